From an optimization exercise on the open Yosys and OpenROAD flow, aimed at a short achievable clock period and few clock cycles; shortcuts taken in it are not production practice. Where RTL was checked, it was by simulation tests only, not by an equivalence proof against the original. Runs are listed by start time; runs that overlapped did not see each other's results, and the first one shown may already differ from the original design. Some runs may be left out. An edit can pass the tests and still lose a function that they never use. Function not checked in runs 1, 2, 4 to 6 and 9 to 11: the RTL went through the layout flow alone. No driver is modelled on the clock port, so clocking that relies on it looks cheaper here than on a real chip. Power figures rest on the tool's default switching activity, not on a simulated workload.

==> flow/run.sh <==
#!/bin/bash
# synth_recipe.tcl (not shown) runs the flow's synth.tcl, then flattens the netlist and writes it again
# the make line also repeats each setting of config.mk as NAME=value (left out here)
make -C /OpenROAD-flow-scripts/flow DESIGN_CONFIG=/design/flow/config.mk WORK_HOME=/design/flow/orfs CLKGATE_MAP_FILE= SYNTH_SCRIPT=/design/flow/synth_recipe.tcl finish
==> flow/config.mk <==
export PLATFORM = sky130hd
export DESIGN_NAME = RISCV_TOP
export DESIGN_NICKNAME = RISCV_TOP
export VERILOG_FILES = /design/flow/design.v
export SDC_FILE = /design/flow/constraint.sdc
export NUM_CORES = 4
export LEC_CHECK = 0
export CAP_MARGIN = 20
export CORE_MARGIN = 2
export CORE_UTILIZATION = 40
export SETUP_SLACK_MARGIN = 5
export SLEW_MARGIN = 20
export TNS_END_PERCENT = 100
==> flow/constraint.sdc <==
create_clock -name core_clock -period 10.0 [get_ports {CLK}]
set_input_delay 2.0000 -clock core_clock [delete_from_list [all_inputs] [get_ports {CLK}]]
set_output_delay 2.0000 -clock core_clock [all_outputs]
set_load 0.01 [all_outputs]
==> flow/design.v <==
module RISCV_TOP (
	input wire CLK,
	input wire RSTn,
	output wire I_MEM_CSN,
	input wire [31:0] I_MEM_DI, 
	output reg [11:0] I_MEM_ADDR, 
	output wire D_MEM_CSN,
	input wire [31:0] D_MEM_DI,
	output wire [31:0] D_MEM_DOUT,
	output wire [11:0] D_MEM_ADDR, 
	output wire D_MEM_WEN,
	output wire [3:0] D_MEM_BE,
	output wire RF_WE,
	output wire [4:0] RF_RA1,
	output wire [4:0] RF_RA2,
	output wire [4:0] RF_WA1,
	input wire [31:0] RF_RD1,
	input wire [31:0] RF_RD2,
	output wire [31:0] RF_WD,
	output wire HALT,                    
	output reg [31:0] NUM_INST,          
	output wire [31:0] OUTPUT_PORT       
	);
	reg rstq;
	reg csn;
	always @(posedge CLK) begin
		rstq <= RSTn;
		csn <= ~RSTn;
	end
	assign I_MEM_CSN = csn;
	assign D_MEM_CSN = csn;
	reg [11:2] pcF;
	reg vD;
	reg [31:0] irD;
	reg [11:2] pcD;
	reg predTD, hitD;
	reg [1:0] ctrD;
	reg [31:0] opA, opB, immE;
	reg selA_M, selA_W, selA_R;
	reg selB_I, selB_M, selB_W, selB_R;
	reg selS_M, selS_W, selS_R;
	reg subE, arithE;
	reg rAdd, rSll, rSlt, rSltu, rXor, rSr, rOr, rAnd, rLink;
	reg [2:0] f3E;
	reg [4:0] rdE;
	reg weE, ldE, stE, brE, jalE, jrE, haltE, vE;
	reg [12:2] linkE;
	reg [11:2] pcE, brTgtE, fallE, predNextE;
	reg predTE, hitE;
	reg [1:0] ctrE;
	reg [31:0] resM, stdM;
	reg [4:0] rdM;
	reg weM, ldM, nwenM, haltM, vM;
	reg [31:0] resW;
	reg [4:0] rdW;
	reg weW, haltW, vW;
	reg [31:0] btb_v;
	reg [11:7] btb_tag [0:31];
	reg [11:2] btb_tgt [0:31];
	reg btb_unc [0:31];
	reg [1:0] btb_ctr [0:31];
	reg updV, updUnc;
	reg [6:2] updIdx;
	reg [11:7] updTag;
	reg [11:2] updTgt;
	reg [1:0] updCtr;
	wire [6:2] fidx = pcF[6:2];
	wire hitF = rstq & btb_v[fidx] & (btb_tag[fidx] == pcF[11:7]);
	wire [1:0] ctrF = btb_ctr[fidx];
	wire predTF = hitF & (btb_unc[fidx] | ctrF[1]);
	wire [11:2] btbTgtF = btb_tgt[fidx];
	integer k;
	always @(posedge CLK) begin
		if (!rstq) begin
			btb_v <= 32'b0;
		end
		else if (updV) begin
			btb_v[updIdx] <= 1'b1;
			btb_tag[updIdx] <= updTag;
			btb_tgt[updIdx] <= updTgt;
			btb_unc[updIdx] <= updUnc;
			btb_ctr[updIdx] <= updCtr;
		end
	end
	wire [6:0] opD = irD[6:0];
	wire [4:0] rdD = irD[11:7];
	wire [4:0] rs1D = irD[19:15];
	wire [4:0] rs2D = irD[24:20];
	wire [2:0] f3D = irD[14:12];
	wire isRD = opD == 7'b0110011;
	wire isID = opD == 7'b0010011;
	wire isLdD = opD == 7'b0000011;
	wire isStD = opD == 7'b0100011;
	wire isBrD = opD == 7'b1100011;
	wire isJalD = opD == 7'b1101111;
	wire isJalrD = opD == 7'b1100111;
	wire wrD = isRD | isID | isLdD | isJalD | isJalrD;
	wire useRs1D = isRD | isID | isLdD | isStD | isBrD | isJalrD;
	wire useRs2D = isRD | isStD | isBrD;
	wire useImmD = isID | isLdD | isStD | isJalrD;
	wire [31:0] immD = isStD ? {{20{irD[31]}}, irD[31:25], irD[11:7]} : {{20{irD[31]}}, irD[31:20]};
	wire [11:2] tgtBD = pcD + {irD[7], irD[30:25], irD[11:9]};
	wire [11:2] tgtJD = pcD + {irD[20], irD[30:22]};
	wire [11:2] tgtJrD = linkE[11:2] + irD[31:22];
	wire [11:2] fallD = pcD + 10'd1;
	wire stall = vD & ldE & weE & ((useRs1D & (rs1D == rdE)) | (useRs2D & (rs2D == rdE)));
	wire redirE;
	wire [11:2] tgtE;
	wire jrFwdD = jalE & (rdE == rs1D) | jrE & (rdE == rs1D);
	wire dJal = isJalD & (pcF != tgtJD);
	wire dBr = isBrD & ~hitD & irD[31];
	wire dJr = isJalrD & weE & jrFwdD & (pcF != tgtJrD);
	wire redirD = vD & ~stall & (dJal | dBr | dJr);
	wire [11:2] tgtD = isJalD ? tgtJD : (isBrD ? tgtBD : tgtJrD);
	wire mA_E = weE & (rdE == rs1D);
	wire mA_M = weM & (rdM == rs1D);
	wire mB_E = weE & (rdE == rs2D);
	wire mB_M = weM & (rdM == rs2D);
	wire goE = vD & ~redirE & ~stall;
	always @(*) I_MEM_ADDR = {pcF, 2'b00};
	always @(posedge CLK) begin
		if (!RSTn) begin
			pcF <= 10'b0;
			vD <= 1'b0;
		end
		else if (redirE) begin
			pcF <= tgtE;
			vD <= 1'b0;
		end
		else if (!stall) begin
			if (redirD) pcF <= tgtD;
			else if (predTF) pcF <= btbTgtF;
			else pcF <= pcF + 10'd1;
			vD <= ~redirD;
		end
	end
	always @(posedge CLK) begin
		if (!stall) begin
			irD <= I_MEM_DI;
			pcD <= pcF;
			predTD <= predTF;
			hitD <= hitF;
			ctrD <= ctrF;
		end
	end
	always @(posedge CLK) begin
		opA <= RF_RD1;
		opB <= RF_RD2;
		immE <= immD;
		selA_M <= mA_E;
		selA_W <= ~mA_E & mA_M;
		selA_R <= ~mA_E & ~mA_M;
		selB_I <= useImmD;
		selB_M <= ~useImmD & mB_E;
		selB_W <= ~useImmD & ~mB_E & mB_M;
		selB_R <= ~useImmD & ~mB_E & ~mB_M;
		selS_M <= mB_E;
		selS_W <= ~mB_E & mB_M;
		selS_R <= ~mB_E & ~mB_M;
		subE <= (isRD & (f3D == 3'b000) & irD[30]) | ((isRD | isID) & (f3D == 3'b010 || f3D == 3'b011)) | isBrD;
		arithE <= irD[30];
		rAdd <= ((isRD | isID) & (f3D == 3'b000)) | isLdD | isStD;
		rSll <= (isRD | isID) & (f3D == 3'b001);
		rSlt <= (isRD | isID) & (f3D == 3'b010);
		rSltu <= (isRD | isID) & (f3D == 3'b011);
		rXor <= (isRD | isID) & (f3D == 3'b100);
		rSr <= (isRD | isID) & (f3D == 3'b101);
		rOr <= (isRD | isID) & (f3D == 3'b110);
		rAnd <= (isRD | isID) & (f3D == 3'b111);
		rLink <= isJalD | isJalrD;
		f3E <= f3D;
		rdE <= rdD;
		linkE <= {1'b0, pcD} + 11'd1;
		pcE <= pcD;
		brTgtE <= isJalD ? tgtJD : tgtBD;
		fallE <= fallD;
		predNextE <= redirD ? tgtD : pcF;
		predTE <= predTD | (isBrD & dBr);
		hitE <= hitD;
		ctrE <= ctrD;
	end
	always @(posedge CLK) begin
		if (!RSTn) begin
			vE <= 1'b0;
			weE <= 1'b0;
			ldE <= 1'b0;
			stE <= 1'b0;
			brE <= 1'b0;
			jalE <= 1'b0;
			jrE <= 1'b0;
			haltE <= 1'b0;
		end
		else begin
			vE <= goE;
			weE <= goE & wrD & (rdD != 5'd0);
			ldE <= goE & isLdD;
			stE <= goE & isStD;
			brE <= goE & isBrD;
			jalE <= goE & isJalD;
			jrE <= goE & isJalrD;
			haltE <= goE & (irD == 32'h00008067);
		end
	end
	wire [31:0] A = ({32{selA_M}} & resM) | ({32{selA_W}} & resW) | ({32{selA_R}} & opA);
	wire [31:0] B = ({32{selB_I}} & immE) | ({32{selB_M}} & resM) | ({32{selB_W}} & resW) | ({32{selB_R}} & opB);
	wire [31:0] S = ({32{selS_M}} & resM) | ({32{selS_W}} & resW) | ({32{selS_R}} & opB);
	wire [32:0] sum = {1'b0, A} + {1'b0, B ^ {32{subE}}} + {32'b0, subE};
	wire ltu = ~sum[32];
	wire lt = (A[31] ^ B[31]) ? A[31] : sum[31];
	wire eq = (A == S);
	wire signed [31:0] sraV = $signed(A) >>> B[4:0];
	wire [31:0] srlV = A >> B[4:0];
	wire [31:0] srv = arithE ? sraV : srlV;
	wire [31:0] res =
		({32{rAdd}} & sum[31:0]) |
		({32{rSll}} & (A << B[4:0])) |
		({32{rSlt}} & {31'b0, lt}) |
		({32{rSltu}} & {31'b0, ltu}) |
		({32{rXor}} & (A ^ B)) |
		({32{rSr}} & srv) |
		({32{rOr}} & (A | B)) |
		({32{rAnd}} & (A & B)) |
		({32{rLink}} & {19'b0, linkE, 2'b00});
	reg taken;
	always @(*) begin
		case (f3E)
			3'b000: taken = eq;
			3'b001: taken = ~eq;
			3'b100: taken = lt;
			3'b101: taken = ~lt;
			3'b110: taken = ltu;
			3'b111: taken = ~ltu;
			default: taken = 1'b0;
		endcase
	end
	wire jrMiss = (sum[11:2] != predNextE);
	assign redirE = (brE & (taken ^ predTE)) | (jrE & jrMiss);
	assign tgtE = jrE ? sum[11:2] : (predTE ? fallE : brTgtE);
	always @(posedge CLK) begin
		updV <= (brE & (taken | hitE)) | (jalE & (brTgtE != fallE)) | jrE;
		updIdx <= pcE[6:2];
		updTag <= pcE[11:7];
		updTgt <= jrE ? sum[11:2] : brTgtE;
		updUnc <= ~brE;
		if (hitE)
			updCtr <= taken ? ((ctrE == 2'b11) ? 2'b11 : ctrE + 2'd1) : ((ctrE == 2'b00) ? 2'b00 : ctrE - 2'd1);
		else
			updCtr <= 2'b11;
	end
	always @(posedge CLK) begin
		resM <= res;
		stdM <= S;
		rdM <= rdE;
		ldM <= ldE;
	end
	always @(posedge CLK) begin
		if (!RSTn) begin
			weM <= 1'b0;
			nwenM <= 1'b1;
			haltM <= 1'b0;
			vM <= 1'b0;
		end
		else begin
			weM <= weE;
			nwenM <= ~stE;
			haltM <= haltE & (A == 32'd12);
			vM <= vE;
		end
	end
	assign D_MEM_ADDR = resM[11:0];
	assign D_MEM_DOUT = stdM;
	assign D_MEM_WEN = nwenM;
	assign D_MEM_BE = 4'b1111;
	always @(posedge CLK) begin
		resW <= ldM ? D_MEM_DI : resM;
		rdW <= rdM;
	end
	always @(posedge CLK) begin
		if (!RSTn) begin
			weW <= 1'b0;
			haltW <= 1'b0;
			vW <= 1'b0;
		end
		else begin
			weW <= weM;
			haltW <= haltM;
			vW <= vM;
		end
	end
	assign RF_RA1 = rs1D;
	assign RF_RA2 = rs2D;
	assign RF_WE = weW;
	assign RF_WA1 = rdW;
	assign RF_WD = resW;
	assign OUTPUT_PORT = resW;
	assign HALT = haltW;
	always @(posedge CLK) begin
		if (!rstq) NUM_INST <= 32'b0;
		else NUM_INST <= NUM_INST + {31'b0, vW};
	end
endmodule
==> results of run 1 <==
## cell usage after synthesis, drive strengths merged (109+ instances only)
cell type and number:
o21ai 140, dfxtp 377, nand2 327, mux2i 156, buf 139, edfxtp 622
xor2 110, xnor2 109, mux4 162, inv 147, ha 125, clkbuf 134
a21oi 194, nor2 172
## routing by layer
layer	wire [µm]	vias up
li1	-	14740
met1	65900	16510
met2	67390	1554
met3	12630	217
met4	3738	0
met5	0	-
## how the worst min path moves through the flow
stage               startpoint         to
floorplan               pcE[2]  updIdx[2]
global placement        pcE[3]  updIdx[3]
detailed placement      pcE[4]  updIdx[4]
CTS                     pcE[3]  updIdx[3]
global route            pcE[3]  updIdx[3]
finish                  pcE[3]  updIdx[3]
## power by group
group          leakage [nW]  switching (mW)  internal (mW)
logic                  9.26           0.625          0.451
registers              8.54           0.142           4.46
clock network          1.72            1.67           2.25
## cells by family after synthesis
| kind of cell | share of synthesized area |
|---|---|
| other | 0.0001598 |
| flip-flops | 0.5579 |
| AND/OR/NAND/NOR | 0.09236 |
| multiplexers | 0.1262 |
| buffers and inverters | 0.03990 |
| adder cells (fa/ha/maj) | 0.03498 |
| XOR/XNOR | 0.04176 |
| AO/OA/AOI/OAI | 0.1068 |
## final cells by class
| cell class | count | area, µm² |
|---|---|---|
| Timing Repair Buffer | 388 | 3751 |
| Clock buffer | 137 | 2924 |
| Fill cell | 10400 | 61300 |
| Tap cell | 1524 | 1907 |
| Clock inverter | 58 | 579.3 |
| Multi-Input combinational cell | 2389 | 19090 |
| Sequential cell | 999 | 26250 |
| Antenna cell | 2 | 5.005 |
| Inverter | 147 | 551.8 |
## repair_timing
item / 4_1_cts / 5_1_grt
buffers inserted: 9 / 3
pin swaps: 2 / 3
endpoints found under the setup margin: 34 / 26
cloned: 0 / 1
resized for setup: 10 / 13
==> impl_metrics.xml, run 1 <==
<?xml version="1.0" encoding="UTF-8"?>
<metrics>
  <group name="timing">
    <metric name="worst_pin_slew" unit="ps">1123</metric>
    <metric name="hold_slack" unit="ps">333.6</metric>
    <metric name="setup_viol" unit="">0</metric>
    <metric name="achievable-frequency" unit="GHz">0.2096</metric>
    <metric name="worst_clock_skew" unit="ps">35.16</metric>
    <metric name="final.setup.tns" unit="ps">0</metric>
    <metric name="layout_worst_path_cycle_share" unit="">0.4771</metric>
    <metric name="max_slew_margin" unit="">0.2501</metric>
    <metric name="timing.final.max_slew_violations" unit="">0</metric>
    <metric name="final_ws_setup" unit="ps">5229</metric>
    <metric name="timing.final.crit_period" unit="ps">4771</metric>
    <metric name="number_of_hold_violations_in_the_final_report" unit="">0</metric>
    <metric name="unrepaired_setup_endpoints_after_global_routing" unit="">false</metric>
  </group>
  <group name="detailed_routing">
    <metric name="detail_route.vias_per_cell" unit="">5.851</metric>
    <metric name="num_vias" unit="">33030</metric>
    <metric name="drt_first_iter_violations" unit="">3962</metric>
    <metric name="final_antenna_net_count" unit="">0</metric>
    <metric name="drcViolationCount" unit="">0</metric>
    <metric name="routed_wire_length_per_instance" unit="µm">26.51</metric>
    <metric name="first_pass_iters" unit="">9</metric>
    <metric name="finalWirelength" unit="µm">149600</metric>
  </group>
  <group name="clocking">
    <metric name="cts-htree-levels" unit="">3</metric>
    <metric name="ctsHoldBuffers" unit="">0</metric>
    <metric name="cts-buffers-inserted" unit="">103</metric>
    <metric name="cts.path.max_buffers" unit="">3</metric>
    <metric name="clock-sinks" unit="">999</metric>
    <metric name="clk_latency" unit="ps">720</metric>
    <metric name="clk_root_buffer_cell" unit="">sky130_fd_sc_hd__clkbuf_16</metric>
    <metric name="tritoncts" unit="">done</metric>
    <metric name="clkTransAtPathRegs" unit="ps">60</metric>
  </group>
  <group name="place">
    <metric name="dpl.hpwl" unit="µm">102100</metric>
    <metric name="placement.cell_area" unit="µm²">51340</metric>
    <metric name="place.port_buffers" unit="">299</metric>
    <metric name="place.gp.congestion" unit="">0.9888</metric>
    <metric name="preCtsSetupSlack" unit="ps">4045</metric>
    <metric name="placed_cells_incl_taps" unit="">5434</metric>
  </group>
  <group name="global_route">
    <metric name="grt_pass1_wl" unit="µm">218600</metric>
    <metric name="grt-ovfl-total" unit="">0</metric>
    <metric name="globalRoute.busiestLayer" unit="">met2</metric>
    <metric name="grt_pass1_vias" unit="">31800</metric>
    <metric name="largest_net_degree_at_the_start_of_global_routing" unit="">114</metric>
    <metric name="number_of_antenna_violations_at_the_first_check_in_global_routing" unit="">3</metric>
    <metric name="grt_util_met3" unit="">0.04420</metric>
    <metric name="grt.met1_usage" unit="">0.3503</metric>
    <metric name="global_route.usage.met2" unit="">0.3758</metric>
    <metric name="grt_util_all_layers" unit="">0.2426</metric>
  </group>
  <group name="critical_path">
    <metric name="regToRegStartpoint" unit="">selB_M</metric>
    <metric name="critical_path_peak_fanout" unit="">50</metric>
    <metric name="slowest_stage" unit="">sky130_fd_sc_hd__o41ai_4</metric>
    <metric name="worst-r2r-cell-count" unit="">19</metric>
    <metric name="crit_path_end_kind" unit="">flip-flop</metric>
    <metric name="crit_buf_inv" unit="">5</metric>
    <metric name="required_time_at_the_worst_slack_endpoint" unit="ps">10600</metric>
    <metric name="worstSetupPathDepth" unit="">19</metric>
    <metric name="worstSetupStartpoint" unit="">selB_M</metric>
    <metric name="setup.reg_to_reg.worst_slack" unit="ps">5230</metric>
    <metric name="critical_path.cell_chain" unit="">buf_8 -&gt; a22oi_1 -&gt; nand2_2 -&gt; buf_12 -&gt; clkinv_1 -&gt; buf_12 -&gt; xnor2_1 -&gt; ha_1 -&gt; nor2b_1 -&gt; o31a_1 -&gt; a41oi_2 -&gt; o21bai_1 -&gt; a21oi_1 -&gt; xnor2_1 -&gt; xor2_1 -&gt; o41ai_4 -&gt; o211ai_4 -&gt; buf_4 -&gt; nor4_1</metric>
    <metric name="cpLargestDelayFamily" unit="">compound AO/OA/AOI/OAI gates</metric>
    <metric name="criticalPathCategory" unit="">flip-flop to flip-flop</metric>
    <metric name="endpoint" unit="">haltE</metric>
    <metric name="cp_slowest_stage_delay" unit="ps">400</metric>
    <metric name="critical_path.reg2reg.endpoint" unit="">haltE</metric>
    <metric name="critPathArrivalTime" unit="ps">5370</metric>
    <metric name="critical_path.startpoint_type" unit="">flip-flop</metric>
  </group>
  <group name="power">
    <metric name="peakVddDrop" unit="mV">0.1601</metric>
    <metric name="totalPowerFinal" unit="mW">9.595</metric>
    <metric name="leakage" unit="nW">19.52</metric>
    <metric name="power_per_cell_area" unit="nW/µm²">174.2</metric>
  </group>
  <group name="synth">
    <metric name="synth-warning-count" unit="">1</metric>
    <metric name="synth-main-ff-cell" unit="">sky130_fd_sc_hd__edfxtp_1</metric>
    <metric name="netlist.top_cell.by_area" unit="">sky130_fd_sc_hd__edfxtp_1</metric>
    <metric name="mappedNetlistArea" unit="µm²">47010</metric>
    <metric name="postSynthAreaPerCell" unit="µm²">12.36</metric>
    <metric name="synth.ff_latch_count" unit="">999</metric>
    <metric name="synth_enable_flop_cells" unit="">622</metric>
    <metric name="synthTopCellsByArea" unit="">sky130_fd_sc_hd__edfxtp_1 40%, sky130_fd_sc_hd__dfxtp_1 16%, sky130_fd_sc_hd__mux4_2 7.8%</metric>
    <metric name="syn-instance-count" unit="">3804</metric>
    <metric name="yosysSeqAreaShare" unit="">0.5579</metric>
    <metric name="yosys_top_cell_area_share" unit="">0.3973</metric>
    <metric name="post_synth_num_cell_types" unit="">81</metric>
    <metric name="async_reset_ff_frac" unit="">0</metric>
  </group>
  <group name="die">
    <metric name="design.portCount" unit="">306</metric>
    <metric name="core" unit="µm²">116400</metric>
    <metric name="initial_utilization" unit="">0.4040</metric>
    <metric name="die_x" unit="µm">346.8</metric>
    <metric name="floorplan.die.height" unit="µm">346.8</metric>
    <metric name="floorplan.rows" unit="">125</metric>
    <metric name="die-area" unit="µm²">120300</metric>
  </group>
  <group name="run_status">
    <metric name="outcome" unit="">no timing/DRC/antenna violations</metric>
  </group>
  <group name="worst_hold_path">
    <metric name="hp-class" unit="">flip-flop to flip-flop</metric>
    <metric name="timing.hold.worst_path_depth" unit="">0</metric>
  </group>
  <group name="finish">
    <metric name="layout_commonest_cell" unit="">sky130_fd_sc_hd__edfxtp_1</metric>
    <metric name="post_layout_nonfiller_instances" unit="">5644</metric>
    <metric name="regMostFlops" unit="">btb_tgt</metric>
    <metric name="syn_to_layout_area_delta" unit="%">17.14</metric>
    <metric name="flip_flop_count_of_the_largest_register_all_copies_and_words_added" unit="">320</metric>
    <metric name="postLayoutCoreUtil" unit="">0.4732</metric>
    <metric name="postLayoutCellArea" unit="µm²">55060</metric>
    <metric name="biggestRegsByFlops" unit="">btb_tgt x320, btb_tag x160, btb_ctr x64</metric>
    <metric name="drive_gt1_frac" unit="">0.1362</metric>
    <metric name="finalNetCount" unit="">4287</metric>
    <metric name="layout_common_cells" unit="">622 x sky130_fd_sc_hd__edfxtp_1, 359 x sky130_fd_sc_hd__dfxtp_1, 322 x sky130_fd_sc_hd__nand2_1, 299 x sky130_fd_sc_hd__clkdlybuf4s50_1, 192 x sky130_fd_sc_hd__a21oi_1</metric>
  </group>
  <group name="flow_run">
    <metric name="drv_cap" unit="">0</metric>
  </group>
</metrics>
==> run 2, diff against run 1 <==
==> flow/flow/run.sh (new file) <==
#!/bin/bash
set -o pipefail
bash standard.sh SETUP_SLACK_MARGIN=6.5 TNS_END_PERCENT=100 finish > standard_flow.log 2>&1
==> flow/standard.sh (new file) <==
#!/bin/bash
# synth_recipe.tcl (not shown) runs the flow's synth.tcl, then flattens the netlist and writes it again
# the make line also repeats each setting of config.mk as NAME=value (left out here)
make -C /OpenROAD-flow-scripts/flow DESIGN_CONFIG=/design/flow/config.mk WORK_HOME=/design/flow/orfs CLKGATE_MAP_FILE= SYNTH_SCRIPT=/design/flow/synth_recipe.tcl "${@:-finish}"
--- a/flow/config.mk
+++ b/flow/config.mk
@@ -10,4 +10,2 @@
 export CORE_UTILIZATION = 40
-export SETUP_SLACK_MARGIN = 5
 export SLEW_MARGIN = 20
-export TNS_END_PERCENT = 100
removed: flow/run.sh
==> impl_metrics.xml, run 2 <==
<?xml version="1.0" encoding="UTF-8"?>
<metrics>
  <group name="timing">
    <metric name="timing.final.crit_period" unit="ps">4024</metric>
    <metric name="unrepaired_setup_endpoints_after_global_routing" unit="">true</metric>
    <metric name="number_of_hold_violations_in_the_final_report" unit="">0</metric>
    <metric name="hold_slack" unit="ps">325.8</metric>
    <metric name="worst_pin_slew" unit="ps">1110</metric>
    <metric name="layout_worst_path_cycle_share" unit="">0.4024</metric>
    <metric name="achievable-frequency" unit="GHz">0.2485</metric>
    <metric name="timing.final.max_slew_violations" unit="">0</metric>
    <metric name="worst_clock_skew" unit="ps">31.35</metric>
    <metric name="max_slew_margin" unit="">0.2592</metric>
    <metric name="setup_viol" unit="">0</metric>
    <metric name="final.setup.tns" unit="ps">0</metric>
  </group>
  <group name="synth">
    <metric name="synth_simple_gate_area_frac" unit="">0.09236</metric>
    <metric name="yosys.area_share.xor_xnor" unit="">0.04176</metric>
    <metric name="synthTopCellsByArea" unit="">sky130_fd_sc_hd__edfxtp_1 40%, sky130_fd_sc_hd__dfxtp_1 16%, sky130_fd_sc_hd__mux4_2 7.8%</metric>
    <metric name="post_synth_num_cell_types" unit="">81</metric>
    <metric name="yosys_top_cell_area_share" unit="">0.3973</metric>
    <metric name="mappedNetlistArea" unit="µm²">47010</metric>
    <metric name="synth-main-ff-cell" unit="">sky130_fd_sc_hd__edfxtp_1</metric>
    <metric name="combinational_family_with_the_most_area_after_synthesis" unit="">multiplexers</metric>
    <metric name="syn-instance-count" unit="">3804</metric>
    <metric name="netlist.top_cell.by_area" unit="">sky130_fd_sc_hd__edfxtp_1</metric>
    <metric name="synthMuxAreaShare" unit="">0.1262</metric>
    <metric name="synthMostInstantiatedCell" unit="">sky130_fd_sc_hd__edfxtp_1</metric>
    <metric name="synth_enable_flop_cells" unit="">622</metric>
    <metric name="synth-compound-area-share" unit="">0.1068</metric>
    <metric name="synth-warning-count" unit="">1</metric>
    <metric name="synth.ff_latch_count" unit="">999</metric>
    <metric name="yosysSeqAreaShare" unit="">0.5579</metric>
    <metric name="post_synth_most_frequent_cells" unit="">622 x sky130_fd_sc_hd__edfxtp_1, 377 x sky130_fd_sc_hd__dfxtp_1, 327 x sky130_fd_sc_hd__nand2_1, 192 x sky130_fd_sc_hd__a21oi_1, 172 x sky130_fd_sc_hd__nor2_1</metric>
    <metric name="async_reset_ff_frac" unit="">0</metric>
    <metric name="post_synth_fa_ha_maj_area_fraction" unit="">0.03498</metric>
    <metric name="postSynthAreaPerCell" unit="µm²">12.36</metric>
  </group>
  <group name="detailed_routing">
    <metric name="detail_route.vias_per_cell" unit="">5.922</metric>
    <metric name="final_antenna_net_count" unit="">0</metric>
    <metric name="drcViolationCount" unit="">0</metric>
    <metric name="num_vias" unit="">34300</metric>
    <metric name="finalWirelength" unit="µm">158800</metric>
    <metric name="drt_first_iter_violations" unit="">4308</metric>
    <metric name="first_pass_iters" unit="">9</metric>
    <metric name="routed_wire_length_per_instance" unit="µm">27.41</metric>
  </group>
  <group name="place">
    <metric name="dpl.hpwl" unit="µm">104600</metric>
    <metric name="place.gp.congestion" unit="">0.9832</metric>
    <metric name="place.port_buffers" unit="">299</metric>
  </group>
  <group name="clocking">
    <metric name="clk_latency" unit="ps">700</metric>
    <metric name="clkTransAtPathRegs" unit="ps">60</metric>
    <metric name="clk_root_buffer_cell" unit="">sky130_fd_sc_hd__clkbuf_16</metric>
    <metric name="cts-buffers-inserted" unit="">104</metric>
    <metric name="cts-htree-levels" unit="">3</metric>
    <metric name="cts.path.max_buffers" unit="">3</metric>
    <metric name="clock-sinks" unit="">999</metric>
    <metric name="ctsHoldBuffers" unit="">0</metric>
    <metric name="tritoncts" unit="">done</metric>
  </group>
  <group name="die">
    <metric name="floorplan.die.height" unit="µm">346.8</metric>
    <metric name="floorplan.rows" unit="">125</metric>
    <metric name="die-area" unit="µm²">120300</metric>
    <metric name="core" unit="µm²">116400</metric>
    <metric name="initial_utilization" unit="">0.4040</metric>
    <metric name="design.portCount" unit="">306</metric>
    <metric name="die_x" unit="µm">346.8</metric>
  </group>
  <group name="worst_hold_path">
    <metric name="hp-start" unit="">pcE[11]</metric>
    <metric name="hp-class" unit="">flip-flop to flip-flop</metric>
    <metric name="timing.hold.worst_endpoint" unit="">updTag[11]</metric>
    <metric name="timing.hold.worst_path_depth" unit="">0</metric>
  </group>
  <group name="global_route">
    <metric name="grt_pass1_wl" unit="µm">227600</metric>
    <metric name="number_of_antenna_violations_at_the_first_check_in_global_routing" unit="">7</metric>
    <metric name="grt-ovfl-total" unit="">0</metric>
    <metric name="grt_pass1_vias" unit="">32590</metric>
    <metric name="grt_util_all_layers" unit="">0.2546</metric>
    <metric name="largest_net_degree_at_the_start_of_global_routing" unit="">70</metric>
  </group>
  <group name="finish">
    <metric name="layout_commonest_cell" unit="">sky130_fd_sc_hd__edfxtp_1</metric>
    <metric name="layout_common_cells" unit="">622 x sky130_fd_sc_hd__edfxtp_1, 311 x sky130_fd_sc_hd__nand2_1, 294 x sky130_fd_sc_hd__dfxtp_1, 178 x sky130_fd_sc_hd__buf_4, 171 x sky130_fd_sc_hd__a21oi_1</metric>
    <metric name="biggestRegsByFlops" unit="">btb_tgt x320, btb_tag x160, btb_ctr x64</metric>
    <metric name="regMostFlops" unit="">btb_tgt</metric>
    <metric name="drive_gt1_frac" unit="">0.2192</metric>
    <metric name="finalNetCount" unit="">4435</metric>
    <metric name="syn_to_layout_area_delta" unit="%">22.85</metric>
    <metric name="flip_flop_count_of_the_largest_register_all_copies_and_words_added" unit="">320</metric>
  </group>
  <group name="critical_path">
    <metric name="criticalPathCategory" unit="">flip-flop to flip-flop</metric>
    <metric name="critical_path_peak_fanout" unit="">8</metric>
    <metric name="crit_path_end_kind" unit="">flip-flop</metric>
    <metric name="setup.reg_to_reg.worst_slack" unit="ps">5980</metric>
    <metric name="critical_path.startpoint_type" unit="">flip-flop</metric>
    <metric name="worst-r2r-cell-count" unit="">17</metric>
    <metric name="critPathArrivalTime" unit="ps">4600</metric>
    <metric name="critical_path.reg2reg.endpoint" unit="">pcF[9]</metric>
    <metric name="required_time_at_the_worst_slack_endpoint" unit="ps">10580</metric>
    <metric name="regToRegStartpoint" unit="">selB_W</metric>
  </group>
  <group name="power">
    <metric name="leakage" unit="nW">21.37</metric>
    <metric name="peakVddDrop" unit="mV">0.1546</metric>
    <metric name="power_per_cell_area" unit="nW/µm²">171.6</metric>
  </group>
  <group name="flow_run">
    <metric name="drv_cap" unit="">0</metric>
  </group>
  <group name="run_status">
    <metric name="outcome" unit="">no timing/DRC/antenna violations</metric>
  </group>
</metrics>
-- run 2: cell counts after synthesis --
Identical to the previous run, type by type.
-- run 2: logic make-up after synthesis --
family	after synthesis
AOI/OAI and AO/OA	746
adders and majority gates	129
xor gates and xnor gates	221
muxes	382
and+or+nand+nor	905
buffers and inverters	420
other	2
DFF	999
-- run 2: layout make-up --
class	instances	area (µm²)
sequential	999	26400
timing repair buffer	534	5219
multi-input combinational	2389	20020
fill	10270	58610
antenna	3	7.507
timing repair inverter	1	8.758
inverter	147	575.6
clock buffer	129	2861
tap	1524	1907
clock inverter	66	749.5
-- run 2: worst max-delay path by stage --
| stage | start | to | slack (ps) | cells past startpoint |
|---|---|---|---|---|
| after floorplan | selB_W | flip-flop | 6050 | 19 |
| after global placement | selB_R | pcF[9] | 4100 | 17 |
| after detailed placement | selB_R | pcF[9] | 4110 | 17 |
| after CTS | selB_W | pcF[9] | 6100 | 17 |
| after global routing | selB_W | pcF[9] | 5850 | 17 |
| final | selB_W | pcF[9] | 5980 | 17 |
-- run 2: layer usage --
layer  track usage  routed length, µm
met2        0.3863              70020
met5             0                 34
met4       0.07427               5162
met1        0.3658              68490
met3       0.05518              15060
-- run 2: report_power, final --
group          total, mW  internal [mW]  switching (mW)
sequential          4.58           4.45           0.127
combinational       1.26          0.544           0.721
clock               4.07           2.38            1.68
total               9.91           7.38            2.53
-- run 2: stage by stage --
stage               power [mW]  std cells  utilization  setup slack [ps]  area, µm²
finish                   9.908       5792       0.4963              5976      57750
global route             10.21       5789       0.4962              5854      57740
floorplan                5.331       3808            -              6049      47290
global placement         5.738       5435       0.4423              4104      51460
CTS                      9.896       5748       0.4895              6101      56960
detailed placement       5.737       5435       0.4423              4112      51470
-- run 2: repair_timing --
item	4_1_cts	5_1_grt
pin swaps	63	55
gates resized for setup	450	89
setup endpoints to repair	253	69
setup buffers	109	36
gates cloned	9	5
-- run 2: critical path, stage by stage (launching register included) --
cell and delay (ps):
sky130_fd_sc_hd__dfxtp_4 380, sky130_fd_sc_hd__buf_4 160, sky130_fd_sc_hd__bufbuf_16 260, sky130_fd_sc_hd__a22oi_1 150, sky130_fd_sc_hd__nand3_1 210, sky130_fd_sc_hd__xor2_1 240, sky130_fd_sc_hd__ha_2 350, sky130_fd_sc_hd__a21oi_2 210
sky130_fd_sc_hd__o21ai_0 120, sky130_fd_sc_hd__a21o_1 190, sky130_fd_sc_hd__a21o_1 200, sky130_fd_sc_hd__a41oi_4 290, sky130_fd_sc_hd__o21a_1 170, sky130_fd_sc_hd__o211ai_1 140, sky130_fd_sc_hd__o21a_2 180, sky130_fd_sc_hd__o211ai_4 210
sky130_fd_sc_hd__buf_6 160, sky130_fd_sc_hd__mux2_4 290
==> run 3, diff against run 2 <==
==> flow/design.v (replaced) <==
module RISCV_TOP (
	input wire CLK,
	input wire RSTn,
	output wire I_MEM_CSN,
	input wire [31:0] I_MEM_DI, 
	output reg [11:0] I_MEM_ADDR, 
	output wire D_MEM_CSN,
	input wire [31:0] D_MEM_DI,
	output wire [31:0] D_MEM_DOUT,
	output wire [11:0] D_MEM_ADDR, 
	output wire D_MEM_WEN,
	output wire [3:0] D_MEM_BE,
	output wire RF_WE,
	output wire [4:0] RF_RA1,
	output wire [4:0] RF_RA2,
	output wire [4:0] RF_WA1,
	input wire [31:0] RF_RD1,
	input wire [31:0] RF_RD2,
	output wire [31:0] RF_WD,
	output wire HALT,                    
	output reg [31:0] NUM_INST,          
	output wire [31:0] OUTPUT_PORT       
	);
	localparam PB = 6;	 
	reg rstq;
	reg csn;
	always @(posedge CLK) begin
		rstq <= RSTn;
		csn <= ~RSTn;
	end
	assign I_MEM_CSN = csn;
	assign D_MEM_CSN = csn;
	reg [11:2] pcF;
	reg vD;
	reg [31:0] irD;
	reg [11:2] pcD, predNextD;
	reg predTD;
	reg [31:0] opA, opB, opBI, immE;
	reg selA_M, selB_M, selS_M;
	reg mEq, mNe, mLt, mGe, mLtu, mGeu;
	reg subE, arithE;
	reg [4:0] shE;
	reg selSh_M;
	reg [11:0] jrX;
	reg rAdd, rSll, rSlt, rSltu, rXor, rSr, rOr, rAnd, rLink;
	reg [2:0] f3E;
	reg [4:0] rdE;
	reg weE, ldE, stE, brE, jalE, jrE, haltE, vE;
	reg [11:2] pcE, brTgtE, fallE, fall2E, predNextE;
	reg predTE;
	reg addiE;
	reg zeroPre;
	reg [31:0] resM, stdM;
	reg [4:0] rdM;
	reg weM, ldM, nwenM, haltM, vM;
	reg redirM;
	reg [11:2] tgtM;
	reg [31:0] resW;
	reg [4:0] rdW;
	reg weW, haltW, vW;
	reg [(1<<PB)-1:0] bp_v;
	reg [1:0] bp_c [0:(1<<PB)-1];
	reg bpUpd, bpTaken, bpHit;
	reg [1:0] bpCtr;
	reg [PB+1:2] bpIdx;
	always @(posedge CLK) begin
		if (!rstq) begin
			bp_v <= {(1<<PB){1'b0}};
		end
		else begin
			if (bpUpd) begin
				bp_v[bpIdx] <= 1'b1;
				if (!bpHit)
					bp_c[bpIdx] <= bpTaken ? 2'b11 : 2'b01;
				else if (bpTaken)
					bp_c[bpIdx] <= (bpCtr == 2'b11) ? 2'b11 : bpCtr + 2'd1;
				else
					bp_c[bpIdx] <= (bpCtr == 2'b00) ? 2'b00 : bpCtr - 2'd1;
			end
		end
	end
	wire [6:0] opD = irD[6:0];
	wire [4:0] rdD = irD[11:7];
	wire [4:0] rs1D = irD[19:15];
	wire [4:0] rs2D = irD[24:20];
	wire [2:0] f3D = irD[14:12];
	wire isRD = opD == 7'b0110011;
	wire isID = opD == 7'b0010011;
	wire isLdD = opD == 7'b0000011;
	wire isStD = opD == 7'b0100011;
	wire isBrD = opD == 7'b1100011;
	wire isJalD = opD == 7'b1101111;
	wire isJalrD = opD == 7'b1100111;
	wire wrD = isRD | isID | isLdD | isJalD | isJalrD;
	wire useRs1D = isRD | isID | isLdD | isStD | isBrD | isJalrD;
	wire useRs2D = isRD | isStD | isBrD;
	wire useImmD = isID | isLdD | isStD | isJalrD;
	wire subD = (isRD & (f3D == 3'b000) & irD[30]) | ((isRD | isID) & (f3D == 3'b010 || f3D == 3'b011));
	wire shiftD = (isRD | isID) & (f3D[1:0] == 2'b01);
	wire [31:0] immD = isStD ? {{20{irD[31]}}, irD[31:25], irD[11:7]} : {{20{irD[31]}}, irD[31:20]};
	wire [11:2] tgtBD = pcD + {irD[7], irD[30:25], irD[11:9]};
	wire [11:2] tgtJD = pcD + {irD[20], irD[30:22]};
	wire redirE, skipE;
	wire [11:2] tgtE;
	wire stall = vD & ldE & weE & ((useRs1D & (rs1D == rdE)) | (useRs2D & (rs2D == rdE)));
	wire goE = RSTn & vD & ~redirM & ~redirE & ~skipE & ~stall;
	wire fuseD = vD & isBrD & ~f3D[2] & ~f3D[1] & addiE & ~selA_M &
		(((rs2D == 5'd0) & (rs1D == rdE)) | ((rs1D == 5'd0) & (rs2D == rdE)));
	wire earlyT = f3D[0] ^ zeroPre;
	wire earlyRedir = fuseD & (earlyT ^ predTD);
	wire mA_E = weE & (rdE == rs1D);
	wire mA_M = weM & (rdM == rs1D);
	wire mB_E = weE & (rdE == rs2D);
	wire mB_M = weM & (rdM == rs2D);
	wire [31:0] resWn = ldM ? D_MEM_DI : resM;
	always @(*) I_MEM_ADDR = {pcF, 2'b00};
	wire [31:0] iw = I_MEM_DI;
	wire fJal = iw[3];
	wire fBr = iw[6] & ~iw[2];
	wire fJalr = iw[6] & iw[2] & ~iw[3];
	wire [PB+1:2] fbi = pcF[PB+1:2];
	wire [1:0] fCtr = bp_c[fbi];
	wire addiOkD = vD & isID & (f3D == 3'b000) & (rdD != 5'd0) & ~mA_E & ~mA_M;
	wire fFuse = addiOkD & (iw[14:13] == 2'b00) & (iw[24:20] == 5'd0) & (iw[19:15] == rdD);
	wire [31:0] immID = {{20{irD[31]}}, irD[31:20]};
	wire zeroF, zeroFW;
	sumzero zf (.a(RF_RD1), .b(immID), .z(zeroF));
	sumzero zw (.a(resWn), .b(immID), .z(zeroFW));
	wire fBrT = fFuse ? (iw[12] ^ zeroF) : ((rstq & bp_v[fbi]) ? fCtr[1] : iw[31]);
	wire dLink = vD & (isJalD | isJalrD) & (rdD != 5'd0);
	wire fLnk = dLink & (rdD == iw[19:15]);
	wire [11:2] fTJ = pcF + {iw[20], iw[30:22]};
	wire [11:2] fTB = pcF + {iw[7], iw[30:25], iw[11:9]};
	wire [11:2] fTR = pcD + 10'd1 + iw[31:22];
	wire fTake = fJal | (fBr & fBrT) | (fJalr & fLnk);
	wire [11:2] fTgt = fJal ? fTJ : (fBr ? fTB : fTR);
	wire [11:2] nextF = fTake ? fTgt : pcF + 10'd1;
	wire lateE = redirE & ~redirM;
	wire lateD = earlyRedir & ~redirM;
	wire [11:2] valD = earlyT ? tgtBD : pcD + 10'd1;
	always @(posedge CLK) begin
		if (!RSTn) begin
			pcF <= 10'b0;
			vD <= 1'b0;
		end
		else if (lateE) begin
			pcF <= tgtE;
			vD <= 1'b0;
		end
		else if (lateD) begin
			pcF <= valD;
			vD <= 1'b0;
		end
		else if (redirM) begin
			pcF <= tgtM;
			vD <= 1'b0;
		end
		else if (!stall) begin
			pcF <= nextF;
			vD <= 1'b1;
		end
	end
	always @(posedge CLK) begin
		if (!stall) begin
			irD <= iw;
			pcD <= pcF;
			predTD <= fBr & fBrT;
			predNextD <= nextF;
		end
	end
	always @(posedge CLK) begin
		opA <= mA_M ? resWn : RF_RD1;
		opB <= mB_M ? resWn : RF_RD2;
		opBI <= (useImmD ? immD : (mB_M ? resWn : RF_RD2)) ^ {32{subD}};
		shE <= shiftD ? (useImmD ? immD[4:0] : (mB_M ? resWn[4:0] : RF_RD2[4:0])) : 5'd0;
		selSh_M <= shiftD & ~useImmD & mB_E;
		jrX <= {predNextD, 2'b00} - immD[11:0];
		immE <= immD;
		selA_M <= mA_E;
		selB_M <= ~useImmD & mB_E;
		selS_M <= mB_E;
		mEq <= goE & isBrD & ~fuseD & (((f3D == 3'b000) & ~predTD) | ((f3D == 3'b001) & predTD));
		mNe <= goE & isBrD & ~fuseD & (((f3D == 3'b001) & ~predTD) | ((f3D == 3'b000) & predTD));
		mLt <= goE & isBrD & ~fuseD & (((f3D == 3'b100) & ~predTD) | ((f3D == 3'b101) & predTD));
		mGe <= goE & isBrD & ~fuseD & (((f3D == 3'b101) & ~predTD) | ((f3D == 3'b100) & predTD));
		mLtu <= goE & isBrD & ~fuseD & (((f3D == 3'b110) & ~predTD) | ((f3D == 3'b111) & predTD));
		mGeu <= goE & isBrD & ~fuseD & (((f3D == 3'b111) & ~predTD) | ((f3D == 3'b110) & predTD));
		subE <= subD;
		arithE <= irD[30];
		rAdd <= ((isRD | isID) & (f3D == 3'b000)) | isLdD | isStD;
		rSll <= (isRD | isID) & (f3D == 3'b001);
		rSlt <= (isRD | isID) & (f3D == 3'b010);
		rSltu <= (isRD | isID) & (f3D == 3'b011);
		rXor <= (isRD | isID) & (f3D == 3'b100);
		rSr <= (isRD | isID) & (f3D == 3'b101);
		rOr <= (isRD | isID) & (f3D == 3'b110);
		rAnd <= (isRD | isID) & (f3D == 3'b111);
		rLink <= isJalD | isJalrD;
		f3E <= f3D;
		rdE <= rdD;
		pcE <= pcD;
		brTgtE <= isJalD ? tgtJD : tgtBD;
		fallE <= pcD + 10'd1;
		fall2E <= pcD + 10'd2;
		predNextE <= predNextD;
		predTE <= fuseD ? earlyT : predTD;
		zeroPre <= mA_M ? zeroFW : zeroF;
	end
	always @(posedge CLK) begin
		if (!RSTn) begin
			vE <= 1'b0;
			weE <= 1'b0;
			ldE <= 1'b0;
			stE <= 1'b0;
			brE <= 1'b0;
			jalE <= 1'b0;
			jrE <= 1'b0;
			haltE <= 1'b0;
			addiE <= 1'b0;
		end
		else begin
			vE <= goE;
			weE <= goE & wrD & (rdD != 5'd0);
			ldE <= goE & isLdD;
			stE <= goE & isStD;
			brE <= goE & isBrD;
			jalE <= goE & isJalD;
			jrE <= goE & isJalrD;
			haltE <= goE & (irD == 32'h00008067);
			addiE <= goE & isID & (f3D == 3'b000) & (rdD != 5'd0);
		end
	end
	wire [31:0] A = selA_M ? resM : opA;
	wire [31:0] B = selB_M ? (resM ^ {32{subE}}) : opBI;
	wire [4:0] shamt = selSh_M ? resM[4:0] : shE;
	wire [31:0] S = selS_M ? resM : opB;
	wire [32:0] sum = {1'b0, A} + {1'b0, B} + {32'b0, subE};
	wire ltu = ~sum[32];
	wire lt = (A[31] == B[31]) ? A[31] : sum[31];
	wire signed [31:0] sraV = $signed(A) >>> shamt;
	wire [31:0] srlV = A >> shamt;
	wire [31:0] srv = arithE ? sraV : srlV;
	wire [12:2] linkE = {1'b0, pcE} + 11'd1;
	wire [31:0] res =
		({32{rAdd}} & sum[31:0]) |
		({32{rSll}} & (A << shamt)) |
		({32{rSlt}} & {31'b0, lt}) |
		({32{rSltu}} & {31'b0, ltu}) |
		({32{rXor}} & (A ^ B)) |
		({32{rSr}} & srv) |
		({32{rOr}} & (A | B)) |
		({32{rAnd}} & (A & B)) |
		({32{rLink}} & {19'b0, linkE, 2'b00});
	wire eqRR, ltRR, ltuRR, eqMR, ltMR, ltuMR, eqRM, ltRM, ltuRM;
	cmp32 cRR (.a(opA), .b(opB), .eq(eqRR), .lt(ltRR), .ltu(ltuRR));
	cmp32 cMR (.a(resM), .b(opB), .eq(eqMR), .lt(ltMR), .ltu(ltuMR));
	cmp32 cRM (.a(opA), .b(resM), .eq(eqRM), .lt(ltRM), .ltu(ltuRM));
	wire cmpEq = selA_M ? (selS_M | eqMR) : (selS_M ? eqRM : eqRR);
	wire cmpLt = selA_M ? (~selS_M & ltMR) : (selS_M ? ltRM : ltRR);
	wire cmpLtu = selA_M ? (~selS_M & ltuMR) : (selS_M ? ltuRM : ltuRR);
	reg taken;
	always @(*) begin
		case (f3E)
			3'b000: taken = cmpEq;
			3'b001: taken = ~cmpEq;
			3'b100: taken = cmpLt;
			3'b101: taken = ~cmpLt;
			3'b110: taken = cmpLtu;
			3'b111: taken = ~cmpLtu;
			default: taken = 1'b0;
		endcase
	end
	wire brMiss = (mEq & cmpEq) | (mNe & ~cmpEq) | (mLt & cmpLt) | (mGe & ~cmpLt) | (mLtu & cmpLtu) | (mGeu & ~cmpLtu);
	wire skipOK = ~predTE & (pcF == brTgtE);
	assign skipE = brMiss & skipOK;
	assign redirE = brMiss & ~skipOK;
	assign tgtE = predTE ? fallE : brTgtE;
	wire [11:0] jrSum = A[11:0] + immE[11:0];
	wire [11:2] jrTgt = jrSum[11:2];
	always @(posedge CLK) begin
		redirM <= RSTn & ~redirM & ((jrE & ~(selA_M ? (resM[11:0] == jrX) : (opA[11:0] == jrX))) | (jalE & (brTgtE != predNextE)));
		tgtM <= jrE ? jrTgt : brTgtE;
	end
	wire [PB+1:2] ebi = pcE[PB+1:2];
	always @(posedge CLK) begin
		bpUpd <= brE & ~redirM;
		bpIdx <= ebi;
		bpTaken <= taken;
		bpHit <= bp_v[ebi];
		bpCtr <= bp_c[ebi];
	end
	always @(posedge CLK) begin
		resM <= res;
		stdM <= S;
		rdM <= rdE;
		ldM <= ldE;
	end
	always @(posedge CLK) begin
		if (!RSTn) begin
			weM <= 1'b0;
			nwenM <= 1'b1;
			haltM <= 1'b0;
			vM <= 1'b0;
		end
		else begin
			weM <= weE & ~redirM;
			nwenM <= ~(stE & ~redirM);
			haltM <= haltE & ~redirM & (A == 32'd12);
			vM <= vE & ~redirM;
		end
	end
	assign D_MEM_ADDR = resM[11:0];
	assign D_MEM_DOUT = stdM;
	assign D_MEM_WEN = nwenM;
	assign D_MEM_BE = 4'b1111;
	always @(posedge CLK) begin
		resW <= resWn;
		rdW <= rdM;
	end
	always @(posedge CLK) begin
		if (!RSTn) begin
			weW <= 1'b0;
			haltW <= 1'b0;
			vW <= 1'b0;
		end
		else begin
			weW <= weM;
			haltW <= haltM;
			vW <= vM;
		end
	end
	assign RF_RA1 = rs1D;
	assign RF_RA2 = rs2D;
	assign RF_WE = weW;
	assign RF_WA1 = rdW;
	assign RF_WD = resW;
	assign OUTPUT_PORT = resW;
	assign HALT = haltW;
	always @(posedge CLK) begin
		if (!rstq) NUM_INST <= 32'b0;
		else NUM_INST <= NUM_INST + {31'b0, vW};
	end
endmodule
module cmp32 (
	input wire [31:0] a,
	input wire [31:0] b,
	output wire eq,
	output wire lt,
	output wire ltu
	);
	wire [30:0] g0 = ~a[30:0] & b[30:0];
	wire [30:0] e0 = ~(a[30:0] ^ b[30:0]);
	wire [15:0] g1, e1;
	wire [7:0] g2, e2;
	wire [3:0] g3, e3;
	wire [1:0] g4, e4;
	genvar i;
	generate
		for (i = 0; i < 15; i = i + 1) begin : l1
			assign g1[i] = g0[2*i+1] | (e0[2*i+1] & g0[2*i]);
			assign e1[i] = e0[2*i+1] & e0[2*i];
		end
		assign g1[15] = g0[30];
		assign e1[15] = e0[30];
		for (i = 0; i < 8; i = i + 1) begin : l2
			assign g2[i] = g1[2*i+1] | (e1[2*i+1] & g1[2*i]);
			assign e2[i] = e1[2*i+1] & e1[2*i];
		end
		for (i = 0; i < 4; i = i + 1) begin : l3
			assign g3[i] = g2[2*i+1] | (e2[2*i+1] & g2[2*i]);
			assign e3[i] = e2[2*i+1] & e2[2*i];
		end
		for (i = 0; i < 2; i = i + 1) begin : l4
			assign g4[i] = g3[2*i+1] | (e3[2*i+1] & g3[2*i]);
			assign e4[i] = e3[2*i+1] & e3[2*i];
		end
	endgenerate
	wire gLo = g4[1] | (e4[1] & g4[0]);
	wire eLo = e4[1] & e4[0];
	wire eHi = ~(a[31] ^ b[31]);
	assign eq = eHi & eLo;
	assign ltu = (~a[31] & b[31]) | (eHi & gLo);
	assign lt = (a[31] & ~b[31]) | (eHi & gLo);
endmodule
module sumzero (
	input wire [31:0] a,
	input wire [31:0] b,
	output wire z
	);
	wire [31:0] x = a ^ b;
	wire [31:0] o = a | b;
	assign z = ~x[0] & (x[31:1] == o[30:0]);
endmodule
==> flow/flow/run.sh (replaced) <==
#!/bin/bash
set -o pipefail
bash standard.sh SETUP_SLACK_MARGIN=7.0 TNS_END_PERCENT=100 finish > standard_flow.log 2>&1
--- a/flow/config.mk
+++ b/flow/config.mk
@@ -9,3 +9,3 @@
 export CORE_MARGIN = 2
-export CORE_UTILIZATION = 40
+export CORE_UTILIZATION = 55
 export SLEW_MARGIN = 20
==> impl_metrics.xml, run 3 <==
<?xml version="1.0" encoding="UTF-8"?>
<metrics>
  <group name="run_status">
    <metric name="outcome" unit="">no timing/DRC/antenna violations</metric>
  </group>
  <group name="timing">
    <metric name="setup_viol" unit="">0</metric>
    <metric name="timing.final.max_slew_violations" unit="">0</metric>
    <metric name="worst_clock_skew" unit="ps">36.06</metric>
    <metric name="final.setup.tns" unit="ps">0</metric>
    <metric name="worst_pin_slew" unit="ps">1105</metric>
    <metric name="layout_worst_path_cycle_share" unit="">0.4238</metric>
    <metric name="timing.final.crit_period" unit="ps">4238</metric>
    <metric name="number_of_hold_violations_in_the_final_report" unit="">0</metric>
    <metric name="achievable-frequency" unit="GHz">0.2360</metric>
    <metric name="unrepaired_setup_endpoints_after_global_routing" unit="">true</metric>
    <metric name="max_slew_margin" unit="">0.2633</metric>
  </group>
  <group name="worst_hold_path">
    <metric name="timing.hold.worst_path_depth" unit="">1</metric>
    <metric name="hp-start" unit="">stE</metric>
    <metric name="hp-class" unit="">flip-flop to flip-flop</metric>
    <metric name="timing.hold.worst_endpoint" unit="">nwenM</metric>
  </group>
  <group name="critical_path">
    <metric name="crit_buf_inv" unit="">5</metric>
    <metric name="crit_path_end_kind" unit="">flip-flop</metric>
    <metric name="cpMostUsedCell" unit="">sky130_fd_sc_hd__buf_12</metric>
    <metric name="criticalPathCategory" unit="">input port to flip-flop</metric>
    <metric name="worst-r2r-cell-count" unit="">16</metric>
    <metric name="required_time_at_the_worst_slack_endpoint" unit="ps">10550</metric>
    <metric name="setup.reg_to_reg.worst_slack" unit="ps">5890</metric>
    <metric name="critPathArrivalTime" unit="ps">4790</metric>
    <metric name="critical_path.cell_chain" unit="">buf_8 -&gt; inv_4 -&gt; ha_4 -&gt; xnor2_2 -&gt; nor4_2 -&gt; nand4_1 -&gt; nor4_4 -&gt; buf_6 -&gt; xnor2_4 -&gt; nor3_4 -&gt; a211oi_4 -&gt; buf_12 -&gt; buf_12 -&gt; mux2i_4 -&gt; a221oi_2 -&gt; a211oi_1</metric>
    <metric name="cpLargestDelayFamily" unit="">simple AND/OR/NAND/NOR gates</metric>
    <metric name="critical_path.startpoint_type" unit="">input port</metric>
    <metric name="critical_path_peak_fanout" unit="">8</metric>
    <metric name="cp_slowest_stage_delay" unit="ps">330</metric>
    <metric name="slowest_stage" unit="">sky130_fd_sc_hd__nor4_2</metric>
    <metric name="critical_path.reg2reg.endpoint" unit="">pcF[10]</metric>
    <metric name="regToRegStartpoint" unit="">irD[31]</metric>
  </group>
  <group name="synth">
    <metric name="postSynthAreaPerCell" unit="µm²">9.475</metric>
    <metric name="netlist.top_cell.by_area" unit="">sky130_fd_sc_hd__dfxtp_1</metric>
    <metric name="synthTopCellsByArea" unit="">sky130_fd_sc_hd__dfxtp_1 24%, sky130_fd_sc_hd__edfxtp_1 14%, sky130_fd_sc_hd__ha_1 9.4%</metric>
    <metric name="async_reset_ff_frac" unit="">0</metric>
    <metric name="synth-warning-count" unit="">1</metric>
    <metric name="syn-instance-count" unit="">4065</metric>
    <metric name="post_synth_most_frequent_cells" unit="">454 x sky130_fd_sc_hd__dfxtp_1, 407 x sky130_fd_sc_hd__nor2_1, 288 x sky130_fd_sc_hd__ha_1, 277 x sky130_fd_sc_hd__a21oi_1, 277 x sky130_fd_sc_hd__nand2_1</metric>
    <metric name="synth-main-ff-cell" unit="">sky130_fd_sc_hd__dfxtp_1</metric>
    <metric name="synth.ff_latch_count" unit="">635</metric>
    <metric name="synth_enable_flop_cells" unit="">181</metric>
    <metric name="yosysSeqAreaShare" unit="">0.3771</metric>
    <metric name="yosys_top_cell_area_share" unit="">0.2360</metric>
    <metric name="mappedNetlistArea" unit="µm²">38520</metric>
    <metric name="synthMostInstantiatedCell" unit="">sky130_fd_sc_hd__dfxtp_1</metric>
    <metric name="post_synth_num_cell_types" unit="">92</metric>
  </group>
  <group name="detailed_routing">
    <metric name="drt_first_iter_violations" unit="">3715</metric>
    <metric name="drcViolationCount" unit="">0</metric>
    <metric name="finalWirelength" unit="µm">150100</metric>
    <metric name="routed_wire_length_per_instance" unit="µm">27.04</metric>
    <metric name="final_antenna_net_count" unit="">0</metric>
    <metric name="detail_route.vias_per_cell" unit="">6.260</metric>
    <metric name="first_pass_iters" unit="">9</metric>
    <metric name="num_vias" unit="">34740</metric>
  </group>
  <group name="die">
    <metric name="initial_utilization" unit="">0.5529</metric>
    <metric name="design.portCount" unit="">306</metric>
    <metric name="floorplan.die.height" unit="µm">268.6</metric>
    <metric name="die_x" unit="µm">268.6</metric>
    <metric name="die-area" unit="µm²">72160</metric>
    <metric name="floorplan.rows" unit="">97</metric>
    <metric name="core" unit="µm²">69660</metric>
  </group>
  <group name="finish">
    <metric name="layout_commonest_cell" unit="">sky130_fd_sc_hd__nor2_1</metric>
    <metric name="layout_common_cells" unit="">397 x sky130_fd_sc_hd__nor2_1, 298 x sky130_fd_sc_hd__dfxtp_1, 282 x sky130_fd_sc_hd__buf_4, 274 x sky130_fd_sc_hd__nand2_1, 233 x sky130_fd_sc_hd__a21oi_1</metric>
    <metric name="biggestRegsByFlops" unit="">bp_c x128, bp_v x64</metric>
    <metric name="finalNetCount" unit="">4973</metric>
    <metric name="final.fill_count" unit="">5126</metric>
    <metric name="regMostFlops" unit="">bp_c</metric>
    <metric name="flip_flop_count_of_the_largest_register_all_copies_and_words_added" unit="">128</metric>
    <metric name="postLayoutCoreUtil" unit="">0.7288</metric>
    <metric name="syn_to_layout_area_delta" unit="%">31.83</metric>
    <metric name="drive_gt1_frac" unit="">0.3118</metric>
  </group>
  <group name="global_route">
    <metric name="grt-ovfl-total" unit="">0</metric>
    <metric name="grt_util_all_layers" unit="">0.4012</metric>
    <metric name="grt_pass1_wl" unit="µm">214600</metric>
    <metric name="number_of_antenna_violations_at_the_first_check_in_global_routing" unit="">4</metric>
    <metric name="largest_net_degree_at_the_start_of_global_routing" unit="">89</metric>
    <metric name="grt_pass1_vias" unit="">33510</metric>
  </group>
  <group name="power">
    <metric name="leakage" unit="nW">20.51</metric>
    <metric name="power_per_cell_area" unit="nW/µm²">154.9</metric>
    <metric name="peakVddDrop" unit="mV">0.1563</metric>
    <metric name="totalPowerFinal" unit="mW">7.865</metric>
  </group>
  <group name="clocking">
    <metric name="tritoncts" unit="">done</metric>
    <metric name="cts-htree-levels" unit="">3</metric>
    <metric name="clock-sinks" unit="">635</metric>
    <metric name="clk_root_buffer_cell" unit="">sky130_fd_sc_hd__clkbuf_16</metric>
    <metric name="clkTransAtPathRegs" unit="ps">60</metric>
    <metric name="cts-buffers-inserted" unit="">74</metric>
    <metric name="cts.path.max_buffers" unit="">3</metric>
    <metric name="clk_latency" unit="ps">660</metric>
    <metric name="ctsHoldBuffers" unit="">0</metric>
  </group>
  <group name="place">
    <metric name="place.port_buffers" unit="">299</metric>
    <metric name="place.gp.congestion" unit="">0.9968</metric>
    <metric name="dpl.hpwl" unit="µm">102300</metric>
  </group>
  <group name="flow_run">
    <metric name="drv_cap" unit="">0</metric>
  </group>
</metrics>
-- run 3: changes by cell type in the layout (fill, tap and decap cells not counted), moves of 82 or more --
cell / before / now
sky130_fd_sc_hd__buf_4: 178 / 282
sky130_fd_sc_hd__buf_6: 17 / 217
sky130_fd_sc_hd__dlygate4sd2_1: 162 / 11
sky130_fd_sc_hd__edfxtp_1: 622 / 181
sky130_fd_sc_hd__ha_1: 112 / 222
sky130_fd_sc_hd__mux2i_1: 151 / 69
sky130_fd_sc_hd__nor2_1: 136 / 397
sky130_fd_sc_hd__xnor2_1: 100 / 230
-- run 3: power by group --
group          internal [mW]  switching [mW]  total (mW)
registers               2.85           0.252        3.10
logic                  0.940            1.06        2.00
clock network           1.58            1.18        2.76
-- run 3: cell type report --
type                    count  area, µm²  share of cell area
multi-input cells        2895      24610              0.4847
flip-flops and latches    635      14870              0.2929
repair buffers            673       6569              0.1294
clock buffers             109       2097             0.04130
well taps                 940       1176             0.02316
inverters                 269       1075             0.02117
clock inverters            28      371.6            0.007319
diodes                      1      2.502          0.00004929
-- run 3: cells by family after synthesis --
logic type,after synthesis,share of synthesized area
fa+ha+maj,296,0.09746
compound gates,850,0.1419
simple gates,1098,0.1334
other cells,2,0.0001950
buf+inv,539,0.05994
flops,635,0.3771
xor+xnor,324,0.07368
mux,321,0.1163
-- run 3: worst max-delay path by stage --
stage	slack (ps)	startpoint	cells after the start	endpoint
2_1_floorplan	5650	RF_RD1[27]	13	flip-flop
3_3_place_gp	4070	RF_RD1[27]	13	pcF[9]
3_5_place_dp	4030	RF_RD1[27]	13	pcF[9]
4_1_cts	5850	RF_RD1[5]	16	pcF[10]
5_1_grt	5640	RF_RD1[14]	16	pcF[10]
6_report	5760	RF_RD1[30]	16	pcF[10]
-- run 3: timing repair --
action / 4_1_cts / 5_1_grt
gates cloned: 7 / 3
resized for setup: 1515 / 186
pin swaps: 132 / 95
buffers inserted: 243 / 71
endpoints found under the setup margin: 266 / 284
-- run 3: worst reg2reg max path, delay by kind of cell, from the launching register on --
kind                       cells  cell delay (ps)
buffers and inverters          5             1340
and+or+nand+nor                4              850
AOI/OAI and AO/OA              3              570
adders and majority gates      1              390
DFF                            1              350
xor gates and xnor gates       2              270
muxes                          1              240
-- run 3: per-layer routing --
layer / wire [µm] / GRT usage / up-vias
li1: - / - / 15470
met2: 70070 / 0.6642 / 1938
met5: 24 / 0 / -
met4: 11430 / 0.2508 / 4
met3: 13240 / 0.08183 / 603
met1: 55330 / 0.4787 / 16730
-- run 3: through the flow --
stage | cell area (µm²) | hold slack [ps] | setup WS, ps | cells
3_3_place_gp | 42690 | 348.1 | 4072 | 5087
5_1_grt | 50770 | 385.6 | 5635 | 5550
4_1_cts | 49390 | 374.1 | 5848 | 5474
3_5_place_dp | 42690 | 356.7 | 4033 | 5087
2_1_floorplan | 39500 | 329.0 | 5645 | 4069
6_report | 50770 | 373.9 | 5762 | 5550
Testbench counts for the RTL of run 3, summed over its fixed seeds: cycles 44,553.
==> run 4, diff against run 3 <==
--- a/flow/design.v
+++ b/flow/design.v
@@ -128,11 +128,15 @@
 	sumzero zw (.a(resWn), .b(immID), .z(zeroFW));
-	wire fBrT = fFuse ? (iw[12] ^ zeroF) : ((rstq & bp_v[fbi]) ? fCtr[1] : iw[31]);
+	wire fBrTn = (rstq & bp_v[fbi]) ? fCtr[1] : iw[31];
+	wire fBrT1 = fFuse ? ~iw[12] : fBrTn;
+	wire fBrT0 = fFuse ? iw[12] : fBrTn;
 	wire dLink = vD & (isJalD | isJalrD) & (rdD != 5'd0);
 	wire fLnk = dLink & (rdD == iw[19:15]);
-	wire [11:2] fTJ = pcF + {iw[20], iw[30:22]};
-	wire [11:2] fTB = pcF + {iw[7], iw[30:25], iw[11:9]};
-	wire [11:2] fTR = pcD + 10'd1 + iw[31:22];
-	wire fTake = fJal | (fBr & fBrT) | (fJalr & fLnk);
-	wire [11:2] fTgt = fJal ? fTJ : (fBr ? fTB : fTR);
-	wire [11:2] nextF = fTake ? fTgt : pcF + 10'd1;
+	wire [11:2] fallD = pcD + 10'd1;
+	wire [11:2] fBase = fJalr ? fallD : pcF;
+	wire [11:2] fImm = fJal ? {iw[20], iw[30:22]} : (fBr ? {iw[7], iw[30:25], iw[11:9]} : iw[31:22]);
+	wire [11:2] fTgt;
+	addcs10 fadd (.a(fBase), .b(fImm), .s(fTgt));
+	wire [11:2] pcInc = pcF + 10'd1;
+	wire [11:2] nextF1 = (fJal | (fBr & fBrT1) | (fJalr & fLnk)) ? fTgt : pcInc;
+	wire [11:2] nextF0 = (fJal | (fBr & fBrT0) | (fJalr & fLnk)) ? fTgt : pcInc;
 	wire lateE = redirE & ~redirM;
@@ -140,2 +144,6 @@
 	wire [11:2] valD = earlyT ? tgtBD : pcD + 10'd1;
+	wire redirAny = lateE | lateD | redirM;
+	wire [11:2] pcRedir = lateE ? tgtE : (lateD ? valD : tgtM);
+	wire [11:2] pcN1 = redirAny ? pcRedir : (stall ? pcF : nextF1);
+	wire [11:2] pcN0 = redirAny ? pcRedir : (stall ? pcF : nextF0);
 	always @(posedge CLK) begin
@@ -145,17 +153,6 @@
 		end
-		else if (lateE) begin
-			pcF <= tgtE;
-			vD <= 1'b0;
-		end
-		else if (lateD) begin
-			pcF <= valD;
-			vD <= 1'b0;
-		end
-		else if (redirM) begin
-			pcF <= tgtM;
-			vD <= 1'b0;
-		end
-		else if (!stall) begin
-			pcF <= nextF;
-			vD <= 1'b1;
+		else begin
+			pcF <= zeroF ? pcN1 : pcN0;
+			if (redirAny) vD <= 1'b0;
+			else if (!stall) vD <= 1'b1;
 		end
@@ -166,4 +163,4 @@
 			pcD <= pcF;
-			predTD <= fBr & fBrT;
-			predNextD <= nextF;
+			predTD <= zeroF ? (fBr & fBrT1) : (fBr & fBrT0);
+			predNextD <= zeroF ? nextF1 : nextF0;
 		end
@@ -393 +390,11 @@
 endmodule
+module addcs10 (
+	input wire [9:0] a,
+	input wire [9:0] b,
+	output wire [9:0] s
+	);
+	wire [5:0] lo = {1'b0, a[4:0]} + {1'b0, b[4:0]};
+	wire [4:0] hi0 = a[9:5] + b[9:5];
+	wire [4:0] hi1 = a[9:5] + b[9:5] + 5'd1;
+	assign s = {lo[5] ? hi1 : hi0, lo[4:0]};
+endmodule
==> impl_metrics.xml, run 4 <==
<?xml version="1.0" encoding="UTF-8"?>
<metrics>
  <group name="run_status">
    <metric name="outcome" unit="">no timing/DRC/antenna violations</metric>
  </group>
  <group name="finish">
    <metric name="layout_commonest_cell" unit="">sky130_fd_sc_hd__nor2_1</metric>
    <metric name="ff_latch_area" unit="µm²">14900</metric>
    <metric name="flip_flop_count_of_the_largest_register_all_copies_and_words_added" unit="">128</metric>
    <metric name="layout_common_cells" unit="">398 x sky130_fd_sc_hd__nor2_1, 282 x sky130_fd_sc_hd__dfxtp_1, 280 x sky130_fd_sc_hd__buf_4, 270 x sky130_fd_sc_hd__nand2_1, 244 x sky130_fd_sc_hd__a21oi_1</metric>
    <metric name="finalNetCount" unit="">4925</metric>
    <metric name="post_layout_nonfiller_instances" unit="">5505</metric>
    <metric name="regMostFlops" unit="">bp_c</metric>
    <metric name="syn_to_layout_area_delta" unit="%">31.46</metric>
    <metric name="biggestRegsByFlops" unit="">bp_c x128, bp_v x64</metric>
    <metric name="final.fill_count" unit="">5006</metric>
    <metric name="drive_gt1_frac" unit="">0.3219</metric>
    <metric name="multi_input_area" unit="µm²">24090</metric>
  </group>
  <group name="timing">
    <metric name="timing.final.crit_period" unit="ps">4182</metric>
    <metric name="final.setup.tns" unit="ps">0</metric>
    <metric name="timing.final.max_slew_violations" unit="">0</metric>
    <metric name="worst_pin_slew" unit="ps">989.8</metric>
    <metric name="final_ws_setup" unit="ps">5818</metric>
    <metric name="max_slew_margin" unit="">0.3340</metric>
    <metric name="number_of_hold_violations_in_the_final_report" unit="">0</metric>
    <metric name="setup_viol" unit="">0</metric>
    <metric name="unrepaired_setup_endpoints_after_global_routing" unit="">true</metric>
    <metric name="achievable-frequency" unit="GHz">0.2391</metric>
    <metric name="layout_worst_path_cycle_share" unit="">0.4182</metric>
    <metric name="worst_clock_skew" unit="ps">52.71</metric>
  </group>
  <group name="synth">
    <metric name="synth_enable_flop_cells" unit="">181</metric>
    <metric name="synthTopCellsByArea" unit="">sky130_fd_sc_hd__dfxtp_1 24%, sky130_fd_sc_hd__edfxtp_1 14%, sky130_fd_sc_hd__ha_1 9.1%</metric>
    <metric name="synth.ff_latch_count" unit="">635</metric>
    <metric name="synth-main-ff-cell" unit="">sky130_fd_sc_hd__dfxtp_1</metric>
    <metric name="post_synth_most_frequent_cells" unit="">454 x sky130_fd_sc_hd__dfxtp_1, 411 x sky130_fd_sc_hd__nor2_1, 288 x sky130_fd_sc_hd__a21oi_1, 280 x sky130_fd_sc_hd__nand2_1, 277 x sky130_fd_sc_hd__ha_1</metric>
    <metric name="async_reset_ff_frac" unit="">0</metric>
    <metric name="postSynthAreaPerCell" unit="µm²">9.451</metric>
    <metric name="yosysSeqAreaShare" unit="">0.3807</metric>
    <metric name="synthMostInstantiatedCell" unit="">sky130_fd_sc_hd__dfxtp_1</metric>
    <metric name="syn-instance-count" unit="">4037</metric>
    <metric name="yosys_top_cell_area_share" unit="">0.2382</metric>
    <metric name="netlist.top_cell.by_area" unit="">sky130_fd_sc_hd__dfxtp_1</metric>
    <metric name="synth-warning-count" unit="">1</metric>
    <metric name="post_synth_num_cell_types" unit="">95</metric>
    <metric name="mappedNetlistArea" unit="µm²">38150</metric>
  </group>
  <group name="detailed_routing">
    <metric name="finalWirelength" unit="µm">145100</metric>
    <metric name="detail_route.vias_per_cell" unit="">6.173</metric>
    <metric name="drt_first_iter_violations" unit="">3578</metric>
    <metric name="first_pass_iters" unit="">8</metric>
    <metric name="routed_wire_length_per_instance" unit="µm">26.36</metric>
    <metric name="num_vias" unit="">33980</metric>
    <metric name="drcViolationCount" unit="">0</metric>
    <metric name="final_antenna_net_count" unit="">0</metric>
  </group>
  <group name="place">
    <metric name="place.gp.congestion" unit="">1.016</metric>
    <metric name="dpl.hpwl" unit="µm">100000</metric>
    <metric name="placed_cells_incl_taps" unit="">5057</metric>
    <metric name="place.port_buffers" unit="">299</metric>
    <metric name="preCtsSetupSlack" unit="ps">4130</metric>
  </group>
  <group name="die">
    <metric name="die_x" unit="µm">267.4</metric>
    <metric name="initial_utilization" unit="">0.5563</metric>
    <metric name="die-area" unit="µm²">71490</metric>
    <metric name="design.portCount" unit="">306</metric>
    <metric name="floorplan.die.height" unit="µm">267.4</metric>
    <metric name="core" unit="µm²">68590</metric>
    <metric name="floorplan.rows" unit="">96</metric>
  </group>
  <group name="clocking">
    <metric name="clkTransAtPathRegs" unit="ps">60</metric>
    <metric name="cts-htree-levels" unit="">3</metric>
    <metric name="cts.path.max_buffers" unit="">3</metric>
    <metric name="cts-buffers-inserted" unit="">71</metric>
    <metric name="clk_latency" unit="ps">650</metric>
    <metric name="ctsHoldBuffers" unit="">0</metric>
    <metric name="tritoncts" unit="">done</metric>
    <metric name="clock-sinks" unit="">635</metric>
    <metric name="clk_root_buffer_cell" unit="">sky130_fd_sc_hd__clkbuf_16</metric>
  </group>
  <group name="critical_path">
    <metric name="crit_path_end_kind" unit="">flip-flop</metric>
    <metric name="required_time_at_the_worst_slack_endpoint" unit="ps">10570</metric>
    <metric name="critical_path_peak_fanout" unit="">3</metric>
    <metric name="critPathArrivalTime" unit="ps">4750</metric>
    <metric name="critical_path.startpoint_type" unit="">input port</metric>
    <metric name="criticalPathCategory" unit="">input port to flip-flop</metric>
  </group>
  <group name="power">
    <metric name="p_int" unit="mW">5.532</metric>
    <metric name="p_sw_frac" unit="">0.3237</metric>
    <metric name="pwr-share-clk" unit="">0.340</metric>
    <metric name="power_per_cell_area" unit="nW/µm²">163.1</metric>
    <metric name="peakVddDrop" unit="mV">0.1914</metric>
    <metric name="leakage" unit="nW">20.19</metric>
    <metric name="flop_pwr_share" unit="">0.391</metric>
    <metric name="net-switching-power" unit="mW">2.648</metric>
    <metric name="p_comb_frac" unit="">0.268</metric>
  </group>
  <group name="global_route">
    <metric name="grt_util_all_layers" unit="">0.3952</metric>
    <metric name="largest_net_degree_at_the_start_of_global_routing" unit="">68</metric>
    <metric name="grt_pass1_wl" unit="µm">209600</metric>
    <metric name="grt_pass1_vias" unit="">33030</metric>
    <metric name="grt-ovfl-total" unit="">0</metric>
    <metric name="number_of_antenna_violations_at_the_first_check_in_global_routing" unit="">4</metric>
  </group>
  <group name="worst_hold_path">
    <metric name="hp-class" unit="">flip-flop to flip-flop</metric>
  </group>
  <group name="flow_run">
    <metric name="drv_cap" unit="">0</metric>
  </group>
</metrics>
==> run 4: cell count changes in the layout (fill, tap and decap cells not counted), sizes merged, moves of 11 or more <==
cell,previous run,this run
mux2,90,102
clkbuf,117,94
mux2i,139,122
ha,288,277
nand2b,30,16
clkdlybuf4s50,78,93
a31oi,16,27
nor3,43,55
xnor2,251,217
a21oi,277,288
o21ai,159,172
xor2,73,96
o22ai,26,13
==> run 4: worst paths after layout <==
kind                                 start   endpoint  slack [ps]  cells after the start
worst max-delay path            RF_RD1[13]  flip-flop        5820                     14
worst min register to register         ldE        ldM         350                      0
worst max register to register     irD[31]  flip-flop        5970                     15
worst min-delay path                   ldE        ldM         350                      0
==> run 4: power groups by stage <==
stage | sequential [mW] | clock, mW | combinational [mW]
floorplan | 3.07 | 0 | 1.31
global placement | 3.27 | 0 | 1.73
detailed placement | 3.27 | 0 | 1.75
CTS | 3.19 | 2.80 | 2.04
global route | 3.21 | 2.90 | 2.34
finish | 3.20 | 2.78 | 2.20
==> run 4: logic make-up after synthesis <==
logic type               synth area share
AO/OA/AOI/OAI                      0.1441
XOR/XNOR                          0.07185
adder cells (fa/ha/maj)           0.09425
buffers and inverters             0.06274
flip-flops                         0.3807
multiplexers                       0.1168
other                           0.0001968
AND/OR/NAND/NOR                    0.1294
==> run 4: metal layers <==
| layer | vias up | part of all wire | global-route usage |
|---|---|---|---|
| met5 | - | 0 | 0 |
| met4 | 0 | 0.073 | 0.2434 |
| met3 | 562 | 0.079 | 0.07025 |
| met2 | 1789 | 0.48 | 0.6666 |
| met1 | 16360 | 0.37 | 0.4686 |
| li1 | 15270 | - | - |
==> run 4: timing repair <==
item | in CTS | in global routing
pin swaps | 149 | 105
buffers inserted | 240 | 65
cloned | 8 | 0
endpoints found under the setup margin | 273 | 328
endpoints found under the hold margin | 0 | 0
resized for setup | 1508 | 206
==> run 4: worst max-delay path, stage by stage <==
cell and delay [ps]:
sky130_fd_sc_hd__buf_2 130, sky130_fd_sc_hd__inv_2 50, sky130_fd_sc_hd__ha_4 200, sky130_fd_sc_hd__xnor2_1 130, sky130_fd_sc_hd__nor4_2 290, sky130_fd_sc_hd__nand4_1 250
sky130_fd_sc_hd__nor3_4 370, sky130_fd_sc_hd__xor2_2 200, sky130_fd_sc_hd__o21ai_2 100, sky130_fd_sc_hd__o21ai_4 190, sky130_fd_sc_hd__buf_12 140, sky130_fd_sc_hd__mux2_4 290
sky130_fd_sc_hd__a31o_1 220, sky130_fd_sc_hd__a21oi_2 180
==> run 4: final cells by class <==
cell class	instances	share of cell area
Antenna cell	4	0.0001996
Clock buffer	89	0.03839
Clock inverter	42	0.01163
Inverter	277	0.02160
Multi-Input combinational cell	2856	0.4802
Sequential cell	635	0.2972
Tap cell	931	0.02323
Timing Repair Buffer	671	0.1276
==> run 4: per-stage QoR <==
step           total power [mW]    util  hold slack (ps)  instance area (µm²)
2_1_floorplan             4.386       -            329.0                38860
3_3_place_gp              4.997  0.6142            334.8                42130
3_5_place_dp              5.010  0.6142            340.8                42130
4_1_cts                   8.021  0.7113            351.2                48790
5_1_grt                   8.454  0.7312            363.3                50150
6_report                  8.181  0.7313            349.5                50150
==> run 5, diff against run 4 <==
==> flow/flow/run.sh (replaced) <==
#!/bin/bash
set -o pipefail
export BUFFER_PORTS_ARGS="-buffer_cell sky130_fd_sc_hd__buf_4"
export MATCH_CELL_FOOTPRINT=0
bash standard.sh SETUP_SLACK_MARGIN=7.0 TNS_END_PERCENT=100 MATCH_CELL_FOOTPRINT=0 \
	"BUFFER_PORTS_ARGS=-buffer_cell sky130_fd_sc_hd__buf_4" finish > standard_flow.log 2>&1
==> impl_metrics.xml, run 5 <==
<?xml version="1.0" encoding="UTF-8"?>
<metrics>
  <group name="run_status">
    <metric name="outcome" unit="">no timing/DRC/antenna violations</metric>
  </group>
  <group name="die">
    <metric name="die-area" unit="µm²">71490</metric>
    <metric name="design.portCount" unit="">306</metric>
    <metric name="core" unit="µm²">68590</metric>
    <metric name="floorplan.die.height" unit="µm">267.4</metric>
    <metric name="initial_utilization" unit="">0.5563</metric>
    <metric name="floorplan.rows" unit="">96</metric>
    <metric name="die_x" unit="µm">267.4</metric>
  </group>
  <group name="synth">
    <metric name="post_synth_most_frequent_cells" unit="">454 x sky130_fd_sc_hd__dfxtp_1, 411 x sky130_fd_sc_hd__nor2_1, 288 x sky130_fd_sc_hd__a21oi_1, 280 x sky130_fd_sc_hd__nand2_1, 277 x sky130_fd_sc_hd__ha_1</metric>
    <metric name="synthMostInstantiatedCell" unit="">sky130_fd_sc_hd__dfxtp_1</metric>
    <metric name="yosys.area_share.xor_xnor" unit="">0.07185</metric>
    <metric name="post_synth_fa_ha_maj_area_fraction" unit="">0.09425</metric>
    <metric name="syn-instance-count" unit="">4037</metric>
    <metric name="synth-compound-area-share" unit="">0.1441</metric>
    <metric name="postSynthAreaPerCell" unit="µm²">9.451</metric>
    <metric name="synth-main-ff-cell" unit="">sky130_fd_sc_hd__dfxtp_1</metric>
    <metric name="yosys_top_cell_area_share" unit="">0.2382</metric>
    <metric name="synthTopCellsByArea" unit="">sky130_fd_sc_hd__dfxtp_1 24%, sky130_fd_sc_hd__edfxtp_1 14%, sky130_fd_sc_hd__ha_1 9.1%</metric>
    <metric name="yosysSeqAreaShare" unit="">0.3807</metric>
    <metric name="mappedNetlistArea" unit="µm²">38150</metric>
    <metric name="netlist.top_cell.by_area" unit="">sky130_fd_sc_hd__dfxtp_1</metric>
    <metric name="async_reset_ff_frac" unit="">0</metric>
    <metric name="synth_simple_gate_area_frac" unit="">0.1294</metric>
    <metric name="post_synth_num_cell_types" unit="">95</metric>
    <metric name="synth.ff_latch_count" unit="">635</metric>
    <metric name="synth-warning-count" unit="">1</metric>
    <metric name="combinational_family_with_the_most_area_after_synthesis" unit="">compound AO/OA/AOI/OAI gates</metric>
    <metric name="synthMuxAreaShare" unit="">0.1168</metric>
    <metric name="synth_enable_flop_cells" unit="">181</metric>
  </group>
  <group name="critical_path">
    <metric name="critical_path.cell_chain" unit="">buf_6 -&gt; inv_4 -&gt; ha_4 -&gt; xnor2_4 -&gt; nor4_4 -&gt; nand4_1 -&gt; nor3_4 -&gt; xor2_2 -&gt; o21ai_2 -&gt; o21ai_4 -&gt; buf_12 -&gt; buf_4 -&gt; mux2_4 -&gt; nand2_2 -&gt; a31oi_2</metric>
    <metric name="slowest_stage" unit="">sky130_fd_sc_hd__nor3_4</metric>
    <metric name="crit_buf_inv" unit="">4</metric>
    <metric name="criticalPathCategory" unit="">input port to flip-flop</metric>
    <metric name="cpLargestDelayFamily" unit="">simple AND/OR/NAND/NOR gates</metric>
    <metric name="critical_path_peak_fanout" unit="">6</metric>
    <metric name="critical_path.startpoint_type" unit="">input port</metric>
    <metric name="critPathArrivalTime" unit="ps">4690</metric>
    <metric name="cp_slowest_stage_delay" unit="ps">340</metric>
    <metric name="required_time_at_the_worst_slack_endpoint" unit="ps">10510</metric>
    <metric name="crit_path_end_kind" unit="">flip-flop</metric>
  </group>
  <group name="finish">
    <metric name="postLayoutCoreUtil" unit="">0.7259</metric>
    <metric name="layout_common_cells" unit="">414 x sky130_fd_sc_hd__buf_4, 397 x sky130_fd_sc_hd__nor2_1, 285 x sky130_fd_sc_hd__dfxtp_1, 270 x sky130_fd_sc_hd__nand2_1, 243 x sky130_fd_sc_hd__a21oi_1</metric>
    <metric name="n_antenna_cell" unit="">0</metric>
    <metric name="postLayoutCellArea" unit="µm²">49780</metric>
    <metric name="regMostFlops" unit="">bp_c</metric>
    <metric name="final.fill_count" unit="">4986</metric>
    <metric name="finalNetCount" unit="">4918</metric>
    <metric name="syn_to_layout_area_delta" unit="%">30.49</metric>
    <metric name="drive_gt1_frac" unit="">0.3341</metric>
    <metric name="flip_flop_count_of_the_largest_register_all_copies_and_words_added" unit="">128</metric>
    <metric name="layout_commonest_cell" unit="">sky130_fd_sc_hd__buf_4</metric>
    <metric name="biggestRegsByFlops" unit="">bp_c x128, bp_v x64</metric>
  </group>
  <group name="timing">
    <metric name="final.setup.tns" unit="ps">0</metric>
    <metric name="timing.final.max_slew_violations" unit="">0</metric>
    <metric name="achievable-frequency" unit="GHz">0.2390</metric>
    <metric name="layout_worst_path_cycle_share" unit="">0.4183</metric>
    <metric name="unrepaired_setup_endpoints_after_global_routing" unit="">true</metric>
    <metric name="worst_pin_slew" unit="ps">1152</metric>
    <metric name="number_of_hold_violations_in_the_final_report" unit="">0</metric>
    <metric name="worst_clock_skew" unit="ps">37.27</metric>
    <metric name="max_slew_margin" unit="">0.2308</metric>
    <metric name="setup_viol" unit="">0</metric>
    <metric name="timing.final.crit_period" unit="ps">4183</metric>
    <metric name="final_ws_setup" unit="ps">5817</metric>
  </group>
  <group name="place">
    <metric name="place.gp.congestion" unit="">0.9942</metric>
    <metric name="placement.cell_area" unit="µm²">41390</metric>
    <metric name="place.port_buffers" unit="">299</metric>
    <metric name="preCtsSetupSlack" unit="ps">4572</metric>
    <metric name="dpl.hpwl" unit="µm">99720</metric>
  </group>
  <group name="global_route">
    <metric name="grt-ovfl-total" unit="">0</metric>
    <metric name="number_of_antenna_violations_at_the_first_check_in_global_routing" unit="">3</metric>
    <metric name="grt_pass1_wl" unit="µm">206300</metric>
    <metric name="grt_pass1_vias" unit="">32440</metric>
    <metric name="grt_util_all_layers" unit="">0.3884</metric>
    <metric name="largest_net_degree_at_the_start_of_global_routing" unit="">101</metric>
  </group>
  <group name="power">
    <metric name="peakVddDrop" unit="mV">0.2031</metric>
    <metric name="leakage" unit="nW">20.27</metric>
    <metric name="power_per_cell_area" unit="nW/µm²">165.2</metric>
  </group>
  <group name="detailed_routing">
    <metric name="detail_route.vias_per_cell" unit="">6.130</metric>
    <metric name="final_antenna_net_count" unit="">0</metric>
    <metric name="drt_first_iter_violations" unit="">3362</metric>
    <metric name="routed_wire_length_per_instance" unit="µm">25.96</metric>
    <metric name="first_pass_iters" unit="">5</metric>
    <metric name="drcViolationCount" unit="">0</metric>
    <metric name="num_vias" unit="">33680</metric>
    <metric name="finalWirelength" unit="µm">142700</metric>
  </group>
  <group name="flow_run">
    <metric name="drv_cap" unit="">0</metric>
  </group>
  <group name="clocking">
    <metric name="clkTransAtPathRegs" unit="ps">60</metric>
    <metric name="clk_root_buffer_cell" unit="">sky130_fd_sc_hd__clkbuf_16</metric>
    <metric name="clock-sinks" unit="">635</metric>
    <metric name="cts-htree-levels" unit="">3</metric>
    <metric name="clk_latency" unit="ps">650</metric>
    <metric name="cts.path.max_buffers" unit="">3</metric>
    <metric name="cts-buffers-inserted" unit="">72</metric>
    <metric name="tritoncts" unit="">done</metric>
    <metric name="ctsHoldBuffers" unit="">0</metric>
  </group>
  <group name="worst_hold_path">
    <metric name="hp-class" unit="">flip-flop to flip-flop</metric>
  </group>
</metrics>
[run 5: cells by family (layout without fill, tap and decap cells)]
family                     Yosys count  after routing
AOI/OAI and AO/OA                  861            861
xor gates and xnor gates           313            313
other                                2              6
adders and majority gates          284            284
muxes                              315            315
DFF                                635            635
buffers and inverters              550           1073
and+or+nand+nor                   1077           1077
[run 5: worst register-to-register path, delay by kind of cell (launching register included)]
| family | cells | cell delay (ps) |
|---|---|---|
| buffers and inverters | 4 | 1150 |
| and+or+nand+nor | 4 | 940 |
| AOI/OAI and AO/OA | 3 | 470 |
| adders and majority gates | 1 | 360 |
| DFF | 1 | 350 |
| xor gates and xnor gates | 2 | 340 |
| muxes | 1 | 300 |
[run 5: area by class of cell]
class                   instances  area, µm²  share of cell area
inverters                     277       1087             0.02184
repair buffers                663       6233              0.1252
multi-input cells            2856      23840              0.4789
clock buffers                 107       2096             0.04210
flip-flops and latches        635      14880              0.2990
well taps                     931       1165             0.02340
clock inverters                26      479.2            0.009626
[run 5: stage by stage]
step           hold slack (ps)  power [mW]  cells
5_1_grt                  370.4       8.500   5495
2_1_floorplan            329.0       4.385   4041
3_3_place_gp             340.6       4.978   5059
4_1_cts                  370.1       8.034   5384
3_5_place_dp             345.0       4.987   5059
6_report                 372.6       8.227   5495
[run 5: metal layers]
| metal | track usage | up-vias | part of all wire |
|---|---|---|---|
| met4 | 0.2408 | 2 | 0.076 |
| met1 | 0.4689 | 16220 | 0.38 |
| met5 | 0 | - | 0.000091 |
| met2 | 0.6463 | 1658 | 0.47 |
| li1 | - | 15270 | - |
| met3 | 0.06703 | 530 | 0.073 |
[run 5: where the power goes]
group | switching, mW | leakage (nW) | internal (mW)
logic | 1.14 | 13.3 | 1.01
clock network | 1.16 | 1.24 | 1.71
registers | 0.325 | 5.74 | 2.89
total | 2.62 | 20.3 | 5.61
[run 5: final timing paths]
kind              startpoint         to  slack [ps]  depth (start not counted)
setup / recovery  RF_RD1[29]  flip-flop        5820                         15
hold / removal           ldE        ldM         370                          0
setup reg to reg     irD[31]  flip-flop        5970                         15
hold reg to reg          ldE        ldM         370                          0
[run 5: timing repair]
action,in CTS,in global routing
gates cloned,9,2
hold endpoints to repair,0,0
resized for setup,600,255
pin swaps,91,118
setup buffers,183,109
setup endpoints to repair,266,296
==> run 6, diff against run 5 <==
--- a/flow/design.v
+++ b/flow/design.v
@@ -122,21 +122,11 @@
 	wire [1:0] fCtr = bp_c[fbi];
-	wire addiOkD = vD & isID & (f3D == 3'b000) & (rdD != 5'd0) & ~mA_E & ~mA_M;
-	wire fFuse = addiOkD & (iw[14:13] == 2'b00) & (iw[24:20] == 5'd0) & (iw[19:15] == rdD);
-	wire [31:0] immID = {{20{irD[31]}}, irD[31:20]};
-	wire zeroF, zeroFW;
-	sumzero zf (.a(RF_RD1), .b(immID), .z(zeroF));
-	sumzero zw (.a(resWn), .b(immID), .z(zeroFW));
-	wire fBrTn = (rstq & bp_v[fbi]) ? fCtr[1] : iw[31];
-	wire fBrT1 = fFuse ? ~iw[12] : fBrTn;
-	wire fBrT0 = fFuse ? iw[12] : fBrTn;
+	wire fBrT = (rstq & bp_v[fbi]) ? fCtr[1] : iw[31];
 	wire dLink = vD & (isJalD | isJalrD) & (rdD != 5'd0);
 	wire fLnk = dLink & (rdD == iw[19:15]);
-	wire [11:2] fallD = pcD + 10'd1;
-	wire [11:2] fBase = fJalr ? fallD : pcF;
-	wire [11:2] fImm = fJal ? {iw[20], iw[30:22]} : (fBr ? {iw[7], iw[30:25], iw[11:9]} : iw[31:22]);
-	wire [11:2] fTgt;
-	addcs10 fadd (.a(fBase), .b(fImm), .s(fTgt));
-	wire [11:2] pcInc = pcF + 10'd1;
-	wire [11:2] nextF1 = (fJal | (fBr & fBrT1) | (fJalr & fLnk)) ? fTgt : pcInc;
-	wire [11:2] nextF0 = (fJal | (fBr & fBrT0) | (fJalr & fLnk)) ? fTgt : pcInc;
+	wire [11:2] fTJ = pcF + {iw[20], iw[30:22]};
+	wire [11:2] fTB = pcF + {iw[7], iw[30:25], iw[11:9]};
+	wire [11:2] fTR = pcD + 10'd1 + iw[31:22];
+	wire fTake = fJal | (fBr & fBrT) | (fJalr & fLnk);
+	wire [11:2] fTgt = fJal ? fTJ : (fBr ? fTB : fTR);
+	wire [11:2] nextF = fTake ? fTgt : pcF + 10'd1;
 	wire lateE = redirE & ~redirM;
@@ -144,6 +134,2 @@
 	wire [11:2] valD = earlyT ? tgtBD : pcD + 10'd1;
-	wire redirAny = lateE | lateD | redirM;
-	wire [11:2] pcRedir = lateE ? tgtE : (lateD ? valD : tgtM);
-	wire [11:2] pcN1 = redirAny ? pcRedir : (stall ? pcF : nextF1);
-	wire [11:2] pcN0 = redirAny ? pcRedir : (stall ? pcF : nextF0);
 	always @(posedge CLK) begin
@@ -153,6 +139,17 @@
 		end
-		else begin
-			pcF <= zeroF ? pcN1 : pcN0;
-			if (redirAny) vD <= 1'b0;
-			else if (!stall) vD <= 1'b1;
+		else if (lateE) begin
+			pcF <= tgtE;
+			vD <= 1'b0;
+		end
+		else if (lateD) begin
+			pcF <= valD;
+			vD <= 1'b0;
+		end
+		else if (redirM) begin
+			pcF <= tgtM;
+			vD <= 1'b0;
+		end
+		else if (!stall) begin
+			pcF <= nextF;
+			vD <= 1'b1;
 		end
@@ -163,4 +160,4 @@
 			pcD <= pcF;
-			predTD <= zeroF ? (fBr & fBrT1) : (fBr & fBrT0);
-			predNextD <= zeroF ? nextF1 : nextF0;
+			predTD <= fBr & fBrT;
+			predNextD <= nextF;
 		end
@@ -203,3 +200,3 @@
 		predTE <= fuseD ? earlyT : predTD;
-		zeroPre <= mA_M ? zeroFW : zeroF;
+		zeroPre <= ((mA_M ? resWn : RF_RD1) == 32'd0 - immD);
 	end
@@ -381,20 +378 @@
 endmodule
-module sumzero (
-	input wire [31:0] a,
-	input wire [31:0] b,
-	output wire z
-	);
-	wire [31:0] x = a ^ b;
-	wire [31:0] o = a | b;
-	assign z = ~x[0] & (x[31:1] == o[30:0]);
-endmodule
-module addcs10 (
-	input wire [9:0] a,
-	input wire [9:0] b,
-	output wire [9:0] s
-	);
-	wire [5:0] lo = {1'b0, a[4:0]} + {1'b0, b[4:0]};
-	wire [4:0] hi0 = a[9:5] + b[9:5];
-	wire [4:0] hi1 = a[9:5] + b[9:5] + 5'd1;
-	assign s = {lo[5] ? hi1 : hi0, lo[4:0]};
-endmodule
==> impl_metrics.xml, run 6 <==
<?xml version="1.0" encoding="UTF-8"?>
<metrics>
  <group name="synth">
    <metric name="mappedNetlistArea" unit="µm²">37640</metric>
    <metric name="yosys_top_cell_area_share" unit="">0.2415</metric>
    <metric name="netlist.top_cell.by_area" unit="">sky130_fd_sc_hd__dfxtp_1</metric>
    <metric name="yosysSeqAreaShare" unit="">0.3859</metric>
    <metric name="syn-instance-count" unit="">3997</metric>
    <metric name="synth-main-ff-cell" unit="">sky130_fd_sc_hd__dfxtp_1</metric>
    <metric name="synth.ff_latch_count" unit="">635</metric>
    <metric name="synthTopCellsByArea" unit="">sky130_fd_sc_hd__dfxtp_1 24%, sky130_fd_sc_hd__edfxtp_1 14%, sky130_fd_sc_hd__ha_1 7.5%</metric>
    <metric name="async_reset_ff_frac" unit="">0</metric>
    <metric name="post_synth_num_cell_types" unit="">89</metric>
    <metric name="post_synth_most_frequent_cells" unit="">454 x sky130_fd_sc_hd__dfxtp_1, 379 x sky130_fd_sc_hd__nor2_1, 307 x sky130_fd_sc_hd__a21oi_1, 299 x sky130_fd_sc_hd__nand2_1, 227 x sky130_fd_sc_hd__inv_1</metric>
    <metric name="synth_enable_flop_cells" unit="">181</metric>
    <metric name="postSynthAreaPerCell" unit="µm²">9.417</metric>
    <metric name="synth-warning-count" unit="">1</metric>
    <metric name="synthMostInstantiatedCell" unit="">sky130_fd_sc_hd__dfxtp_1</metric>
  </group>
  <group name="timing">
    <metric name="final.setup.tns" unit="ps">0</metric>
    <metric name="layout_worst_path_cycle_share" unit="">0.4033</metric>
    <metric name="achievable-frequency" unit="GHz">0.2480</metric>
    <metric name="timing.final.crit_period" unit="ps">4033</metric>
    <metric name="setup_viol" unit="">0</metric>
    <metric name="max_slew_margin" unit="">0.2959</metric>
    <metric name="timing.final.max_slew_violations" unit="">0</metric>
    <metric name="number_of_hold_violations_in_the_final_report" unit="">0</metric>
    <metric name="worst_pin_slew" unit="ps">1046</metric>
    <metric name="worst_clock_skew" unit="ps">27.81</metric>
    <metric name="unrepaired_setup_endpoints_after_global_routing" unit="">true</metric>
  </group>
  <group name="finish">
    <metric name="postLayoutCellArea" unit="µm²">47640</metric>
    <metric name="biggestRegsByFlops" unit="">bp_c x128, bp_v x64</metric>
    <metric name="syn_to_layout_area_delta" unit="%">26.57</metric>
    <metric name="ff_latch_area" unit="µm²">14810</metric>
    <metric name="layout_commonest_cell" unit="">sky130_fd_sc_hd__nor2_1</metric>
    <metric name="finalNetCount" unit="">4760</metric>
    <metric name="drive_gt1_frac" unit="">0.3044</metric>
    <metric name="postLayoutCoreUtil" unit="">0.7056</metric>
    <metric name="final.fill_count" unit="">5128</metric>
    <metric name="layout_common_cells" unit="">369 x sky130_fd_sc_hd__nor2_1, 364 x sky130_fd_sc_hd__buf_4, 314 x sky130_fd_sc_hd__dfxtp_1, 288 x sky130_fd_sc_hd__nand2_1, 270 x sky130_fd_sc_hd__a21oi_1</metric>
    <metric name="multi_input_area" unit="µm²">22960</metric>
    <metric name="regMostFlops" unit="">bp_c</metric>
    <metric name="flip_flop_count_of_the_largest_register_all_copies_and_words_added" unit="">128</metric>
  </group>
  <group name="die">
    <metric name="initial_utilization" unit="">0.5575</metric>
    <metric name="die_x" unit="µm">265.6</metric>
    <metric name="core" unit="µm²">67510</metric>
    <metric name="die-area" unit="µm²">70540</metric>
    <metric name="floorplan.rows" unit="">95</metric>
    <metric name="design.portCount" unit="">306</metric>
    <metric name="floorplan.die.height" unit="µm">265.6</metric>
  </group>
  <group name="detailed_routing">
    <metric name="num_vias" unit="">33150</metric>
    <metric name="drt_first_iter_violations" unit="">3280</metric>
    <metric name="final_antenna_net_count" unit="">0</metric>
    <metric name="drcViolationCount" unit="">0</metric>
    <metric name="finalWirelength" unit="µm">135300</metric>
    <metric name="detail_route.vias_per_cell" unit="">6.217</metric>
    <metric name="routed_wire_length_per_instance" unit="µm">25.37</metric>
    <metric name="first_pass_iters" unit="">5</metric>
  </group>
  <group name="clocking">
    <metric name="clkTransAtPathRegs" unit="ps">60</metric>
    <metric name="tritoncts" unit="">done</metric>
    <metric name="clock-sinks" unit="">635</metric>
    <metric name="cts-buffers-inserted" unit="">71</metric>
    <metric name="ctsHoldBuffers" unit="">0</metric>
    <metric name="cts-htree-levels" unit="">3</metric>
    <metric name="clk_latency" unit="ps">640</metric>
    <metric name="cts.path.max_buffers" unit="">3</metric>
    <metric name="clk_root_buffer_cell" unit="">sky130_fd_sc_hd__clkbuf_16</metric>
  </group>
  <group name="global_route">
    <metric name="grt.met1_usage" unit="">0.4575</metric>
    <metric name="number_of_antenna_violations_at_the_first_check_in_global_routing" unit="">3</metric>
    <metric name="globalRoute.busiestLayer" unit="">met2</metric>
    <metric name="grt_util_met3" unit="">0.05656</metric>
    <metric name="grt_pass1_vias" unit="">32160</metric>
    <metric name="grt_util_all_layers" unit="">0.3684</metric>
    <metric name="grt_pass1_wl" unit="µm">197500</metric>
    <metric name="global_route.usage.met2" unit="">0.6146</metric>
    <metric name="largest_net_degree_at_the_start_of_global_routing" unit="">65</metric>
    <metric name="grt-ovfl-total" unit="">0</metric>
  </group>
  <group name="power">
    <metric name="p_int" unit="mW">5.071</metric>
    <metric name="power_per_cell_area" unit="nW/µm²">153.6</metric>
    <metric name="p_sw_frac" unit="">0.3070</metric>
    <metric name="pwr-share-clk" unit="">0.363</metric>
    <metric name="leakage" unit="nW">19.17</metric>
    <metric name="p_comb_frac" unit="">0.224</metric>
    <metric name="peakVddDrop" unit="mV">0.2044</metric>
    <metric name="net-switching-power" unit="mW">2.247</metric>
    <metric name="flop_pwr_share" unit="">0.413</metric>
  </group>
  <group name="critical_path">
    <metric name="criticalPathCategory" unit="">flip-flop to flip-flop</metric>
    <metric name="critical_path_peak_fanout" unit="">6</metric>
    <metric name="required_time_at_the_worst_slack_endpoint" unit="ps">10510</metric>
    <metric name="critPathArrivalTime" unit="ps">4540</metric>
    <metric name="crit_path_end_kind" unit="">flip-flop</metric>
    <metric name="critical_path.startpoint_type" unit="">flip-flop</metric>
  </group>
  <group name="place">
    <metric name="place.gp.congestion" unit="">1.012</metric>
    <metric name="place.port_buffers" unit="">299</metric>
    <metric name="placement.cell_area" unit="µm²">40570</metric>
    <metric name="dpl.hpwl" unit="µm">93230</metric>
  </group>
  <group name="worst_hold_path">
    <metric name="hp-class" unit="">flip-flop to flip-flop</metric>
  </group>
  <group name="run_status">
    <metric name="outcome" unit="">no timing/DRC/antenna violations</metric>
  </group>
  <group name="flow_run">
    <metric name="drv_cap" unit="">0</metric>
  </group>
</metrics>
[run 6: cell types whose count changed after synthesis, moves of 17 or more]
cell / before / now
sky130_fd_sc_hd__a211oi_1: 42 / 25
sky130_fd_sc_hd__o21ai_0: 162 / 195
sky130_fd_sc_hd__xnor2_1: 217 / 197
sky130_fd_sc_hd__a21oi_1: 288 / 307
sky130_fd_sc_hd__clkbuf_1: 143 / 161
sky130_fd_sc_hd__mux2i_1: 119 / 156
sky130_fd_sc_hd__nor2b_1: 22 / 56
sky130_fd_sc_hd__nand2_1: 280 / 299
sky130_fd_sc_hd__ha_1: 277 / 226
sky130_fd_sc_hd__nor2_1: 411 / 379
sky130_fd_sc_hd__xor2_1: 96 / 68
sky130_fd_sc_hd__inv_1: 275 / 227
sky130_fd_sc_hd__o21a_1: 80 / 59
[run 6: kinds of logic (layout without fill, tap and decap cells)]
kind of cell,Yosys count,count (layout),share of synthesized area
multiplexers,352,352,0.1277
AND/OR/NAND/NOR,1118,1120,0.1385
XOR/XNOR,266,266,0.06226
other,2,10,0.0001995
AO/OA/AOI/OAI,892,892,0.1495
buffers and inverters,498,949,0.05681
adder cells (fa/ha/maj),234,234,0.07912
flip-flops,635,635,0.3859
[run 6: layout make-up]
type,count,area share
Multi-Input combinational cell,2870,0.4819
Inverter,231,0.01870
Clock buffer,94,0.04037
Antenna cell,4,0.0002101
Tap cell,873,0.02293
Clock inverter,36,0.008641
Timing Repair Buffer,588,0.1164
Sequential cell,635,0.3109
[run 6: metrics by stage]
step                setup slack (ps)  hold WS, ps  cells  power, mW
finish                          5967        383.3   5331      7.318
global route                    5942        384.3   5328      7.551
CTS                             6101        378.5   5244      7.217
detailed placement              5515        367.0   4951      4.424
global placement                5558        368.0   4951      4.419
floorplan                       5837        329.0   4001      3.963
[run 6: power groups by stage]
stage / registers (mW) / logic [mW] / clock network, mW
finish: 3.02 / 1.64 / 2.66
CTS: 3.02 / 1.53 / 2.67
global route: 3.03 / 1.75 / 2.77
detailed placement: 3.08 / 1.34 / 0
global placement: 3.08 / 1.34 / 0
floorplan: 2.97 / 0.991 / 0
[run 6: per-layer routing]
metal | vias up | part of all wire
met4 | 0 | 0.068
li1 | 15090 | -
met1 | 15960 | 0.38
met2 | 1663 | 0.47
met5 | - | 0
met3 | 439 | 0.076
[run 6: critical path: stages (launching register included)]
cell	delay (ps)
sky130_fd_sc_hd__dfxtp_1	490
sky130_fd_sc_hd__inv_1	110
sky130_fd_sc_hd__ha_1	310
sky130_fd_sc_hd__nand4_1	240
sky130_fd_sc_hd__nor4_4	420
sky130_fd_sc_hd__nand2_1	130
sky130_fd_sc_hd__a311oi_1	310
sky130_fd_sc_hd__nor3_1	150
sky130_fd_sc_hd__o41ai_4	280
sky130_fd_sc_hd__buf_4	190
sky130_fd_sc_hd__mux2i_4	320
sky130_fd_sc_hd__a211oi_4	100
sky130_fd_sc_hd__buf_6	190
sky130_fd_sc_hd__buf_4	130
sky130_fd_sc_hd__a211o_1	220
sky130_fd_sc_hd__a32o_2	280
[run 6: worst paths after layout]
kind         cells past startpoint     from      to  slack [ps]
max                             15  opA[15]  pcF[4]        5970
max reg2reg                     15  opA[15]  pcF[4]        5970
min reg2reg                      0   rdM[2]  rdW[2]         380
min                              0   rdM[2]  rdW[2]         380
[run 6: repair_timing]
item | CTS | global route
cloned | 6 | 5
gates resized for setup | 569 | 141
endpoints found under the setup margin | 284 | 264
buffers inserted | 157 | 78
pin swaps | 102 | 66
==> run 7, diff against run 6 <==
--- a/flow/design.v
+++ b/flow/design.v
@@ -102,6 +102,4 @@
 	wire [11:2] tgtJD = pcD + {irD[20], irD[30:22]};
-	wire redirE, skipE;
-	wire [11:2] tgtE;
 	wire stall = vD & ldE & weE & ((useRs1D & (rs1D == rdE)) | (useRs2D & (rs2D == rdE)));
-	wire goE = RSTn & vD & ~redirM & ~redirE & ~skipE & ~stall;
+	wire goE = RSTn & vD & ~redirM & ~stall;
 	wire fuseD = vD & isBrD & ~f3D[2] & ~f3D[1] & addiE & ~selA_M &
@@ -131,3 +129,2 @@
 	wire [11:2] nextF = fTake ? fTgt : pcF + 10'd1;
-	wire lateE = redirE & ~redirM;
 	wire lateD = earlyRedir & ~redirM;
@@ -139,6 +136,2 @@
 		end
-		else if (lateE) begin
-			pcF <= tgtE;
-			vD <= 1'b0;
-		end
 		else if (lateD) begin
@@ -267,6 +260,2 @@
 	wire brMiss = (mEq & cmpEq) | (mNe & ~cmpEq) | (mLt & cmpLt) | (mGe & ~cmpLt) | (mLtu & cmpLtu) | (mGeu & ~cmpLtu);
-	wire skipOK = ~predTE & (pcF == brTgtE);
-	assign skipE = brMiss & skipOK;
-	assign redirE = brMiss & ~skipOK;
-	assign tgtE = predTE ? fallE : brTgtE;
 	wire [11:0] jrSum = A[11:0] + immE[11:0];
@@ -274,4 +263,4 @@
 	always @(posedge CLK) begin
-		redirM <= RSTn & ~redirM & ((jrE & ~(selA_M ? (resM[11:0] == jrX) : (opA[11:0] == jrX))) | (jalE & (brTgtE != predNextE)));
-		tgtM <= jrE ? jrTgt : brTgtE;
+		redirM <= RSTn & ~redirM & (brMiss | (jrE & ~(selA_M ? (resM[11:0] == jrX) : (opA[11:0] == jrX))) | (jalE & (brTgtE != predNextE)));
+		tgtM <= jrE ? jrTgt : ((brE & predTE) ? fallE : brTgtE);
 	end
==> flow/flow/run.sh (replaced) <==
#!/bin/bash
set -o pipefail
export BUFFER_PORTS_ARGS="-buffer_cell sky130_fd_sc_hd__buf_4"
export MATCH_CELL_FOOTPRINT=0
bash standard.sh SETUP_SLACK_MARGIN=6.4 TNS_END_PERCENT=100 MATCH_CELL_FOOTPRINT=0 \
	"BUFFER_PORTS_ARGS=-buffer_cell sky130_fd_sc_hd__buf_4" finish > standard_flow.log 2>&1
==> impl_metrics.xml, run 7 <==
<?xml version="1.0" encoding="UTF-8"?>
<metrics>
  <group name="finish">
    <metric name="layout_commonest_cell" unit="">sky130_fd_sc_hd__dfxtp_1</metric>
    <metric name="postLayoutCellArea" unit="µm²">43940</metric>
    <metric name="flip_flop_count_of_the_largest_register_all_copies_and_words_added" unit="">128</metric>
    <metric name="biggestRegsByFlops" unit="">bp_c x128, bp_v x64</metric>
    <metric name="regMostFlops" unit="">bp_c</metric>
    <metric name="n_antenna_cell" unit="">0</metric>
    <metric name="finalNetCount" unit="">4451</metric>
    <metric name="drive_gt1_frac" unit="">0.2135</metric>
    <metric name="postLayoutCoreUtil" unit="">0.6543</metric>
    <metric name="layout_common_cells" unit="">433 x sky130_fd_sc_hd__dfxtp_1, 385 x sky130_fd_sc_hd__buf_4, 350 x sky130_fd_sc_hd__nor2_1, 262 x sky130_fd_sc_hd__nand2_1, 237 x sky130_fd_sc_hd__inv_1</metric>
    <metric name="syn_to_layout_area_delta" unit="%">17.97</metric>
    <metric name="post_layout_nonfiller_instances" unit="">5019</metric>
    <metric name="final.fill_count" unit="">5448</metric>
  </group>
  <group name="critical_path">
    <metric name="required_time_at_the_worst_slack_endpoint" unit="ps">10520</metric>
    <metric name="critical_path.startpoint_type" unit="">flip-flop</metric>
    <metric name="critPathArrivalTime" unit="ps">4140</metric>
    <metric name="criticalPathCategory" unit="">flip-flop to flip-flop</metric>
    <metric name="critical_path_peak_fanout" unit="">33</metric>
    <metric name="crit_path_end_kind" unit="">flip-flop</metric>
  </group>
  <group name="global_route">
    <metric name="grt-ovfl-total" unit="">0</metric>
    <metric name="largest_net_degree_at_the_start_of_global_routing" unit="">71</metric>
    <metric name="grt_pass1_wl" unit="µm">191300</metric>
    <metric name="number_of_antenna_violations_at_the_first_check_in_global_routing" unit="">1</metric>
    <metric name="grt_pass1_vias" unit="">30950</metric>
    <metric name="grt_util_met3" unit="">0.05341</metric>
    <metric name="grt.met1_usage" unit="">0.4321</metric>
    <metric name="grt_util_all_layers" unit="">0.3604</metric>
    <metric name="global_route.usage.met2" unit="">0.6202</metric>
    <metric name="globalRoute.busiestLayer" unit="">met2</metric>
  </group>
  <group name="detailed_routing">
    <metric name="detail_route.vias_per_cell" unit="">6.263</metric>
    <metric name="drcViolationCount" unit="">0</metric>
    <metric name="first_pass_iters" unit="">6</metric>
    <metric name="num_vias" unit="">31430</metric>
    <metric name="routed_wire_length_per_instance" unit="µm">25.79</metric>
    <metric name="final_antenna_net_count" unit="">0</metric>
    <metric name="finalWirelength" unit="µm">129500</metric>
    <metric name="drt_first_iter_violations" unit="">2606</metric>
  </group>
  <group name="synth">
    <metric name="post_synth_num_cell_types" unit="">84</metric>
    <metric name="netlist.top_cell.by_area" unit="">sky130_fd_sc_hd__dfxtp_1</metric>
    <metric name="post_synth_most_frequent_cells" unit="">454 x sky130_fd_sc_hd__dfxtp_1, 351 x sky130_fd_sc_hd__nor2_1, 262 x sky130_fd_sc_hd__nand2_1, 249 x sky130_fd_sc_hd__a21oi_1, 245 x sky130_fd_sc_hd__inv_1</metric>
    <metric name="synth-warning-count" unit="">1</metric>
    <metric name="yosysSeqAreaShare" unit="">0.3899</metric>
    <metric name="yosys_top_cell_area_share" unit="">0.2440</metric>
    <metric name="postSynthAreaPerCell" unit="µm²">9.630</metric>
    <metric name="mappedNetlistArea" unit="µm²">37250</metric>
    <metric name="syn-instance-count" unit="">3868</metric>
    <metric name="synthMostInstantiatedCell" unit="">sky130_fd_sc_hd__dfxtp_1</metric>
    <metric name="synth.ff_latch_count" unit="">635</metric>
    <metric name="synthTopCellsByArea" unit="">sky130_fd_sc_hd__dfxtp_1 24%, sky130_fd_sc_hd__edfxtp_1 15%, sky130_fd_sc_hd__ha_1 7.6%</metric>
    <metric name="synth_enable_flop_cells" unit="">181</metric>
    <metric name="synth-main-ff-cell" unit="">sky130_fd_sc_hd__dfxtp_1</metric>
    <metric name="async_reset_ff_frac" unit="">0</metric>
  </group>
  <group name="clocking">
    <metric name="clkTransAtPathRegs" unit="ps">60</metric>
    <metric name="clk_latency" unit="ps">630</metric>
    <metric name="tritoncts" unit="">done</metric>
    <metric name="cts-buffers-inserted" unit="">71</metric>
    <metric name="cts-htree-levels" unit="">3</metric>
    <metric name="cts.path.max_buffers" unit="">3</metric>
    <metric name="clock-sinks" unit="">635</metric>
    <metric name="ctsHoldBuffers" unit="">0</metric>
    <metric name="clk_root_buffer_cell" unit="">sky130_fd_sc_hd__clkbuf_16</metric>
  </group>
  <group name="power">
    <metric name="peakVddDrop" unit="mV">0.1371</metric>
    <metric name="power_per_cell_area" unit="nW/µm²">167.0</metric>
    <metric name="leakage" unit="nW">17.84</metric>
  </group>
  <group name="die">
    <metric name="core" unit="µm²">67160</metric>
    <metric name="die_x" unit="µm">264.2</metric>
    <metric name="initial_utilization" unit="">0.5547</metric>
    <metric name="die-area" unit="µm²">69830</metric>
    <metric name="design.portCount" unit="">306</metric>
    <metric name="floorplan.die.height" unit="µm">264.2</metric>
    <metric name="floorplan.rows" unit="">95</metric>
  </group>
  <group name="timing">
    <metric name="timing.final.crit_period" unit="ps">3620</metric>
    <metric name="setup_viol" unit="">0</metric>
    <metric name="timing.final.max_slew_violations" unit="">0</metric>
    <metric name="hold_slack" unit="ps">366.2</metric>
    <metric name="layout_worst_path_cycle_share" unit="">0.3620</metric>
    <metric name="worst_clock_skew" unit="ps">24.32</metric>
    <metric name="worst_pin_slew" unit="ps">1017</metric>
    <metric name="final.setup.tns" unit="ps">0</metric>
    <metric name="max_slew_margin" unit="">0.3169</metric>
    <metric name="number_of_hold_violations_in_the_final_report" unit="">0</metric>
    <metric name="achievable-frequency" unit="GHz">0.2763</metric>
    <metric name="unrepaired_setup_endpoints_after_global_routing" unit="">true</metric>
  </group>
  <group name="place">
    <metric name="place.gp.congestion" unit="">1.025</metric>
    <metric name="dpl.hpwl" unit="µm">95560</metric>
    <metric name="placement.cell_area" unit="µm²">39850</metric>
    <metric name="place.port_buffers" unit="">299</metric>
    <metric name="placed_cells_incl_taps" unit="">4819</metric>
  </group>
  <group name="worst_hold_path">
    <metric name="hp-class" unit="">flip-flop to flip-flop</metric>
  </group>
  <group name="run_status">
    <metric name="outcome" unit="">no timing/DRC/antenna violations</metric>
  </group>
  <group name="flow_run">
    <metric name="drv_cap" unit="">0</metric>
  </group>
</metrics>
run 7: metrics by stage:
stage               power (mW)  worst slack, ps
floorplan                4.037             6126
global placement         4.492             5084
detailed placement       4.521             5018
CTS                      7.268             6316
global route             7.598             6278
finish                   7.337             6380
run 7: area by class of cell:
| class | instances | area, µm² | area share |
|---|---|---|---|
| Clock inverter | 36 | 440.4 | 0.01002 |
| Timing Repair Buffer | 406 | 3302 | 0.07514 |
| Multi-Input combinational cell | 2727 | 21600 | 0.4916 |
| Tap cell | 873 | 1092 | 0.02486 |
| Clock buffer | 95 | 2009 | 0.04573 |
| Sequential cell | 635 | 14560 | 0.3314 |
| Inverter | 247 | 934.6 | 0.02127 |
run 7: where the power goes:
| group | switching, mW | leakage [nW] | internal, mW |
|---|---|---|---|
| combinational | 0.854 | 11.0 | 0.669 |
| clock | 1.14 | 1.20 | 1.61 |
| sequential | 0.216 | 5.67 | 2.85 |
| total | 2.21 | 17.8 | 5.13 |
run 7: repair_timing:
item	4_1_cts	5_1_grt
endpoints found under the setup margin	70	53
cloned	2	5
setup buffers	20	42
gates resized for setup	97	127
endpoints found under the hold margin	0	0
pin swaps	5	29
run 7: metal layers:
metal	wire length, µm	vias up
met5	0	-
met4	8373	0
met1	48650	15230
met2	63310	1522
met3	9130	398
li1	-	14280
run 7: critical path, cell delays in order, from the launching register on:
cell and delay [ps]:
sky130_fd_sc_hd__dfxtp_2 580, sky130_fd_sc_hd__mux2_4 650, sky130_fd_sc_hd__mux2i_1 480, sky130_fd_sc_hd__nand2_1 90, sky130_fd_sc_hd__o21ai_1 440, sky130_fd_sc_hd__o21ai_1 380, sky130_fd_sc_hd__o21ai_0 500, sky130_fd_sc_hd__nand2b_1 180
sky130_fd_sc_hd__a31oi_1 90, sky130_fd_sc_hd__o311ai_1 110
run 7: path summary, 6_finish.rpt:
check | from | to | slack (ps) | cells past startpoint
worst max-delay path | selSh_M | resM[30] | 6380 | 9
worst min-delay path | ldE | ldM | 370 | 0
worst max register to register | selSh_M | resM[30] | 6380 | 9
worst min register to register | ldE | ldM | 370 | 0
run 7: kinds of logic after synthesis:
family / Yosys count / share of synthesized area
muxes: 389 / 0.1414
and+or+nand+nor: 1003 / 0.1246
other: 2 / 0.0002016
DFF: 635 / 0.3899
adders and majority gates: 234 / 0.07994
xor gates and xnor gates: 254 / 0.05972
buffers and inverters: 511 / 0.05965
AOI/OAI and AO/OA: 840 / 0.1445
Testbench counts for the RTL of run 7, summed over its fixed seeds: cycles 46,499.
==> run 8, diff against run 7 <==
==> flow/flow/run.sh (replaced) <==
#!/bin/bash
set -o pipefail
export BUFFER_PORTS_ARGS="-buffer_cell sky130_fd_sc_hd__buf_4"
export MATCH_CELL_FOOTPRINT=0
bash standard.sh SETUP_SLACK_MARGIN=7.0 TNS_END_PERCENT=100 MATCH_CELL_FOOTPRINT=0 \
	"BUFFER_PORTS_ARGS=-buffer_cell sky130_fd_sc_hd__buf_4" finish > standard_flow.log 2>&1
==> impl_metrics.xml, run 8 <==
<?xml version="1.0" encoding="UTF-8"?>
<metrics>
  <group name="timing">
    <metric name="timing.final.crit_period" unit="ps">3517</metric>
    <metric name="timing.final.max_slew_violations" unit="">0</metric>
    <metric name="final.setup.tns" unit="ps">0</metric>
    <metric name="worst_pin_slew" unit="ps">1075</metric>
    <metric name="layout_worst_path_cycle_share" unit="">0.3517</metric>
    <metric name="unrepaired_setup_endpoints_after_global_routing" unit="">true</metric>
    <metric name="number_of_hold_violations_in_the_final_report" unit="">0</metric>
    <metric name="max_slew_margin" unit="">0.2787</metric>
    <metric name="setup_viol" unit="">0</metric>
    <metric name="achievable-frequency" unit="GHz">0.2844</metric>
    <metric name="worst_clock_skew" unit="ps">32.62</metric>
  </group>
  <group name="power">
    <metric name="p_comb_frac" unit="">0.246</metric>
    <metric name="power_per_cell_area" unit="nW/µm²">155.8</metric>
    <metric name="p_sw_frac" unit="">0.3069</metric>
    <metric name="pwr-share-clk" unit="">0.349</metric>
    <metric name="net-switching-power" unit="mW">2.322</metric>
    <metric name="p_int" unit="mW">5.245</metric>
    <metric name="peakVddDrop" unit="mV">0.1539</metric>
    <metric name="leakage" unit="nW">19.55</metric>
    <metric name="flop_pwr_share" unit="">0.405</metric>
  </group>
  <group name="critical_path">
    <metric name="worstSetupStartpoint" unit="">D_MEM_DI[12]</metric>
    <metric name="crit_buf_inv" unit="">1</metric>
    <metric name="slowest_stage" unit="">sky130_fd_sc_hd__or3_1</metric>
    <metric name="cpLargestDelayFamily" unit="">simple AND/OR/NAND/NOR gates</metric>
    <metric name="critical_path_peak_fanout" unit="">3</metric>
    <metric name="criticalPathCategory" unit="">input port to flip-flop</metric>
    <metric name="critPathArrivalTime" unit="ps">4040</metric>
    <metric name="required_time_at_the_worst_slack_endpoint" unit="ps">10530</metric>
    <metric name="critical_path.startpoint_type" unit="">input port</metric>
    <metric name="crit_path_end_kind" unit="">flip-flop</metric>
    <metric name="regToRegStartpoint" unit="">pcF[2]</metric>
    <metric name="cp_slowest_stage_delay" unit="ps">410</metric>
    <metric name="critical_path.cell_chain" unit="">buf_4 -&gt; nand2_1 -&gt; o21ai_0 -&gt; mux2i_1 -&gt; nand4_1 -&gt; or3_1 -&gt; nor3_4 -&gt; o2111ai_1 -&gt; a2111oi_2</metric>
  </group>
  <group name="detailed_routing">
    <metric name="detail_route.vias_per_cell" unit="">6.351</metric>
    <metric name="routed_wire_length_per_instance" unit="µm">26.81</metric>
    <metric name="finalWirelength" unit="µm">141000</metric>
    <metric name="num_vias" unit="">33410</metric>
    <metric name="drt_first_iter_violations" unit="">3351</metric>
    <metric name="drcViolationCount" unit="">0</metric>
    <metric name="final_antenna_net_count" unit="">0</metric>
    <metric name="first_pass_iters" unit="">6</metric>
  </group>
  <group name="run_status">
    <metric name="outcome" unit="">no timing/DRC/antenna violations</metric>
  </group>
  <group name="die">
    <metric name="initial_utilization" unit="">0.5547</metric>
    <metric name="die-area" unit="µm²">69830</metric>
    <metric name="die_x" unit="µm">264.2</metric>
    <metric name="core" unit="µm²">67160</metric>
    <metric name="floorplan.rows" unit="">95</metric>
    <metric name="design.portCount" unit="">306</metric>
    <metric name="floorplan.die.height" unit="µm">264.2</metric>
  </group>
  <group name="global_route">
    <metric name="grt_util_all_layers" unit="">0.3854</metric>
    <metric name="grt.met1_usage" unit="">0.4516</metric>
    <metric name="number_of_antenna_violations_at_the_first_check_in_global_routing" unit="">4</metric>
    <metric name="globalRoute.busiestLayer" unit="">met2</metric>
    <metric name="grt_util_met3" unit="">0.07345</metric>
    <metric name="largest_net_degree_at_the_start_of_global_routing" unit="">100</metric>
    <metric name="grt_pass1_wl" unit="µm">203700</metric>
    <metric name="grt_pass1_vias" unit="">33010</metric>
    <metric name="grt-ovfl-total" unit="">0</metric>
    <metric name="global_route.usage.met2" unit="">0.6415</metric>
  </group>
  <group name="finish">
    <metric name="post_layout_nonfiller_instances" unit="">5260</metric>
    <metric name="regMostFlops" unit="">bp_c</metric>
    <metric name="finalNetCount" unit="">4694</metric>
    <metric name="biggestRegsByFlops" unit="">bp_c x128, bp_v x64</metric>
    <metric name="syn_to_layout_area_delta" unit="%">30.38</metric>
    <metric name="layout_commonest_cell" unit="">sky130_fd_sc_hd__buf_4</metric>
    <metric name="multi_input_area" unit="µm²">23180</metric>
    <metric name="layout_common_cells" unit="">392 x sky130_fd_sc_hd__buf_4, 337 x sky130_fd_sc_hd__nor2_1, 285 x sky130_fd_sc_hd__dfxtp_1, 258 x sky130_fd_sc_hd__nand2_1, 222 x sky130_fd_sc_hd__inv_1</metric>
    <metric name="final.fill_count" unit="">4753</metric>
    <metric name="flip_flop_count_of_the_largest_register_all_copies_and_words_added" unit="">128</metric>
    <metric name="ff_latch_area" unit="µm²">14880</metric>
    <metric name="drive_gt1_frac" unit="">0.3409</metric>
  </group>
  <group name="synth">
    <metric name="postSynthAreaPerCell" unit="µm²">9.630</metric>
    <metric name="synth-warning-count" unit="">1</metric>
    <metric name="post_synth_num_cell_types" unit="">84</metric>
    <metric name="synthMostInstantiatedCell" unit="">sky130_fd_sc_hd__dfxtp_1</metric>
    <metric name="yosys_top_cell_area_share" unit="">0.2440</metric>
    <metric name="synthTopCellsByArea" unit="">sky130_fd_sc_hd__dfxtp_1 24%, sky130_fd_sc_hd__edfxtp_1 15%, sky130_fd_sc_hd__ha_1 7.6%</metric>
    <metric name="synth_enable_flop_cells" unit="">181</metric>
    <metric name="synth.ff_latch_count" unit="">635</metric>
    <metric name="yosysSeqAreaShare" unit="">0.3899</metric>
    <metric name="synth-main-ff-cell" unit="">sky130_fd_sc_hd__dfxtp_1</metric>
    <metric name="mappedNetlistArea" unit="µm²">37250</metric>
    <metric name="syn-instance-count" unit="">3868</metric>
    <metric name="post_synth_most_frequent_cells" unit="">454 x sky130_fd_sc_hd__dfxtp_1, 351 x sky130_fd_sc_hd__nor2_1, 262 x sky130_fd_sc_hd__nand2_1, 249 x sky130_fd_sc_hd__a21oi_1, 245 x sky130_fd_sc_hd__inv_1</metric>
    <metric name="async_reset_ff_frac" unit="">0</metric>
    <metric name="netlist.top_cell.by_area" unit="">sky130_fd_sc_hd__dfxtp_1</metric>
  </group>
  <group name="place">
    <metric name="place.gp.congestion" unit="">1.005</metric>
    <metric name="placed_cells_incl_taps" unit="">4820</metric>
    <metric name="place.port_buffers" unit="">299</metric>
    <metric name="dpl.hpwl" unit="µm">95610</metric>
  </group>
  <group name="worst_hold_path">
    <metric name="hp-class" unit="">flip-flop to flip-flop</metric>
    <metric name="hp-start" unit="">ldE</metric>
  </group>
  <group name="clocking">
    <metric name="clock-sinks" unit="">635</metric>
    <metric name="clkTransAtPathRegs" unit="ps">60</metric>
    <metric name="tritoncts" unit="">done</metric>
    <metric name="cts-buffers-inserted" unit="">70</metric>
    <metric name="cts-htree-levels" unit="">3</metric>
    <metric name="cts.path.max_buffers" unit="">3</metric>
    <metric name="clk_latency" unit="ps">640</metric>
    <metric name="clk_root_buffer_cell" unit="">sky130_fd_sc_hd__clkbuf_16</metric>
    <metric name="ctsHoldBuffers" unit="">0</metric>
  </group>
  <group name="flow_run">
    <metric name="drv_cap" unit="">0</metric>
  </group>
</metrics>
## run 8: metal layers
metal / vias up / share of wire
met3: 596 / 0.075
met2: 1837 / 0.48
li1: 14770 / -
met1: 16200 / 0.37
met4: 4 / 0.080
met5: - / 0.00023
## run 8: final cells by class
cell class,count,area share
multi-input combinational,2731,0.4773
antenna,1,0.00005152
clock inverter,26,0.006337
tap,873,0.02249
clock buffer,101,0.04160
timing repair inverter,1,0.0001546
timing repair buffer,645,0.1262
inverter,247,0.01958
sequential,635,0.3063
## run 8: power by group through the flow
stage                     clock network (mW)  registers, mW  logic [mW]
after global placement                     0           3.12        1.38
after global routing                    2.77           3.08        1.98
final                                   2.64           3.07        1.86
after detailed placement                   0           3.12        1.40
after CTS                               2.64           3.06        1.67
after floorplan                            0           3.01        1.05
## run 8: worst reg2reg max path: stages, from the launching register on
cell and delay [ps]:
sky130_fd_sc_hd__dfxtp_4 360, sky130_fd_sc_hd__buf_12 130, sky130_fd_sc_hd__mux4_2 510, sky130_fd_sc_hd__mux4_2 550
sky130_fd_sc_hd__a211oi_2 250, sky130_fd_sc_hd__o32ai_2 140, sky130_fd_sc_hd__mux2i_2 160, sky130_fd_sc_hd__buf_4 170
sky130_fd_sc_hd__a211o_4 370, sky130_fd_sc_hd__buf_6 140, sky130_fd_sc_hd__mux2i_2 200, sky130_fd_sc_hd__o21ai_1 110
sky130_fd_sc_hd__a21oi_2 310
## run 8: what timing repair did
action	4_1_cts	5_1_grt
pin swaps	119	123
setup buffers	199	95
resized for setup	654	265
gates cloned	13	5
setup endpoints to repair	345	342
## run 8: path summary, 6_finish.rpt
check | slack (ps) | cells past startpoint | endpoint
worst min register to register | 340 | 0 | ldM
worst min-delay path | 340 | 0 | ldM
worst max-delay path | 6480 | 9 | zeroPre
worst max register to register | 6490 | 12 | pcF[6]
## run 8: logic make-up after synthesis
family | share of synthesized area
fa+ha+maj | 0.07994
flops | 0.3899
simple gates | 0.1246
compound gates | 0.1445
xor+xnor | 0.05972
buf+inv | 0.05965
mux | 0.1414
other cells | 0.0002016
## run 8: through the flow
step,hold slack (ps),instance area [µm²],setup slack (ps),util,total power [mW]
6_report,339.8,48570,6483,0.7232,7.567
5_1_grt,355.0,48570,6391,0.7232,7.820
4_1_cts,344.8,46520,6535,0.6927,7.375
3_5_place_dp,338.9,40160,5271,0.5980,4.530
3_3_place_gp,341.8,40160,5353,0.5980,4.497
2_1_floorplan,325.0,37840,6126,-,4.053
==> run 9, diff against run 8 <==
--- a/flow/design.v
+++ b/flow/design.v
@@ -23,3 +23,3 @@
 	);
-	localparam PB = 6;	 
+	localparam PB = 5;	 
 	reg rstq;
@@ -51,3 +51,3 @@
 	reg addiE;
-	reg zeroPre;
+	reg zeroPre, zeroOk;
 	reg [31:0] resM, stdM;
@@ -61,3 +61,3 @@
 	reg [(1<<PB)-1:0] bp_v;
-	reg [1:0] bp_c [0:(1<<PB)-1];
+	reg [(1<<PB)-1:0] bp_h, bp_l;
 	reg bpUpd, bpTaken, bpHit;
@@ -73,7 +73,7 @@
 				if (!bpHit)
-					bp_c[bpIdx] <= bpTaken ? 2'b11 : 2'b01;
+					{bp_h[bpIdx], bp_l[bpIdx]} <= bpTaken ? 2'b11 : 2'b01;
 				else if (bpTaken)
-					bp_c[bpIdx] <= (bpCtr == 2'b11) ? 2'b11 : bpCtr + 2'd1;
+					{bp_h[bpIdx], bp_l[bpIdx]} <= (bpCtr == 2'b11) ? 2'b11 : bpCtr + 2'd1;
 				else
-					bp_c[bpIdx] <= (bpCtr == 2'b00) ? 2'b00 : bpCtr - 2'd1;
+					{bp_h[bpIdx], bp_l[bpIdx]} <= (bpCtr == 2'b00) ? 2'b00 : bpCtr - 2'd1;
 			end
@@ -104,3 +104,3 @@
 	wire goE = RSTn & vD & ~redirM & ~stall;
-	wire fuseD = vD & isBrD & ~f3D[2] & ~f3D[1] & addiE & ~selA_M &
+	wire fuseD = vD & isBrD & ~f3D[2] & ~f3D[1] & addiE & ~selA_M & zeroOk &
 		(((rs2D == 5'd0) & (rs1D == rdE)) | ((rs1D == 5'd0) & (rs2D == rdE)));
@@ -113,2 +113,6 @@
 	wire [31:0] resWn = ldM ? D_MEM_DI : resM;
+	wire [31:0] immID = {{20{irD[31]}}, irD[31:20]};
+	wire zeroF, zeroFM;
+	sumzero zf (.a(RF_RD1), .b(immID), .z(zeroF));
+	sumzero zm (.a(resM), .b(immID), .z(zeroFM));
 	always @(*) I_MEM_ADDR = {pcF, 2'b00};
@@ -119,4 +123,3 @@
 	wire [PB+1:2] fbi = pcF[PB+1:2];
-	wire [1:0] fCtr = bp_c[fbi];
-	wire fBrT = (rstq & bp_v[fbi]) ? fCtr[1] : iw[31];
+	wire fBrT = (rstq & bp_v[fbi]) ? bp_h[fbi] : iw[31];
 	wire dLink = vD & (isJalD | isJalrD) & (rdD != 5'd0);
@@ -193,3 +196,4 @@
 		predTE <= fuseD ? earlyT : predTD;
-		zeroPre <= ((mA_M ? resWn : RF_RD1) == 32'd0 - immD);
+		zeroPre <= mA_M ? zeroFM : zeroF;
+		zeroOk <= ~(mA_M & ldM);
 	end
@@ -272,3 +276,3 @@
 		bpHit <= bp_v[ebi];
-		bpCtr <= bp_c[ebi];
+		bpCtr <= {bp_h[ebi], bp_l[ebi]};
 	end
@@ -367 +371,20 @@
 endmodule
+module sumzero (
+	input wire [31:0] a,
+	input wire [31:0] b,
+	output wire z
+	);
+	wire [31:0] x = a ^ b;
+	wire [31:0] o = a | b;
+	assign z = ~x[0] & (x[31:1] == o[30:0]);
+endmodule
+module addcs10 (
+	input wire [9:0] a,
+	input wire [9:0] b,
+	output wire [9:0] s
+	);
+	wire [5:0] lo = {1'b0, a[4:0]} + {1'b0, b[4:0]};
+	wire [4:0] hi0 = a[9:5] + b[9:5];
+	wire [4:0] hi1 = a[9:5] + b[9:5] + 5'd1;
+	assign s = {lo[5] ? hi1 : hi0, lo[4:0]};
+endmodule
==> impl_metrics.xml, run 9 <==
<?xml version="1.0" encoding="UTF-8"?>
<metrics>
  <group name="critical_path">
    <metric name="critical_path.cell_chain" unit="">buf_12 -&gt; xnor2_4 -&gt; a21oi_2 -&gt; inv_2 -&gt; fa_2 -&gt; inv_2 -&gt; fa_2 -&gt; a21o_1 -&gt; nand4_1 -&gt; a311o_1 -&gt; a211oi_4 -&gt; a31oi_4 -&gt; o21ai_4 -&gt; a311oi_2 -&gt; xnor2_1 -&gt; a221o_1</metric>
    <metric name="cp_slowest_stage_delay" unit="ps">380</metric>
    <metric name="critPathArrivalTime" unit="ps">4150</metric>
    <metric name="required_time_at_the_worst_slack_endpoint" unit="ps">10510</metric>
    <metric name="crit_buf_inv" unit="">3</metric>
    <metric name="critical_path_peak_fanout" unit="">3</metric>
    <metric name="cpLargestDelayFamily" unit="">compound AO/OA/AOI/OAI gates</metric>
    <metric name="slowest_stage" unit="">sky130_fd_sc_hd__fa_2</metric>
    <metric name="crit_path_end_kind" unit="">flip-flop</metric>
    <metric name="criticalPathCategory" unit="">flip-flop to flip-flop</metric>
    <metric name="critical_path.startpoint_type" unit="">flip-flop</metric>
  </group>
  <group name="synth">
    <metric name="post_synth_fa_ha_maj_area_fraction" unit="">0.1232</metric>
    <metric name="syn-instance-count" unit="">3487</metric>
    <metric name="synth.ff_latch_count" unit="">462</metric>
    <metric name="postSynthAreaPerCell" unit="µm²">8.686</metric>
    <metric name="post_synth_most_frequent_cells" unit="">409 x sky130_fd_sc_hd__dfxtp_1, 341 x sky130_fd_sc_hd__a21oi_1, 299 x sky130_fd_sc_hd__nor2_1, 287 x sky130_fd_sc_hd__ha_1, 275 x sky130_fd_sc_hd__inv_1</metric>
    <metric name="synth-main-ff-cell" unit="">sky130_fd_sc_hd__dfxtp_1</metric>
    <metric name="yosysSeqAreaShare" unit="">0.3229</metric>
    <metric name="synthMuxAreaShare" unit="">0.09613</metric>
    <metric name="netlist.top_cell.by_area" unit="">sky130_fd_sc_hd__dfxtp_1</metric>
    <metric name="synth_enable_flop_cells" unit="">53</metric>
    <metric name="synthMostInstantiatedCell" unit="">sky130_fd_sc_hd__dfxtp_1</metric>
    <metric name="synthTopCellsByArea" unit="">sky130_fd_sc_hd__dfxtp_1 27%, sky130_fd_sc_hd__ha_1 12%, sky130_fd_sc_hd__xnor2_1 6.1%</metric>
    <metric name="mappedNetlistArea" unit="µm²">30290</metric>
    <metric name="combinational_family_with_the_most_area_after_synthesis" unit="">compound AO/OA/AOI/OAI gates</metric>
    <metric name="synth_simple_gate_area_frac" unit="">0.1334</metric>
    <metric name="synth-warning-count" unit="">33</metric>
    <metric name="yosys.area_share.xor_xnor" unit="">0.08907</metric>
    <metric name="async_reset_ff_frac" unit="">0</metric>
    <metric name="yosys_top_cell_area_share" unit="">0.2703</metric>
    <metric name="post_synth_num_cell_types" unit="">87</metric>
    <metric name="synth-compound-area-share" unit="">0.1638</metric>
  </group>
  <group name="timing">
    <metric name="max_slew_margin" unit="">0.2269</metric>
    <metric name="worst_pin_slew" unit="ps">1160</metric>
    <metric name="setup_viol" unit="">0</metric>
    <metric name="achievable-frequency" unit="GHz">0.2742</metric>
    <metric name="timing.final.max_slew_violations" unit="">0</metric>
    <metric name="timing.final.crit_period" unit="ps">3646</metric>
    <metric name="worst_clock_skew" unit="ps">33.16</metric>
    <metric name="number_of_hold_violations_in_the_final_report" unit="">0</metric>
    <metric name="unrepaired_setup_endpoints_after_global_routing" unit="">true</metric>
    <metric name="final.setup.tns" unit="ps">0</metric>
    <metric name="layout_worst_path_cycle_share" unit="">0.3646</metric>
  </group>
  <group name="detailed_routing">
    <metric name="num_vias" unit="">29090</metric>
    <metric name="routed_wire_length_per_instance" unit="µm">26.69</metric>
    <metric name="final_antenna_net_count" unit="">0</metric>
    <metric name="finalWirelength" unit="µm">122900</metric>
    <metric name="detail_route.vias_per_cell" unit="">6.318</metric>
    <metric name="first_pass_iters" unit="">6</metric>
    <metric name="drt_first_iter_violations" unit="">3033</metric>
    <metric name="drcViolationCount" unit="">0</metric>
  </group>
  <group name="flow_run">
    <metric name="drv_cap" unit="">0</metric>
  </group>
  <group name="global_route">
    <metric name="grt-ovfl-total" unit="">0</metric>
    <metric name="largest_net_degree_at_the_start_of_global_routing" unit="">68</metric>
    <metric name="grt_util_all_layers" unit="">0.4061</metric>
    <metric name="grt_pass1_wl" unit="µm">174500</metric>
    <metric name="number_of_antenna_violations_at_the_first_check_in_global_routing" unit="">1</metric>
    <metric name="grt_pass1_vias" unit="">28300</metric>
  </group>
  <group name="clocking">
    <metric name="cts-buffers-inserted" unit="">49</metric>
    <metric name="cts.path.max_buffers" unit="">3</metric>
    <metric name="clkTransAtPathRegs" unit="ps">70</metric>
    <metric name="tritoncts" unit="">done</metric>
    <metric name="clk_root_buffer_cell" unit="">sky130_fd_sc_hd__clkbuf_16</metric>
    <metric name="clock-sinks" unit="">462</metric>
    <metric name="clk_latency" unit="ps">640</metric>
    <metric name="cts-htree-levels" unit="">2</metric>
  </group>
  <group name="power">
    <metric name="peakVddDrop" unit="mV">0.1415</metric>
    <metric name="power_per_cell_area" unit="nW/µm²">141.6</metric>
    <metric name="leakage" unit="nW">16.81</metric>
  </group>
  <group name="die">
    <metric name="floorplan.die.height" unit="µm">238.7</metric>
    <metric name="initial_utilization" unit="">0.5530</metric>
    <metric name="design.portCount" unit="">306</metric>
    <metric name="floorplan.rows" unit="">86</metric>
    <metric name="core" unit="µm²">54770</metric>
    <metric name="die_x" unit="µm">238.7</metric>
    <metric name="die-area" unit="µm²">56960</metric>
  </group>
  <group name="finish">
    <metric name="layout_commonest_cell" unit="">sky130_fd_sc_hd__buf_4</metric>
    <metric name="ff_latch_area" unit="µm²">10050</metric>
    <metric name="finalNetCount" unit="">4286</metric>
    <metric name="layout_common_cells" unit="">326 x sky130_fd_sc_hd__buf_4, 300 x sky130_fd_sc_hd__a21oi_1, 291 x sky130_fd_sc_hd__nor2_1, 268 x sky130_fd_sc_hd__dfxtp_1, 265 x sky130_fd_sc_hd__ha_1</metric>
    <metric name="drive_gt1_frac" unit="">0.2816</metric>
    <metric name="multi_input_area" unit="µm²">19940</metric>
    <metric name="syn_to_layout_area_delta" unit="%">27.80</metric>
    <metric name="final.fill_count" unit="">4084</metric>
    <metric name="postLayoutCellArea" unit="µm²">38710</metric>
  </group>
  <group name="place">
    <metric name="place.gp.congestion" unit="">1.047</metric>
    <metric name="dpl.hpwl" unit="µm">85970</metric>
    <metric name="place.port_buffers" unit="">299</metric>
    <metric name="placement.cell_area" unit="µm²">33130</metric>
  </group>
  <group name="worst_hold_path">
    <metric name="hp-class" unit="">flip-flop to flip-flop</metric>
  </group>
  <group name="run_status">
    <metric name="outcome" unit="">no timing/DRC/antenna violations</metric>
  </group>
</metrics>
==> run 9: cell types whose count changed after synthesis, sizes merged, moves of 30 or more <==
cell    delta
a21oi     +95
clkbuf    -32
dfxtp     -45
edfxtp   -128
ha        +61
inv       +30
mux4      -87
nand2     -66
nor2      -50
o21a      -64
o21ai     -47
==> run 9: path summary, 6_finish.rpt <==
path              slack, ps  endpoint   start  depth (start not counted)
hold / removal          360  bpIdx[3]  pcE[3]                          0
setup / recovery       6350  resM[24]    subE                         16
setup reg to reg       6350  resM[24]    subE                         16
hold reg to reg         360  bpIdx[3]  pcE[3]                          0
==> run 9: layer usage <==
layer | global-route usage | vias up | wire (µm)
met5 | 0 | - | 0
met4 | 0.2792 | 0 | 10960
met3 | 0.06824 | 529 | 9723
met2 | 0.6785 | 1640 | 56680
met1 | 0.4769 | 13960 | 45520
li1 | - | 12960 | -
==> run 9: kinds of logic (layout without fill, tap and decap cells) <==
family / count (synthesis) / count (layout)
AOI/OAI and AO/OA: 793 / 794
adders and majority gates: 294 / 294
xor gates and xnor gates: 308 / 308
muxes: 268 / 268
other: 2 / 7
and+or+nand+nor: 860 / 860
buffers and inverters: 500 / 907
DFF: 462 / 462
==> run 9: cell type report <==
| type | instances | share of cell area |
|---|---|---|
| diodes | 1 | 0.00006465 |
| clock buffers | 69 | 0.03675 |
| clock inverters | 19 | 0.006950 |
| inverters | 278 | 0.02731 |
| multi-input cells | 2530 | 0.5151 |
| flip-flops and latches | 462 | 0.2597 |
| well taps | 704 | 0.02276 |
| repair buffers | 541 | 0.1314 |
==> run 9: through the flow <==
step                      cells  hold slack [ps]  power, mW    util  setup slack [ps]
after floorplan            3491            331.5      2.950       -              5993
after global placement     4308            355.5      3.320  0.6047              5636
after detailed placement   4308            354.6      3.343  0.6048              5650
after CTS                  4543            359.7      5.377  0.6884              6344
after global routing       4604            371.1      5.652  0.7067              6229
final                      4604            356.5      5.482  0.7067              6354
==> run 9: where the power goes <==
part / internal [mW] / switching, mW / total [mW]
registers: 2.03 / 0.154 / 2.19
clock network: 1.10 / 0.831 / 1.93
logic: 0.611 / 0.747 / 1.36
==> run 9: timing repair <==
item,4_1_cts,5_1_grt
pin swaps,68,75
setup endpoints to repair,246,275
setup buffers,141,57
hold buffers,0,0
gates cloned,6,3
resized for setup,494,126
==> run 10, diff against run 9 <==
--- a/flow/design.v
+++ b/flow/design.v
@@ -227,3 +227,6 @@
 	wire [31:0] S = selS_M ? resM : opB;
-	wire [32:0] sum = {1'b0, A} + {1'b0, B} + {32'b0, subE};
+	wire [32:0] sumR, sumM;
+	add32 addR (.a(opA), .b(B), .ci(subE), .s(sumR));
+	add32 addM (.a(resM), .b(B), .ci(subE), .s(sumM));
+	wire [32:0] sum = selA_M ? sumM : sumR;
 	wire ltu = ~sum[32];
@@ -380,11 +383,58 @@
 endmodule
-module addcs10 (
-	input wire [9:0] a,
-	input wire [9:0] b,
-	output wire [9:0] s
+module add32 (
+	input wire [31:0] a,
+	input wire [31:0] b,
+	input wire ci,
+	output wire [32:0] s
 	);
-	wire [5:0] lo = {1'b0, a[4:0]} + {1'b0, b[4:0]};
-	wire [4:0] hi0 = a[9:5] + b[9:5];
-	wire [4:0] hi1 = a[9:5] + b[9:5] + 5'd1;
-	assign s = {lo[5] ? hi1 : hi0, lo[4:0]};
+	wire [32:0] g0 = {a & b, ci};
+	wire [32:0] p0 = {a ^ b, 1'b0};
+	wire [32:0] g1, p1, g2, p2, g3, p3, g4, p4, g5, p5, g6;
+	genvar i;
+	generate
+		for (i = 0; i < 33; i = i + 1) begin : lv
+			if (i >= 1) begin : a1
+				assign g1[i] = g0[i] | (p0[i] & g0[i-1]);
+				assign p1[i] = p0[i] & p0[i-1];
+			end else begin : b1
+				assign g1[i] = g0[i];
+				assign p1[i] = p0[i];
+			end
+			if (i >= 2) begin : a2
+				assign g2[i] = g1[i] | (p1[i] & g1[i-2]);
+				assign p2[i] = p1[i] & p1[i-2];
+			end else begin : b2
+				assign g2[i] = g1[i];
+				assign p2[i] = p1[i];
+			end
+			if (i >= 4) begin : a3
+				assign g3[i] = g2[i] | (p2[i] & g2[i-4]);
+				assign p3[i] = p2[i] & p2[i-4];
+			end else begin : b3
+				assign g3[i] = g2[i];
+				assign p3[i] = p2[i];
+			end
+			if (i >= 8) begin : a4
+				assign g4[i] = g3[i] | (p3[i] & g3[i-8]);
+				assign p4[i] = p3[i] & p3[i-8];
+			end else begin : b4
+				assign g4[i] = g3[i];
+				assign p4[i] = p3[i];
+			end
+			if (i >= 16) begin : a5
+				assign g5[i] = g4[i] | (p4[i] & g4[i-16]);
+				assign p5[i] = p4[i] & p4[i-16];
+			end else begin : b5
+				assign g5[i] = g4[i];
+				assign p5[i] = p4[i];
+			end
+			if (i >= 32) begin : a6
+				assign g6[i] = g5[i] | (p5[i] & g5[i-32]);
+			end else begin : b6
+				assign g6[i] = g5[i];
+			end
+		end
+	endgenerate
+	assign s[31:0] = p0[32:1] ^ g6[31:0];
+	assign s[32] = g6[32];
 endmodule
==> impl_metrics.xml, run 10 <==
<?xml version="1.0" encoding="UTF-8"?>
<metrics>
  <group name="run_status">
    <metric name="outcome" unit="">no timing/DRC/antenna violations</metric>
  </group>
  <group name="critical_path">
    <metric name="critPathArrivalTime" unit="ps">4120</metric>
    <metric name="slowest_stage" unit="">sky130_fd_sc_hd__dfxtp_4</metric>
    <metric name="critical_path_peak_fanout" unit="">8</metric>
    <metric name="critical_path.cell_chain" unit="">clkbuf_16 -&gt; nor2_4 -&gt; a21oi_4 -&gt; ha_2 -&gt; nand4_1 -&gt; or2_4 -&gt; or3_4 -&gt; o22ai_4 -&gt; o31ai_4 -&gt; o31ai_4 -&gt; a311o_1 -&gt; nand3_1 -&gt; a311o_1</metric>
    <metric name="cp_slowest_stage_delay" unit="ps">490</metric>
    <metric name="crit_path_end_kind" unit="">flip-flop</metric>
    <metric name="critical_path.startpoint_type" unit="">flip-flop</metric>
    <metric name="criticalPathCategory" unit="">flip-flop to flip-flop</metric>
    <metric name="required_time_at_the_worst_slack_endpoint" unit="ps">10460</metric>
  </group>
  <group name="timing">
    <metric name="worst_clock_skew" unit="ps">54.52</metric>
    <metric name="layout_worst_path_cycle_share" unit="">0.3661</metric>
    <metric name="worst_pin_slew" unit="ps">1196</metric>
    <metric name="setup_viol" unit="">0</metric>
    <metric name="achievable-frequency" unit="GHz">0.2731</metric>
    <metric name="timing.final.max_slew_violations" unit="">0</metric>
    <metric name="max_slew_margin" unit="">0.1950</metric>
    <metric name="number_of_hold_violations_in_the_final_report" unit="">0</metric>
    <metric name="timing.final.crit_period" unit="ps">3661</metric>
    <metric name="unrepaired_setup_endpoints_after_global_routing" unit="">true</metric>
    <metric name="final_ws_setup" unit="ps">6339</metric>
    <metric name="final.setup.tns" unit="ps">0</metric>
  </group>
  <group name="die">
    <metric name="die_x" unit="µm">248.3</metric>
    <metric name="floorplan.die.height" unit="µm">248.3</metric>
    <metric name="design.portCount" unit="">306</metric>
    <metric name="floorplan.rows" unit="">89</metric>
    <metric name="die-area" unit="µm²">61650</metric>
    <metric name="core" unit="µm²">59020</metric>
    <metric name="initial_utilization" unit="">0.5561</metric>
  </group>
  <group name="global_route">
    <metric name="number_of_antenna_violations_at_the_first_check_in_global_routing" unit="">4</metric>
    <metric name="grt_util_all_layers" unit="">0.4157</metric>
    <metric name="grt_pass1_vias" unit="">31290</metric>
    <metric name="grt-ovfl-total" unit="">0</metric>
    <metric name="largest_net_degree_at_the_start_of_global_routing" unit="">68</metric>
    <metric name="grt_pass1_wl" unit="µm">193600</metric>
  </group>
  <group name="detailed_routing">
    <metric name="finalWirelength" unit="µm">137000</metric>
    <metric name="drcViolationCount" unit="">0</metric>
    <metric name="routed_wire_length_per_instance" unit="µm">27.15</metric>
    <metric name="first_pass_iters" unit="">8</metric>
    <metric name="num_vias" unit="">32500</metric>
    <metric name="detail_route.vias_per_cell" unit="">6.440</metric>
    <metric name="drt_first_iter_violations" unit="">3303</metric>
    <metric name="final_antenna_net_count" unit="">0</metric>
  </group>
  <group name="synth">
    <metric name="synthMuxAreaShare" unit="">0.1011</metric>
    <metric name="post_synth_num_cell_types" unit="">80</metric>
    <metric name="yosysSeqAreaShare" unit="">0.2980</metric>
    <metric name="syn-instance-count" unit="">3788</metric>
    <metric name="synth_enable_flop_cells" unit="">53</metric>
    <metric name="synth-warning-count" unit="">33</metric>
    <metric name="async_reset_ff_frac" unit="">0</metric>
    <metric name="yosys.area_share.xor_xnor" unit="">0.08806</metric>
    <metric name="synth-main-ff-cell" unit="">sky130_fd_sc_hd__dfxtp_1</metric>
    <metric name="netlist.top_cell.by_area" unit="">sky130_fd_sc_hd__dfxtp_1</metric>
    <metric name="synthTopCellsByArea" unit="">sky130_fd_sc_hd__dfxtp_1 25%, sky130_fd_sc_hd__ha_1 13%, sky130_fd_sc_hd__mux2i_1 5.8%</metric>
    <metric name="yosys_top_cell_area_share" unit="">0.2495</metric>
    <metric name="postSynthAreaPerCell" unit="µm²">8.665</metric>
    <metric name="synth-compound-area-share" unit="">0.1732</metric>
    <metric name="post_synth_fa_ha_maj_area_fraction" unit="">0.1385</metric>
    <metric name="post_synth_most_frequent_cells" unit="">409 x sky130_fd_sc_hd__dfxtp_1, 352 x sky130_fd_sc_hd__ha_1, 322 x sky130_fd_sc_hd__a21oi_1, 277 x sky130_fd_sc_hd__inv_1, 270 x sky130_fd_sc_hd__nor2_1</metric>
    <metric name="synthMostInstantiatedCell" unit="">sky130_fd_sc_hd__dfxtp_1</metric>
    <metric name="mappedNetlistArea" unit="µm²">32820</metric>
    <metric name="combinational_family_with_the_most_area_after_synthesis" unit="">compound AO/OA/AOI/OAI gates</metric>
    <metric name="synth.ff_latch_count" unit="">462</metric>
    <metric name="synth_simple_gate_area_frac" unit="">0.1345</metric>
  </group>
  <group name="power">
    <metric name="flop_pwr_share" unit="">0.384</metric>
    <metric name="p_sw_frac" unit="">0.3145</metric>
    <metric name="peakVddDrop" unit="mV">0.1409</metric>
    <metric name="leakage" unit="nW">18.97</metric>
    <metric name="power_per_cell_area" unit="nW/µm²">131.9</metric>
    <metric name="p_int" unit="mW">3.894</metric>
    <metric name="p_comb_frac" unit="">0.261</metric>
    <metric name="pwr-share-clk" unit="">0.355</metric>
    <metric name="net-switching-power" unit="mW">1.786</metric>
  </group>
  <group name="clocking">
    <metric name="clk_root_buffer_cell" unit="">sky130_fd_sc_hd__clkbuf_16</metric>
    <metric name="clkTransAtPathRegs" unit="ps">70</metric>
    <metric name="cts-htree-levels" unit="">2</metric>
    <metric name="clk_latency" unit="ps">630</metric>
    <metric name="clock-sinks" unit="">462</metric>
    <metric name="ctsHoldBuffers" unit="">0</metric>
    <metric name="cts.path.max_buffers" unit="">3</metric>
    <metric name="tritoncts" unit="">done</metric>
    <metric name="cts-buffers-inserted" unit="">50</metric>
  </group>
  <group name="worst_hold_path">
    <metric name="hp-class" unit="">flip-flop to flip-flop</metric>
  </group>
  <group name="finish">
    <metric name="ff_latch_area" unit="µm²">10060</metric>
    <metric name="layout_commonest_cell" unit="">sky130_fd_sc_hd__buf_4</metric>
    <metric name="final.fill_count" unit="">4246</metric>
    <metric name="finalNetCount" unit="">4721</metric>
    <metric name="layout_common_cells" unit="">376 x sky130_fd_sc_hd__buf_4, 298 x sky130_fd_sc_hd__ha_1, 268 x sky130_fd_sc_hd__inv_1, 259 x sky130_fd_sc_hd__nor2_1, 259 x sky130_fd_sc_hd__dfxtp_1</metric>
    <metric name="syn_to_layout_area_delta" unit="%">31.19</metric>
    <metric name="drive_gt1_frac" unit="">0.3053</metric>
    <metric name="multi_input_area" unit="µm²">23370</metric>
    <metric name="postLayoutCellArea" unit="µm²">43060</metric>
  </group>
  <group name="place">
    <metric name="place.port_buffers" unit="">299</metric>
    <metric name="place.gp.congestion" unit="">0.9991</metric>
    <metric name="dpl.hpwl" unit="µm">95560</metric>
    <metric name="placement.cell_area" unit="µm²">35770</metric>
    <metric name="preCtsSetupSlack" unit="ps">5626</metric>
  </group>
  <group name="flow_run">
    <metric name="drv_cap" unit="">0</metric>
  </group>
</metrics>
-- run 10: repair_timing --
action	CTS	global route
endpoints found under the hold margin	0	0
buffers inserted	174	93
endpoints found under the setup margin	247	331
cloned	11	3
pin swaps	143	128
gates resized for setup	634	162
-- run 10: cell type report --
class                           count  share of cell area
Clock inverter                     25            0.008921
Inverter                          280             0.02502
Tap cell                          773             0.02246
Sequential cell                   462              0.2336
Timing Repair Buffer              619              0.1350
Antenna cell                        3           0.0001743
Clock buffer                       66             0.03211
Multi-Input combinational cell   2819              0.5427
-- run 10: through the flow --
step           utilization  power [mW]  instances  hold slack, ps
2_1_floorplan            -       2.965       3792           343.4
5_1_grt             0.7294       5.860       5044           399.0
4_1_cts             0.7034       5.520       4948           381.1
6_report            0.7296       5.681       5047           395.2
3_5_place_dp        0.6061       3.370       4672           367.5
3_3_place_gp        0.6059       3.344       4672           361.3
-- run 10: worst max-delay path: cells and delay by family (launching register included) --
kind | cells | cell delay [ps]
simple gates | 5 | 970
fa+ha+maj | 1 | 300
buf+inv | 1 | 240
flops | 1 | 490
compound gates | 6 | 1510
-- run 10: kinds of logic after synthesis --
kind of cell             Yosys count
AND/OR/NAND/NOR                  924
AO/OA/AOI/OAI                    897
buffers and inverters            511
flip-flops                       462
adder cells (fa/ha/maj)          359
XOR/XNOR                         330
multiplexers                     303
other                              2
-- run 10: final timing paths --
| kind | slack (ps) | endpoint | start | cells past startpoint |
|---|---|---|---|---|
| setup reg to reg | 6340 | resM[0] | selB_M | 13 |
| hold / removal | 400 | rdW[2] | rdM[2] | 0 |
| hold reg to reg | 400 | rdW[2] | rdM[2] | 0 |
| setup / recovery | 6340 | resM[0] | selB_M | 13 |
-- run 10: per-layer routing --
metal  track usage  wire, µm
met1        0.4799     49760
met2        0.7070     64160
met3       0.07251     11700
met4        0.2736     11390
met5             0        13
-- run 10: power by group through the flow --
stage	Sequential [mW]	Clock [mW]	Combinational, mW
2_1_floorplan	2.15	0	0.812
3_5_place_dp	2.22	0	1.15
3_3_place_gp	2.22	0	1.12
5_1_grt	2.19	2.09	1.58
6_report	2.18	2.01	1.48
4_1_cts	2.17	2.01	1.34
==> run 11, diff against run 10 <==
==> flow/flow/run.sh (replaced) <==
#!/bin/bash
# The standard layout (standard.sh: unchanged synthesis, floorplan, power grid,
# placement, CTS and routing) with these changes to how timing is repaired:
# - the port buffers are plain buffers (buf_4) instead of the delay cells buffer_ports
#   otherwise picks;
# - the resizer may swap a cell for one of another footprint, so it can resize them;
# - two more setup repairs: after placement (post_resize.tcl) and after CTS's own
#   repair (post_cts.tcl).
# Every tool's output goes to standard_flow.log in this folder.
set -o pipefail
here=$(pwd)
export BUFFER_PORTS_ARGS="-buffer_cell sky130_fd_sc_hd__buf_4"
export MATCH_CELL_FOOTPRINT=0
export POST_RESIZE_TCL=$here/flow/post_resize.tcl
export POST_CTS_TCL=$here/flow/post_cts.tcl
bash standard.sh SETUP_SLACK_MARGIN=7.0 TNS_END_PERCENT=100 MATCH_CELL_FOOTPRINT=0 \
	"BUFFER_PORTS_ARGS=-buffer_cell sky130_fd_sc_hd__buf_4" \
	POST_RESIZE_TCL=$here/flow/post_resize.tcl POST_CTS_TCL=$here/flow/post_cts.tcl \
	finish > standard_flow.log 2>&1
==> flow/flow/post_cts.tcl (new file) <==
# A second setup repair after CTS's own, then legalize again.
estimate_parasitics -placement
repair_timing -setup -setup_margin $::env(SETUP_SLACK_MARGIN) -repair_tns 100 -verbose
detailed_placement
check_placement -verbose
==> flow/flow/post_resize.tcl (new file) <==
# An extra setup repair once the design is placed, before CTS.
estimate_parasitics -placement
repair_timing -setup -setup_margin $::env(SETUP_SLACK_MARGIN) -repair_tns 100 -verbose
==> impl_metrics.xml, run 11 <==
<?xml version="1.0" encoding="UTF-8"?>
<metrics>
  <group name="synth">
    <metric name="async_reset_ff_frac" unit="">0</metric>
    <metric name="synth-warning-count" unit="">33</metric>
    <metric name="netlist.top_cell.by_area" unit="">sky130_fd_sc_hd__dfxtp_1</metric>
    <metric name="postSynthAreaPerCell" unit="µm²">8.665</metric>
    <metric name="post_synth_most_frequent_cells" unit="">409 x sky130_fd_sc_hd__dfxtp_1, 352 x sky130_fd_sc_hd__ha_1, 322 x sky130_fd_sc_hd__a21oi_1, 277 x sky130_fd_sc_hd__inv_1, 270 x sky130_fd_sc_hd__nor2_1</metric>
    <metric name="synthMostInstantiatedCell" unit="">sky130_fd_sc_hd__dfxtp_1</metric>
    <metric name="synthTopCellsByArea" unit="">sky130_fd_sc_hd__dfxtp_1 25%, sky130_fd_sc_hd__ha_1 13%, sky130_fd_sc_hd__mux2i_1 5.8%</metric>
    <metric name="syn-instance-count" unit="">3788</metric>
    <metric name="mappedNetlistArea" unit="µm²">32820</metric>
    <metric name="yosys_top_cell_area_share" unit="">0.2495</metric>
    <metric name="synth.ff_latch_count" unit="">462</metric>
    <metric name="synth_enable_flop_cells" unit="">53</metric>
    <metric name="yosysSeqAreaShare" unit="">0.2980</metric>
    <metric name="post_synth_num_cell_types" unit="">80</metric>
    <metric name="synth-main-ff-cell" unit="">sky130_fd_sc_hd__dfxtp_1</metric>
  </group>
  <group name="die">
    <metric name="floorplan.rows" unit="">89</metric>
    <metric name="die_x" unit="µm">248.3</metric>
    <metric name="design.portCount" unit="">306</metric>
    <metric name="floorplan.die.height" unit="µm">248.3</metric>
    <metric name="initial_utilization" unit="">0.5561</metric>
  </group>
  <group name="run_status">
    <metric name="error_message" unit="">Error: resize.tcl, 39 can&#x27;t read &quot;::env(SETUP_SLACK_MARGIN)&quot;: no such variable</metric>
    <metric name="outcome" unit="">aborted with a tool error</metric>
    <metric name="haltStage" unit="">3_4_place_resized</metric>
  </group>
  <group name="place">
    <metric name="place.gp.congestion" unit="">0.9991</metric>
    <metric name="place.port_buffers" unit="">299</metric>
  </group>
</metrics>
[run 11: cell counts after synthesis]
No cell type changed its count.
[run 11: worst max path at each step]
stage | cells after the start | startpoint | endpoint
floorplan | 9 | I_MEM_DI[22] | predNextD[8]
global placement | 12 | I_MEM_DI[22] | pcF[10]
[run 11: power groups by stage]
stage / combinational, mW / sequential, mW / clock, mW
2_1_floorplan: 0.812 / 2.15 / 0
3_3_place_gp: 1.12 / 2.22 / 0
[run 11: cells by family after synthesis]
kind of cell,share of synthesized area
AO/OA/AOI/OAI,0.1732
buffers and inverters,0.06656
AND/OR/NAND/NOR,0.1345
flip-flops,0.2980
multiplexers,0.1011
XOR/XNOR,0.08806
adder cells (fa/ha/maj),0.1385
other,0.0002288
[run 11: stage by stage]
step	std cells	total power, mW	worst slack (ps)	instance area [µm²]	hold WS, ps
after floorplan	3792	2.965	6146	33390	343.4
after global placement	4672	3.344	5714	35760	361.3
==> run 12, diff against run 11 <==
==> flow/design.v: back to that of run 7 <==
==> flow/flow/run.sh (replaced) <==
#!/bin/bash
set -o pipefail
export BUFFER_PORTS_ARGS="-buffer_cell sky130_fd_sc_hd__buf_4"
export MATCH_CELL_FOOTPRINT=0
bash standard.sh SETUP_SLACK_MARGIN=7.0 TNS_END_PERCENT=100 MATCH_CELL_FOOTPRINT=0 \
	"BUFFER_PORTS_ARGS=-buffer_cell sky130_fd_sc_hd__buf_4" finish > standard_flow.log 2>&1
--- a/flow/config.mk
+++ b/flow/config.mk
@@ -9,3 +9,3 @@
 export CORE_MARGIN = 2
-export CORE_UTILIZATION = 55
+export CORE_UTILIZATION = 65
 export SLEW_MARGIN = 20
removed: flow/flow/post_cts.tcl
removed: flow/flow/post_resize.tcl
==> impl_metrics.xml, run 12 <==
<?xml version="1.0" encoding="UTF-8"?>
<metrics>
  <group name="synth">
    <metric name="synthMostInstantiatedCell" unit="">sky130_fd_sc_hd__dfxtp_1</metric>
    <metric name="synth-warning-count" unit="">1</metric>
    <metric name="netlist.top_cell.by_area" unit="">sky130_fd_sc_hd__dfxtp_1</metric>
    <metric name="synthTopCellsByArea" unit="">sky130_fd_sc_hd__dfxtp_1 24%, sky130_fd_sc_hd__edfxtp_1 15%, sky130_fd_sc_hd__ha_1 7.6%</metric>
    <metric name="yosys_top_cell_area_share" unit="">0.2440</metric>
    <metric name="post_synth_most_frequent_cells" unit="">454 x sky130_fd_sc_hd__dfxtp_1, 351 x sky130_fd_sc_hd__nor2_1, 262 x sky130_fd_sc_hd__nand2_1, 249 x sky130_fd_sc_hd__a21oi_1, 245 x sky130_fd_sc_hd__inv_1</metric>
    <metric name="async_reset_ff_frac" unit="">0</metric>
    <metric name="synth_enable_flop_cells" unit="">181</metric>
    <metric name="yosysSeqAreaShare" unit="">0.3899</metric>
    <metric name="synth.ff_latch_count" unit="">635</metric>
    <metric name="synth-main-ff-cell" unit="">sky130_fd_sc_hd__dfxtp_1</metric>
    <metric name="mappedNetlistArea" unit="µm²">37250</metric>
    <metric name="syn-instance-count" unit="">3868</metric>
    <metric name="post_synth_num_cell_types" unit="">84</metric>
    <metric name="postSynthAreaPerCell" unit="µm²">9.630</metric>
  </group>
  <group name="place">
    <metric name="place.port_buffers" unit="">299</metric>
    <metric name="place.gp.congestion" unit="">1.066</metric>
    <metric name="placed_cells_incl_taps" unit="">4697</metric>
    <metric name="preCtsSetupSlack" unit="ps">4866</metric>
    <metric name="dpl.hpwl" unit="µm">96260</metric>
    <metric name="placement.cell_area" unit="µm²">39970</metric>
  </group>
  <group name="die">
    <metric name="die_x" unit="µm">243.4</metric>
    <metric name="initial_utilization" unit="">0.6594</metric>
    <metric name="floorplan.rows" unit="">87</metric>
    <metric name="design.portCount" unit="">306</metric>
    <metric name="floorplan.die.height" unit="µm">243.4</metric>
  </group>
  <group name="global_route">
    <metric name="largest_net_degree_at_the_start_of_global_routing" unit="">87</metric>
    <metric name="grt_util_all_layers" unit="">0.8645</metric>
    <metric name="grt-ovfl-total" unit="">721</metric>
  </group>
  <group name="clocking">
    <metric name="cts-buffers-inserted" unit="">67</metric>
    <metric name="clk_root_buffer_cell" unit="">sky130_fd_sc_hd__clkbuf_16</metric>
    <metric name="clock-sinks" unit="">635</metric>
    <metric name="cts.path.max_buffers" unit="">3</metric>
    <metric name="cts-htree-levels" unit="">3</metric>
  </group>
  <group name="run_status">
    <metric name="error_message" unit="">[ERROR GRT-0232] Routing congestion too high. Check the congestion heatmap in the GUI.</metric>
    <metric name="haltStage" unit="">5_1_grt</metric>
    <metric name="outcome" unit="">aborted with a tool error</metric>
  </group>
</metrics>
[run 12: changes by cell type after synthesis, sizes merged, moves of 52 or more]
cell / previous run / this run
edfxtp: 53 / 181
nor2: 270 / 351
o21a: 20 / 76
xor2: 122 / 70
ha: 352 / 226
a21oi: 323 / 249
mux4: 12 / 97
[run 12: cells by family after synthesis]
| logic type | after synthesis | synth area share |
|---|---|---|
| flip-flops | 635 | 0.3899 |
| AND/OR/NAND/NOR | 1003 | 0.1246 |
| buffers and inverters | 511 | 0.05965 |
| adder cells (fa/ha/maj) | 234 | 0.07994 |
| multiplexers | 389 | 0.1414 |
| XOR/XNOR | 254 | 0.05972 |
| AO/OA/AOI/OAI | 840 | 0.1445 |
| other | 2 | 0.0002016 |
[run 12: metal layers]
layer,GRT usage,overflow
met1,0.8634,24
met4,0.8753,240
met5,0.5016,6
met2,0.9867,409
met3,0.7480,42
[run 12: how the worst max path moves through the flow]
stage / start / endpoint / slack, ps / cells after the start
4_1_cts: I_MEM_DI[23] / pcF[9] / 6510 / 11
3_5_place_dp: irD[4] / zeroPre / 4870 / 10
3_3_place_gp: irD[4] / zeroPre / 4980 / 10
2_1_floorplan: I_MEM_DI[23] / pcF[9] / 6130 / 10
[run 12: power by group through the flow]
stage	combinational (mW)	clock, mW	sequential, mW
CTS	1.66	2.58	3.09
floorplan	1.05	0	3.01
global placement	1.33	0	3.13
detailed placement	1.39	0	3.14
[run 12: what timing repair did]
| action | in CTS |
|---|---|
| endpoints found under the setup margin | 343 |
| pin swaps | 116 |
| buffers inserted | 207 |
| hold buffers | 0 |
| gates resized for setup | 710 |
| gates cloned | 11 |
Testbench counts for the RTL of run 12, summed over its fixed seeds: cycles 46,499.
==> run 13, diff against run 12 <==
==> flow/flow/run.sh (replaced) <==
#!/bin/bash
# The standard layout (standard.sh: unchanged synthesis, floorplan, power grid,
# placement, CTS and routing) with these changes to how timing is repaired:
# - the port buffers are plain buffers (buf_4) instead of the delay cells buffer_ports
#   otherwise picks;
# - the resizer may swap a cell for one of another footprint, so it can resize them;
# - two more setup repairs: after placement (post_resize.tcl) and after CTS's own
#   repair (post_cts.tcl).
# Every tool's output goes to standard_flow.log in this folder.
set -o pipefail
here=$(pwd)
export BUFFER_PORTS_ARGS="-buffer_cell sky130_fd_sc_hd__buf_4"
export MATCH_CELL_FOOTPRINT=0
export POST_RESIZE_TCL=$here/flow/post_resize.tcl
export POST_CTS_TCL=$here/flow/post_cts.tcl
bash standard.sh SETUP_SLACK_MARGIN=7.0 TNS_END_PERCENT=100 MATCH_CELL_FOOTPRINT=0 \
	"BUFFER_PORTS_ARGS=-buffer_cell sky130_fd_sc_hd__buf_4" \
	POST_RESIZE_TCL=$here/flow/post_resize.tcl POST_CTS_TCL=$here/flow/post_cts.tcl \
	finish > standard_flow.log 2>&1
==> flow/flow/post_cts.tcl (new file) <==
# A second setup repair after CTS's own, then legalize again.
estimate_parasitics -placement
repair_timing -setup -setup_margin 7.0 -repair_tns 100 -verbose
detailed_placement
check_placement -verbose
==> flow/flow/post_resize.tcl (new file) <==
# An extra setup repair once the design is placed, before CTS.
estimate_parasitics -placement
repair_timing -setup -setup_margin 7.0 -repair_tns 100 -verbose
--- a/flow/config.mk
+++ b/flow/config.mk
@@ -9,3 +9,3 @@
 export CORE_MARGIN = 2
-export CORE_UTILIZATION = 65
+export CORE_UTILIZATION = 55
 export SLEW_MARGIN = 20
==> impl_metrics.xml, run 13 <==
<?xml version="1.0" encoding="UTF-8"?>
<metrics>
  <group name="detailed_routing">
    <metric name="finalWirelength" unit="µm">145000</metric>
    <metric name="detail_route.vias_per_cell" unit="">6.375</metric>
    <metric name="first_pass_iters" unit="">6</metric>
    <metric name="drt_first_iter_violations" unit="">3482</metric>
    <metric name="num_vias" unit="">34060</metric>
    <metric name="drcViolationCount" unit="">0</metric>
    <metric name="final_antenna_net_count" unit="">0</metric>
    <metric name="routed_wire_length_per_instance" unit="µm">27.14</metric>
  </group>
  <group name="place">
    <metric name="placement.cell_area" unit="µm²">42460</metric>
    <metric name="dpl.hpwl" unit="µm">99830</metric>
    <metric name="placed_cells_incl_taps" unit="">4923</metric>
    <metric name="place.port_buffers" unit="">299</metric>
    <metric name="place.gp.congestion" unit="">1.005</metric>
  </group>
  <group name="timing">
    <metric name="setup_viol" unit="">0</metric>
    <metric name="timing.final.max_slew_violations" unit="">0</metric>
    <metric name="number_of_hold_violations_in_the_final_report" unit="">0</metric>
    <metric name="max_slew_margin" unit="">0.2415</metric>
    <metric name="achievable-frequency" unit="GHz">0.2848</metric>
    <metric name="final.setup.tns" unit="ps">0</metric>
    <metric name="worst_clock_skew" unit="ps">47.11</metric>
    <metric name="layout_worst_path_cycle_share" unit="">0.3511</metric>
    <metric name="unrepaired_setup_endpoints_after_global_routing" unit="">true</metric>
    <metric name="worst_pin_slew" unit="ps">1136</metric>
    <metric name="timing.final.crit_period" unit="ps">3511</metric>
    <metric name="hold_slack" unit="ps">350.4</metric>
  </group>
  <group name="critical_path">
    <metric name="setup.reg_to_reg.worst_slack" unit="ps">6520</metric>
    <metric name="endpoint" unit="">pcF[8]</metric>
    <metric name="cpLargestDelayFamily" unit="">compound AO/OA/AOI/OAI gates</metric>
    <metric name="critPathArrivalTime" unit="ps">4040</metric>
    <metric name="crit_buf_inv" unit="">2</metric>
    <metric name="critical_path.cell_chain" unit="">buf_8 -&gt; ha_4 -&gt; inv_2 -&gt; fa_2 -&gt; nor2b_2 -&gt; o21ai_1 -&gt; nor3b_4 -&gt; o31ai_2 -&gt; a21oi_2 -&gt; xnor2_1 -&gt; mux2i_1 -&gt; mux2i_1 -&gt; o21a_1</metric>
    <metric name="regToRegStartpoint" unit="">pcF[2]</metric>
    <metric name="cpMostUsedCell" unit="">sky130_fd_sc_hd__mux2i_1</metric>
    <metric name="critical_path_peak_fanout" unit="">3</metric>
    <metric name="cp_slowest_stage_delay" unit="ps">340</metric>
    <metric name="criticalPathCategory" unit="">input port to flip-flop</metric>
    <metric name="required_time_at_the_worst_slack_endpoint" unit="ps">10530</metric>
    <metric name="critical_path.startpoint_type" unit="">input port</metric>
    <metric name="worstSetupPathDepth" unit="">13</metric>
    <metric name="worst-r2r-cell-count" unit="">11</metric>
    <metric name="worstSetupStartpoint" unit="">I_MEM_DI[22]</metric>
    <metric name="crit_path_end_kind" unit="">flip-flop</metric>
    <metric name="slowest_stage" unit="">sky130_fd_sc_hd__fa_2</metric>
  </group>
  <group name="clocking">
    <metric name="clkTransAtPathRegs" unit="ps">70</metric>
    <metric name="clock-sinks" unit="">635</metric>
    <metric name="clk_latency" unit="ps">640</metric>
    <metric name="tritoncts" unit="">done</metric>
  </group>
  <group name="synth">
    <metric name="synthMuxAreaShare" unit="">0.1414</metric>
    <metric name="post_synth_fa_ha_maj_area_fraction" unit="">0.07994</metric>
    <metric name="synth-warning-count" unit="">1</metric>
    <metric name="synthMostInstantiatedCell" unit="">sky130_fd_sc_hd__dfxtp_1</metric>
    <metric name="synth.ff_latch_count" unit="">635</metric>
    <metric name="mappedNetlistArea" unit="µm²">37250</metric>
    <metric name="async_reset_ff_frac" unit="">0</metric>
    <metric name="yosys.area_share.xor_xnor" unit="">0.05972</metric>
    <metric name="combinational_family_with_the_most_area_after_synthesis" unit="">compound AO/OA/AOI/OAI gates</metric>
    <metric name="post_synth_num_cell_types" unit="">84</metric>
    <metric name="yosysSeqAreaShare" unit="">0.3899</metric>
    <metric name="synthTopCellsByArea" unit="">sky130_fd_sc_hd__dfxtp_1 24%, sky130_fd_sc_hd__edfxtp_1 15%, sky130_fd_sc_hd__ha_1 7.6%</metric>
    <metric name="postSynthAreaPerCell" unit="µm²">9.630</metric>
    <metric name="post_synth_most_frequent_cells" unit="">454 x sky130_fd_sc_hd__dfxtp_1, 351 x sky130_fd_sc_hd__nor2_1, 262 x sky130_fd_sc_hd__nand2_1, 249 x sky130_fd_sc_hd__a21oi_1, 245 x sky130_fd_sc_hd__inv_1</metric>
    <metric name="synth_simple_gate_area_frac" unit="">0.1246</metric>
    <metric name="synth_enable_flop_cells" unit="">181</metric>
    <metric name="syn-instance-count" unit="">3868</metric>
    <metric name="synth-compound-area-share" unit="">0.1445</metric>
    <metric name="netlist.top_cell.by_area" unit="">sky130_fd_sc_hd__dfxtp_1</metric>
    <metric name="synth-main-ff-cell" unit="">sky130_fd_sc_hd__dfxtp_1</metric>
    <metric name="yosys_top_cell_area_share" unit="">0.2440</metric>
  </group>
  <group name="global_route">
    <metric name="grt_util_all_layers" unit="">0.3993</metric>
    <metric name="largest_net_degree_at_the_start_of_global_routing" unit="">100</metric>
    <metric name="grt_pass1_vias" unit="">33800</metric>
    <metric name="number_of_antenna_violations_at_the_first_check_in_global_routing" unit="">4</metric>
    <metric name="grt-ovfl-total" unit="">0</metric>
    <metric name="grt_pass1_wl" unit="µm">210700</metric>
  </group>
  <group name="power">
    <metric name="leakage" unit="nW">20.17</metric>
    <metric name="power_per_cell_area" unit="nW/µm²">152.8</metric>
    <metric name="totalPowerFinal" unit="mW">7.623</metric>
    <metric name="peakVddDrop" unit="mV">0.1293</metric>
  </group>
  <group name="die">
    <metric name="design.portCount" unit="">306</metric>
    <metric name="floorplan.rows" unit="">95</metric>
    <metric name="floorplan.die.height" unit="µm">264.2</metric>
    <metric name="die_x" unit="µm">264.2</metric>
    <metric name="core" unit="µm²">67160</metric>
    <metric name="die-area" unit="µm²">69830</metric>
    <metric name="initial_utilization" unit="">0.5547</metric>
  </group>
  <group name="flow_run">
    <metric name="drv_cap" unit="">0</metric>
  </group>
  <group name="worst_hold_path">
    <metric name="hp-class" unit="">flip-flop to flip-flop</metric>
    <metric name="hp-start" unit="">ldE</metric>
  </group>
  <group name="finish">
    <metric name="layout_commonest_cell" unit="">sky130_fd_sc_hd__buf_4</metric>
    <metric name="flip_flop_count_of_the_largest_register_all_copies_and_words_added" unit="">128</metric>
    <metric name="post_layout_nonfiller_instances" unit="">5343</metric>
    <metric name="postLayoutCellArea" unit="µm²">49890</metric>
    <metric name="layout_common_cells" unit="">452 x sky130_fd_sc_hd__buf_4, 337 x sky130_fd_sc_hd__nor2_1, 282 x sky130_fd_sc_hd__dfxtp_1, 252 x sky130_fd_sc_hd__nand2_1, 230 x sky130_fd_sc_hd__buf_6</metric>
    <metric name="finalNetCount" unit="">4774</metric>
    <metric name="biggestRegsByFlops" unit="">bp_c x128, bp_v x64</metric>
    <metric name="syn_to_layout_area_delta" unit="%">33.92</metric>
    <metric name="drive_gt1_frac" unit="">0.3694</metric>
    <metric name="regMostFlops" unit="">bp_c</metric>
  </group>
  <group name="run_status">
    <metric name="outcome" unit="">no timing/DRC/antenna violations</metric>
  </group>
</metrics>
[run 13: worst register-to-register path: stages (launching register included)]
cell	delay, ps
sky130_fd_sc_hd__dfxtp_4	370
sky130_fd_sc_hd__buf_12	130
sky130_fd_sc_hd__mux4_2	510
sky130_fd_sc_hd__mux4_2	550
sky130_fd_sc_hd__a211oi_2	230
sky130_fd_sc_hd__o32ai_2	130
sky130_fd_sc_hd__mux2i_2	160
sky130_fd_sc_hd__buf_4	170
sky130_fd_sc_hd__a211o_4	400
sky130_fd_sc_hd__mux2_4	320
sky130_fd_sc_hd__o21a_1	170
sky130_fd_sc_hd__o221a_2	220
[run 13: worst min path at each step]
stage	to	slack [ps]	cells past startpoint
after global routing	ldM	350	0
final	ldM	350	0
after detailed placement	ldM	340	0
after global placement	ldM	340	0
after floorplan	ldM	320	0
[run 13: per-stage QoR]
stage,setup WS (ps),util
after floorplan,6126,-
after global placement,5353,0.5980
after detailed placement,5794,0.6323
after global routing,6345,0.7427
final,6489,0.7428
[run 13: layout make-up]
type                            count  area (µm²)
Antenna cell                        3       7.507
Fill cell                        4553       17270
Clock buffer                      107        2044
Timing Repair Buffer              725        6894
Tap cell                          873        1092
Timing Repair inverter              1       7.507
Multi-Input combinational cell   2730       23690
Sequential cell                   635       14890
Inverter                          247       950.9
Clock inverter                     22       316.6
[run 13: where the power goes]
part           total, mW  internal [mW]  switching, mW
combinational       1.88          0.885          0.998
clock               2.67           1.54           1.14
sequential          3.07           2.85          0.221
[run 13: cells by family after synthesis]
| family | after synthesis |
|---|---|
| AOI/OAI and AO/OA | 840 |
| xor gates and xnor gates | 254 |
| adders and majority gates | 234 |
| buffers and inverters | 511 |
| DFF | 635 |
| muxes | 389 |
| other | 2 |
| and+or+nand+nor | 1003 |
[run 13: per-layer routing]
layer / global-route usage / vias to the layer above / part of all wire
met4: 0.2907 / 2 / 0.088
met2: 0.6598 / 1994 / 0.47
met3: 0.07205 / 645 / 0.082
li1: - / 14950 / -
met1: 0.4673 / 16470 / 0.36
met5: 0.003465 / - / 0.000069
==> run 14, diff against run 13 <==
--- a/flow/flow/run.sh
+++ b/flow/flow/run.sh
@@ -15,3 +15,3 @@
 export POST_CTS_TCL=$here/flow/post_cts.tcl
-bash standard.sh SETUP_SLACK_MARGIN=7.0 TNS_END_PERCENT=100 MATCH_CELL_FOOTPRINT=0 \
+bash standard.sh SETUP_SLACK_MARGIN=7.5 TNS_END_PERCENT=100 MATCH_CELL_FOOTPRINT=0 \
 	"BUFFER_PORTS_ARGS=-buffer_cell sky130_fd_sc_hd__buf_4" \
==> flow/flow/post_cts.tcl (replaced) <==
# A second setup repair after CTS's own, then legalize again.
estimate_parasitics -placement
repair_timing -setup -setup_margin 7.5 -repair_tns 100 -verbose
detailed_placement
check_placement -verbose
==> flow/flow/post_resize.tcl (replaced) <==
# An extra setup repair once the design is placed, before CTS.
estimate_parasitics -placement
repair_timing -setup -setup_margin 7.5 -repair_tns 100 -verbose
==> impl_metrics.xml, run 14 <==
<?xml version="1.0" encoding="UTF-8"?>
<metrics>
  <group name="detailed_routing">
    <metric name="routed_wire_length_per_instance" unit="µm">32.06</metric>
    <metric name="final_antenna_net_count" unit="">0</metric>
    <metric name="drt_first_iter_violations" unit="">5317</metric>
    <metric name="drcViolationCount" unit="">0</metric>
    <metric name="finalWirelength" unit="µm">177000</metric>
    <metric name="num_vias" unit="">38030</metric>
    <metric name="detail_route.vias_per_cell" unit="">6.888</metric>
    <metric name="first_pass_iters" unit="">9</metric>
  </group>
  <group name="finish">
    <metric name="final.fill_count" unit="">3578</metric>
    <metric name="layout_commonest_cell" unit="">sky130_fd_sc_hd__buf_4</metric>
    <metric name="finalNetCount" unit="">4947</metric>
    <metric name="flip_flop_count_of_the_largest_register_all_copies_and_words_added" unit="">128</metric>
    <metric name="drive_gt1_frac" unit="">0.4401</metric>
    <metric name="biggestRegsByFlops" unit="">bp_c x128, bp_v x64</metric>
    <metric name="layout_common_cells" unit="">503 x sky130_fd_sc_hd__buf_4, 318 x sky130_fd_sc_hd__nor2_1, 306 x sky130_fd_sc_hd__buf_6, 277 x sky130_fd_sc_hd__dfxtp_1, 222 x sky130_fd_sc_hd__nand2_1</metric>
    <metric name="syn_to_layout_area_delta" unit="%">45.31</metric>
    <metric name="postLayoutCoreUtil" unit="">0.8060</metric>
    <metric name="regMostFlops" unit="">bp_c</metric>
  </group>
  <group name="die">
    <metric name="core" unit="µm²">67160</metric>
    <metric name="initial_utilization" unit="">0.5547</metric>
    <metric name="floorplan.die.height" unit="µm">264.2</metric>
    <metric name="floorplan.rows" unit="">95</metric>
    <metric name="die_x" unit="µm">264.2</metric>
    <metric name="design.portCount" unit="">306</metric>
    <metric name="die-area" unit="µm²">69830</metric>
  </group>
  <group name="synth">
    <metric name="mappedNetlistArea" unit="µm²">37250</metric>
    <metric name="synth_enable_flop_cells" unit="">181</metric>
    <metric name="synth-main-ff-cell" unit="">sky130_fd_sc_hd__dfxtp_1</metric>
    <metric name="async_reset_ff_frac" unit="">0</metric>
    <metric name="syn-instance-count" unit="">3868</metric>
    <metric name="post_synth_most_frequent_cells" unit="">454 x sky130_fd_sc_hd__dfxtp_1, 351 x sky130_fd_sc_hd__nor2_1, 262 x sky130_fd_sc_hd__nand2_1, 249 x sky130_fd_sc_hd__a21oi_1, 245 x sky130_fd_sc_hd__inv_1</metric>
    <metric name="post_synth_num_cell_types" unit="">84</metric>
    <metric name="postSynthAreaPerCell" unit="µm²">9.630</metric>
    <metric name="netlist.top_cell.by_area" unit="">sky130_fd_sc_hd__dfxtp_1</metric>
    <metric name="synthMostInstantiatedCell" unit="">sky130_fd_sc_hd__dfxtp_1</metric>
    <metric name="synth-warning-count" unit="">1</metric>
    <metric name="synth.ff_latch_count" unit="">635</metric>
    <metric name="synthTopCellsByArea" unit="">sky130_fd_sc_hd__dfxtp_1 24%, sky130_fd_sc_hd__edfxtp_1 15%, sky130_fd_sc_hd__ha_1 7.6%</metric>
    <metric name="yosysSeqAreaShare" unit="">0.3899</metric>
    <metric name="yosys_top_cell_area_share" unit="">0.2440</metric>
  </group>
  <group name="critical_path">
    <metric name="critical_path.cell_chain" unit="">buf_4 -&gt; xnor2_1 -&gt; nand4_1 -&gt; nor4_4 -&gt; a211o_4 -&gt; mux2i_1 -&gt; o21ai_1 -&gt; a21oi_2</metric>
    <metric name="criticalPathCategory" unit="">input port to flip-flop</metric>
    <metric name="worstSetupStartpoint" unit="">I_MEM_DI[19]</metric>
    <metric name="critPathArrivalTime" unit="ps">4290</metric>
    <metric name="crit_path_end_kind" unit="">flip-flop</metric>
    <metric name="critical_path.startpoint_type" unit="">input port</metric>
    <metric name="slowest_stage" unit="">sky130_fd_sc_hd__nor4_4</metric>
    <metric name="required_time_at_the_worst_slack_endpoint" unit="ps">10540</metric>
    <metric name="crit_buf_inv" unit="">1</metric>
    <metric name="regToRegStartpoint" unit="">opA[10]</metric>
    <metric name="critical_path_peak_fanout" unit="">5</metric>
    <metric name="cp_slowest_stage_delay" unit="ps">510</metric>
    <metric name="cpLargestDelayFamily" unit="">simple AND/OR/NAND/NOR gates</metric>
  </group>
  <group name="run_status">
    <metric name="outcome" unit="">no timing/DRC/antenna violations</metric>
  </group>
  <group name="place">
    <metric name="place.gp.congestion" unit="">1.006</metric>
    <metric name="dpl.hpwl" unit="µm">108700</metric>
    <metric name="place.port_buffers" unit="">299</metric>
    <metric name="preCtsSetupSlack" unit="ps">5773</metric>
  </group>
  <group name="timing">
    <metric name="unrepaired_setup_endpoints_after_global_routing" unit="">true</metric>
    <metric name="timing.final.max_slew_violations" unit="">0</metric>
    <metric name="max_slew_margin" unit="">0.2035</metric>
    <metric name="setup_viol" unit="">0</metric>
    <metric name="final_ws_setup" unit="ps">6248</metric>
    <metric name="layout_worst_path_cycle_share" unit="">0.3752</metric>
    <metric name="achievable-frequency" unit="GHz">0.2666</metric>
    <metric name="worst_clock_skew" unit="ps">62.47</metric>
    <metric name="number_of_hold_violations_in_the_final_report" unit="">0</metric>
    <metric name="final.setup.tns" unit="ps">0</metric>
    <metric name="worst_pin_slew" unit="ps">1186</metric>
    <metric name="timing.final.crit_period" unit="ps">3752</metric>
  </group>
  <group name="global_route">
    <metric name="grt-ovfl-total" unit="">0</metric>
    <metric name="grt_util_all_layers" unit="">0.4497</metric>
    <metric name="largest_net_degree_at_the_start_of_global_routing" unit="">100</metric>
    <metric name="number_of_antenna_violations_at_the_first_check_in_global_routing" unit="">13</metric>
    <metric name="grt_pass1_vias" unit="">36690</metric>
    <metric name="grt_pass1_wl" unit="µm">235200</metric>
  </group>
  <group name="clocking">
    <metric name="clk_latency" unit="ps">680</metric>
    <metric name="clock-sinks" unit="">635</metric>
    <metric name="tritoncts" unit="">done</metric>
    <metric name="clkTransAtPathRegs" unit="ps">80</metric>
  </group>
  <group name="power">
    <metric name="flop_pwr_share" unit="">0.376</metric>
    <metric name="p_int" unit="mW">5.511</metric>
    <metric name="power_per_cell_area" unit="nW/µm²">151.6</metric>
    <metric name="leakage" unit="nW">22.00</metric>
    <metric name="pwr-share-clk" unit="">0.354</metric>
    <metric name="peakVddDrop" unit="mV">0.2071</metric>
    <metric name="p_sw_frac" unit="">0.3285</metric>
    <metric name="net-switching-power" unit="mW">2.696</metric>
    <metric name="p_comb_frac" unit="">0.270</metric>
  </group>
  <group name="flow_run">
    <metric name="drv_cap" unit="">0</metric>
  </group>
  <group name="worst_hold_path">
    <metric name="hp-class" unit="">flip-flop to flip-flop</metric>
    <metric name="hp-start" unit="">ldE</metric>
  </group>
</metrics>
-- run 14: cell types whose count changed in the layout (fill, tap and decap cells not counted), moves of 18 or more --
cell	change
sky130_fd_sc_hd__a21oi_1	-36
sky130_fd_sc_hd__a21oi_2	+26
sky130_fd_sc_hd__buf_12	+22
sky130_fd_sc_hd__buf_4	+51
sky130_fd_sc_hd__buf_6	+76
sky130_fd_sc_hd__inv_1	-19
sky130_fd_sc_hd__inv_2	+18
sky130_fd_sc_hd__mux2i_1	-35
sky130_fd_sc_hd__mux2i_4	+44
sky130_fd_sc_hd__nand2_1	-30
sky130_fd_sc_hd__nand2_4	+21
sky130_fd_sc_hd__nor2_1	-19
sky130_fd_sc_hd__o21ai_4	+21
-- run 14: path summary, 6_finish.rpt --
check / endpoint / slack, ps / cells past startpoint
hold / removal: ldM / 390 / 0
hold reg to reg: ldM / 390 / 0
setup / recovery: pcF[2] / 6250 / 8
setup reg to reg: bpTaken / 6310 / 13
-- run 14: area by class of cell --
cell class	instances	area, µm²	share of cell area
repair buffers	900	9090	0.1679
diodes	4	10.01	0.0001849
flip-flops and latches	635	14920	0.2756
inverters	247	969.7	0.01791
clock inverters	33	406.6	0.007512
multi-input cells	2728	25470	0.4706
clock buffers	101	2170	0.04008
well taps	873	1092	0.02018
-- run 14: kinds of logic after synthesis --
family	share of synthesized area
muxes	0.1414
DFF	0.3899
other	0.0002016
adders and majority gates	0.07994
and+or+nand+nor	0.1246
buffers and inverters	0.05965
AOI/OAI and AO/OA	0.1445
xor gates and xnor gates	0.05972
-- run 14: worst reg2reg max path: stages (launching register included) --
cell and delay, ps:
sky130_fd_sc_hd__dfxtp_4 450, sky130_fd_sc_hd__inv_2 80, sky130_fd_sc_hd__ha_4 280, sky130_fd_sc_hd__nand4_1 170, sky130_fd_sc_hd__buf_4 210, sky130_fd_sc_hd__a211oi_4 540, sky130_fd_sc_hd__nor4_2 110, sky130_fd_sc_hd__a311o_1 330
sky130_fd_sc_hd__nand3_2 130, sky130_fd_sc_hd__buf_6 120, sky130_fd_sc_hd__nor2_4 40, sky130_fd_sc_hd__o32ai_4 430, sky130_fd_sc_hd__nor2_1 80, sky130_fd_sc_hd__or4_4 560
-- run 14: power groups by stage --
stage | clock network [mW] | registers, mW | logic (mW)
after floorplan | 0 | 3.01 | 1.08
after global placement | 0 | 3.13 | 1.42
after detailed placement | 0 | 3.11 | 1.69
after global routing | 2.97 | 3.09 | 2.30
final | 2.90 | 3.08 | 2.22
-- run 14: per-layer routing --
metal | vias to the layer above | track usage | share of wire
li1 | 15280 | - | -
met1 | 18060 | 0.5158 | 0.33
met2 | 3306 | 0.7358 | 0.44
met3 | 1360 | 0.09666 | 0.11
met4 | 18 | 0.3454 | 0.11
met5 | - | 0 | 0.0016
-- run 14: metrics by stage --
step / power, mW / hold WS (ps) / std cells / area (µm²)
after floorplan: 4.093 / 324.1 / 3872 / 38900
after global placement: 4.547 / 344.7 / 4816 / 41070
after detailed placement: 4.807 / 352.9 / 5103 / 46350
final: 8.207 / 391.8 / 5521 / 54130
after global routing: 8.354 / 387.9 / 5519 / 54120

==> what the ideal ports hide <==
The results above use ideal ports. As a check the final layouts listed here were re-extracted and re-timed, cells and wires unchanged.
Step 1, drivers: a clkbuf_16 drives CLK and a buf_2 each remaining input, both assumed.
Step 2 also shifts input and output timing later by t, the mid clock arrival at the registers, as if the neighbouring blocks saw the same clock.
Slacks: no drivers / after step 1 / after step 2; pairs: no drivers / after step 1.
run	shift t [ns]	setup WS [ns]	worst setup path after step 2	worst slew at a driven data input, ns
run 1	0.768	5.229 / 5.229 / 5.229	register to register	0.07
run 2	0.750	5.976 / 5.976 / 5.866	input to register	0.07
run 3	0.708	5.762 / 5.775 / 5.067	input to register	0.09
run 4	0.686	5.818 / 5.845 / 5.159	input to register	0.09
run 5	0.699	5.817 / 5.837 / 5.138	input to register	0.11
run 6	0.697	5.967 / 5.967 / 5.453	input to register	0.08
run 7	0.680	6.380 / 6.329 / 5.732	input to register	0.08
run 8	0.692	6.483 / 6.489 / 5.827	input to register	0.07
run 9	0.690	6.354 / 6.354 / 5.718	input to register	0.07
run 10	0.661	6.339 / 6.339 / 5.808	input to register	0.06
run 13	0.681	6.489 / 6.505 / 5.824	input to register	0.09
run 14	0.719	6.248 / 6.285 / 5.566	input to register	0.09
After both steps setup and hold are still met in every run listed. For run 3, which loses most, drivers alone change the setup slack by +0.013 ns; drivers and shift together by -0.695 ns.
